This is an optimization exercise on Yosys and OpenROAD, whose aim is small area, not a production implementation. Where RTL was checked, it was by simulation tests only, not by an equivalence proof against the original. Runs are listed by start time; runs that overlapped did not see each other's results, and the first one shown may already differ from the original design. Not every run is shown, and edits may drop behaviour that the tests do not exercise. Only the layout flow was run in runs 2 to 8, 11, 12 and 17; the RTL was not checked for function there. Power and IR drop assume default switching activity.

==> design/flow/design.v <==
module L2RnR2L(clk8,reset8,frame_busy,cmd_inst,cmd_data,neo_size,sizeplus1,
   l2r_data,l2r_done,l2r_go);
   input clk8;
   input reset8;
   input frame_busy;
   input [3:0] cmd_inst;
   input [27:0] cmd_data;
   input [7:0] neo_size;
   input [7:0] sizeplus1;
   output l2r_done;
   output [25:0] l2r_data;
   output l2r_go;
   reg l2r_done;
   reg [25:0] l2r_data;
   reg l2r_go;
   reg [25:0] data_buf;
   reg [3:0] rite_blu;
   reg [3:0] rite_grn;
   reg [3:0] rite_red;
   reg [3:0] left_blu;
   reg [3:0] left_grn;
   reg [3:0] left_red;
   reg [4:0] mix_blu_int;
   reg [4:0] mix_grn_int;
   reg [4:0] mix_red_int;
   reg [3:0] nx_rite_blu;
   reg [3:0] nx_rite_grn;
   reg [3:0] nx_rite_red;
   reg [3:0] nx_left_blu;
   reg [3:0] nx_left_grn;
   reg [3:0] nx_left_red;
   reg [3:0] mix_blu;
   reg [3:0] mix_grn;
   reg [3:0] mix_red;
   wire [3:0] nx_mix_blu;
   wire [3:0] nx_mix_grn;
   wire [3:0] nx_mix_red;
   reg [2:0] num_lites;
   reg [4:0] address;
   reg [11:0] random;
   reg [3:0] mainsm;
   reg calc_start;
   reg calc_addr;
   reg calc_lim;
   reg do_compare;
   reg sel_color;
   reg [3:0] iteraysm;
   reg [4:0] num_lite_less1;
   reg [4:0] inner_rite_lite;
   reg [4:0] inner_rite_lim;
   reg [4:0] iteray;
   reg iteray_up;
   reg iteray_en;
   reg iteray_done;
   reg [2:0] colorsm;
   reg calc_randnum;
   reg calc_color;
   reg calc_mix;
   wire feedback = random[10] ~^ random[9];  
   reg [4:0] left_addr_lo;
   reg [4:0] left_addr_hi;
   reg [4:0] rite_addr_lo;
   reg [4:0] rite_addr_hi;
   reg left_cmp_lo;
   reg left_cmp_hi;
   reg rite_cmp_lo;
   reg rite_cmp_hi;
   reg [1:0] cmp;
   wire [1:0] cmp_int;
	reg [7:0] brite;	 
	reg [7:0] briter;	 
   localparam black = 4'h0;
   localparam s_init  = 4'b0000;
   localparam s_start = 4'b0001;
   localparam s_addr  = 4'b0011;
   localparam s_lim   = 4'b0010;
   localparam s_cmp   = 4'b0110;
   localparam s_color = 4'b0111;
   localparam s_go    = 4'b0101;
   localparam s_busy  = 4'b0100;
   localparam s_done  = 4'b1100;
   localparam s_cmd   = 4'b1001;
   localparam i_init  = 4'b0000;
   localparam i_start = 4'b0001;
   localparam i_addr  = 4'b0011;
   localparam i_loop  = 4'b0111;
   localparam i_iter  = 4'b1111;
   localparam i_next  = 4'b1011;
   localparam i_pause = 4'b0110;
   localparam c_init  = 3'b000;
   localparam c_num   = 3'b001;
   localparam c_color = 3'b011;
   localparam c_mix   = 3'b010;
   localparam c_wait  = 3'b110;
   localparam zero  = 2'b00;
   localparam seven = 2'b01;
   localparam eight = 2'b10;
   localparam fs    = 2'b11;
   localparam cmp_black = 2'b00;
   localparam cmp_rite  = 2'b01;
   localparam cmp_left  = 2'b10;
   localparam cmp_mix   = 2'b11;
   always @ (posedge clk8 or posedge reset8)
   begin
      if (reset8)
         begin
            l2r_done   <= 1'b0;
            l2r_go     <= 1'b0;
            num_lites  <= 3'b000;
				brite		  <= 8'h08;
            calc_start <= 1'b0;
            calc_addr  <= 1'b0;
            calc_lim   <= 1'b0;
            do_compare <= 1'b0;
            sel_color  <= 1'b0;
            mainsm     <= s_init;
         end
      else
         case (mainsm)
            s_init:
               begin
                  num_lites <= cmd_data[22:20];
						brite 	 <= cmd_data[19:12];
                  if (cmd_inst == 4'h6)
                     mainsm <= s_start;
               end
            s_start:
               begin
                  calc_start <= 1'b1;  
                  mainsm     <= s_addr;
               end
            s_addr:
               begin
                  calc_start <= 1'b0;
                  mainsm     <= s_lim;
               end
            s_lim:
               begin
                  calc_lim   <= 1'b1;
                  mainsm     <= s_cmp;
               end
            s_cmp:
               begin
                  calc_lim   <= 1'b0;
                  do_compare <= 1'b1;
                  mainsm     <= s_color;
               end
            s_color:
               begin
                  do_compare <= 1'b0;
                  sel_color  <= 1'b1;
                  mainsm     <= s_go;
               end
            s_go:
               begin
                  sel_color  <= 1'b0;
                  l2r_go     <= 1'b1;
                  if (frame_busy == 1)
                     mainsm <= s_busy;
               end
            s_busy:
               begin
                  l2r_go <= 1'b0;
                  if (frame_busy == 0)
                     mainsm <= s_done;
               end
            s_done:
               begin
                  calc_addr <= 1'b1;
                  l2r_done  <= 1'b1;
                  mainsm    <= s_cmd;
               end
            s_cmd:
               begin
                  calc_addr <= 1'b0;
                  l2r_done  <= 1'b0;
                  num_lites <= cmd_data[22:20];
						brite 	 <= cmd_data[19:12];
                  if (cmd_inst == 4'h6)
                     mainsm <= s_start;
               end
            default:
               begin
                  l2r_go <= 1'b0;
                  mainsm <= s_cmd;
               end
         endcase
   end
   always @ (posedge clk8 or posedge reset8)
   begin
      if (reset8)
         address <= 5'b00000;
      else
         if (calc_addr)
            begin
               if (address == neo_size[4:0])  
                  address <= 5'b00000;  
               else
                  address <= address + 1'b1;
            end
   end
   always @ (posedge clk8 or posedge reset8)
   begin
      if (reset8)
         begin
            left_addr_lo <= 5'b00000;
            left_addr_hi <= 5'b00000;
            rite_addr_lo <= 5'b00000;
            rite_addr_hi <= 5'b00000;
         end
      else
         if (calc_lim)
            begin
               left_addr_lo <= iteray;
               left_addr_hi <= num_lites + iteray;  
               rite_addr_lo <= inner_rite_lim - iteray;  
               rite_addr_hi <= neo_size[4:0] - iteray;  
            end
   end
   always @ (posedge clk8 or posedge reset8)
   begin
      if (reset8)
         begin
            left_cmp_lo <= 1'b0;
            left_cmp_hi <= 1'b0;
            rite_cmp_lo <= 1'b0;
            rite_cmp_hi <= 1'b0;
         end
      else
         if (do_compare)
            begin
               begin
                  if (address >= left_addr_lo)
                     left_cmp_lo <= 1'b1;
                  else
                     left_cmp_lo <= 1'b0;
               end
               begin
                  if (address <= left_addr_hi)
                     left_cmp_hi <= 1'b1;
                  else
                     left_cmp_hi <= 1'b0;
               end
               begin
                  if (address >= rite_addr_lo)
                     rite_cmp_lo <= 1'b1;
                  else
                     rite_cmp_lo <= 1'b0;
               end
               begin
                  if (address <= rite_addr_hi)
                     rite_cmp_hi <= 1'b1;
                  else
                     rite_cmp_hi <= 1'b0;
               end
            end
   end
   assign cmp_int = {left_cmp_lo & left_cmp_hi, rite_cmp_lo & rite_cmp_hi};
   always @ (cmp_int)
   begin
      cmp <= cmp_int;
   end
	always @ (posedge clk8 or posedge reset8)
   begin
      if (reset8)
         briter <= 8'h0C; 
		else
			begin
				if (calc_start)
					briter <= brite + {1'b0, brite[7:1]};
			end
	end
   always @ (posedge clk8 or posedge reset8)
   begin
      if (reset8)
         begin
            num_lite_less1  <= 5'b00000;
            inner_rite_lite <= 5'b00000;
            inner_rite_lim  <= 5'b00000;
            iteray_en       <= 1'b0;
            iteray_done     <= 1'b0;
            iteraysm        <= i_init;
         end
      else
         case (iteraysm)
            i_init:
               begin
                  iteray_en       <= 1'b0;
                  iteray_done     <= 1'b0;
                  if (sel_color)
                     iteraysm     <= i_start;
               end
            i_start:
               begin
                  num_lite_less1  <= num_lites - 3'b001;
                  inner_rite_lite <= sizeplus1[4:0] - num_lites; 
                  inner_rite_lim  <= neo_size[4:0] - num_lites; 
                  iteraysm        <= i_addr;
               end
            i_addr:
               begin
                  if (address[4:3] == 2'b01)
                     iteraysm <= i_loop;
               end
            i_loop:
               begin
                  if (iteray_up == 1'b0 && iteray == 5'b00000)
                     iteraysm <= i_pause;  
                  else
                     iteraysm <= i_iter;  
               end
            i_iter:
               begin
                  iteray_en <= 1'b1;
                  iteraysm  <= i_next;
               end
            i_next:
               begin
                  iteray_en <= 1'b0;
                  if (address[4] == 1'b1)
                     iteraysm <= i_addr;  
               end
            i_pause:
               begin
                  iteray_done <= 1'b1;
                  if (address == neo_size[4:0] && calc_addr == 1'b1)
                     iteraysm <= i_init;  
               end
            default:
               begin
                  iteraysm <= i_init;
               end
         endcase
   end
   always @ (posedge clk8 or posedge reset8)
   begin
      if (reset8)
         begin
            iteray    <= 5'b00000;
            iteray_up <= 1'b1;
         end
      else
         begin
            begin
               if (iteray_en == 1'b1 && iteray == inner_rite_lite)
                  iteray_up <= 1'b0;
               else if (iteray_done == 1'b1)
                  iteray_up <= 1'b1;
            end
            if (iteray_en)
               begin
                  if (iteray_up == 1'b1 && iteray < inner_rite_lite)
                     iteray <= iteray + 1'b1;
                  else
                     iteray <= iteray - 1'b1;
               end
         end
   end
   always @ (posedge clk8 or posedge reset8)
   begin
      if (reset8)
         begin
            calc_randnum <= 1'b0;
            calc_color   <= 1'b0;
            calc_mix     <= 1'b0;
            colorsm      <= c_init;
         end
      else
         case (colorsm)
            c_init:
               begin
                  calc_randnum <= 1'b0;
                  calc_color   <= 1'b0;
                  calc_mix     <= 1'b0;
                  if (address[4] == 1'b1)
                     colorsm <= c_num;
               end
            c_num:
               begin
                  calc_randnum <= 1'b1;
                  colorsm      <= c_color;
               end
            c_color:
               begin
                  calc_randnum <= 1'b0;
                  calc_color   <= 1'b1;
                  colorsm      <= c_mix;
               end
            c_mix:
               begin
                  calc_color   <= 1'b0;
                  calc_mix     <= 1'b1;
                  colorsm      <= c_wait;
               end
            c_wait:
               begin
                  calc_mix     <= 1'b0;
                  if (address[4] == 1'b0)
                     colorsm <= c_init;
               end
            default:
               colorsm <= c_init;
         endcase
   end
   always @ (posedge clk8 or posedge reset8)
   begin
      if (reset8)
         random <= 12'h563;  
      else
         begin
            if (calc_randnum)
               random <= {random[10:0], feedback};  
         end
   end
   always @ (posedge clk8 or posedge reset8)
   begin
      if (reset8)
         begin
            nx_rite_blu <= 4'h0;
            nx_rite_grn <= 4'h0;
            nx_rite_red <= 4'h0;
            nx_left_blu <= 4'h0;
            nx_left_grn <= 4'h0;
            nx_left_red <= 4'h0;
         end
      else
         begin
            if (calc_color)
               begin
                  case (random[11:10])
                     3'b00:
                        begin
                           nx_rite_blu <= 4'h0;
                           nx_rite_grn <= 4'h0;
                           nx_rite_red <= 4'hF;
                           nx_left_blu <= 4'h0;
                           nx_left_grn <= 4'h8;
                           nx_left_red <= 4'h0;
                        end
                     3'b01:
                        begin
                           nx_rite_blu <= 4'h0;
                           nx_rite_grn <= 4'h0;
                           nx_rite_red <= 4'hF;
                           nx_left_blu <= 4'h8; 
                           nx_left_grn <= 4'h0;
                           nx_left_red <= 4'h0;
                        end
                     3'b10:
                        begin
                           nx_rite_blu <= 4'h8;
                           nx_rite_grn <= 4'h0;
                           nx_rite_red <= 4'hF;
                           nx_left_blu <= 4'h0;
                           nx_left_grn <= 4'h8;
                           nx_left_red <= 4'hF;
                        end
                     3'b11:
                        begin
                           nx_rite_blu <= 4'h0;
                           nx_rite_grn <= 4'hF;
                           nx_rite_red <= 4'h0;
                           nx_left_blu <= 4'h8;
                           nx_left_grn <= 4'h0;
                           nx_left_red <= 4'h0;
                        end
                  endcase
               end
         end
   end
   always @ (posedge clk8 or posedge reset8)
   begin
      if (reset8)
         begin
            mix_blu_int <= 5'b00000;
            mix_grn_int <= 5'b00000;
            mix_red_int <= 5'b00000;
         end
      else
         if (calc_mix)
            begin
               mix_blu_int <= nx_rite_blu + nx_left_blu;
               mix_grn_int <= nx_rite_grn + nx_left_grn;
               mix_red_int <= nx_rite_red + nx_left_red;
            end
   end
   assign nx_mix_blu = mix_blu_int[4] ? 4'hF : mix_blu_int[3:0];
   assign nx_mix_grn = mix_grn_int[4] ? 4'hF : mix_grn_int[3:0];
   assign nx_mix_red = mix_red_int[4] ? 4'hF : mix_red_int[3:0];
   always @ (posedge clk8 or posedge reset8)
   begin
      if (reset8)
         begin
            rite_blu <= 4'h0;
            rite_grn <= 4'hF;
            rite_red <= 4'h0;
            left_blu <= 4'h0;
            left_grn <= 4'h0;
            left_red <= 4'hF;
            mix_blu  <= 4'h0;
            mix_grn  <= 4'hF;
            mix_red  <= 4'hF;
         end
      else
         begin
            if (iteray_done == 1'b1)
               begin
                  rite_blu <= nx_rite_blu;
                  rite_grn <= nx_rite_grn;
                  rite_red <= nx_rite_red;
                  left_blu <= nx_left_blu;
                  left_grn <= nx_left_grn;
                  left_red <= nx_left_red;
                  mix_blu  <= nx_mix_blu;
                  mix_grn  <= nx_mix_grn;
                  mix_red  <= nx_mix_red;
               end
         end
   end  
   always @ (posedge clk8 or posedge reset8)
   begin
      if (reset8)
         begin
            l2r_data <= 26'h0000000;
         end
      else
         begin
            if (sel_color)
               begin
                  case (cmp)
                     cmp_black:
                        begin
                           l2r_data <= {1'b0, address, brite, black, black, black};
                        end
                     cmp_rite:
                        begin
                           l2r_data <= {1'b0, address, brite, rite_blu, rite_grn, rite_red};
                        end
                     cmp_left:
                        begin
                           l2r_data <= {1'b0, address, brite, left_blu, left_grn, left_red};
                        end
                     cmp_mix:
                        begin
                           l2r_data <= {1'b0, address, briter, mix_blu, mix_grn, mix_red};
                        end
                  endcase
               end
         end
   end
endmodule            
==> design/flow/run.sh <==
#!/bin/bash
# synth_recipe.tcl (not shown) runs the flow's synth.tcl, then flattens the netlist and writes it again
# the make line also repeats each setting of config.mk as NAME=value (left out here)
make -C /OpenROAD-flow-scripts/flow DESIGN_CONFIG=/design/flow/config.mk WORK_HOME=/design/flow/orfs CLKGATE_MAP_FILE= SYNTH_SCRIPT=/design/flow/synth_recipe.tcl finish
==> design/flow/config.mk <==
export PLATFORM = sky130hd
export DESIGN_NAME = L2RnR2L
export DESIGN_NICKNAME = L2RnR2L
export VERILOG_FILES = /design/flow/design.v
export SDC_FILE = /design/flow/constraint.sdc
export NUM_CORES = 4
export LEC_CHECK = 0
export CAP_MARGIN = 20
export CORE_MARGIN = 2
export CORE_UTILIZATION = 40
export SLEW_MARGIN = 20
==> design/flow/constraint.sdc <==
create_clock -name core_clock -period 10.0 [get_ports {clk8}]
set_input_delay 2.0000 -clock core_clock [delete_from_list [all_inputs] [get_ports {clk8}]]
set_output_delay 2.0000 -clock core_clock [all_outputs]
set_load 0.01 [all_outputs]
==> run summary, run 1 <==
status complete, no violations; grt total ovfl 0; Worst Setup Path Type reg -> out; Die Wd 141 um; post-synthesis cell area 7470 um2; layout cells sized above 1 13.6%; RSZ-0062 raised after global routing false; total wire length 15.0 mm; post-route DRC violation count 0; Power Dens Cells 286 nW/um2; DIE AREA 19800 um2; Yosys cell types 57; Syn. warnings 1; port buffer count 54; CP Max Fanout 12; Area contributors post-synth dfrtp_1 42%, ha_1 9.5%, mux2_2 7.1%, dfstp_2 5.6%, a21oi_1 3.5%; DRT iter0 DRCs 267; Initial Util 41.2%; cts repair resizes 0; clk latency of the worst-skew pair 420 ps; placed wire-length estimate 10.5 mm; Clock Tree Buf Depth 2; switching pwr 0.872 mW; fin nets 872; Placer Congestion 0.803; Inserted Clock Buffers 17; chip height 141 um; startpoint type of the worst setup path flip-flop; Synth Area in Compound Gates 13.3%; CTS tree done; Pint 1.65 mW; most frequent cell after synthesis dfrtp_1; switch share 34.6%; WP buf/inv 1; final slew viol count 0; P_leak 3.98 nW; minimum clock period 3650 ps; synthesized area per cell 10.4 um2; tightest hold margin 477 ps; FF+latch count, synth 142; CP peak stage delay 630 ps; Core Region 18100 um2; xor/xnor cell area share of the yosys netlist 3.63%; via count 5170; Flop pwr share 35.8%; Setup violations, final 0; Max-Cap Viols 0; initial antenna violation count 0; cell taking the most area after synthesis dfrtp_1; Arr. time, crit path 1650 ps; global-route wire length before repair 25.4 mm; Area Growth Syn to Fin 17.9%; pin count of the biggest net entering global routing 78; Seq/Total Area, Yosys 47.8%; largest family of logic cells by synthesized area compound AO/OA/AOI/OAI gates; Tcrit/Tclk final 36.5%; Via-to-Cell Ratio 5.18; Fmax 0.274 GHz; Gate power share 36.4%; vias in the first global route 5130; number of fill cells 1654; top cells by count, synth 126 x dfrtp_1, 63 x inv_1, 57 x ha_1; setup TNS 0 ps; clock slew at reported path FFs 60 ps; mux share of post-synthesis cell area 8.29%; clk root buf clkbuf_16; Clock power frac 27.8%; CP Capture Type output port; Antenna Violating Nets Remaining 0; DRT Pass-1 Iters 5; wire length per cell 15.0 um; setup bufs post-CTS 0; number of flops mapped to enable cells by yosys 0; Slew headroom 50.8%; CTS Hold Bufs 0; Clock Skew 6.88 ps; Critical-path top delay cell clkdlybuf4s50_1; ys async rst share 100%; Syn Inst Count 716; total track usage 16.2%; Worst Hold Class reg -> reg; CP cell instances clkdlybuf4s50_1; worst slew pin tran 738 ps; Top delay family on crit path buffers and inverters; Post-Synth Adder-Cell Area 11.4%; Synth top area share 42.2%; top_reg_cell synth dfrtp_1; worst vdd ir 0.135 mV; Final Hold Viols 0; H-Tree Depth 4; CP Data Required Time 8000 ps; simple logic cell fraction of the synthesized area 9.99%; io pins 79; ANT cells 0; Row Count 49; clk sink count 142
## routing by layer
metal,up-vias,part of all wire [%],global-route usage (%)
met5,-,0,0
met4,0,2.3,6.89
met3,27,3.1,3.26
met2,99,49,26.9
met1,2505,45,20.7
li1,2539,-,-
## final cells by class
class	instances	area, um2	area share, %
clock buffers	19	443	5.03
clock inverters	13	211	2.40
inverters	63	241	2.74
multi-input cells	476	3490	39.6
flip-flops and latches	142	3570	40.6
well taps	229	287	3.25
repair buffers	57	567	6.43
## power by group through the flow
stage / clock [mW] / sequential, mW / combinational, mW
finish: 0.701 / 0.903 / 0.916
global placement: 0 / 0.906 / 0.877
global route: 0.745 / 0.927 / 1.03
CTS: 0.715 / 0.904 / 0.925
detailed placement: 0 / 0.914 / 0.917
floorplan: 0 / 0.850 / 0.720
## kinds of logic after synthesis
| group | after synthesis |
|---|---|
| adder cells (fa/ha/maj) | 64 |
| multiplexers | 56 |
| other | 1 |
| AO/OA/AOI/OAI | 164 |
| buffers and inverters | 98 |
| flip-flops | 142 |
| XOR/XNOR | 31 |
| AND/OR/NAND/NOR | 160 |
## state kept, by name (all words and copies together) (netlist names), 4 cells and up
name / count
briter: 8
iteray: 5
iteraysm: 4
inner_rite_lim: 5
inner_rite_lite: 5
rite_addr_hi: 5
brite: 8
left_addr_lo: 5
mainsm: 4
rite_addr_lo: 5
l2r_data: 19
left_addr_hi: 5
address: 5
random: 12
## path summary, 6_finish.rpt
path                            from         endpoint  slack, ps  cells after the start
max                        calc_addr         l2r_done       6350                      1
min in group asynchronous     reset8  rite_addr_hi[2]       2040                      2
min                        briter[4]        briter[4]        480                      1
min reg2reg                briter[4]        briter[4]        480                      1
max reg2reg                iteray[2]        iteray[4]       7390                     10
max in group asynchronous     reset8      left_cmp_lo       6860                      3
## stage by stage
stage	utilization, %	setup slack, ps	area (um2)	power (mW)	std cells
finish	48.6	6350	8810	2.52	999
global route	48.6	6270	8810	2.71	999
CTS	48.5	6320	8810	2.54	999
detailed placement	44.9	6010	8150	1.83	967
global placement	44.9	6050	8150	1.78	967
floorplan	-	4220	7470	1.57	716
## layout by cell type (no fill, tap or decap), drive strengths merged, types with 10 or more instances in the layout
cell type	n
dfrtp	126
inv	65
ha	57
nand2	56
clkdlybuf4s50	54
a21oi	53
o21ai	50
mux2	47
nor2	45
xnor2	20
clkbuf	19
a21o	17
nand3	16
dfstp	16
xor2	11
nor3	10
==> run 2, diff against run 1 <==
==> design/flow/design.v (replaced) <==
module L2RnR2L(clk8,reset8,frame_busy,cmd_inst,cmd_data,neo_size,sizeplus1,
   l2r_data,l2r_done,l2r_go);
   input clk8;
   input reset8;
   input frame_busy;
   input [3:0] cmd_inst;
   input [27:0] cmd_data;
   input [7:0] neo_size;
   input [7:0] sizeplus1;
   output l2r_done;
   output [25:0] l2r_data;
   output l2r_go;
   localparam s_cmd   = 4'b0000;  
   localparam s_start = 4'b0001;
   localparam s_addr  = 4'b0011;
   localparam s_lim   = 4'b0010;
   localparam s_cmp   = 4'b0110;
   localparam s_color = 4'b0111;
   localparam s_go1   = 4'b0101;  
   localparam s_go    = 4'b0100;
   localparam s_busy1 = 4'b1100;
   localparam s_busy  = 4'b1101;
   localparam s_done  = 4'b1111;
   localparam s_cmd1  = 4'b1110;  
   localparam i_init  = 4'b0000;
   localparam i_initd = 4'b1000;  
   localparam i_start = 4'b0001;
   localparam i_addr  = 4'b0011;
   localparam i_loop  = 4'b0111;
   localparam i_iter  = 4'b0101;
   localparam i_nexte = 4'b0100;  
   localparam i_next  = 4'b0110;
   localparam i_paus1 = 4'b0010;  
   localparam i_pause = 4'b1010;
   reg [3:0] mainsm;
   reg [3:0] iteraysm;
   reg [2:0] num_lites;
   reg [7:0] brite;
   reg wrap;             
   reg [4:0] la;         
   reg [7:0] lb;         
   reg [3:0] lc;         
   reg cmp_left, cmp_rite;
   reg [4:0] inner_rite_lite;
   reg [4:0] inner_rite_lim;
   reg [4:0] iteray;
   reg iteray_up;
   reg [11:0] random;
   reg rvalid;           
   reg [2:0] dcode;      
   assign l2r_data = {1'b0, la, lb, lc[3], 3'b000, lc[2], {3{lc[1]}}, {4{lc[0]}}};
   assign l2r_done = (mainsm == s_cmd1);
   assign l2r_go   = (mainsm == s_go) | (mainsm == s_busy1);
   wire cmdlike   = (mainsm == s_cmd) | (mainsm == s_cmd1);
   wire sel_color = (mainsm == s_go1);
   wire pend      = ~mainsm[3] & (mainsm != s_go);
   wire iteray_done = (iteraysm == i_pause) | (iteraysm == i_initd);
   wire iteray_en   = (iteraysm == i_nexte);
   function ge5(input [4:0] x, input [4:0] y);
      integer i; reg c;
      begin
         c = 1'b1;
         for (i = 0; i < 5; i = i + 1)
            c = (x[i] & ~y[i]) | (x[i] & c) | (~y[i] & c);
         ge5 = c;
      end
   endfunction
   function [4:0] sub5(input [4:0] x, input [4:0] y);
      integer i; reg c;
      begin
         c = 1'b1;
         for (i = 0; i < 5; i = i + 1) begin
            sub5[i] = x[i] ^ ~y[i] ^ c;
            c = (x[i] & ~y[i]) | (x[i] & c) | (~y[i] & c);
         end
      end
   endfunction
   function [4:0] add5(input [4:0] x, input [4:0] y);
      integer i; reg c;
      begin
         c = 1'b0;
         for (i = 0; i < 5; i = i + 1) begin
            add5[i] = x[i] ^ y[i] ^ c;
            c = (x[i] & y[i]) | (x[i] & c) | (y[i] & c);
         end
      end
   endfunction
   wire [4:0] inc  = la + 1'b1;
   wire [4:0] addr_p = wrap ? 5'd0 : inc;      
   wire [4:1] addr = pend ? addr_p[4:1] : la[4:1];
   wire at_max = (la == neo_size[4:0]);
   wire pend16 = pend & ~wrap & (la == 5'd15);
   always @ (posedge clk8 or posedge reset8)
   begin
      if (reset8)
         mainsm <= s_cmd;
      else
         case (mainsm)
            s_cmd, s_cmd1:
               if (cmd_inst == 4'h6) mainsm <= s_start;
               else mainsm <= s_cmd;
            s_start: mainsm <= s_addr;
            s_addr:  mainsm <= s_lim;
            s_lim:   mainsm <= s_cmp;
            s_cmp:   mainsm <= s_color;
            s_color: mainsm <= s_go1;
            s_go1, s_go:
               if (frame_busy) mainsm <= s_busy1;
               else mainsm <= s_go;
            s_busy1, s_busy:
               if (!frame_busy) mainsm <= s_done;
               else mainsm <= s_busy;
            s_done:  mainsm <= s_cmd1;
            default: mainsm <= s_cmd;
         endcase
   end
   always @ (posedge clk8 or posedge reset8)
   begin
      if (reset8)
         begin
            wrap <= 1'b1;
         end
      else
         begin
            if (mainsm == s_cmd1)
               wrap <= at_max;
         end
   end
   always @ (posedge clk8)
   begin
      if (cmdlike)
         begin
            num_lites <= cmd_data[22:20];
            brite     <= cmd_data[19:12];
         end
   end
   wire [4:0] left_addr_hi = add5({2'b00, num_lites}, iteray);
   wire [4:0] rite_addr_lo = sub5(inner_rite_lim, iteray);
   wire [4:0] rite_addr_hi = sub5(neo_size[4:0], iteray);
   always @ (posedge clk8)
   begin
      if (mainsm == s_cmp)
         begin
            cmp_left <= ge5(addr_p, iteray) & ge5(left_addr_hi, addr_p);
            cmp_rite <= ge5(addr_p, rite_addr_lo) & ge5(rite_addr_hi, addr_p);
         end
   end
   always @ (posedge clk8 or posedge reset8)
   begin
      if (reset8)
         iteraysm <= i_init;
      else
         case (iteraysm)
            i_init, i_initd:
               if (sel_color) iteraysm <= i_start;
               else iteraysm <= i_init;
            i_start: iteraysm <= i_addr;
            i_addr:
               if (addr[4:3] == 2'b01) iteraysm <= i_loop;
            i_loop:
               if (iteray_up == 1'b0 && iteray == 5'b00000)
                  iteraysm <= i_paus1;
               else
                  iteraysm <= i_iter;
            i_iter: iteraysm <= i_nexte;
            i_nexte, i_next:
               if (addr[4]) iteraysm <= i_addr;
               else iteraysm <= i_next;
            i_paus1, i_pause:
               if (mainsm == s_cmd1 && at_max) iteraysm <= i_initd;
               else iteraysm <= i_pause;
            default: iteraysm <= i_init;
         endcase
   end
   always @ (posedge clk8)
   begin
      if (iteraysm == i_start)
         inner_rite_lite <= sub5(sizeplus1[4:0], {2'b00, num_lites});
   end
   always @ (posedge clk8 or posedge reset8)
   begin
      if (reset8)
         inner_rite_lim <= 5'b00000;
      else if (iteraysm == i_start)
         inner_rite_lim <= sub5(neo_size[4:0], {2'b00, num_lites});
   end
   wire it_eq  = (iteray == inner_rite_lite);
   wire it_dec = ~iteray_up | it_eq;
   wire [4:0] it_z = iteray ^ {5{it_dec}};
   wire [4:0] it_t;
   assign it_t[0] = iteray_en;
   assign it_t[1] = it_t[0] & it_z[0];
   assign it_t[2] = it_t[1] & it_z[1];
   assign it_t[3] = it_t[2] & it_z[2];
   assign it_t[4] = it_t[3] & it_z[3];
   always @ (posedge clk8 or posedge reset8)
   begin
      if (reset8)
         begin
            iteray    <= 5'b00000;
            iteray_up <= 1'b1;
         end
      else
         begin
            if (iteray_en == 1'b1 && it_eq)
               iteray_up <= 1'b0;
            else if (iteray_done == 1'b1)
               iteray_up <= 1'b1;
            iteray <= iteray ^ it_t;
         end
   end
   wire feedback = random[10] ~^ random[9];
   wire [1:0] nx_code = pend16 ? random[10:9] : random[11:10];
   wire nx_valid = rvalid | pend16;
   always @ (posedge clk8 or posedge reset8)
   begin
      if (reset8)
         begin
            random <= 12'h563;
            rvalid <= 1'b0;
            dcode  <= 3'b000;
         end
      else
         begin
            if (sel_color & pend16)
               begin
                  random <= {random[10:0], feedback};
                  rvalid <= 1'b1;
               end
            if (iteray_done)
               dcode <= {nx_valid, nx_code};
         end
   end
   reg [3:0] rite_c, left_c, mix_c;
   always @*
   begin
      case (dcode)
         3'b000:  rite_c = 4'b0110;
         3'b100,
         3'b101:  rite_c = 4'b0001;
         3'b110:  rite_c = 4'b1001;
         3'b111:  rite_c = 4'b0110;
         default: rite_c = 4'b0000;
      endcase
      case (dcode)
         3'b000:  left_c = 4'b0001;
         3'b100:  left_c = 4'b0100;
         3'b101:  left_c = 4'b1000;
         3'b110:  left_c = 4'b0101;
         3'b111:  left_c = 4'b1000;
         default: left_c = 4'b0000;
      endcase
      case (dcode)
         3'b000:  mix_c = 4'b0111;
         3'b100:  mix_c = 4'b0101;
         3'b101:  mix_c = 4'b1001;
         3'b110:  mix_c = 4'b1101;
         3'b111:  mix_c = 4'b1110;
         default: mix_c = 4'b0000;
      endcase
   end
   reg [7:0] briter;
   reg bc;
   integer k;
   always @*
   begin
      bc = 1'b0;
      for (k = 0; k < 7; k = k + 1)
         begin
            briter[k] = brite[k] ^ brite[k+1] ^ bc;
            bc = (brite[k] & brite[k+1]) | (brite[k] & bc) | (brite[k+1] & bc);
         end
      briter[7] = brite[7] ^ bc;
   end
   always @ (posedge clk8 or posedge reset8)
   begin
      if (reset8)
         begin
            la <= 5'b00000;
            lb <= 8'h00;
            lc <= 4'h0;
         end
      else if (sel_color)
         begin
            la <= addr_p;
            case ({cmp_left, cmp_rite})
               2'b00: begin lb <= brite;  lc <= 4'h0;   end
               2'b01: begin lb <= brite;  lc <= rite_c; end
               2'b10: begin lb <= brite;  lc <= left_c; end
               2'b11: begin lb <= briter; lc <= mix_c;  end
            endcase
         end
   end
endmodule
==> run 2 against run 1 <==
Against the previous run: power down 52%; cell count down 41%; count of clock-buffer cells in the layout down 9; largest power group is now sequential cells; clock skew up 3.8 ps; first-iteration DRC count down 72%; worst hold slack about the same; utilization up 0.096 points; setup slack worse by 1200 ps; critical path depth up 11; largest cell class is now multi-input gates.
==> run summary, run 2 <==
status complete, no violations (unchanged); CP Max Fanout 4 (was 12); pre-CTS WS 4810 ps (was 6010 ps); setup bufs post-CTS 0 (unchanged); post-synthesis cell area 4240 um2 (was 7470 um2); Worst Hold Class reg -> reg (unchanged); wire length per cell 13.5 um (was 15.0 um); DIE AREA 11400 um2 (was 19800 um2); minimum clock period 4850 ps (was 3650 ps); chip height 107 um (was 141 um); total wire length 7.99 mm (was 15.0 mm); CTS tree done (unchanged); Power Dens Cells 243 nW/um2 (was 286 nW/um2); Gate power share 39.4% (was 36.4%); Initial Util 41.1% (was 41.2%); Via-to-Cell Ratio 5.03 (was 5.18); RSZ-0062 raised after global routing false (unchanged); switching pwr 0.455 mW (was 0.872 mW); ys async rst share 74.6% (was 100%); global-route wire length before repair 13.8 mm (was 25.4 mm); DRT iter0 DRCs 76 (was 267); grt total ovfl 0 (unchanged); area of the multi-input gates 2110 um2 (was 3490 um2); pin count of the biggest net entering global routing 54 (was 78); Area Growth Syn to Fin 18.5% (was 17.9%); final slew viol count 0 (unchanged); clk sink count 71 (was 142); final non-filler cell total 590 (was 999); Arr. time, crit path 5030 ps (was 1650 ps); Clock Skew 10.7 ps (was 6.88 ps); clock slew at reported path FFs 80 ps (was 60 ps); synthesized area per cell 10.4 um2 (about the same); number of fill cells 996 (was 1654); Tcrit/Tclk final 48.5% (was 36.5%); clk latency of the worst-skew pair 350 ps (was 420 ps); cell taking the most area after synthesis dfrtp_1 (unchanged); number of flops mapped to enable cells by yosys 18 (was 0); Flop pwr share 39.7% (was 35.8%); Inserted Clock Buffers 9 (was 17); startpoint type of the worst setup path primary input (was flip-flop); most frequent cell after synthesis dfrtp_1 (unchanged); Antenna Violating Nets Remaining 0 (unchanged); Seq/Total Area, Yosys 44.3% (was 47.8%); sequential cell area 1880 um2 (was 3570 um2); layout cells sized above 1 10.6% (was 13.6%); Clock power frac 20.9% (was 27.8%); Worst Setup Path Type in -> reg (was reg -> out); io pins 79 (unchanged); Slew headroom 40.1% (was 50.8%); commonest non-fill, non-tap cell in the layout clkdlybuf4s50_1 (was dfrtp_1); DP Cell Count 574 (was 967); Syn Inst Count 409 (was 716); Area contributors post-synth dfrtp_1 27%, edfxtp_1 13%, fa_1 7.6%, dfstp_2 5.0%, ha_1 4.4% (was dfrtp_1 42%, ha_1 9.5%, mux2_2 7.1%, dfstp_2 5.6%, a21oi_1 3.5%); top cells by count, synth 45 x dfrtp_1, 34 x nand2_1, 31 x nor2_1 (was 126 x dfrtp_1, 63 x inv_1, 57 x ha_1); CP peak stage delay 500 ps (was 630 ps); vias in the first global route 2960 (was 5130); worst vdd ir 0.0907 mV (was 0.135 mV); total track usage 15.4% (was 16.2%); tightest hold margin 477 ps (about the same); Total Power 1.22 mW (was 2.52 mW); H-Tree Depth 3 (was 4); Syn. warnings 1 (unchanged); Core Region 10300 um2 (was 18100 um2); Yosys cell types 56 (was 57); switch share 37.2% (was 34.6%); worst slew pin tran 898 ps (was 738 ps); FF+latch count, synth 71 (was 142); cts repair resizes 0 (unchanged); Placer Congestion 0.820 (was 0.803); fin nets 531 (was 872); CP cell instances clkdlybuf4s50_1 > inv_1 > ha_1 > fa_1 > fa_1 > fa_1 > xnor2_1 > mux2i_1 > xor2_1 > o21ai_0 > a32o_1 > a21oi_1 (was clkdlybuf4s50_1); Setup violations, final 0 (unchanged); port buffer count 51 (was 54); Largest register FFs 12 (was 19); CP dominant cell by count fa_1; Final Hold Viols 0 (unchanged); setup TNS 0 ps (unchanged); Max-Cap Viols 0 (unchanged); post-route DRC violation count 0 (unchanged); Row Count 37 (was 49); Fmax 0.206 GHz (was 0.274 GHz); via count 2969 (was 5170); Final WS setup 5150 ps (was 6350 ps); Die Wd 107 um (was 141 um); Clock Tree Buf Depth 2 (unchanged); placed wire-length estimate 6.00 mm (was 10.5 mm); CP Data Required Time 10180 ps (was 8000 ps); ANT cells 0 (unchanged); DRT Pass-1 Iters 4 (was 5); CP Capture Type flip-flop (was output port); top_reg_cell synth dfrtp_1 (unchanged); most frequent cells in the layout 51 x clkdlybuf4s50_1, 45 x dfrtp_1, 34 x nand2_1 (was 126 x dfrtp_1, 62 x inv_1, 57 x ha_1); Synth top area share 26.6% (was 42.2%); clk root buf clkbuf_8 (was clkbuf_16); initial antenna violation count 0 (unchanged); Reg2Reg Setup Slack 6640 ps (was 7390 ps); Pint 0.766 mW (was 1.65 mW); P_leak 2.18 nW (was 3.98 nW); Regs by FF count random x12, brite x8, lb x8 (was l2r_data x19, random x12); Critical-path top delay cell clkdlybuf4s50_1 (unchanged); CTS Hold Bufs 0 (unchanged); Largest Register random (was l2r_data)
[run 2: changes by cell type after synthesis, sizes merged, moves of 18 or more]
cell / previous run / this run
ha: 57 / 15
a21oi: 53 / 24
mux2: 47 / 12
edfxtp: 0 / 18
dfrtp: 126 / 45
o21ai: 50 / 29
nand2: 56 / 34
inv: 63 / 29
[run 2: power groups by stage]
stage          combinational (mW)  clock (mW)  sequential [mW]
2_1_floorplan               0.357           0            0.458
3_3_place_gp                0.474           0            0.486
3_5_place_dp                0.484           0            0.491
4_1_cts                     0.487       0.263            0.485
5_1_grt                     0.550       0.275            0.500
6_report                    0.481       0.255            0.484
[run 2: path summary, 6_finish.rpt]
check,cells after the start,start,to
worst min register to register,1,rvalid,rvalid
worst min-delay path,1,rvalid,rvalid
max in group asynchronous,3,reset8,inner_rite_lim[2]
worst max register to register,11,brite[1],lb[6]
worst max-delay path,12,neo_size[0],cmp_rite
min in group asynchronous,3,reset8,random[7]
[run 2: area by class of cell]
| class | instances | area share, % |
|---|---|---|
| well taps | 136 | 3.39 |
| clock buffers | 10 | 2.54 |
| repair buffers | 54 | 10.6 |
| inverters | 29 | 2.17 |
| multi-input cells | 284 | 42.1 |
| flip-flops and latches | 71 | 37.4 |
| clock inverters | 6 | 1.84 |
[run 2: per-stage QoR]
| stage | area (um2) | util, % |
|---|---|---|
| floorplan | 4250 | - |
| global placement | 4800 | 46.5 |
| detailed placement | 4800 | 46.5 |
| CTS | 5020 | 48.6 |
| global route | 5020 | 48.6 |
| finish | 5020 | 48.6 |
[run 2: routing by layer]
layer	share of wire (%)	global-route usage (%)	wire length, um
met5	0	0	0
met1	44	18.6	3500
met4	3.9	8.81	312
met2	49	26.3	3940
met3	3.1	2.31	244
[run 2: worst max-delay path: cells and delay by family]
kind / cells / cell delay, ps
xor gates and xnor gates: 2 / 450
buffers and inverters: 2 / 580
AOI/OAI and AO/OA: 3 / 470
adders and majority gates: 4 / 1380
muxes: 1 / 140
[run 2: logic make-up after synthesis]
kind of cell | synth area share [%]
and+or+nand+nor | 13.1
AOI/OAI and AO/OA | 10.3
muxes | 5.55
adders and majority gates | 14.0
buffers and inverters | 6.14
other | 0.0885
xor gates and xnor gates | 6.61
DFF | 44.3
==> run 3, diff against run 2 <==
--- a/design/flow/config.mk
+++ b/design/flow/config.mk
@@ -7,5 +7,6 @@
 export LEC_CHECK = 0
 export CAP_MARGIN = 20
 export CORE_MARGIN = 2
-export CORE_UTILIZATION = 40
+export CORE_UTILIZATION = 70
+export PLACE_DENSITY = 0.85
 export SLEW_MARGIN = 20
==> run 3 against run 2 <==
Against the previous run: maximum frequency fell by 0.47%; clock skew fell by 1.5 ps; global-route usage rose by 13 points; clock power fell by 13%; area after synthesis did not move; still clean on timing, DRC and antenna; first-iteration DRC count rose by 120%; combinational power rose by 2%; worst hold slack got worse by 13 ps; register-to-register slack got worse by 20 ps; design area fell by 2.3%; sequential power rose by 1%; non-clock buffer count fell by 2.
==> run summary, run 3 <==
status complete, no violations (unchanged); vias in the first global route 3057 (was 2960); setup bufs post-CTS 0 (unchanged); Fmax 0.205 GHz (was 0.206 GHz); post-synthesis cell area 4240 um2 (unchanged); RSZ-0062 raised after global routing false (unchanged); Critical-path top delay cell clkdlybuf4s50_1 (unchanged); Area Growth Syn to Fin 15.7% (was 18.5%); via count 3039 (was 2969); worst slew pin tran 964 ps (was 898 ps); fin nets 529 (was 531); worst vdd ir 0.165 mV (was 0.0907 mV); ANT cells 0 (unchanged); minimum clock period 4870 ps (was 4850 ps); Worst Setup Path Type in -> reg (unchanged); wire length per cell 16.1 um (was 13.5 um); Slew headroom 35.8% (was 40.1%); Regs by FF count random x12, brite x8, lb x8 (unchanged); Pint 0.729 mW (was 0.766 mW); Largest Register random (unchanged); clk root buf clkbuf_8 (unchanged); Die Wd 81.8 um (was 107 um); most frequent cells in the layout 51 x clkdlybuf4s50_1, 45 x dfrtp_1, 34 x nand2_1 (unchanged); H-Tree Depth 3 (unchanged); Syn Inst Count 409 (unchanged); global-route wire length before repair 14.0 mm (was 13.8 mm); Antenna Violating Nets Remaining 0 (unchanged); pin count of the biggest net entering global routing 54 (unchanged); switching pwr 0.471 mW (was 0.455 mW); grt total ovfl 0 (unchanged); post-route DRC violation count 0 (unchanged); Via-to-Cell Ratio 5.77 (was 5.03); Inserted Clock Buffers 9 (unchanged); Initial Util 72.0% (was 41.1%); io pins 79 (unchanged); CTS tree done (unchanged); Post-Synth Adder-Cell Area 14.0% (unchanged); port buffer count 51 (unchanged); Arr. time, crit path 5060 ps (was 5030 ps); Clock Tree Buf Depth 2 (unchanged); CP cell instances clkdlybuf4s50_1 > inv_1 > ha_1 > fa_1 > fa_1 > fa_1 > xnor2_1 > mux2i_1 > xor2_1 > o21ai_0 > a32o_1 > a21oi_1 (unchanged); Syn. warnings 1 (unchanged); Max-Cap Viols 0 (unchanged); chip height 81.8 um (was 107 um); DRT Pass-1 Iters 4 (unchanged); Clock power frac 18.4% (was 20.9%); Total Power 1.20 mW (was 1.22 mW); WP buf/inv 2 (unchanged); CP Max Fanout 4 (unchanged); clock slew at reported path FFs 80 ps (about the same); final slew viol count 0 (unchanged); CP dominant cell by count fa_1 (unchanged); Yosys cell types 56 (unchanged); Top delay family on crit path adder cells (unchanged); FF+latch count, synth 71 (unchanged); total track usage 28.7% (was 15.4%); top cells by count, synth 45 x dfrtp_1, 34 x nand2_1, 31 x nor2_1 (unchanged); Setup violations, final 0 (unchanged); R2R depth 11 (unchanged); Clock Skew 9.15 ps (was 10.7 ps); switch share 39.2% (was 37.2%); Gate power share 40.8% (was 39.4%); Row Count 28 (was 37); Largest register FFs 12 (unchanged); clk sink count 71 (unchanged); Area contributors post-synth dfrtp_1 27%, edfxtp_1 13%, fa_1 7.6%, dfstp_2 5.0%, ha_1 4.4% (unchanged); number of flops mapped to enable cells by yosys 18 (unchanged); total wire length 8.47 mm (was 7.99 mm); Tcrit/Tclk final 48.7% (was 48.5%); Core Region 5890 um2 (was 10300 um2); final non-filler cell total 527 (was 590); Core Util, Final 83.3% (was 48.6%); Worst Hold Class reg -> reg (unchanged); Final Hold Viols 0 (unchanged); Reg2Reg Setup Slack 6620 ps (was 6640 ps); CP Capture Type flip-flop (unchanged); cts repair resizes 0 (unchanged); CP peak stage delay 510 ps (was 500 ps); tightest hold margin 464 ps (was 477 ps); setup TNS 0 ps (unchanged); startpoint type of the worst setup path primary input (unchanged); Synth top area share 26.6% (unchanged); Flop pwr share 40.8% (was 39.7%); most frequent cell after synthesis dfrtp_1 (unchanged); xor/xnor cell area share of the yosys netlist 6.61% (unchanged); mux share of post-synthesis cell area 5.55% (unchanged); layout cells sized above 1 10.6% (about the same); synthesized area per cell 10.4 um2 (unchanged); top_reg_cell synth dfrtp_1 (unchanged); DRT iter0 DRCs 165 (was 76); initial antenna violation count 0 (unchanged); commonest non-fill, non-tap cell in the layout clkdlybuf4s50_1 (unchanged); simple logic cell fraction of the synthesized area 13.1% (unchanged); CP Depth 12 (unchanged); ys async rst share 74.6% (unchanged); Placer Congestion 0.839 (was 0.820); hold depth 1 (unchanged); Synth Area in Compound Gates 10.3% (unchanged); Seq/Total Area, Yosys 44.3% (unchanged); placed wire-length estimate 6.13 mm (was 6.00 mm); cell taking the most area after synthesis dfrtp_1 (unchanged); Power Dens Cells 245 nW/um2 (was 243 nW/um2); clk latency of the worst-skew pair 350 ps (about the same); CP Data Required Time 10190 ps (was 10180 ps); DIE AREA 6690 um2 (was 11400 um2); CTS Hold Bufs 0 (unchanged); DP Cell Count 511 (was 574); largest family of logic cells by synthesized area adder cells (unchanged); P_leak 2.16 nW (was 2.18 nW)
## run 3: cell types whose count changed in the layout (fill, tap and decap cells not counted), sizes merged
| cell | before | now |
|---|---|---|
| bufinv | 2 | 0 |
| buf | 3 | 1 |
| clkinv | 2 | 3 |
| clkinvlp | 0 | 1 |
## run 3: power groups by stage
stage	clock, mW	combinational [mW]	sequential [mW]
floorplan	0	0.357	0.458
global placement	0	0.464	0.484
detailed placement	0	0.486	0.493
CTS	0.226	0.491	0.488
global route	0.241	0.549	0.503
finish	0.221	0.489	0.490
## run 3: worst paths after layout
kind / from / end
min in group asynchronous: reset8 / mainsm[0]
worst min register to register: rvalid / rvalid
max in group asynchronous: reset8 / inner_rite_lim[0]
worst max register to register: brite[1] / lb[6]
worst min-delay path: rvalid / rvalid
worst max-delay path: neo_size[0] / cmp_rite
## run 3: cell type report
cell class                      instances  area (um2)
Fill cell                             351         981
Multi-Input combinational cell        284        2120
Sequential cell                        71        1880
Inverter                               29         110
Timing Repair Buffer                   52         518
Tap cell                               75        93.8
Clock inverter                          6        40.0
Clock buffer                           10         149
## run 3: metrics by stage
step	instance area (um2)	setup slack, ps
6_report	4900	5130
5_1_grt	4900	5020
4_1_cts	4900	5150
3_5_place_dp	4710	4810
3_3_place_gp	4710	4900
2_1_floorplan	4250	5590
## run 3: per-layer routing
layer	global-route usage, %	up-vias	share of wire, %
met1	33.5	1471	41
met3	7.80	18	4.3
li1	-	1468	-
met2	50.7	82	53
met4	9.83	0	2.1
met5	0	-	0
## run 3: logic make-up (layout without fill, tap and decap cells)
| kind of cell | count (synthesis) | after routing |
|---|---|---|
| buffers and inverters | 57 | 97 |
| flip-flops | 71 | 71 |
| multiplexers | 22 | 22 |
| AO/OA/AOI/OAI | 73 | 73 |
| XOR/XNOR | 32 | 32 |
| adder cells (fa/ha/maj) | 39 | 39 |
| AND/OR/NAND/NOR | 114 | 114 |
| other | 1 | 4 |
## run 3: worst reg2reg max path, stage by stage, from the launching register on
cell and delay, ps:
edfxtp_1 470, ha_1 250, a211o_1 330, a211o_1 310, fa_1 380, fa_1 400, fa_1 380, inv_1 80
fa_1 400, nor2_1 110, a21oi_1 50, o21ai_0 140
==> run 4, diff against run 3 <==
--- a/design/flow/config.mk
+++ b/design/flow/config.mk
@@ -8,5 +8,7 @@
 export CAP_MARGIN = 20
 export CORE_MARGIN = 2
 export CORE_UTILIZATION = 70
+export CTS_CLUSTER_DIAMETER = 200
+export CTS_CLUSTER_SIZE = 50
 export PLACE_DENSITY = 0.85
 export SLEW_MARGIN = 20
==> run 4 against run 3 <==
Against the previous run: maximum frequency did not move; via count did not move; global-route usage did not move; count of clock-buffer cells in the layout did not move; non-clock buffer count did not move; first-iteration DRC count did not move; highest routed layer unchanged; synthesized cell count did not move.
==> run summary, run 4 <==
clock slew at reported path FFs 80 ps (about the same); Post-DP Area 4710 um2 (unchanged); Antenna Violating Nets Remaining 0 (unchanged); Setup violations, final 0 (unchanged); clk sink count 71 (unchanged); FF-to-FF End lb[6] (unchanged); crit path launch neo_size[0] (unchanged); clk latency of the worst-skew pair 350 ps (about the same); post-synthesis cell area 4240 um2 (unchanged); via count 3039 (unchanged); fin nets 529 (unchanged); Row Count 28 (unchanged); Largest Register random (unchanged); Arr. time, crit path 5060 ps (about the same); total track usage 28.7% (unchanged); worst vdd ir 0.165 mV (unchanged); Regs by FF count random x12, brite x8, lb x8 (unchanged); port buffer count 51 (unchanged); placed wire-length estimate 6.13 mm (unchanged); Area Growth Syn to Fin 15.7% (unchanged); global-route wire length before repair 14.0 mm (unchanged); vias in the first global route 3057 (unchanged); CP dominant cell by count fa_1 (unchanged); startpoint type of the worst setup path primary input (unchanged); Area contributors post-synth dfrtp_1 27%, edfxtp_1 13%, fa_1 7.6%, dfstp_2 5.0%, ha_1 4.4% (unchanged); setup bufs post-CTS 0 (unchanged); minimum clock period 4870 ps (unchanged); Initial Util 72.0% (unchanged); layout cells sized above 1 10.6% (unchanged); RR Startpoint brite[1] (unchanged); CP Max Fanout 4 (unchanged); final instance area 4900 um2 (unchanged); Syn Inst Count 409 (unchanged); CP cell instances clkdlybuf4s50_1 > inv_1 > ha_1 > fa_1 > fa_1 > fa_1 > xnor2_1 > mux2i_1 > xor2_1 > o21ai_0 > a32o_1 > a21oi_1 (unchanged); Placer Congestion 0.839 (unchanged); Inserted Clock Buffers 9 (unchanged); Largest register FFs 12 (unchanged); R2R depth 11 (unchanged); pre-CTS WS 4810 ps (unchanged); clk root buf clkbuf_8 (unchanged); wire length per cell 16.1 um (unchanged); Synth top area share 26.6% (unchanged); critical hold path startpoint rvalid (unchanged); most frequent cells in the layout 51 x clkdlybuf4s50_1, 45 x dfrtp_1, 34 x nand2_1 (unchanged); H-Tree Depth 3 (unchanged); CP peak stage delay 510 ps (about the same); commonest non-fill, non-tap cell in the layout clkdlybuf4s50_1 (unchanged); most frequent cell after synthesis dfrtp_1 (unchanged); Fmax 0.205 GHz (unchanged); CP Data Required Time 10190 ps (about the same); Syn. warnings 1 (unchanged); top cells by count, synth 45 x dfrtp_1, 34 x nand2_1, 31 x nor2_1 (unchanged); P_leak 2.16 nW (unchanged); Seq/Total Area, Yosys 44.3% (unchanged); setup TNS 0 ps (unchanged); DIE AREA 6690 um2 (unchanged); Die Wd 81.8 um (unchanged); Yosys cell types 56 (unchanged); DRT Pass-1 Iters 4 (unchanged); Worst Setup Path Type in -> reg (unchanged); synthesized area per cell 10.4 um2 (unchanged); Tcrit/Tclk final 48.7% (unchanged); CTS Hold Bufs 0 (unchanged); Reg2Reg Setup Slack 6620 ps (about the same); Setup crit end cmp_rite (unchanged); number of flops mapped to enable cells by yosys 18 (unchanged); CP Capture Type flip-flop (unchanged); Clock Skew 9.15 ps (unchanged); pin count of the biggest net entering global routing 54 (unchanged); FF+latch count, synth 71 (unchanged); chip height 81.8 um (unchanged); Core Region 5890 um2 (unchanged); Power Dens Cells 245 nW/um2 (unchanged); post-route DRC violation count 0 (unchanged); ANT cells 0 (unchanged); final slew viol count 0 (unchanged); Worst Hold Class reg -> reg (unchanged); initial antenna violation count 0 (unchanged); cts repair resizes 0 (unchanged); status complete, no violations (unchanged); CTS tree done (unchanged); io pins 79 (unchanged); RSZ-0062 raised after global routing false (unchanged); Via-to-Cell Ratio 5.77 (unchanged); grt total ovfl 0 (unchanged); worst slew pin tran 964 ps (unchanged); number of fill cells 351 (unchanged); Critical-path top delay cell clkdlybuf4s50_1 (unchanged); Final WS setup 5130 ps (unchanged); cell taking the most area after synthesis dfrtp_1 (unchanged); Final Hold Viols 0 (unchanged); Max-Cap Viols 0 (unchanged); Slew headroom 35.8% (unchanged); total wire length 8.47 mm (unchanged); ys async rst share 74.6% (unchanged); DRT iter0 DRCs 165 (unchanged); Clock Tree Buf Depth 2 (unchanged); top_reg_cell synth dfrtp_1 (unchanged)
## run 4: cell counts in the layout (fill, tap and decap cells not counted)
Identical to the previous run, type by type.
## run 4: final cells by class
class / count / area [um2] / share of cell area, %
clock buffer: 10 / 149 / 3.04
timing repair buffer: 52 / 518 / 10.6
inverter: 29 / 110 / 2.24
tap: 75 / 93.8 / 1.91
multi-input combinational: 284 / 2120 / 43.2
clock inverter: 6 / 40.0 / 0.816
sequential: 71 / 1880 / 38.3
## run 4: worst min-delay path by stage
stage | to | slack (ps) | cells after the start
final | rvalid | 460 | 1
after detailed placement | rvalid | 450 | 1
after global placement | rvalid | 450 | 1
after global routing | rvalid | 490 | 1
after CTS | rvalid | 470 | 1
after floorplan | rvalid | 430 | 1
## run 4: critical path, delay by kind of cell
family	cells	cell delay (ps)
adder cells (fa/ha/maj)	4	1380
buffers and inverters	2	590
XOR/XNOR	2	480
AO/OA/AOI/OAI	3	460
multiplexers	1	150
## run 4: through the flow
step / hold WS (ps) / util, % / total power, mW / cells
after detailed placement: 447 / 80.0 / 0.979 / 511
after global placement: 446 / 80.0 / 0.948 / 511
after global routing: 485 / 83.3 / 1.29 / 527
after CTS: 469 / 83.2 / 1.21 / 527
after floorplan: 429 / - / 0.815 / 412
final: 464 / 83.3 / 1.20 / 527
## run 4: logic make-up (layout without fill, tap and decap cells)
family | Yosys count | in the layout | share of synthesized area [%]
AO/OA/AOI/OAI | 73 | 73 | 10.3
XOR/XNOR | 32 | 32 | 6.61
adder cells (fa/ha/maj) | 39 | 39 | 14.0
buffers and inverters | 57 | 97 | 6.14
flip-flops | 71 | 71 | 44.3
multiplexers | 22 | 22 | 5.55
other | 1 | 4 | 0.0885
AND/OR/NAND/NOR | 114 | 114 | 13.1
## run 4: per-layer routing
metal | up-vias | track usage (%) | share of wire [%]
li1 | 1468 | - | -
met3 | 18 | 7.80 | 4.3
met5 | - | 0 | 0
met4 | 0 | 9.83 | 2.1
met2 | 82 | 50.7 | 53
met1 | 1471 | 33.5 | 41
## run 4: where the power goes
part	internal [mW]	switching (mW)
sequential	0.382	0.108
clock	0.105	0.116
combinational	0.242	0.247
==> run 5, diff against run 4 <==
--- a/design/flow/config.mk
+++ b/design/flow/config.mk
@@ -8,7 +8,8 @@
 export CAP_MARGIN = 20
 export CORE_MARGIN = 2
 export CORE_UTILIZATION = 70
-export CTS_CLUSTER_DIAMETER = 200
-export CTS_CLUSTER_SIZE = 50
+export CTS_BUF_LIST = sky130_fd_sc_hd__clkbuf_4 sky130_fd_sc_hd__clkbuf_8
+export CTS_CLUSTER_DIAMETER = 100
+export CTS_CLUSTER_SIZE = 30
 export PLACE_DENSITY = 0.85
 export SLEW_MARGIN = 20
==> run 5 against run 4 <==
Against the previous run: still clean; non-clock buffer count did not move; routed wire length rose by 1.4%; design area rose by 0.10%; setup slack got worse by 2.0 ps; cell count did not move; critical endpoint unchanged; largest cell class unchanged; largest power group is now combinational logic; highest routed layer unchanged.
==> run summary, run 5 <==
CP cell instances clkdlybuf4s50_1 > inv_1 > ha_1 > fa_1 > fa_1 > fa_1 > xnor2_1 > mux2i_1 > xor2_1 > o21ai_0 > a32o_1 > a21oi_1 (unchanged); setup TNS 0 ps (unchanged); Reg2Reg Setup Slack 6530 ps (was 6620 ps); final slew viol count 0 (unchanged); worst slew pin tran 959 ps (was 964 ps); synthesized area per cell 10.4 um2 (unchanged); Worst Setup Path Type in -> reg (unchanged); cell taking the most area after synthesis dfrtp_1 (unchanged); Initial Util 72.0% (unchanged); Area Growth Syn to Fin 15.8% (was 15.7%); RSZ-0062 raised after global routing false (unchanged); Syn Inst Count 409 (unchanged); fin nets 529 (unchanged); Core Region 5890 um2 (unchanged); clk latency of the worst-skew pair 360 ps (was 350 ps); FF-to-FF End lb[6] (unchanged); M1 wire length 3.45 mm (was 3.47 mm); placed wire-length estimate 6.13 mm (unchanged); global-route wire length before repair 14.1 mm (was 14.0 mm); CP Capture Type flip-flop (unchanged); Fmax 0.205 GHz (about the same); area of the multi-input gates 2120 um2 (unchanged); Slew headroom 36.1% (was 35.8%); ANT cells 0 (unchanged); hold depth 1 (unchanged); commonest non-fill, non-tap cell in the layout clkdlybuf4s50_1 (unchanged); Antenna Violating Nets Remaining 0 (unchanged); status complete, no violations (unchanged); DRT iter0 DRCs 168 (was 165); clock slew at reported path FFs 80 ps (about the same); Yosys cell types 56 (unchanged); wire length per cell 16.3 um (was 16.1 um); Placer Congestion 0.839 (unchanged); Clock Tree Buf Depth 2 (unchanged); FF+latch count, synth 71 (unchanged); Arr. time, crit path 5070 ps (was 5060 ps); Clock Skew 7.22 ps (was 9.15 ps); critical hold path startpoint rvalid (unchanged); number of fill cells 349 (was 351); most frequent cells in the layout 51 x clkdlybuf4s50_1, 45 x dfrtp_1, 34 x nand2_1 (unchanged); Post-DP Area 4710 um2 (unchanged); CTS tree done (unchanged); Largest Register random (unchanged); io pins 79 (unchanged); setup bufs post-CTS 0 (unchanged); Syn. warnings 1 (unchanged); hold worst-path end rvalid (unchanged); top cells by count, synth 45 x dfrtp_1, 34 x nand2_1, 31 x nor2_1 (unchanged); layout cells sized above 1 10.6% (unchanged); R2R depth 11 (unchanged); Critical-path top delay cell clkdlybuf4s50_1 (unchanged); number of flops mapped to enable cells by yosys 18 (unchanged); vias in the first global route 3090 (was 3057); Regs by FF count random x12, brite x8, lb x8 (unchanged); Power Dens Cells 247 nW/um2 (was 245 nW/um2); CP Max Fanout 4 (unchanged); DIE AREA 6690 um2 (unchanged); CP peak stage delay 510 ps (about the same); via count 3079 (was 3039); CP dominant cell by count fa_1 (unchanged); crit path launch neo_size[0] (unchanged); Inserted Clock Buffers 9 (unchanged); Tcrit/Tclk final 48.7% (about the same); RR Startpoint brite[1] (unchanged); H-Tree Depth 3 (unchanged); P_leak 2.16 nW (about the same); clk root buf clkbuf_8 (unchanged); initial antenna violation count 0 (unchanged); chip height 81.8 um (unchanged); Max-Cap Viols 0 (unchanged); post-route DRC violation count 0 (unchanged); DRT Pass-1 Iters 4 (unchanged); total track usage 28.7% (about the same); Setup violations, final 0 (unchanged); Final Hold Viols 0 (unchanged); sequential cell area 1880 um2 (unchanged); Synth top area share 26.6% (unchanged); WL met2 4.55 mm (was 4.46 mm); final instance area 4910 um2 (was 4900 um2); most frequent cell after synthesis dfrtp_1 (unchanged); clk sink count 71 (unchanged); Area contributors post-synth dfrtp_1 27%, edfxtp_1 13%, fa_1 7.6%, dfstp_2 5.0%, ha_1 4.4% (unchanged); final non-filler cell total 527 (unchanged); Die Wd 81.8 um (unchanged); ys async rst share 74.6% (unchanged); pin count of the biggest net entering global routing 54 (unchanged); Core Util, Final 83.4% (was 83.3%); Largest register FFs 12 (unchanged); met3 WL 385 um (was 361 um); total wire length 8.59 mm (was 8.47 mm); Via-to-Cell Ratio 5.84 (was 5.77); top_reg_cell synth dfrtp_1 (unchanged); grt total ovfl 0 (unchanged); port buffer count 51 (unchanged); DP Cell Count 511 (unchanged); post-synthesis cell area 4240 um2 (unchanged); minimum clock period 4870 ps (about the same); worst vdd ir 0.156 mV (was 0.165 mV); cts repair resizes 0 (unchanged); startpoint type of the worst setup path primary input (unchanged); CP Data Required Time 10200 ps (was 10190 ps); CTS Hold Bufs 0 (unchanged); Max Used Layer met4 (unchanged); Worst Hold Class reg -> reg (unchanged); Seq/Total Area, Yosys 44.3% (unchanged); Row Count 28 (unchanged)
==> run 5: cell counts after synthesis <==
Identical to the previous run, type by type.
==> run 5: layout make-up <==
class	instances	share of cell area, %
Clock inverter	7	1.43
Multi-Input combinational cell	284	43.1
Timing Repair Buffer	52	10.6
Tap cell	75	1.91
Clock buffer	9	2.52
Inverter	29	2.24
Sequential cell	71	38.2
==> run 5: per-stage QoR <==
step	setup slack [ps]	power (mW)	hold slack, ps
3_5_place_dp	4810	0.979	447
5_1_grt	5020	1.30	485
3_3_place_gp	4900	0.948	446
4_1_cts	5140	1.22	469
6_report	5130	1.21	465
2_1_floorplan	5590	0.815	429
==> run 5: cell families (layout without fill, tap and decap cells) <==
kind of cell / after synthesis / count (layout) / share of synthesized area [%]
AND/OR/NAND/NOR: 114 / 114 / 13.1
buffers and inverters: 57 / 97 / 6.14
other: 1 / 4 / 0.0885
multiplexers: 22 / 22 / 5.55
flip-flops: 71 / 71 / 44.3
adder cells (fa/ha/maj): 39 / 39 / 14.0
XOR/XNOR: 32 / 32 / 6.61
AO/OA/AOI/OAI: 73 / 73 / 10.3
==> run 5: worst max path at each step <==
stage,to,slack (ps),cells past startpoint
after global routing,cmp_rite,5020,12
after floorplan,cmp_rite,5590,11
after detailed placement,cmp_rite,4810,12
after global placement,cmp_rite,4900,12
after CTS,cmp_rite,5140,12
final,cmp_rite,5130,12
==> run 5: layer usage <==
layer  GRT usage [%]  vias up
li1                -     1469
met1            33.5     1515
met2            51.2       74
met3            6.59       21
met4            11.0        0
met5               0        -
==> run 5: worst max-delay path: cells and delay by family <==
| family | cells | cell delay (ps) |
|---|---|---|
| adders and majority gates | 4 | 1380 |
| buffers and inverters | 2 | 590 |
| xor gates and xnor gates | 2 | 490 |
| AOI/OAI and AO/OA | 3 | 470 |
| muxes | 1 | 150 |
==> run 5: report_power, final <==
group / switching [mW] / total [mW] / internal (mW) / leakage, nW
Sequential: 0.109 / 0.491 / 0.382 / 0.813
Combinational: 0.249 / 0.492 / 0.243 / 1.25
Clock: 0.114 / 0.230 / 0.115 / 0.100
Total: 0.472 / 1.21 / 0.740 / 2.16
==> run 6, diff against run 5 <==
==> design/flow/flow/run.sh (new file) <==
#!/bin/bash
# Standard layout, with the smallest buffer as the port buffer.
set -euo pipefail
export BUFFER_PORTS_ARGS="-buffer_cell sky130_fd_sc_hd__buf_1"
bash standard.sh > standard.log 2>&1
==> design/flow/standard.sh (new file) <==
#!/bin/bash
# synth_recipe.tcl (not shown) runs the flow's synth.tcl, then flattens the netlist and writes it again
# the make line also repeats each setting of config.mk as NAME=value (left out here)
make -C /OpenROAD-flow-scripts/flow DESIGN_CONFIG=/design/flow/config.mk WORK_HOME=/design/flow/orfs CLKGATE_MAP_FILE= SYNTH_SCRIPT=/design/flow/synth_recipe.tcl "${@:-finish}"
--- a/design/flow/config.mk
+++ b/design/flow/config.mk
@@ -8,8 +8,5 @@
 export CAP_MARGIN = 20
 export CORE_MARGIN = 2
 export CORE_UTILIZATION = 70
-export CTS_BUF_LIST = sky130_fd_sc_hd__clkbuf_4 sky130_fd_sc_hd__clkbuf_8
-export CTS_CLUSTER_DIAMETER = 100
-export CTS_CLUSTER_SIZE = 30
 export PLACE_DENSITY = 0.85
 export SLEW_MARGIN = 20
removed: design/flow/run.sh
==> run 6 against run 5 <==
Against the previous run: power down 6.1%; first-iteration DRC count down 16%; via count is 1.2% lower; critical path type unchanged; utilization is 5.5 points lower; count of clock-buffer cells in the layout rose by 1.
==> run summary, run 6 <==
top cells by count, synth 45 x dfrtp_1, 34 x nand2_1, 31 x nor2_1 (unchanged); final slew viol count 0 (unchanged); final non-filler cell total 527 (unchanged); clk latency of the worst-skew pair 350 ps (was 360 ps); Row Count 28 (unchanged); CP peak stage delay 410 ps (was 510 ps); port buffer count 51 (unchanged); CTS tree done (unchanged); total wire length 7.93 mm (was 8.59 mm); Largest register FFs 12 (unchanged); clk sink count 71 (unchanged); DRT iter0 DRCs 141 (was 168); Syn. warnings 1 (unchanged); clock slew at reported path FFs 70 ps (was 80 ps); clk root buf clkbuf_8 (unchanged); FF+latch count, synth 71 (unchanged); Worst Hold Class reg -> reg (unchanged); pin count of the biggest net entering global routing 54 (unchanged); grt total ovfl 0 (unchanged); placed wire-length estimate 5.84 mm (was 6.13 mm); CP Data Required Time 10190 ps (was 10200 ps); Initial Util 72.0% (unchanged); Slew headroom 36.6% (was 36.1%); Core Util, Final 77.9% (was 83.4%); setup bufs post-CTS 0 (unchanged); CP Capture Type flip-flop (unchanged); Core Region 5890 um2 (unchanged); Synth top area share 26.6% (unchanged); Regs by FF count random x12, brite x8, lb x8 (unchanged); Largest Register random (unchanged); via count 3043 (was 3079); initial antenna violation count 0 (unchanged); Critical-path top delay cell fa_1 (was clkdlybuf4s50_1); cell taking the most area after synthesis dfrtp_1 (unchanged); DRT Pass-1 Iters 4 (unchanged); ANT cells 0 (unchanged); Setup violations, final 0 (unchanged); Power Dens Cells 248 nW/um2 (was 247 nW/um2); CP dominant cell by count fa_1 (unchanged); startpoint type of the worst setup path primary input (unchanged); Clock Tree Buf Depth 2 (unchanged); DP Cell Count 511 (unchanged); setup TNS 0 ps (unchanged); Area contributors post-synth dfrtp_1 27%, edfxtp_1 13%, fa_1 7.6%, dfstp_2 5.0%, ha_1 4.4% (unchanged); P_leak 2.02 nW (was 2.16 nW); hold depth 1 (unchanged); Arr. time, crit path 4770 ps (was 5070 ps); status complete, no violations (unchanged); wire length per cell 15.0 um (was 16.3 um); cts repair resizes 0 (unchanged); RSZ-0062 raised after global routing false (unchanged); post-synthesis cell area 4240 um2 (unchanged); worst vdd ir 0.138 mV (was 0.156 mV); global-route wire length before repair 13.2 mm (was 14.1 mm); H-Tree Depth 3 (unchanged); io pins 79 (unchanged); Placer Congestion 0.867 (was 0.839); Die Wd 81.8 um (unchanged); Inserted Clock Buffers 9 (unchanged); ys async rst share 74.6% (unchanged); Area Growth Syn to Fin 8.18% (was 15.8%); hold worst-path end rvalid (unchanged); R2R depth 11 (unchanged); vias in the first global route 2885 (was 3090); worst slew pin tran 944 ps (was 959 ps); CP cell instances buf_1 > inv_1 > ha_1 > fa_1 > fa_1 > fa_1 > xnor2_1 > mux2i_1 > xor2_1 > o21ai_0 > a32o_1 > a21oi_1 (was clkdlybuf4s50_1 > inv_1 > ha_1 > fa_1 > fa_1 > fa_1 > xnor2_1 > mux2i_1 > xor2_1 > o21ai_0 > a32o_1 > a21oi_1); critical hold path startpoint rvalid (unchanged); minimum clock period 4580 ps (was 4870 ps); most frequent cells in the layout 51 x buf_1, 45 x dfrtp_1, 34 x nand2_1 (was 51 x clkdlybuf4s50_1, 45 x dfrtp_1, 34 x nand2_1); most frequent cell after synthesis dfrtp_1 (unchanged); RR Startpoint brite[1] (unchanged); Tcrit/Tclk final 45.8% (was 48.7%); FF-to-FF End lb[6] (unchanged); Final Hold Viols 0 (unchanged); CTS Hold Bufs 0 (unchanged); Yosys cell types 56 (unchanged); total track usage 26.5% (was 28.7%); layout cells sized above 1 10.2% (was 10.6%); Clock Skew 11.3 ps (was 7.22 ps); CP Max Fanout 4 (unchanged); synthesized area per cell 10.4 um2 (unchanged); fin nets 529 (unchanged); chip height 81.8 um (unchanged); Worst Setup Path Type in -> reg (unchanged); Reg2Reg Setup Slack 6580 ps (was 6530 ps); commonest non-fill, non-tap cell in the layout buf_1 (was clkdlybuf4s50_1); Via-to-Cell Ratio 5.77 (was 5.84); top_reg_cell synth dfrtp_1 (unchanged); Antenna Violating Nets Remaining 0 (unchanged); Syn Inst Count 409 (unchanged); post-route DRC violation count 0 (unchanged); Seq/Total Area, Yosys 44.3% (unchanged); Fmax 0.218 GHz (was 0.205 GHz); number of flops mapped to enable cells by yosys 18 (unchanged); Max-Cap Viols 0 (unchanged); DIE AREA 6690 um2 (unchanged)
-- run 6: worst max-delay path by stage --
| stage | startpoint | to | slack (ps) | depth (start not counted) |
|---|---|---|---|---|
| after detailed placement | neo_size[0] | cmp_rite | 5130 | 12 |
| after CTS | neo_size[0] | cmp_rite | 5470 | 12 |
| after global placement | neo_size[0] | cmp_rite | 5230 | 12 |
| after floorplan | neo_size[0] | cmp_rite | 5590 | 11 |
| after global routing | neo_size[0] | cmp_rite | 5300 | 12 |
| final | neo_size[0] | cmp_rite | 5420 | 12 |
-- run 6: worst max-delay path, delay by kind of cell --
kind            cells  cell delay (ps)
fa+ha+maj           4             1410
xor+xnor            2              500
compound gates      3              470
buf+inv             2              210
mux                 1              180
-- run 6: per-layer routing --
layer	global-route usage, %	share of wire [%]	routed length [um]
met5	0	0	0
met4	9.50	1.7	136
met3	6.04	5.5	433
met2	44.4	51	4080
met1	34.0	41	3280
-- run 6: power by group --
group | total, mW | internal, mW | switching (mW)
Sequential | 0.485 | 0.382 | 0.104
Clock | 0.221 | 0.114 | 0.107
Combinational | 0.431 | 0.187 | 0.244
-- run 6: cell type report --
cell class	count	area, um2
Timing Repair Buffer	52	199
Clock inverter	6	61.3
Inverter	29	110
Sequential cell	71	1880
Clock buffer	10	128
Multi-Input combinational cell	284	2120
Tap cell	75	93.8
Fill cell	407	1300
-- run 6: kinds of logic (layout without fill, tap and decap cells) --
family / Yosys count / count (layout) / share of synthesized area [%]
and+or+nand+nor: 114 / 114 / 13.1
AOI/OAI and AO/OA: 73 / 73 / 10.3
DFF: 71 / 71 / 44.3
buffers and inverters: 57 / 97 / 6.14
adders and majority gates: 39 / 39 / 14.0
xor gates and xnor gates: 32 / 32 / 6.61
muxes: 22 / 22 / 5.55
other: 1 / 4 / 0.0885
-- run 6: through the flow --
stage | total power, mW | area [um2] | setup slack (ps) | hold slack, ps
3_3_place_gp | 0.890 | 4390 | 5230 | 447
2_1_floorplan | 0.815 | 4250 | 5590 | 429
6_report | 1.14 | 4590 | 5420 | 466
5_1_grt | 1.23 | 4590 | 5300 | 477
3_5_place_dp | 0.917 | 4390 | 5130 | 448
4_1_cts | 1.14 | 4580 | 5470 | 468
==> run 7, diff against run 6 <==
--- a/design/flow/design.v
+++ b/design/flow/design.v
@@ -259,18 +259,19 @@
          default: mix_c = 4'b0000;
       endcase
    end
-   reg [7:0] briter;
-   reg bc;
+   wire mixed = cmp_left & cmp_rite;
+   reg [7:0] lb_d;
+   reg bc, bh;
    integer k;
    always @*
    begin
       bc = 1'b0;
-      for (k = 0; k < 7; k = k + 1)
-         begin
-            briter[k] = brite[k] ^ brite[k+1] ^ bc;
-            bc = (brite[k] & brite[k+1]) | (brite[k] & bc) | (brite[k+1] & bc);
-         end
-      briter[7] = brite[7] ^ bc;
+      for (k = 0; k < 8; k = k + 1)
+         begin
+            bh = (k < 7) ? (brite[k+1] & mixed) : 1'b0;
+            lb_d[k] = brite[k] ^ bh ^ bc;
+            bc = (brite[k] & bh) | (brite[k] & bc) | (bh & bc);
+         end
    end
    always @ (posedge clk8 or posedge reset8)
    begin
@@ -283,11 +284,12 @@
       else if (sel_color)
          begin
             la <= addr_p;
+            lb <= lb_d;
             case ({cmp_left, cmp_rite})
-               2'b00: begin lb <= brite;  lc <= 4'h0;   end
-               2'b01: begin lb <= brite;  lc <= rite_c; end
-               2'b10: begin lb <= brite;  lc <= left_c; end
-               2'b11: begin lb <= briter; lc <= mix_c;  end
+               2'b00: lc <= 4'h0;
+               2'b01: lc <= rite_c;
+               2'b10: lc <= left_c;
+               2'b11: lc <= mix_c;
             endcase
          end
    end
==> design/flow/flow/run.sh (replaced) <==
#!/bin/bash
set -euo pipefail
export BUFFER_PORTS_ARGS="-buffer_cell sky130_fd_sc_hd__buf_1"
export CTS_ARGS="-sink_clustering_enable -repair_clock_nets -dont_use_dummy_load -sink_clustering_size 40 -sink_clustering_max_diameter 150 -buf_list sky130_fd_sc_hd__clkbuf_16"
bash standard.sh > standard.log 2>&1
==> run 7 against run 6 <==
Against the previous run: utilization increased by 1.4 points; via count is 0.43% higher; critical path type unchanged; critical endpoint unchanged; still clean on timing, DRC and antenna; sequential power is 3% lower; largest cell class unchanged; design area rose by 2.4%; die area rose by 1.6%.
==> run summary, run 7 <==
status complete, no violations (unchanged); Max-Cap Viols 0 (unchanged); hold depth 2 (was 1); worst slew pin tran 912 ps (was 944 ps); cell taking the most area after synthesis dfrtp_1 (unchanged); minimum clock period 4270 ps (was 4580 ps); Power Dens Cells 238 nW/um2 (was 248 nW/um2); number of fill cells 371 (was 407); Seq/Total Area, Yosys 43.5% (was 44.3%); Reg2Reg Setup Slack 6380 ps (was 6580 ps); synthesized area per cell 10.3 um2 (was 10.4 um2); number of flops mapped to enable cells by yosys 18 (unchanged); Setup violations, final 0 (unchanged); startpoint type of the worst setup path primary input (unchanged); Syn. warnings 1 (unchanged); RR Startpoint cmp_rite (was brite[1]); GR Util met2 50.5% (was 44.4%); setup bufs post-CTS 0 (unchanged); Clock Skew 19.4 ps (was 11.3 ps); ANT cells 0 (unchanged); hold worst-path end lb[4] (was rvalid); top cells by count, synth 46 x nand2_1, 45 x dfrtp_1, 38 x inv_1 (was 45 x dfrtp_1, 34 x nand2_1, 31 x nor2_1); Regs by FF count random x12, brite x8, lb x8 (unchanged); Arr. time, crit path 4420 ps (was 4770 ps); clk sink count 71 (unchanged); Yosys cell types 59 (was 56); Syn Inst Count 418 (was 409); cts repair resizes 0 (unchanged); vias in the first global route 3010 (was 2885); DIE AREA 6800 um2 (was 6690 um2); P_leak 2.05 nW (was 2.02 nW); via count 3056 (was 3043); placed wire-length estimate 6.26 mm (was 5.84 mm); wire length per cell 16.6 um (was 15.0 um); Post-DP Area 4470 um2 (was 4390 um2); CTS Hold Bufs 0 (unchanged); total track usage 28.8% (was 26.5%); post-synthesis cell area 4310 um2 (was 4240 um2); GRT Max-Usage Layer met2 (unchanged); crit path launch neo_size[0] (unchanged); critical hold path startpoint lb[4] (was rvalid); RSZ-0062 raised after global routing false (unchanged); R2R depth 12 (was 11); Inserted Clock Buffers 9 (unchanged); Synth top area share 26.1% (was 26.6%); most frequent cell after synthesis nand2_1 (was dfrtp_1); CTS tree done (unchanged); Worst Setup Path Type in -> reg (unchanged); setup TNS 0 ps (unchanged); initial antenna violation count 0 (unchanged); top_reg_cell synth dfrtp_1 (unchanged); CP Max Fanout 2 (was 4); Row Count 28 (unchanged); Clock Tree Buf Depth 2 (unchanged); layout cells sized above 1 9.89% (was 10.2%); DRT iter0 DRCs 221 (was 141); Final Hold Viols 0 (unchanged); FF+latch count, synth 71 (unchanged); Slew headroom 39.1% (was 36.6%); GRT met1 Usage 35.0% (was 34.0%); clk root buf clkbuf_16 (was clkbuf_8); Fmax 0.234 GHz (was 0.218 GHz); chip height 82.5 um (was 81.8 um); Largest Register random (unchanged); H-Tree Depth 3 (unchanged); fin nets 537 (was 529); global-route wire length before repair 14.2 mm (was 13.2 mm); most frequent cells in the layout 51 x buf_1, 46 x nand2_1, 45 x dfrtp_1 (was 51 x buf_1, 45 x dfrtp_1, 34 x nand2_1); DRT Pass-1 Iters 4 (unchanged); ys async rst share 74.6% (unchanged); port buffer count 51 (unchanged); final instance area 4700 um2 (was 4590 um2); FF-to-FF End lb[6] (unchanged); Core Region 5920 um2 (was 5890 um2); clock slew at reported path FFs 50 ps (was 70 ps); worst vdd ir 0.160 mV (was 0.138 mV); Antenna Violating Nets Remaining 0 (unchanged); Worst Hold Class reg -> reg (unchanged); final slew viol count 0 (unchanged); Largest register FFs 12 (unchanged); Placer Congestion 0.841 (was 0.867); CP Capture Type flip-flop (unchanged); met3 Use GR 4.35% (was 6.04%); grt total ovfl 0 (unchanged); total wire length 8.81 mm (was 7.93 mm); pin count of the biggest net entering global routing 37 (was 54); commonest non-fill, non-tap cell in the layout buf_1 (unchanged); CP Data Required Time 10160 ps (was 10190 ps); Area contributors post-synth dfrtp_1 26%, edfxtp_1 13%, fa_1 8.4%, dfstp_2 4.9%, nand2_1 4.0% (was dfrtp_1 27%, edfxtp_1 13%, fa_1 7.6%, dfstp_2 5.0%, ha_1 4.4%); Area Growth Syn to Fin 8.94% (was 8.18%); Tcrit/Tclk final 42.7% (was 45.8%); Via-to-Cell Ratio 5.77 (about the same); clk latency of the worst-skew pair 330 ps (was 350 ps); post-route DRC violation count 0 (unchanged); io pins 79 (unchanged); Initial Util 72.8% (was 72.0%); Die Wd 82.5 um (was 81.8 um)
run 7: area by class of cell:
| class | instances | area, um2 | share of cell area (%) |
|---|---|---|---|
| inverters | 40 | 163 | 3.46 |
| clock buffers | 9 | 225 | 4.80 |
| multi-input cells | 280 | 2100 | 44.8 |
| repair buffers | 55 | 234 | 4.98 |
| flip-flops and latches | 71 | 1880 | 40.0 |
| well taps | 75 | 93.8 | 2.00 |
run 7: where the power goes:
part           total, mW  internal [mW]  switching, mW
Clock              0.260          0.157          0.103
Sequential         0.470          0.379         0.0909
Combinational      0.389          0.158          0.231
run 7: through the flow:
stage                     total power, mW  setup WS [ps]  utilization [%]  hold WS, ps  instances
after floorplan                     0.753           5730                -          429        421
final                                1.12           5730             79.3          470        530
after global placement              0.828           5500             75.2          446        520
after CTS                            1.12           5740             79.3          471        530
after detailed placement            0.853           5410             75.5          456        521
after global routing                 1.20           5580             79.3          494        530
run 7: kinds of logic after synthesis:
logic type | count (synthesis) | synth area share (%)
buffers and inverters | 70 | 8.07
AOI/OAI and AO/OA | 69 | 9.46
xor gates and xnor gates | 28 | 5.86
muxes | 18 | 5.17
DFF | 71 | 43.5
and+or+nand+nor | 128 | 15.3
adders and majority gates | 33 | 12.5
other | 1 | 0.0870
run 7: how the worst max path moves through the flow:
stage / end / slack, ps / depth (start not counted)
final: cmp_rite / 5730 / 12
after global routing: cmp_rite / 5580 / 12
after CTS: cmp_rite / 5740 / 12
after detailed placement: cmp_rite / 5410 / 12
after global placement: cmp_rite / 5500 / 12
after floorplan: cmp_rite / 5730 / 11
run 7: worst max-delay path, stage by stage:
cell	delay, ps
buf_1	100
inv_1	90
ha_1	150
inv_1	60
fa_1	390
fa_1	430
fa_1	510
a21oi_1	40
o2111ai_1	200
nand3_1	120
a211o_1	280
o31ai_1	60
run 7: per-layer routing:
metal / wire length (um) / vias up
li1: - / 1460
met1: 3690 / 1477
met2: 4490 / 105
met3: 453 / 14
met4: 175 / 0
met5: 0 / -
==> run 8, diff against run 7 <==
==> design/flow/flow/run.sh (replaced) <==
#!/bin/bash
set -euo pipefail
export BUFFER_PORTS_ARGS="-buffer_cell sky130_fd_sc_hd__buf_1"
export CTS_ARGS="-sink_clustering_enable -repair_clock_nets -dont_use_dummy_load"
bash standard.sh > standard.log 2>&1
==> run 8 against run 7 <==
Against the previous run: global-route usage down 1.5 points; worst hold slack improved by 4.1 ps; critical path depth unchanged; design area is 2.2% lower; maximum frequency up 0.72%; flip-flop and latch count unchanged; power down 8.5%; synthesized cell count unchanged; routed wire length decreased by 5.6%; count of clock-buffer cells in the layout unchanged; non-clock buffer count unchanged.
==> run summary, run 8 <==
io pins 79 (unchanged); Slew headroom 36.3% (was 39.1%); DRT Pass-1 Iters 4 (unchanged); Seq/Total Area, Yosys 43.5% (unchanged); number of flops mapped to enable cells by yosys 18 (unchanged); Area contributors post-synth dfrtp_1 26%, edfxtp_1 13%, fa_1 8.4%, dfstp_2 4.9%, nand2_1 4.0% (unchanged); vias in the first global route 2983 (was 3010); Syn Inst Count 418 (unchanged); Die Wd 82.5 um (unchanged); placed wire-length estimate 6.26 mm (unchanged); FF-to-FF End lb[6] (unchanged); fin nets 537 (unchanged); Initial Util 72.8% (unchanged); Placer Congestion 0.841 (unchanged); P_leak 2.00 nW (was 2.05 nW); total wire length 8.31 mm (was 8.81 mm); critical hold path startpoint lb[5] (was lb[4]); Final WS setup 5760 ps (was 5730 ps); pin count of the biggest net entering global routing 37 (unchanged); DIE AREA 6800 um2 (unchanged); area of the multi-input gates 2100 um2 (unchanged); worst slew pin tran 954 ps (was 912 ps); cell taking the most area after synthesis dfrtp_1 (unchanged); pre-CTS WS 5410 ps (unchanged); most frequent cell after synthesis nand2_1 (unchanged); grt total ovfl 0 (unchanged); port buffer count 51 (unchanged); Regs by FF count random x12, brite x8, lb x8 (unchanged); RSZ-0062 raised after global routing false (unchanged); Largest register FFs 12 (unchanged); synthesized area per cell 10.3 um2 (unchanged); Setup violations, final 0 (unchanged); CP Capture Type flip-flop (unchanged); Synth top area share 26.1% (unchanged); startpoint type of the worst setup path primary input (unchanged); Clock Tree Buf Depth 2 (unchanged); Worst Setup Path Type in -> reg (unchanged); Row Count 28 (unchanged); Max-Cap Viols 0 (unchanged); CP Max Fanout 2 (unchanged); Via-to-Cell Ratio 5.65 (was 5.77); Power Dens Cells 223 nW/um2 (was 238 nW/um2); setup TNS 0 ps (unchanged); commonest non-fill, non-tap cell in the layout buf_1 (unchanged); hold worst-path end lb[5] (was lb[4]); cts repair resizes 0 (unchanged); number of fill cells 387 (was 371); minimum clock period 4240 ps (was 4270 ps); Worst Hold Class reg -> reg (unchanged); sequential cell area 1880 um2 (unchanged); clk latency of the worst-skew pair 350 ps (was 330 ps); Yosys cell types 59 (unchanged); ANT cells 0 (unchanged); Area Growth Syn to Fin 6.59% (was 8.94%); CTS tree done (unchanged); FF+latch count, synth 71 (unchanged); via count 2992 (was 3056); final slew viol count 0 (unchanged); total track usage 27.3% (was 28.8%); setup bufs post-CTS 0 (unchanged); Antenna Violating Nets Remaining 0 (unchanged); clk root buf clkbuf_8 (was clkbuf_16); DP Cell Count 521 (unchanged); post-route DRC violation count 0 (unchanged); clock slew at reported path FFs 70 ps (was 50 ps); initial antenna violation count 0 (unchanged); layout cells sized above 1 9.89% (unchanged); Reg2Reg Setup Slack 6460 ps (was 6380 ps); hold depth 2 (unchanged); Largest Register random (unchanged); Clock Skew 27.5 ps (was 19.4 ps); clk sink count 71 (unchanged); most frequent cells in the layout 51 x buf_1, 46 x nand2_1, 45 x dfrtp_1 (unchanged); RR Startpoint cmp_rite (unchanged); chip height 82.5 um (unchanged); wire length per cell 15.7 um (was 16.6 um); R2R depth 12 (unchanged); post-synthesis cell area 4310 um2 (unchanged); CTS Hold Bufs 0 (unchanged); top cells by count, synth 46 x nand2_1, 45 x dfrtp_1, 38 x inv_1 (unchanged); ys async rst share 74.6% (unchanged); status complete, no violations (unchanged); Inserted Clock Buffers 9 (unchanged); Arr. time, crit path 4410 ps (was 4420 ps); final non-filler cell total 530 (unchanged); Fmax 0.236 GHz (was 0.234 GHz); H-Tree Depth 3 (unchanged); worst vdd ir 0.121 mV (was 0.160 mV); Core Region 5920 um2 (unchanged); Core Util, Final 77.6% (was 79.3%); Tcrit/Tclk final 42.4% (was 42.7%); Syn. warnings 1 (unchanged); Final Hold Viols 0 (unchanged); DRT iter0 DRCs 216 (was 221); global-route wire length before repair 13.6 mm (was 14.2 mm); CP Data Required Time 10170 ps (was 10160 ps); top_reg_cell synth dfrtp_1 (unchanged)
[run 8: stage by stage]
step | total power [mW] | area (um2) | hold WS (ps)
after floorplan | 0.753 | 4320 | 429
after global routing | 1.11 | 4590 | 499
after global placement | 0.828 | 4450 | 446
after CTS | 1.03 | 4590 | 475
after detailed placement | 0.853 | 4470 | 456
final | 1.02 | 4590 | 474
[run 8: how the worst max path moves through the flow]
stage,start,end,slack [ps]
final,neo_size[0],cmp_rite,5760
after global routing,neo_size[0],cmp_rite,5610
after CTS,neo_size[0],cmp_rite,5760
after detailed placement,neo_size[0],cmp_rite,5410
after global placement,neo_size[0],cmp_rite,5500
after floorplan,neo_size[0],cmp_rite,5730
[run 8: critical path, cell delays in order]
cell and delay (ps):
buf_1 100, inv_1 90, ha_1 150, inv_1 60, fa_1 390, fa_1 410
fa_1 510, a21oi_1 40, o2111ai_1 200, nand3_1 120, a211o_1 280, o31ai_1 60
[run 8: cell families (layout without fill, tap and decap cells)]
logic type                 after synthesis  after routing  synth area share (%)
xor gates and xnor gates                28             28                  5.86
other                                    1              4                0.0870
AOI/OAI and AO/OA                       69             69                  9.46
muxes                                   18             18                  5.17
and+or+nand+nor                        128            128                  15.3
DFF                                     71             71                  43.5
buffers and inverters                   70            104                  8.07
adders and majority gates               33             33                  12.5
[run 8: power breakdown]
part,internal [mW],switching (mW)
sequential,0.379,0.0892
combinational,0.157,0.228
clock,0.0802,0.0913
[run 8: final cells by class]
class / instances / share of cell area (%)
repair buffers: 55 / 5.09
clock buffers: 9 / 2.70
multi-input cells: 280 / 45.8
flip-flops and latches: 71 / 40.8
inverters: 40 / 3.54
well taps: 75 / 2.04
[run 8: routing by layer]
layer,up-vias,part of all wire [%],global-route usage (%),wire length (um)
met5,-,0,0,0
met4,0,1.7,9.50,145
met3,12,4.9,5.87,407
met2,89,51,48.2,4220
met1,1440,43,32.8,3540
li1,1451,-,-,-
==> run 9, diff against run 8 <==
--- a/design/flow/design.v
+++ b/design/flow/design.v
@@ -137,11 +137,16 @@
    wire [4:0] left_addr_hi = add5({2'b00, num_lites}, iteray);
    wire [4:0] rite_addr_lo = sub5(inner_rite_lim, iteray);
    wire [4:0] rite_addr_hi = sub5(neo_size[4:0], iteray);
+   wire [4:0] cl_d = sub5(addr_p, iteray);
+   wire cl_c1 = iteray[0] & num_lites[0];
+   wire cl_c2 = (iteray[1] & num_lites[1]) | (iteray[1] & cl_c1) | (num_lites[1] & cl_c1);
+   wire cl_c3 = (iteray[2] & num_lites[2]) | (iteray[2] & cl_c2) | (num_lites[2] & cl_c2);
+   wire cl_b = ge5(addr_p, iteray) & ~(iteray[4] & iteray[3] & cl_c3) & ~cl_d[4] & ~cl_d[3] & ge5({2'b00, num_lites}, {2'b00, cl_d[2:0]});
    always @ (posedge clk8)
    begin
       if (mainsm == s_cmp)
          begin
-            cmp_left <= ge5(addr_p, iteray) & ge5(left_addr_hi, addr_p);
+            cmp_left <= cl_b;
             cmp_rite <= ge5(addr_p, rite_addr_lo) & ge5(rite_addr_hi, addr_p);
          end
    end
==> run 9 against run 8 <==
Against the previous run: critical path type unchanged; count of clock-buffer cells in the layout is the same; area after synthesis shrank 1.0%; via count grew 1.9%; still clean on timing, DRC and antenna; maximum frequency shrank 2.7%; flip-flop and latch count is the same; critical path depth is the same; first-iteration DRC count grew 26%; non-clock buffer count shrank 3; highest routed layer unchanged.
==> run summary, run 9 <==
largest family of logic cells by synthesized area simple AND/OR/NAND/NOR gates (unchanged); Arr. time, crit path 4500 ps (was 4410 ps); top_reg_cell synth dfrtp_1 (unchanged); Syn Inst Count 411 (was 418); post-route DRC violation count 0 (unchanged); total track usage 27.0% (was 27.3%); fin nets 527 (was 537); Worst Hold Class reg -> reg (unchanged); CP Capture Type flip-flop (unchanged); setup TNS 0 ps (unchanged); final slew viol count 0 (unchanged); Clock power frac 18.9% (was 16.7%); clk root buf clkbuf_8 (unchanged); ANT cells 0 (unchanged); Core Util, Final 76.4% (was 77.6%); Fmax 0.230 GHz (was 0.236 GHz); Post-DP Area 4400 um2 (was 4470 um2); total wire length 8.36 mm (was 8.31 mm); final instance area 4520 um2 (was 4590 um2); startpoint type of the worst setup path primary input (unchanged); layout cells sized above 1 9.23% (was 9.89%); Area Growth Syn to Fin 5.98% (was 6.59%); Pint 0.569 mW (was 0.615 mW); global-route wire length before repair 13.5 mm (was 13.6 mm); RSZ-0062 raised after global routing false (unchanged); setup bufs post-CTS 0 (unchanged); Flop pwr share 49.0% (was 45.7%); via count 3049 (was 2992); io pins 79 (unchanged); DIE AREA 6740 um2 (was 6800 um2); Core Region 5920 um2 (unchanged); Clock Tree Buf Depth 2 (unchanged); worst vdd ir 0.154 mV (was 0.121 mV); synthesized area per cell 10.4 um2 (was 10.3 um2); xor/xnor cell area share of the yosys netlist 5.34% (was 5.86%); DRT iter0 DRCs 273 (was 216); simple logic cell fraction of the synthesized area 15.7% (was 15.3%); Clock Skew 15.1 ps (was 27.5 ps); Seq/Total Area, Yosys 44.0% (was 43.5%); Power Dens Cells 205 nW/um2 (was 223 nW/um2); CP Max Fanout 4 (was 2); post-synthesis cell area 4270 um2 (was 4310 um2); Via-to-Cell Ratio 5.87 (was 5.65); clock slew at reported path FFs 70 ps (about the same); Area contributors post-synth dfrtp_1 26%, edfxtp_1 13%, fa_1 9.4%, dfstp_2 4.9%, nand2_1 3.9% (was dfrtp_1 26%, edfxtp_1 13%, fa_1 8.4%, dfstp_2 4.9%, nand2_1 4.0%); Row Count 28 (unchanged); Total Power 0.926 mW (was 1.02 mW); port buffer count 51 (unchanged); tightest hold margin 474 ps (about the same); clk sink count 71 (unchanged); Worst Setup Path Type in -> reg (unchanged); chip height 82.1 um (was 82.5 um); CP Data Required Time 10140 ps (was 10170 ps); number of flops mapped to enable cells by yosys 18 (unchanged); grt total ovfl 0 (unchanged); Placer Congestion 0.895 (was 0.841); Initial Util 72.1% (was 72.8%); vias in the first global route 2852 (was 2983); status complete, no violations (unchanged); Synth Area in Compound Gates 8.36% (was 9.46%); Regs by FF count random x12, brite x8, lb x8 (unchanged); FF+latch count, synth 71 (unchanged); Slew headroom 31.4% (was 36.3%); clk latency of the worst-skew pair 340 ps (was 350 ps); CTS tree done (unchanged); commonest non-fill, non-tap cell in the layout buf_1 (unchanged); Yosys cell types 56 (was 59); CTS Hold Bufs 0 (unchanged); minimum clock period 4360 ps (was 4240 ps); DP Cell Count 510 (was 521); Largest register FFs 12 (unchanged); pin count of the biggest net entering global routing 54 (was 37); Synth top area share 26.4% (was 26.1%); initial antenna violation count 0 (unchanged); cts repair resizes 0 (unchanged); Max-Cap Viols 0 (unchanged); H-Tree Depth 3 (unchanged); ys async rst share 74.6% (unchanged); Die Wd 82.1 um (was 82.5 um); DRT Pass-1 Iters 4 (unchanged); Final WS setup 5640 ps (was 5760 ps); Largest Register random (unchanged); Tcrit/Tclk final 43.6% (was 42.4%); pre-CTS WS 5310 ps (was 5410 ps); wire length per cell 16.1 um (was 15.7 um); Post-Synth Adder-Cell Area 13.3% (was 12.5%); worst slew pin tran 1020 ps (was 954 ps); Syn. warnings 1 (unchanged); switching pwr 0.356 mW (was 0.409 mW); Setup violations, final 0 (unchanged); switch share 38.5% (was 39.9%); top cells by count, synth 45 x dfrtp_1, 44 x nand2_1, 40 x inv_1 (was 46 x nand2_1, 45 x dfrtp_1, 38 x inv_1); Gate power share 32.1% (was 37.6%); Antenna Violating Nets Remaining 0 (unchanged); Final Hold Viols 0 (unchanged); mux share of post-synthesis cell area 5.57% (was 5.17%); P_leak 1.93 nW (was 2.00 nW); most frequent cells in the layout 51 x buf_1, 45 x dfrtp_1, 44 x nand2_1 (was 51 x buf_1, 46 x nand2_1, 45 x dfrtp_1); final non-filler cell total 519 (was 530); placed wire-length estimate 6.19 mm (was 6.26 mm); Inserted Clock Buffers 9 (unchanged); cell taking the most area after synthesis dfrtp_1 (unchanged); most frequent cell after synthesis dfrtp_1 (was nand2_1)
## run 9: cell types whose count changed after synthesis, sizes merged, moves of 3 or more
| cell | previous run | this run |
|---|---|---|
| xor2 | 13 | 8 |
| mux2i | 5 | 8 |
| xnor2 | 15 | 18 |
| a31oi | 1 | 6 |
| o31ai | 4 | 1 |
| a21oi | 21 | 11 |
| nand2b | 10 | 5 |
## run 9: cell families (layout without fill, tap and decap cells)
logic type,after synthesis,in the layout
compound gates,59,59
xor+xnor,26,26
fa+ha+maj,34,34
buf+inv,72,102
flops,71,71
mux,22,22
other cells,1,4
simple gates,126,126
## run 9: metal layers
metal / track usage (%) / wire [um]
met2: 40.9 / 3880
met3: 4.62 / 597
met5: 0 / 0
met4: 10.8 / 150
met1: 39.1 / 3730
## run 9: final cells by class
class | instances | area, um2
flip-flops and latches | 71 | 1880
repair buffers | 52 | 199
well taps | 75 | 93.8
inverters | 41 | 155
multi-input cells | 271 | 2070
fillers | 391 | 1400
clock buffers | 9 | 124
## run 9: power by group through the flow
stage,clock [mW],combinational [mW],sequential (mW)
5_1_grt,0.190,0.339,0.465
2_1_floorplan,0,0.247,0.421
4_1_cts,0.178,0.296,0.452
3_5_place_dp,0,0.293,0.457
6_report,0.175,0.297,0.454
3_3_place_gp,0,0.274,0.450
## run 9: worst max-delay path, cell delays in order
cell and delay [ps]:
buf_1 90, inv_1 90, ha_1 150, inv_1 50, fa_1 390, fa_1 390, fa_1 380, xor2_1 290
mux2i_1 160, xnor2_1 180, nand2_1 70, a221oi_1 270
## run 9: path summary, 6_finish.rpt
check | startpoint | end | slack, ps | cells after the start
hold reg to reg | lb[3] | lb[3] | 470 | 2
hold / removal | lb[3] | lb[3] | 470 | 2
setup reg to reg | cmp_rite | lb[6] | 6370 | 12
min in group asynchronous | reset8 | mainsm[3] | 1800 | 2
max in group asynchronous | reset8 | la[0] | 7660 | 2
setup / recovery | neo_size[0] | cmp_rite | 5640 | 12
==> run 10, diff against run 9 <==
--- a/design/flow/design.v
+++ b/design/flow/design.v
@@ -17,23 +17,21 @@
    localparam s_cmp   = 4'b0110;
    localparam s_color = 4'b0111;
    localparam s_go1   = 4'b0101;  
-   localparam s_go    = 4'b0100;
+   localparam s_go    = 4'b1110;
    localparam s_busy1 = 4'b1100;
    localparam s_busy  = 4'b1101;
-   localparam s_done  = 4'b1111;
-   localparam s_cmd1  = 4'b1110;  
-   localparam i_init  = 4'b0000;
-   localparam i_initd = 4'b1000;  
-   localparam i_start = 4'b0001;
-   localparam i_addr  = 4'b0011;
-   localparam i_loop  = 4'b0111;
-   localparam i_iter  = 4'b0101;
-   localparam i_nexte = 4'b0100;  
-   localparam i_next  = 4'b0110;
-   localparam i_paus1 = 4'b0010;  
-   localparam i_pause = 4'b1010;
+   localparam s_done  = 4'b1001;
+   localparam s_cmd1  = 4'b1000;  
+   localparam i_init  = 3'b000;
+   localparam i_start = 3'b001;
+   localparam i_addr  = 3'b011;
+   localparam i_loop  = 3'b010;
+   localparam i_iter  = 3'b110;
+   localparam i_nexte = 3'b111;  
+   localparam i_next  = 3'b101;
+   localparam i_pause = 3'b100;  
    reg [3:0] mainsm;
-   reg [3:0] iteraysm;
+   reg [2:0] iteraysm;
    reg [2:0] num_lites;
    reg [7:0] brite;
    reg wrap;             
@@ -46,15 +44,14 @@
    reg [4:0] iteray;
    reg iteray_up;
    reg [11:0] random;
-   reg rvalid;           
    reg [2:0] dcode;      
    assign l2r_data = {1'b0, la, lb, lc[3], 3'b000, lc[2], {3{lc[1]}}, {4{lc[0]}}};
    assign l2r_done = (mainsm == s_cmd1);
    assign l2r_go   = (mainsm == s_go) | (mainsm == s_busy1);
    wire cmdlike   = (mainsm == s_cmd) | (mainsm == s_cmd1);
    wire sel_color = (mainsm == s_go1);
-   wire pend      = ~mainsm[3] & (mainsm != s_go);
-   wire iteray_done = (iteraysm == i_pause) | (iteraysm == i_initd);
+   wire pend      = ~mainsm[3];
+   wire iteray_done = (iteraysm == i_pause);
    wire iteray_en   = (iteraysm == i_nexte);
    function ge5(input [4:0] x, input [4:0] y);
       integer i; reg c;
@@ -156,25 +153,22 @@
          iteraysm <= i_init;
       else
          case (iteraysm)
-            i_init, i_initd:
+            i_init:
                if (sel_color) iteraysm <= i_start;
-               else iteraysm <= i_init;
             i_start: iteraysm <= i_addr;
             i_addr:
                if (addr[4:3] == 2'b01) iteraysm <= i_loop;
             i_loop:
                if (iteray_up == 1'b0 && iteray == 5'b00000)
-                  iteraysm <= i_paus1;
+                  iteraysm <= i_pause;
                else
                   iteraysm <= i_iter;
             i_iter: iteraysm <= i_nexte;
             i_nexte, i_next:
                if (addr[4]) iteraysm <= i_addr;
                else iteraysm <= i_next;
-            i_paus1, i_pause:
-               if (mainsm == s_cmd1 && at_max) iteraysm <= i_initd;
-               else iteraysm <= i_pause;
-            default: iteraysm <= i_init;
+            i_pause:
+               if (mainsm == s_cmd1 && at_max) iteraysm <= i_init;
          endcase
    end
    always @ (posedge clk8)
@@ -216,53 +210,37 @@
    end
    wire feedback = random[10] ~^ random[9];
    wire [1:0] nx_code = pend16 ? random[10:9] : random[11:10];
-   wire nx_valid = rvalid | pend16;
    always @ (posedge clk8 or posedge reset8)
    begin
       if (reset8)
          begin
             random <= 12'h563;
-            rvalid <= 1'b0;
             dcode  <= 3'b000;
          end
       else
          begin
             if (sel_color & pend16)
-               begin
-                  random <= {random[10:0], feedback};
-                  rvalid <= 1'b1;
-               end
+               random <= {random[10:0], feedback};
             if (iteray_done)
-               dcode <= {nx_valid, nx_code};
+               dcode <= {1'b1, nx_code};
          end
    end
    reg [3:0] rite_c, left_c, mix_c;
    always @*
    begin
-      case (dcode)
-         3'b000:  rite_c = 4'b0110;
-         3'b100,
-         3'b101:  rite_c = 4'b0001;
-         3'b110:  rite_c = 4'b1001;
-         3'b111:  rite_c = 4'b0110;
-         default: rite_c = 4'b0000;
-      endcase
-      case (dcode)
-         3'b000:  left_c = 4'b0001;
-         3'b100:  left_c = 4'b0100;
-         3'b101:  left_c = 4'b1000;
-         3'b110:  left_c = 4'b0101;
-         3'b111:  left_c = 4'b1000;
-         default: left_c = 4'b0000;
-      endcase
-      case (dcode)
-         3'b000:  mix_c = 4'b0111;
-         3'b100:  mix_c = 4'b0101;
-         3'b101:  mix_c = 4'b1001;
-         3'b110:  mix_c = 4'b1101;
-         3'b111:  mix_c = 4'b1110;
-         default: mix_c = 4'b0000;
-      endcase
+      if (!dcode[2])
+         begin
+            rite_c = 4'b0110;
+            left_c = 4'b0001;
+            mix_c  = 4'b0111;
+         end
+      else
+         case (dcode[1:0])
+            2'b00:   begin rite_c = 4'b0001; left_c = 4'b0100; mix_c = 4'b0101; end
+            2'b01:   begin rite_c = 4'b0001; left_c = 4'b1000; mix_c = 4'b1001; end
+            2'b10:   begin rite_c = 4'b1001; left_c = 4'b0101; mix_c = 4'b1101; end
+            default: begin rite_c = 4'b0110; left_c = 4'b1000; mix_c = 4'b1110; end
+         endcase
    end
    wire mixed = cmp_left & cmp_rite;
    reg [7:0] lb_d;
==> run 10 against run 9 <==
Against the previous run: worst hold slack improved by 6.9 ps; critical path depth is the same; via count down 13%; flip-flop and latch count down 2; register-to-register slack gained 220 ps; area after synthesis decreased by 6.2%; power up 18%; global-route usage down 1.4 points; clock power fell by 4%; critical path type unchanged.
==> run summary, run 10 <==
simple logic cell fraction of the synthesized area 12.9% (was 15.7%); Post-DP Area 4150 um2 (was 4400 um2); largest family of logic cells by synthesized area adder cells (was simple AND/OR/NAND/NOR gates); clk root buf clkbuf_8 (unchanged); final instance area 4280 um2 (was 4520 um2); Area Growth Syn to Fin 6.87% (was 5.98%); worst vdd ir 0.182 mV (was 0.154 mV); mux share of post-synthesis cell area 5.09% (was 5.57%); P_leak 1.88 nW (was 1.93 nW); Arr. time, crit path 4310 ps (was 4500 ps); cts repair resizes 0 (unchanged); DRT Pass-1 Iters 4 (unchanged); Post-Synth Adder-Cell Area 14.4% (was 13.3%); CP Capture Type flip-flop (unchanged); H-Tree Depth 3 (unchanged); Seq/Total Area, Yosys 45.6% (was 44.0%); Antenna Violating Nets Remaining 0 (unchanged); Synth top area share 26.9% (was 26.4%); Slew headroom 42.5% (was 31.4%); Syn. warnings 1 (unchanged); Initial Util 72.7% (was 72.1%); Inserted Clock Buffers 9 (unchanged); CTS tree done (unchanged); Die Wd 79.6 um (was 82.1 um); chip height 79.6 um (was 82.1 um); Yosys cell types 62 (was 56); number of flops mapped to enable cells by yosys 18 (unchanged); cell taking the most area after synthesis dfrtp_1 (unchanged); Regs by FF count random x12, brite x8, lb x8 (unchanged); top_reg_cell synth dfrtp_1 (unchanged); Largest Register random (unchanged); FF+latch count, synth 69 (was 71); Via-to-Cell Ratio 5.53 (was 5.87); ys async rst share 73.9% (was 74.6%); tightest hold margin 481 ps (was 474 ps); ANT cells 0 (unchanged); Max-Cap Viols 0 (unchanged); Clock Tree Buf Depth 2 (unchanged); Worst Hold Class reg -> reg (unchanged); Tcrit/Tclk final 42.4% (was 43.6%); Clock Skew 26.5 ps (was 15.1 ps); Synth Area in Compound Gates 8.41% (was 8.36%); placed wire-length estimate 5.35 mm (was 6.19 mm); setup TNS 0 ps (unchanged); total track usage 25.6% (was 27.0%); Area contributors post-synth dfrtp_1 27%, edfxtp_1 14%, fa_1 10%, dfstp_2 5.3%, nand2_1 4.3% (was dfrtp_1 26%, edfxtp_1 13%, fa_1 9.4%, dfstp_2 4.9%, nand2_1 3.9%); fin nets 492 (was 527); DRT iter0 DRCs 146 (was 273); worst slew pin tran 862 ps (was 1020 ps); xor/xnor cell area share of the yosys netlist 6.12% (was 5.34%); RSZ-0062 raised after global routing false (unchanged); total wire length 7.10 mm (was 8.36 mm); via count 2660 (was 3049); pin count of the biggest net entering global routing 52 (was 54); final slew viol count 0 (unchanged); CTS Hold Bufs 0 (unchanged); Power Dens Cells 255 nW/um2 (was 205 nW/um2); post-synthesis cell area 4000 um2 (was 4270 um2); most frequent cell after synthesis nand2_1 (was dfrtp_1); top cells by count, synth 46 x nand2_1, 43 x dfrtp_1, 37 x inv_1 (was 45 x dfrtp_1, 44 x nand2_1, 40 x inv_1); DIE AREA 6340 um2 (was 6740 um2); grt total ovfl 0 (unchanged); layout cells sized above 1 11.0% (was 9.23%); most frequent cells in the layout 51 x buf_1, 46 x nand2_1, 43 x dfrtp_1 (was 51 x buf_1, 45 x dfrtp_1, 44 x nand2_1); startpoint type of the worst setup path primary input (unchanged); CP Data Required Time 10080 ps (was 10140 ps); vias in the first global route 2590 (was 2852); Placer Congestion 0.853 (was 0.895); Core Region 5510 um2 (was 5920 um2); commonest non-fill, non-tap cell in the layout buf_1 (unchanged); wire length per cell 14.8 um (was 16.1 um); initial antenna violation count 0 (unchanged); Largest register FFs 12 (unchanged); setup bufs post-CTS 0 (unchanged); io pins 79 (unchanged); CP Max Fanout 2 (was 4); minimum clock period 4240 ps (was 4360 ps); Row Count 27 (was 28); Syn Inst Count 370 (was 411); Fmax 0.236 GHz (was 0.230 GHz); post-route DRC violation count 0 (unchanged); synthesized area per cell 10.8 um2 (was 10.4 um2); Final Hold Viols 0 (unchanged); Worst Setup Path Type in -> reg (unchanged); Total Power 1.09 mW (was 0.926 mW); clk latency of the worst-skew pair 350 ps (was 340 ps); status complete, no violations (unchanged); global-route wire length before repair 12.2 mm (was 13.5 mm); clk sink count 69 (was 71); Setup violations, final 0 (unchanged); clock slew at reported path FFs 60 ps (was 70 ps); port buffer count 51 (unchanged)
[run 10: changes by cell type in the layout (fill, tap and decap cells not counted), moves of 3 or more]
cell and change:
inv_1 -3, nand2b_1 -3, nor2_1 -5, mux2i_1 -6, nand3_1 -4, and3_1 -3
nor3_1 -3, mux2_1 +4, mux2_2 -3, a31oi_1 -4, o21ai_0 -4
[run 10: cell type report]
class / count / area [um2]
well taps: 72 / 90.1
repair buffers: 52 / 199
clock buffers: 9 / 124
fillers: 369 / 1230
inverters: 38 / 144
multi-input cells: 241 / 1900
flip-flops and latches: 69 / 1830
[run 10: per-layer routing]
| metal | GRT usage, % | vias up | wire length [um] | share of wire, % |
|---|---|---|---|---|
| met3 | 5.88 | 12 | 367 | 5.2 |
| li1 | - | 1294 | - | - |
| met5 | 0 | - | 0 | 0 |
| met2 | 41.0 | 78 | 3460 | 49 |
| met1 | 35.0 | 1276 | 3130 | 44 |
| met4 | 8.45 | 0 | 146 | 2.1 |
[run 10: cells by family (layout without fill, tap and decap cells)]
family	Yosys count	count (layout)
compound gates	52	52
xor+xnor	28	28
fa+ha+maj	35	35
buf+inv	63	99
flops	69	69
mux	18	18
other cells	1	4
simple gates	104	104
[run 10: through the flow]
step / setup slack [ps] / std cells / utilization [%]
final: 5760 / 481 / 77.7
after global routing: 5620 / 481 / 77.7
after CTS: 5770 / 481 / 77.7
after detailed placement: 5480 / 472 / 75.4
after global placement: 5540 / 472 / 75.4
after floorplan: 5780 / 373 / -
[run 10: path summary, 6_finish.rpt]
path                             startpoint   endpoint  slack [ps]  cells past startpoint
worst max-delay path            neo_size[0]   cmp_rite        5760                     12
worst min-delay path                  lb[1]      lb[1]         480                      2
worst max register to register     cmp_rite      lb[6]        6590                     12
worst min register to register        lb[1]      lb[1]         480                      2
max in group asynchronous            reset8      lb[6]        7690                      2
min in group asynchronous            reset8  random[2]        1780                      2
[run 10: worst max-delay path, stage by stage]
cell and delay, ps:
buf_1 100, inv_1 100, ha_1 160, inv_1 50, fa_1 370, fa_1 390
fa_1 380, xnor2_1 230, a21oi_1 130, xnor2_1 220, a31oi_1 70, o211a_1 130
[run 10: power breakdown]
group	switching (mW)	total, mW	leakage (nW)	internal [mW]
clock network	0.0881	0.168	0.0647	0.0801
registers	0.0972	0.476	0.787	0.379
logic	0.249	0.448	1.03	0.199
==> run 11, diff against run 10 <==
--- a/design/flow/design.v
+++ b/design/flow/design.v
@@ -86,7 +86,6 @@
    wire [4:0] addr_p = wrap ? 5'd0 : inc;      
    wire [4:1] addr = pend ? addr_p[4:1] : la[4:1];
    wire at_max = (la == neo_size[4:0]);
-   wire pend16 = pend & ~wrap & (la == 5'd15);
    always @ (posedge clk8 or posedge reset8)
    begin
       if (reset8)
@@ -209,21 +208,25 @@
          end
    end
    wire feedback = random[10] ~^ random[9];
-   wire [1:0] nx_code = pend16 ? random[10:9] : random[11:10];
-   always @ (posedge clk8 or posedge reset8)
-   begin
-      if (reset8)
-         begin
-            random <= 12'h563;
-            dcode  <= 3'b000;
-         end
-      else
-         begin
-            if (sel_color & pend16)
+   always @ (posedge clk8 or posedge reset8)
+   begin
+      if (reset8)
+         begin
+            random   <= 12'h563;
+            dcode[2] <= 1'b0;
+         end
+      else
+         begin
+            if (mainsm == s_cmd1 && la == 5'd15 && !at_max)
                random <= {random[10:0], feedback};
             if (iteray_done)
-               dcode <= {1'b1, nx_code};
-         end
+               dcode[2] <= 1'b1;
+         end
+   end
+   always @ (posedge clk8)
+   begin
+      if (iteray_done)
+         dcode[1:0] <= random[11:10];
    end
    reg [3:0] rite_c, left_c, mix_c;
    always @*
==> run 11 against run 10 <==
Against the previous run: still clean on timing, DRC and antenna; flip-flop and latch count did not move; routed wire length grew 8.6%; via count grew 4.5%; sequential share of layout area fell by 0.99 points; critical path depth is 2 lower; power up 5.5%; design area increased by 2.9%; sequential power is 1% higher; cell count is 0.21% lower; worst hold slack worse by 41 ps.
==> run summary, run 11 <==
status complete, no violations (unchanged); total track usage 26.5% (was 25.6%); Top delay family on crit path adder cells (unchanged); synthesized area per cell 11.1 um2 (was 10.8 um2); Die Wd 80.9 um (was 79.6 um); setup bufs post-CTS 0 (unchanged); ANT cells 0 (unchanged); Regs by FF count random x12, brite x8, lb x8 (unchanged); clock slew at reported path FFs 70 ps (was 60 ps); fin nets 491 (was 492); Area Growth Syn to Fin 6.54% (was 6.87%); io pins 79 (unchanged); Setup violations, final 0 (unchanged); Reg2Reg Setup Slack 6480 ps (was 6590 ps); final instance area 4400 um2 (was 4280 um2); Clock Tree Buf Depth 2 (unchanged); vias in the first global route 2712 (was 2590); worst slew pin tran 822 ps (was 862 ps); Placer Congestion 0.869 (was 0.853); RSZ-0062 raised after global routing false (unchanged); CP Max Fanout 2 (unchanged); DRT Pass-1 Iters 5 (was 4); Via-to-Cell Ratio 5.79 (was 5.53); CP Data Required Time 10070 ps (was 10080 ps); port buffer count 51 (unchanged); top_reg_cell synth dfrtp_1 (unchanged); Slew headroom 45.2% (was 42.5%); Tcrit/Tclk final 42.5% (was 42.4%); WP buf/inv 3 (unchanged); DP Cell Count 470 (was 472); pin count of the biggest net entering global routing 50 (was 52); final slew viol count 0 (unchanged); Worst Setup Path Type in -> reg (unchanged); Inserted Clock Buffers 9 (unchanged); Largest Register random (unchanged); chip height 80.9 um (was 79.6 um); clk latency of the worst-skew pair 340 ps (was 350 ps); Critical-path top delay cell fa_1 (unchanged); setup TNS 0 ps (unchanged); DIE AREA 6540 um2 (was 6340 um2); Arr. time, crit path 4320 ps (was 4310 ps); cell taking the most area after synthesis dfrtp_1 (unchanged); CP cell instances buf_1 > inv_1 > ha_1 > inv_1 > fa_1 > fa_1 > fa_1 > a21o_1 > o41ai_1 > o32ai_1 (was buf_1 > inv_1 > ha_1 > inv_1 > fa_1 > fa_1 > fa_1 > xnor2_1 > a21oi_1 > xnor2_1 > a31oi_1 > o211a_1); DRT iter0 DRCs 200 (was 146); Antenna Violating Nets Remaining 0 (unchanged); layout cells sized above 1 10.0% (was 11.0%); CTS tree done (unchanged); most frequent cell after synthesis dfrtp_1 (was nand2_1); Fmax 0.235 GHz (was 0.236 GHz); clk root buf clkbuf_8 (unchanged); number of flops mapped to enable cells by yosys 20 (was 18); total wire length 7.71 mm (was 7.10 mm); minimum clock period 4250 ps (was 4240 ps); Area contributors post-synth dfrtp_1 25%, edfxtp_1 15%, fa_1 9.7%, dfstp_2 5.1%, mux2_1 3.3% (was dfrtp_1 27%, edfxtp_1 14%, fa_1 10%, dfstp_2 5.3%, nand2_1 4.3%); Core Region 5610 um2 (was 5510 um2); placed wire-length estimate 5.60 mm (was 5.35 mm); via count 2781 (was 2660); final non-filler cell total 480 (was 481); Yosys cell types 60 (was 62); CP peak stage delay 470 ps (was 390 ps); CTS Hold Bufs 0 (unchanged); Syn. warnings 1 (unchanged); post-synthesis cell area 4130 um2 (was 4000 um2); Syn Inst Count 371 (was 370); Post-DP Area 4270 um2 (was 4150 um2); Clock Skew 13.3 ps (was 26.5 ps); wire length per cell 16.1 um (was 14.8 um); initial antenna violation count 0 (unchanged); FF+latch count, synth 69 (unchanged); worst vdd ir 0.151 mV (was 0.182 mV); H-Tree Depth 3 (unchanged); grt total ovfl 0 (unchanged); Seq/Total Area, Yosys 44.4% (was 45.6%); CP dominant cell by count fa_1 (unchanged); Initial Util 73.7% (was 72.7%); post-route DRC violation count 0 (unchanged); ys async rst share 71.0% (was 73.9%); CP Capture Type flip-flop (unchanged); Row Count 27 (unchanged); startpoint type of the worst setup path primary input (unchanged); top cells by count, synth 41 x dfrtp_1, 34 x inv_1, 30 x nand2_1 (was 46 x nand2_1, 43 x dfrtp_1, 37 x inv_1); Worst Hold Class reg -> reg (unchanged); clk sink count 69 (unchanged); most frequent cells in the layout 51 x buf_1, 41 x dfrtp_1, 33 x inv_1 (was 51 x buf_1, 46 x nand2_1, 43 x dfrtp_1); global-route wire length before repair 12.8 mm (was 12.2 mm); Max-Cap Viols 0 (unchanged); Largest register FFs 12 (unchanged); Final Hold Viols 0 (unchanged); P_leak 1.91 nW (was 1.88 nW); Synth top area share 24.8% (was 26.9%); commonest non-fill, non-tap cell in the layout buf_1 (unchanged); cts repair resizes 0 (unchanged); Power Dens Cells 262 nW/um2 (was 255 nW/um2)
run 11: cell count changes after synthesis, sizes merged, moves of 3 or more:
cell,previous run,this run
mux2,16,19
nand2,47,30
nand3,8,5
mux2i,2,6
a21oi,11,15
inv,38,35
nor2b,3,10
nor3,5,10
xnor2,18,14
nor2,16,13
run 11: cell families after synthesis:
kind of cell    share of synthesized area, %
simple gates                            12.6
flops                                   44.4
buf+inv                                 7.38
compound gates                          9.72
fa+ha+maj                               13.4
mux                                     6.72
xor+xnor                                5.63
other cells                           0.0907
run 11: metrics by stage:
stage | setup WS (ps) | utilization (%) | power (mW) | hold slack [ps]
2_1_floorplan | 5720 | - | 0.860 | 418
3_3_place_gp | 5470 | 76.1 | 0.944 | 428
3_5_place_dp | 5410 | 76.1 | 0.977 | 426
4_1_cts | 5760 | 78.3 | 1.15 | 442
5_1_grt | 5600 | 78.5 | 1.25 | 475
6_report | 5750 | 78.5 | 1.15 | 440
run 11: cell type report:
type	count	area [um2]
Clock buffer	9	124
Multi-Input combinational cell	241	2000
Fill cell	353	1200
Timing Repair Buffer	54	218
Inverter	35	133
Tap cell	72	90.1
Sequential cell	69	1840
run 11: layer usage:
layer,global-route usage (%),wire length (um),part of all wire (%),up-vias
li1,-,-,-,1316
met1,36.8,3430,44,1352
met2,42.1,3760,49,102
met3,4.67,408,5.3,11
met4,10.3,114,1.5,0
met5,0,0,0,-
run 11: final timing paths:
| check | from | to | depth (start not counted) |
|---|---|---|---|
| min in group asynchronous | reset8 | random[3] | 2 |
| worst min register to register | random[11] | dcode[1] | 0 |
| max in group asynchronous | reset8 | inner_rite_lim[0] | 2 |
| worst max-delay path | neo_size[0] | cmp_rite | 10 |
| worst min-delay path | random[11] | dcode[1] | 0 |
| worst max register to register | cmp_rite | lb[6] | 12 |
run 11: power by group:
part	switching [mW]	internal [mW]	leakage [nW]	total, mW
Combinational	0.280	0.221	1.08	0.500
Clock	0.0901	0.0802	0.0647	0.170
Sequential	0.104	0.377	0.764	0.482
Total	0.474	0.678	1.91	1.15
==> run 12, diff against run 11 <==
--- a/design/flow/design.v
+++ b/design/flow/design.v
@@ -86,6 +86,7 @@
    wire [4:0] addr_p = wrap ? 5'd0 : inc;      
    wire [4:1] addr = pend ? addr_p[4:1] : la[4:1];
    wire at_max = (la == neo_size[4:0]);
+   wire pend16 = pend & ~wrap & (la == 5'd15);
    always @ (posedge clk8 or posedge reset8)
    begin
       if (reset8)
@@ -208,6 +209,7 @@
          end
    end
    wire feedback = random[10] ~^ random[9];
+   wire [1:0] nx_code = pend16 ? random[10:9] : random[11:10];
    always @ (posedge clk8 or posedge reset8)
    begin
       if (reset8)
@@ -217,7 +219,7 @@
          end
       else
          begin
-            if (mainsm == s_cmd1 && la == 5'd15 && !at_max)
+            if (sel_color & pend16)
                random <= {random[10:0], feedback};
             if (iteray_done)
                dcode[2] <= 1'b1;
@@ -226,7 +228,7 @@
    always @ (posedge clk8)
    begin
       if (iteray_done)
-         dcode[1:0] <= random[11:10];
+         dcode[1:0] <= nx_code;
    end
    reg [3:0] rite_c, left_c, mix_c;
    always @*
==> run 12 against run 11 <==
Against the previous run: still clean on timing, DRC and antenna; non-clock buffer count down 2; routed wire length decreased by 4.2%; sequential share of layout area increased by 1.3 points; maximum frequency shrank 3.5%; clock skew grew 11 ps; power rose by 4.6%; utilization down 1.4 points; area after synthesis decreased by 2.4%; critical path type unchanged; largest cell class unchanged; highest routed layer unchanged.
==> run summary, run 12 <==
status complete, no violations (unchanged); final non-filler cell total 467 (was 480); Worst Setup Path Type in -> reg (unchanged); CP Data Required Time 10120 ps (was 10070 ps); xor/xnor cell area share of the yosys netlist 6.08% (was 5.63%); Fmax 0.227 GHz (was 0.235 GHz); Core Region 5540 um2 (was 5610 um2); DRT Pass-1 Iters 4 (was 5); setup bufs post-CTS 0 (unchanged); Area Growth Syn to Fin 5.96% (was 6.54%); Via-to-Cell Ratio 5.71 (was 5.79); Final Hold Viols 0 (unchanged); Synth top area share 25.4% (was 24.8%); Initial Util 72.8% (was 73.7%); post-synthesis cell area 4030 um2 (was 4130 um2); simple logic cell fraction of the synthesized area 10.5% (was 12.6%); worst slew pin tran 975 ps (was 822 ps); switch share 40.9% (was 41.2%); most frequent cells in the layout 51 x buf_1, 41 x dfrtp_1, 38 x inv_1 (was 51 x buf_1, 41 x dfrtp_1, 33 x inv_1); Seq/Total Area, Yosys 45.5% (was 44.4%); post-route DRC violation count 0 (unchanged); initial antenna violation count 0 (unchanged); Gate power share 44.7% (was 43.4%); global-route wire length before repair 12.4 mm (was 12.8 mm); Die Wd 79.9 um (was 80.9 um); total track usage 26.0% (was 26.5%); mux share of post-synthesis cell area 6.64% (was 6.72%); most frequent cell after synthesis dfrtp_1 (unchanged); Antenna Violating Nets Remaining 0 (unchanged); H-Tree Depth 3 (unchanged); wire length per cell 15.8 um (was 16.1 um); clk sink count 69 (unchanged); Clock Tree Buf Depth 2 (unchanged); grt total ovfl 0 (unchanged); Worst Hold Class reg -> reg (unchanged); Row Count 27 (unchanged); CP peak stage delay 410 ps (was 470 ps); port buffer count 51 (unchanged); placed wire-length estimate 5.46 mm (was 5.60 mm); clk root buf clkbuf_8 (unchanged); vias in the first global route 2686 (was 2712); CTS Hold Bufs 0 (unchanged); Pint 0.713 mW (was 0.678 mW); Regs by FF count random x12, brite x8, lb x8 (unchanged); layout cells sized above 1 13.7% (was 10.0%); CP dominant cell by count fa_1 (unchanged); Setup violations, final 0 (unchanged); CP cell instances buf_1 > inv_1 > ha_1 > inv_1 > fa_1 > fa_1 > fa_1 > xor2_1 > nand2_1 > o21ai_0 > xnor2_1 > a2111oi_2 (was buf_1 > inv_1 > ha_1 > inv_1 > fa_1 > fa_1 > fa_1 > a21o_1 > o41ai_1 > o32ai_1); fin nets 478 (was 491); Synth Area in Compound Gates 8.31% (was 9.72%); top_reg_cell synth dfrtp_1 (unchanged); Inserted Clock Buffers 9 (unchanged); total wire length 7.39 mm (was 7.71 mm); Syn Inst Count 354 (was 371); switching pwr 0.493 mW (was 0.474 mW); ys async rst share 71.0% (unchanged); P_leak 1.85 nW (was 1.91 nW); critical hold path startpoint lb[7] (was random[11]); Power Dens Cells 282 nW/um2 (was 262 nW/um2); setup TNS 0 ps (unchanged); CP Max Fanout 2 (unchanged); DP Cell Count 458 (was 470); Arr. time, crit path 4520 ps (was 4320 ps); synthesized area per cell 11.4 um2 (was 11.1 um2); CTS tree done (unchanged); Slew headroom 34.7% (was 45.2%); Max-Cap Viols 0 (unchanged); via count 2667 (was 2781); DIE AREA 6390 um2 (was 6540 um2); cts repair resizes 0 (unchanged); top cells by count, synth 41 x dfrtp_1, 39 x inv_1, 25 x nand2_1 (was 41 x dfrtp_1, 34 x inv_1, 30 x nand2_1); cell taking the most area after synthesis dfrtp_1 (unchanged); ANT cells 0 (unchanged); startpoint type of the worst setup path primary input (unchanged); Flop pwr share 41.0% (was 41.8%); Area contributors post-synth dfrtp_1 25%, edfxtp_1 15%, fa_1 9.9%, mux2_2 6.1%, dfstp_2 5.2% (was dfrtp_1 25%, edfxtp_1 15%, fa_1 9.7%, dfstp_2 5.1%, mux2_1 3.3%); Clock Skew 24.2 ps (was 13.3 ps); RR Startpoint cmp_rite (unchanged); Placer Congestion 0.897 (was 0.869); crit path launch neo_size[0] (unchanged); io pins 79 (unchanged); Critical-path top delay cell fa_1 (unchanged); FF+latch count, synth 69 (unchanged); CP Capture Type flip-flop (unchanged); Largest Register random (unchanged); number of flops mapped to enable cells by yosys 20 (unchanged); Syn. warnings 1 (unchanged); Yosys cell types 56 (was 60); pin count of the biggest net entering global routing 50 (unchanged); chip height 79.9 um (was 80.9 um); minimum clock period 4400 ps (was 4250 ps); Clock power frac 14.3% (was 14.8%); Post-Synth Adder-Cell Area 14.6% (was 13.4%); commonest non-fill, non-tap cell in the layout buf_1 (unchanged); final slew viol count 0 (unchanged); clk latency of the worst-skew pair 350 ps (was 340 ps); clock slew at reported path FFs 60 ps (was 70 ps); largest family of logic cells by synthesized area adder cells (unchanged); RSZ-0062 raised after global routing false (unchanged); Largest register FFs 12 (unchanged); worst vdd ir 0.158 mV (was 0.151 mV); DRT iter0 DRCs 220 (was 200); Tcrit/Tclk final 44.0% (was 42.5%)
## run 12: cell count changes after synthesis, sizes merged, moves of 5 or more
cell,previous run,this run
nand2,30,25
nor2b,10,4
nor3,10,5
o21ai,21,16
## run 12: logic make-up after synthesis
family	count (synthesis)
xor+xnor	28
mux	24
simple gates	83
buf+inv	62
other cells	1
compound gates	51
flops	69
fa+ha+maj	36
## run 12: worst max-delay path: cells and delay by family
| family | cells | cell delay (ps) |
|---|---|---|
| and+or+nand+nor | 1 | 80 |
| buffers and inverters | 3 | 230 |
| adders and majority gates | 4 | 1340 |
| xor gates and xnor gates | 2 | 400 |
| AOI/OAI and AO/OA | 2 | 470 |
## run 12: per-layer routing
layer,wire (um),GRT usage [%],vias to the layer above
li1,-,-,1260
met4,98,9.83,0
met5,0,0,-
met2,3640,42.1,92
met1,3250,34.9,1303
met3,407,5.09,12
## run 12: final timing paths
path	end	slack, ps	cells after the start
max reg2reg	lb[6]	6460	12
min in group asynchronous	random[7]	1760	2
max	cmp_rite	5600	12
min	lb[7]	490	2
max in group asynchronous	inner_rite_lim[2]	7720	2
min reg2reg	lb[7]	490	2
## run 12: metrics by stage
stage / hold WS (ps) / instance area (um2) / util (%) / power, mW / setup WS [ps]
after detailed placement: 471 / 4150 / 74.9 / 1.03 / 5350
after CTS: 485 / 4270 / 77.1 / 1.21 / 5670
final: 489 / 4270 / 77.1 / 1.21 / 5600
after global routing: 510 / 4270 / 77.1 / 1.30 / 5470
after floorplan: 456 / 4050 / - / 0.927 / 5740
after global placement: 460 / 4150 / 74.9 / 0.995 / 5470
## run 12: power by group through the flow
stage	registers, mW	logic (mW)	clock network (mW)
global placement	0.492	0.503	0
global route	0.509	0.604	0.185
detailed placement	0.499	0.536	0
CTS	0.494	0.540	0.172
floorplan	0.459	0.468	0
finish	0.495	0.539	0.172
## run 12: cell type report
type                    count  area (um2)
inverters                  39         148
well taps                  72        90.1
flip-flops and latches     69        1840
multi-input cells         226        1880
clock buffers               9         124
repair buffers             52         199
fillers                   364        1270
==> run 13, diff against run 12 <==
--- a/design/flow/design.v
+++ b/design/flow/design.v
@@ -46,10 +46,12 @@
    reg [11:0] random;
    reg [2:0] dcode;      
    assign l2r_data = {1'b0, la, lb, lc[3], 3'b000, lc[2], {3{lc[1]}}, {4{lc[0]}}};
-   assign l2r_done = (mainsm == s_cmd1);
-   assign l2r_go   = (mainsm == s_go) | (mainsm == s_busy1);
-   wire cmdlike   = (mainsm == s_cmd) | (mainsm == s_cmd1);
-   wire sel_color = (mainsm == s_go1);
+   wire is_cmd1   = mainsm[3] & ~mainsm[2] & ~mainsm[0];                
+   wire is_cmp    = ~mainsm[3] & mainsm[2] & mainsm[1] & ~mainsm[0];    
+   assign l2r_done = is_cmd1;
+   assign l2r_go   = mainsm[3] & mainsm[2] & ~mainsm[0];                
+   wire cmdlike   = ~mainsm[2] & ~mainsm[1] & ~mainsm[0];               
+   wire sel_color = ~mainsm[3] & mainsm[2] & ~mainsm[1];               
    wire pend      = ~mainsm[3];
    wire iteray_done = (iteraysm == i_pause);
    wire iteray_en   = (iteraysm == i_nexte);
@@ -119,7 +121,7 @@
          end
       else
          begin
-            if (mainsm == s_cmd1)
+            if (is_cmd1)
                wrap <= at_max;
          end
    end
@@ -141,7 +143,7 @@
    wire cl_b = ge5(addr_p, iteray) & ~(iteray[4] & iteray[3] & cl_c3) & ~cl_d[4] & ~cl_d[3] & ge5({2'b00, num_lites}, {2'b00, cl_d[2:0]});
    always @ (posedge clk8)
    begin
-      if (mainsm == s_cmp)
+      if (is_cmp)
          begin
             cmp_left <= cl_b;
             cmp_rite <= ge5(addr_p, rite_addr_lo) & ge5(rite_addr_hi, addr_p);
@@ -168,7 +170,7 @@
                if (addr[4]) iteraysm <= i_addr;
                else iteraysm <= i_next;
             i_pause:
-               if (mainsm == s_cmd1 && at_max) iteraysm <= i_init;
+               if (is_cmd1 && at_max) iteraysm <= i_init;
          endcase
    end
    always @ (posedge clk8)
==> run 13 against run 12 <==
Against the previous run: still clean on timing, DRC and antenna; clock power fell by 2%; flip-flop and latch count did not move; maximum frequency rose by 5.7%; first-iteration DRC count fell by 39%; combinational power fell by 8.3%; setup slack improved by 240 ps; worst hold slack got worse by 5.9 ps; via count rose by 1.5%; sequential power barely moved; routed wire length fell by 4.3%; largest power group is now sequential cells.
==> run summary, run 13 <==
Flop pwr share 42.7% (was 41.0%); DP Cell Count 460 (was 458); final non-filler cell total 469 (was 467); largest family of logic cells by synthesized area adder cells (unchanged); clk sink count 69 (unchanged); simple logic cell fraction of the synthesized area 10.4% (was 10.5%); Regs by FF count random x12, brite x8, lb x8 (unchanged); io pins 79 (unchanged); CP Capture Type flip-flop (unchanged); Fmax 0.240 GHz (was 0.227 GHz); startpoint type of the worst setup path primary input (unchanged); Synth Area in Compound Gates 8.33% (was 8.31%); Post-Synth Adder-Cell Area 15.3% (was 14.6%); via count 2706 (was 2667); Tcrit/Tclk final 41.6% (was 44.0%); clk latency of the worst-skew pair 340 ps (was 350 ps); Clock power frac 14.5% (was 14.3%); Placer Congestion 0.867 (was 0.897); total track usage 24.9% (was 26.0%); DIE AREA 6220 um2 (was 6390 um2); CTS Hold Bufs 0 (unchanged); Die Wd 78.9 um (was 79.9 um); status complete, no violations (unchanged); setup TNS 0 ps (unchanged); minimum clock period 4160 ps (was 4400 ps); CTS tree done (unchanged); worst vdd ir 0.168 mV (was 0.158 mV); number of fill cells 368 (was 364); initial antenna violation count 0 (unchanged); ys async rst share 71.0% (unchanged); Seq/Total Area, Yosys 46.8% (was 45.5%); ANT cells 0 (unchanged); final slew viol count 0 (unchanged); worst slew pin tran 933 ps (was 975 ps); xor/xnor cell area share of the yosys netlist 6.03% (was 6.08%); Area contributors post-synth dfrtp_1 26%, edfxtp_1 15%, fa_1 10%, mux2_2 5.7%, dfstp_2 5.4% (was dfrtp_1 25%, edfxtp_1 15%, fa_1 9.9%, mux2_2 6.1%, dfstp_2 5.2%); top_reg_cell synth dfrtp_1 (unchanged); P_leak 1.84 nW (was 1.85 nW); Clock Skew 18.8 ps (was 24.2 ps); Syn. warnings 1 (unchanged); Worst Setup Path Type in -> reg (unchanged); cell taking the most area after synthesis dfrtp_1 (unchanged); global-route wire length before repair 11.8 mm (was 12.4 mm); Gate power share 42.7% (was 44.7%); Worst Hold Class reg -> reg (unchanged); layout cells sized above 1 12.8% (was 13.7%); FF+latch count, synth 69 (unchanged); DRT iter0 DRCs 134 (was 220); Arr. time, crit path 4310 ps (was 4520 ps); Row Count 27 (unchanged); Slew headroom 37.6% (was 34.7%); number of flops mapped to enable cells by yosys 20 (unchanged); Clock Tree Buf Depth 2 (unchanged); cts repair resizes 0 (unchanged); met3 WL 459 um (was 407 um); Largest register FFs 12 (unchanged); mux share of post-synthesis cell area 5.74% (was 6.64%); WL met2 3.42 mm (was 3.64 mm); Inserted Clock Buffers 9 (unchanged); CP Max Fanout 2 (unchanged); wire length per cell 15.1 um (was 15.8 um); Antenna Violating Nets Remaining 0 (unchanged); setup bufs post-CTS 0 (unchanged); port buffer count 51 (unchanged); Max-Cap Viols 0 (unchanged); clock slew at reported path FFs 70 ps (was 60 ps); Total Power 1.16 mW (was 1.21 mW); Syn Inst Count 356 (was 354); Largest Register random (unchanged); Via-to-Cell Ratio 5.77 (was 5.71); post-synthesis cell area 3920 um2 (was 4030 um2); H-Tree Depth 3 (unchanged); RSZ-0062 raised after global routing false (unchanged); top cells by count, synth 43 x inv_1, 41 x dfrtp_1, 31 x nand2_1 (was 41 x dfrtp_1, 39 x inv_1, 25 x nand2_1); switch share 40.6% (was 40.9%); Final Hold Viols 0 (unchanged); Yosys cell types 48 (was 56); clk root buf clkbuf_8 (unchanged); chip height 78.9 um (was 79.9 um); most frequent cells in the layout 51 x buf_1, 42 x inv_1, 41 x dfrtp_1 (was 51 x buf_1, 41 x dfrtp_1, 38 x inv_1); fin nets 480 (was 478); Area Growth Syn to Fin 7.69% (was 5.96%); synthesized area per cell 11.0 um2 (was 11.4 um2); vias in the first global route 2608 (was 2686); switching pwr 0.469 mW (was 0.493 mW); Initial Util 71.7% (was 72.8%); CP Data Required Time 10150 ps (was 10120 ps); post-route DRC violation count 0 (unchanged); Core Region 5470 um2 (was 5540 um2); M1 wire length 3.01 mm (was 3.25 mm); total wire length 7.07 mm (was 7.39 mm); Power Dens Cells 274 nW/um2 (was 282 nW/um2); DRT Pass-1 Iters 6 (was 4); Pint 0.688 mW (was 0.713 mW); pin count of the biggest net entering global routing 50 (unchanged); Synth top area share 26.2% (was 25.4%); Setup violations, final 0 (unchanged); grt total ovfl 0 (unchanged); Max Used Layer met4 (unchanged); most frequent cell after synthesis inv_1 (was dfrtp_1); commonest non-fill, non-tap cell in the layout buf_1 (unchanged); placed wire-length estimate 5.24 mm (was 5.46 mm)
## run 13: cell types whose count changed after synthesis, moves of 3 or more
cell      delta
nand2_1      +6
nor2_1       -5
nand3_1      +4
inv_1        +4
nor2b_1      -4
nor3_1       +3
clkbuf_1     +4
o21ai_0      +4
## run 13: area by class of cell
class / count / area (um2) / share of cell area, %
Clock buffer: 9 / 124 / 2.93
Inverter: 43 / 163 / 3.85
Timing Repair Buffer: 52 / 199 / 4.71
Sequential cell: 69 / 1840 / 43.5
Multi-Input combinational cell: 224 / 1810 / 42.9
Tap cell: 72 / 90.1 / 2.13
## run 13: cell families (layout without fill, tap and decap cells)
family | count (synthesis) | count (layout)
and+or+nand+nor | 84 | 84
DFF | 69 | 69
xor gates and xnor gates | 27 | 27
muxes | 20 | 20
adders and majority gates | 37 | 37
other | 1 | 4
AOI/OAI and AO/OA | 52 | 52
buffers and inverters | 66 | 104
## run 13: metrics by stage
step / utilization, % / setup WS (ps) / hold slack [ps] / cell area (um2)
floorplan: - / 5770 / 450 / 3930
global placement: 74.9 / 5560 / 461 / 4100
detailed placement: 74.9 / 5530 / 473 / 4100
CTS: 77.2 / 5870 / 488 / 4220
global route: 77.2 / 5800 / 517 / 4220
finish: 77.2 / 5840 / 483 / 4220
## run 13: worst paths after layout
path / start / to / slack [ps] / cells past startpoint
max: neo_size[0] / cmp_rite / 5840 / 11
min: lb[2] / lb[2] / 480 / 2
max reg2reg: cmp_rite / lb[6] / 6440 / 12
min reg2reg: lb[2] / lb[2] / 480 / 2
max in group asynchronous: reset8 / la[2] / 7730 / 2
min in group asynchronous: reset8 / lb[0] / 1760 / 2
## run 13: power by group through the flow
stage	registers [mW]	clock network [mW]	logic [mW]
2_1_floorplan	0.463	0	0.402
3_3_place_gp	0.491	0	0.467
3_5_place_dp	0.497	0	0.493
4_1_cts	0.492	0.170	0.497
5_1_grt	0.509	0.182	0.568
6_report	0.494	0.168	0.494
## run 13: critical path, cell delays in order
cell      delay (ps)
buf_1             90
inv_1            100
ha_1             150
inv_1             50
fa_1             370
fa_1             390
fa_1             400
xor2_1           250
xnor2_1          170
a211oi_2          90
a211oi_1         260
## run 13: metal layers
layer | up-vias | track usage [%]
met1 | 1310 | 33.7
met2 | 106 | 39.6
met3 | 22 | 5.00
met5 | - | 0
met4 | 0 | 11.2
li1 | 1268 | -
==> run 14, diff against run 13 <==
==> design/flow/flow/run.sh (replaced) <==
#!/bin/bash
set -euo pipefail
export BUFFER_PORTS_ARGS="-buffer_cell sky130_fd_sc_hd__buf_1"
export CTS_ARGS="-sink_clustering_enable -repair_clock_nets -dont_use_dummy_load -buf_list sky130_fd_sc_hd__clkbuf_4 -sink_clustering_size 8 -sink_clustering_max_diameter 40"
bash standard.sh > standard.log 2>&1
==> run 14 against run 13 <==
Against the previous run: sequential power about the same; critical path depth is 1 lower; die area stayed put; sequential share of layout area increased by 0.59 points; clock skew up 18 ps; critical endpoint unchanged; largest cell class unchanged; highest routed layer unchanged.
==> run summary, run 14 <==
post-route DRC violation count 0 (unchanged); Regs by FF count random x12, brite x8, lb x8 (unchanged); cell taking the most area after synthesis dfrtp_1 (unchanged); RR Startpoint cmp_rite (unchanged); Post-Synth Adder-Cell Area 15.3% (unchanged); Max-Cap Viols 0 (unchanged); status complete, no violations (unchanged); final instance area 4170 um2 (was 4220 um2); Reg2Reg Setup Slack 6450 ps (was 6440 ps); sequential cell area 1840 um2 (unchanged); number of fill cells 378 (was 368); post-synthesis cell area 3920 um2 (unchanged); grt total ovfl 0 (unchanged); Syn. warnings 1 (unchanged); startpoint type of the worst setup path primary input (unchanged); clk sink count 69 (unchanged); Clock Skew 36.7 ps (was 18.8 ps); global-route wire length before repair 11.7 mm (was 11.8 mm); Clock power frac 11.1% (was 14.5%); Synth top area share 26.2% (unchanged); hold worst-path end lb[2] (unchanged); initial antenna violation count 0 (unchanged); RSZ-0062 raised after global routing false (unchanged); number of flops mapped to enable cells by yosys 20 (unchanged); switching pwr 0.461 mW (was 0.469 mW); mux share of post-synthesis cell area 5.74% (unchanged); FF-to-FF End lb[6] (unchanged); CP Data Required Time 10160 ps (was 10150 ps); Area contributors post-synth dfrtp_1 26%, edfxtp_1 15%, fa_1 10%, mux2_2 5.7%, dfstp_2 5.4% (unchanged); top_reg_cell synth dfrtp_1 (unchanged); Arr. time, crit path 4200 ps (was 4310 ps); GRT Max-Usage Layer met2 (unchanged); met3 Use GR 6.59% (was 5.00%); setup TNS 0 ps (unchanged); FF+latch count, synth 69 (unchanged); critical hold path startpoint lb[2] (unchanged); io pins 79 (unchanged); placed wire-length estimate 5.24 mm (unchanged); CP Max Fanout 2 (unchanged); Final Hold Viols 0 (unchanged); Inserted Clock Buffers 9 (unchanged); Setup violations, final 0 (unchanged); Row Count 27 (unchanged); total wire length 6.96 mm (was 7.07 mm); xor/xnor cell area share of the yosys netlist 6.03% (unchanged); pin count of the biggest net entering global routing 50 (unchanged); DIE AREA 6220 um2 (unchanged); DRT Pass-1 Iters 4 (was 6); DRT iter0 DRCs 136 (was 134); switch share 41.6% (was 40.6%); commonest non-fill, non-tap cell in the layout buf_1 (unchanged); setup bufs post-CTS 0 (unchanged); Tcrit/Tclk final 40.4% (was 41.6%); worst vdd ir 0.150 mV (was 0.168 mV); Initial Util 71.7% (unchanged); top cells by count, synth 43 x inv_1, 41 x dfrtp_1, 31 x nand2_1 (unchanged); simple logic cell fraction of the synthesized area 10.4% (unchanged); wire length per cell 14.8 um (was 15.1 um); final non-filler cell total 469 (unchanged); Power Dens Cells 266 nW/um2 (was 274 nW/um2); Total Power 1.11 mW (was 1.16 mW); Area Growth Syn to Fin 6.25% (was 7.69%); Largest Register random (unchanged); Yosys cell types 48 (unchanged); DP Cell Count 460 (unchanged); Synth Area in Compound Gates 8.33% (unchanged); ANT cells 0 (unchanged); Gate power share 44.6% (was 42.7%); CTS Hold Bufs 0 (unchanged); layout cells sized above 1 12.8% (unchanged); Largest register FFs 12 (unchanged); port buffer count 51 (unchanged); Core Util, Final 76.2% (was 77.2%); worst slew pin tran 944 ps (was 933 ps); vias in the first global route 2574 (was 2608); fin nets 480 (unchanged); Seq/Total Area, Yosys 46.8% (unchanged); chip height 78.9 um (unchanged); Pint 0.648 mW (was 0.688 mW); hold depth 2 (unchanged); Fmax 0.248 GHz (was 0.240 GHz); Antenna Violating Nets Remaining 0 (unchanged); GR Util met2 38.5% (was 39.6%); Syn Inst Count 356 (unchanged); Die Wd 78.9 um (unchanged); Core Region 5470 um2 (unchanged); final slew viol count 0 (unchanged); P_leak 1.82 nW (was 1.84 nW); clock slew at reported path FFs 110 ps (was 70 ps); Worst Setup Path Type in -> reg (unchanged); ys async rst share 71.0% (unchanged); Flop pwr share 44.3% (was 42.7%); synthesized area per cell 11.0 um2 (unchanged); GRT met1 Usage 34.0% (was 33.7%); CTS tree done (unchanged); via count 2662 (was 2706); most frequent cell after synthesis inv_1 (unchanged); Post-DP Area 4100 um2 (unchanged); R2R depth 12 (unchanged); total track usage 24.9% (unchanged); Slew headroom 36.9% (was 37.6%); minimum clock period 4040 ps (was 4160 ps); Via-to-Cell Ratio 5.68 (was 5.77); clk root buf clkbuf_4 (was clkbuf_8); area of the multi-input gates 1810 um2 (unchanged); clk latency of the worst-skew pair 410 ps (was 340 ps); CP Capture Type flip-flop (unchanged); Placer Congestion 0.867 (unchanged); cts repair resizes 0 (unchanged); H-Tree Depth 3 (unchanged); Clock Tree Buf Depth 2 (unchanged); most frequent cells in the layout 51 x buf_1, 42 x inv_1, 41 x dfrtp_1 (unchanged); Worst Hold Class reg -> reg (unchanged); largest family of logic cells by synthesized area adder cells (unchanged)
==> run 14: cell type report <==
class	instances	area share, %
Multi-Input combinational cell	224	43.5
Sequential cell	69	44.1
Inverter	43	3.90
Tap cell	72	2.16
Timing Repair Buffer	52	4.77
Clock buffer	9	1.62
==> run 14: how the worst max path moves through the flow <==
stage	endpoint	from	cells past startpoint	slack [ps]
after detailed placement	cmp_rite	neo_size[0]	10	5530
after global routing	cmp_rite	neo_size[0]	11	5920
after floorplan	cmp_rite	neo_size[0]	9	5770
after global placement	cmp_rite	neo_size[0]	10	5560
final	cmp_rite	neo_size[0]	10	5960
after CTS	cmp_rite	neo_size[0]	10	5980
==> run 14: metal layers <==
| layer | part of all wire [%] | wire length (um) | vias to the layer above |
|---|---|---|---|
| met2 | 48 | 3350 | 88 |
| li1 | - | - | 1270 |
| met5 | 0 | 0 | - |
| met4 | 2.0 | 138 | 0 |
| met1 | 44 | 3060 | 1290 |
| met3 | 5.8 | 402 | 14 |
==> run 14: worst max-delay path, cell delays in order <==
cell and delay, ps:
buf_1 90, inv_1 100, ha_1 150, inv_1 50, fa_1 370, fa_1 390, fa_1 440, maj3_2 330
a211oi_2 190, a211oi_1 80
==> run 14: power groups by stage <==
stage | sequential (mW) | clock, mW | combinational (mW)
after floorplan | 0.463 | 0 | 0.402
after global placement | 0.491 | 0 | 0.467
after detailed placement | 0.497 | 0 | 0.493
after CTS | 0.491 | 0.126 | 0.497
after global routing | 0.508 | 0.139 | 0.569
final | 0.492 | 0.123 | 0.494
==> run 14: cells by family after synthesis <==
logic type                 count (synthesis)
DFF                                       69
buffers and inverters                     66
adders and majority gates                 37
muxes                                     20
xor gates and xnor gates                  27
other                                      1
and+or+nand+nor                           84
AOI/OAI and AO/OA                         52
==> run 14: stage by stage <==
stage               hold slack, ps  setup slack (ps)
floorplan                      450              5770
global placement               461              5560
detailed placement             473              5530
CTS                            496              5980
global route                   527              5920
finish                         492              5960
==> run 15, diff against run 14 <==
==> design/flow/flow/run.sh (replaced) <==
#!/bin/bash
set -euo pipefail
export BUFFER_PORTS_ARGS="-buffer_cell sky130_fd_sc_hd__buf_1"
export CTS_ARGS="-sink_clustering_enable -repair_clock_nets -dont_use_dummy_load -root_buf sky130_fd_sc_hd__clkbuf_8 -buf_list sky130_fd_sc_hd__clkbuf_4"
bash standard.sh > standard.log 2>&1
==> run 15 against run 14 <==
Against the previous run: still clean on timing, DRC and antenna; maximum frequency down 3.0%; flip-flop and latch count unchanged; first-iteration DRC count down 1.5%; design area grew 1.4%; count of clock-buffer cells in the layout did not move; worst hold slack worse by 9.0 ps; synthesized cell count unchanged; cell count unchanged; routed wire length grew 1.6%; critical path type unchanged; largest cell class unchanged.
==> run summary, run 15 <==
status complete, no violations (unchanged); clk latency of the worst-skew pair 340 ps (was 410 ps); top_reg_cell synth dfrtp_1 (unchanged); worst slew pin tran 933 ps (was 944 ps); CP Max Fanout 2 (unchanged); critical hold path startpoint lb[2] (unchanged); Inserted Clock Buffers 9 (unchanged); io pins 79 (unchanged); setup bufs post-CTS 0 (unchanged); Largest Register random (unchanged); DRT iter0 DRCs 134 (was 136); tightest hold margin 483 ps (was 492 ps); RR Startpoint cmp_rite (unchanged); Area Growth Syn to Fin 7.69% (was 6.25%); number of fill cells 368 (was 378); met3 Use GR 5.00% (was 6.59%); DIE AREA 6220 um2 (unchanged); Syn Inst Count 356 (unchanged); sequential cell area 1840 um2 (unchanged); Via-to-Cell Ratio 5.77 (was 5.68); layout cells sized above 1 12.8% (unchanged); Fmax 0.240 GHz (was 0.248 GHz); Syn. warnings 1 (unchanged); final slew viol count 0 (unchanged); port buffer count 51 (unchanged); Area contributors post-synth dfrtp_1 26%, edfxtp_1 15%, fa_1 10%, mux2_2 5.7%, dfstp_2 5.4% (unchanged); worst vdd ir 0.168 mV (was 0.150 mV); post-route DRC violation count 0 (unchanged); vias in the first global route 2608 (was 2574); clk sink count 69 (unchanged); most frequent cell after synthesis inv_1 (unchanged); Worst Setup Path Type in -> reg (unchanged); CTS Hold Bufs 0 (unchanged); GR Util met2 39.6% (was 38.5%); Final Hold Viols 0 (unchanged); crit path launch neo_size[0] (unchanged); cts repair resizes 0 (unchanged); chip height 78.9 um (unchanged); ys async rst share 71.0% (unchanged); Largest register FFs 12 (unchanged); Final WS setup 5840 ps (was 5960 ps); GRT met1 Usage 33.7% (was 34.0%); total track usage 24.9% (unchanged); Arr. time, crit path 4310 ps (was 4200 ps); setup TNS 0 ps (unchanged); CTS tree done (unchanged); CP Data Required Time 10150 ps (was 10160 ps); global-route wire length before repair 11.8 mm (was 11.7 mm); Yosys cell types 48 (unchanged); minimum clock period 4160 ps (was 4040 ps); area of the multi-input gates 1810 um2 (unchanged); clock slew at reported path FFs 70 ps (was 110 ps); H-Tree Depth 3 (unchanged); Clock Tree Buf Depth 2 (unchanged); final instance area 4220 um2 (was 4170 um2); Worst Hold Class reg -> reg (unchanged); Die Wd 78.9 um (unchanged); initial antenna violation count 0 (unchanged); GRT Max-Usage Layer met2 (unchanged); top cells by count, synth 43 x inv_1, 41 x dfrtp_1, 31 x nand2_1 (unchanged); wire length per cell 15.1 um (was 14.8 um); RSZ-0062 raised after global routing false (unchanged); Seq/Total Area, Yosys 46.8% (unchanged); Row Count 27 (unchanged); Core Region 5470 um2 (unchanged); ANT cells 0 (unchanged); via count 2706 (was 2662); Tcrit/Tclk final 41.6% (was 40.4%); Initial Util 71.7% (unchanged); total wire length 7.07 mm (was 6.96 mm); fin nets 480 (unchanged); startpoint type of the worst setup path primary input (unchanged); Setup violations, final 0 (unchanged); clk root buf clkbuf_8 (was clkbuf_4); Post-DP Area 4100 um2 (unchanged); pin count of the biggest net entering global routing 50 (unchanged); Power Dens Cells 274 nW/um2 (was 266 nW/um2); grt total ovfl 0 (unchanged); synthesized area per cell 11.0 um2 (unchanged); FF+latch count, synth 69 (unchanged); Placer Congestion 0.867 (unchanged); most frequent cells in the layout 51 x buf_1, 42 x inv_1, 41 x dfrtp_1 (unchanged); Regs by FF count random x12, brite x8, lb x8 (unchanged); DRT Pass-1 Iters 6 (was 4); pre-CTS WS 5530 ps (unchanged); Slew headroom 37.6% (was 36.9%); Max-Cap Viols 0 (unchanged); placed wire-length estimate 5.24 mm (unchanged); number of flops mapped to enable cells by yosys 20 (unchanged); Clock Skew 18.8 ps (was 36.7 ps); P_leak 1.84 nW (was 1.82 nW); cell taking the most area after synthesis dfrtp_1 (unchanged); Antenna Violating Nets Remaining 0 (unchanged); commonest non-fill, non-tap cell in the layout buf_1 (unchanged); CP Capture Type flip-flop (unchanged); Synth top area share 26.2% (unchanged); post-synthesis cell area 3920 um2 (unchanged)
[run 15: cell type report]
cell class | instances | area share [%]
clock buffers | 9 | 2.93
multi-input cells | 224 | 42.9
inverters | 43 | 3.85
flip-flops and latches | 69 | 43.5
repair buffers | 52 | 4.71
well taps | 72 | 2.13
[run 15: stage by stage]
stage	util (%)	power, mW	cells
after floorplan	-	0.865	359
after global placement	74.9	0.958	460
after detailed placement	74.9	0.990	460
after CTS	77.2	1.16	469
after global routing	77.2	1.26	469
final	77.2	1.16	469
[run 15: worst paths after layout]
kind                       endpoint  slack (ps)  depth (start not counted)
setup / recovery           cmp_rite        5840                         11
hold / removal                lb[2]         480                          2
setup reg to reg              lb[6]        6440                         12
hold reg to reg               lb[2]         480                          2
max in group asynchronous     la[2]        7730                          2
min in group asynchronous     lb[0]        1760                          2
[run 15: routing by layer]
| metal | vias to the layer above | wire length [um] | part of all wire, % |
|---|---|---|---|
| met4 | 0 | 178 | 2.5 |
| li1 | 1268 | - | - |
| met2 | 106 | 3420 | 48 |
| met1 | 1310 | 3010 | 43 |
| met3 | 22 | 459 | 6.5 |
| met5 | - | 0 | 0 |
[run 15: cell families (layout without fill, tap and decap cells)]
family,count (synthesis),after routing,share of synthesized area (%)
multiplexers,20,20,5.74
AO/OA/AOI/OAI,52,52,8.33
XOR/XNOR,27,27,6.03
AND/OR/NAND/NOR,84,84,10.4
other,1,4,0.0956
buffers and inverters,66,104,7.27
adder cells (fa/ha/maj),37,37,15.3
flip-flops,69,69,46.8
[run 15: worst max-delay path, stage by stage]
cell and delay [ps]:
buf_1 90, inv_1 100, ha_1 150, inv_1 50, fa_1 370, fa_1 390
fa_1 400, xor2_1 250, xnor2_1 170, a211oi_2 90, a211oi_1 260
[run 15: power by group]
group	internal [mW]	leakage [nW]	switching, mW
logic	0.217	1.00	0.278
clock network	0.0801	0.0647	0.0881
registers	0.391	0.779	0.103
total	0.688	1.84	0.469
==> run 16, diff against run 15 <==
==> design/flow/flow/run.sh (replaced) <==
#!/bin/bash
set -euo pipefail
export BUFFER_PORTS_ARGS="-buffer_cell sky130_fd_sc_hd__buf_1"
export CTS_ARGS="-sink_clustering_enable -repair_clock_nets -dont_use_dummy_load -buf_list sky130_fd_sc_hd__clkbuf_4"
bash standard.sh > standard.log 2>&1
==> run 16 against run 15 <==
Against the previous run: sequential power about the same; sequential share of layout area up 0.59 points; flip-flop and latch count unchanged; count of clock-buffer cells in the layout unchanged; non-clock buffer count unchanged; routed wire length down 1.6%; maximum frequency up 3.0%; critical path depth down 1; critical path type unchanged; largest cell class unchanged; largest power group is now combinational logic; highest routed layer unchanged.
==> run summary, run 16 <==
status complete, no violations (unchanged); Yosys cell types 48 (unchanged); Largest register FFs 12 (unchanged); DRT Pass-1 Iters 4 (was 6); CTS tree done (unchanged); Area contributors post-synth dfrtp_1 26%, edfxtp_1 15%, fa_1 10%, mux2_2 5.7%, dfstp_2 5.4% (unchanged); clk latency of the worst-skew pair 410 ps (was 340 ps); commonest non-fill, non-tap cell in the layout buf_1 (unchanged); grt total ovfl 0 (unchanged); Synth top area share 26.2% (unchanged); total track usage 24.9% (unchanged); Placer Congestion 0.867 (unchanged); Core Region 5470 um2 (unchanged); initial antenna violation count 0 (unchanged); Gate power share 44.6% (was 42.7%); Worst Hold Class reg -> reg (unchanged); Post-Synth Adder-Cell Area 15.3% (unchanged); Core Util, Final 76.2% (was 77.2%); post-synthesis cell area 3920 um2 (unchanged); Post-DP Area 4100 um2 (unchanged); Initial Util 71.7% (unchanged); Synth Area in Compound Gates 8.33% (unchanged); pre-CTS WS 5530 ps (unchanged); Row Count 27 (unchanged); cts repair resizes 0 (unchanged); total wire length 6.96 mm (was 7.07 mm); Regs by FF count random x12, brite x8, lb x8 (unchanged); H-Tree Depth 3 (unchanged); fin nets 480 (unchanged); startpoint type of the worst setup path primary input (unchanged); most frequent cells in the layout 51 x buf_1, 42 x inv_1, 41 x dfrtp_1 (unchanged); chip height 78.9 um (unchanged); Fmax 0.248 GHz (was 0.240 GHz); final slew viol count 0 (unchanged); simple logic cell fraction of the synthesized area 10.4% (unchanged); CP Capture Type flip-flop (unchanged); DRT iter0 DRCs 136 (was 134); synthesized area per cell 11.0 um2 (unchanged); clock slew at reported path FFs 110 ps (was 70 ps); Worst Setup Path Type in -> reg (unchanged); vias in the first global route 2574 (was 2608); Largest Register random (unchanged); layout cells sized above 1 12.8% (unchanged); top_reg_cell synth dfrtp_1 (unchanged); Die Wd 78.9 um (unchanged); worst vdd ir 0.150 mV (was 0.168 mV); RSZ-0062 raised after global routing false (unchanged); area of the multi-input gates 1810 um2 (unchanged); sequential cell area 1840 um2 (unchanged); Max-Cap Viols 0 (unchanged); Inserted Clock Buffers 9 (unchanged); Pint 0.648 mW (was 0.688 mW); xor/xnor cell area share of the yosys netlist 6.03% (unchanged); Clock power frac 11.1% (was 14.5%); Clock Tree Buf Depth 2 (unchanged); switching pwr 0.461 mW (was 0.469 mW); Area Growth Syn to Fin 6.25% (was 7.69%); most frequent cell after synthesis inv_1 (unchanged); Tcrit/Tclk final 40.4% (was 41.6%); mux share of post-synthesis cell area 5.74% (unchanged); pin count of the biggest net entering global routing 50 (unchanged); global-route wire length before repair 11.7 mm (was 11.8 mm); port buffer count 51 (unchanged); setup TNS 0 ps (unchanged); Syn Inst Count 356 (unchanged); CP Max Fanout 2 (unchanged); Arr. time, crit path 4200 ps (was 4310 ps); clk root buf clkbuf_4 (was clkbuf_8); via count 2662 (was 2706); Setup violations, final 0 (unchanged); io pins 79 (unchanged); number of flops mapped to enable cells by yosys 20 (unchanged); Seq/Total Area, Yosys 46.8% (unchanged); Clock Skew 36.7 ps (was 18.8 ps); cell taking the most area after synthesis dfrtp_1 (unchanged); number of fill cells 378 (was 368); largest family of logic cells by synthesized area adder cells (unchanged); Reg2Reg Setup Slack 6450 ps (was 6440 ps); ANT cells 0 (unchanged); FF+latch count, synth 69 (unchanged); minimum clock period 4040 ps (was 4160 ps); placed wire-length estimate 5.24 mm (unchanged); Slew headroom 36.9% (was 37.6%); top cells by count, synth 43 x inv_1, 41 x dfrtp_1, 31 x nand2_1 (unchanged); P_leak 1.82 nW (was 1.84 nW); final instance area 4170 um2 (was 4220 um2); setup bufs post-CTS 0 (unchanged); post-route DRC violation count 0 (unchanged); worst slew pin tran 944 ps (was 933 ps); CTS Hold Bufs 0 (unchanged); CP Data Required Time 10160 ps (was 10150 ps); clk sink count 69 (unchanged); Via-to-Cell Ratio 5.68 (was 5.77); Antenna Violating Nets Remaining 0 (unchanged); Final Hold Viols 0 (unchanged); Power Dens Cells 266 nW/um2 (was 274 nW/um2); ys async rst share 71.0% (unchanged); Total Power 1.11 mW (was 1.16 mW); DIE AREA 6220 um2 (unchanged); Flop pwr share 44.3% (was 42.7%); Final WS setup 5960 ps (was 5840 ps); switch share 41.6% (was 40.6%); wire length per cell 14.8 um (was 15.1 um); Syn. warnings 1 (unchanged)
-- run 16: through the flow --
step                hold slack, ps  cells
detailed placement             473    460
finish                         492    469
floorplan                      450    359
global placement               461    460
global route                   527    469
CTS                            496    469
-- run 16: worst max-delay path, cell delays in order --
cell and delay, ps:
buf_1 90, inv_1 100, ha_1 150, inv_1 50
fa_1 370, fa_1 390, fa_1 440, maj3_2 330
a211oi_2 190, a211oi_1 80
-- run 16: metal layers --
metal / share of wire, % / GRT usage (%) / wire length (um) / vias up
met5: 0 / 0 / 0 / -
met4: 2.0 / 10.3 / 138 / 0
met3: 5.8 / 6.59 / 402 / 14
met2: 48 / 38.5 / 3350 / 88
met1: 44 / 34.0 / 3060 / 1290
li1: - / - / - / 1270
-- run 16: cells by family (layout without fill, tap and decap cells) --
kind of cell	after synthesis	count (layout)
fa+ha+maj	37	37
simple gates	84	84
other cells	1	4
compound gates	52	52
buf+inv	66	104
flops	69	69
mux	20	20
xor+xnor	27	27
-- run 16: final timing paths --
check | depth (start not counted) | start | end
min in group asynchronous | 2 | reset8 | lb[0]
min reg2reg | 2 | lb[2] | lb[2]
max reg2reg | 12 | cmp_rite | lb[6]
max | 10 | neo_size[0] | cmp_rite
min | 2 | lb[2] | lb[2]
max in group asynchronous | 2 | reset8 | la[0]
-- run 16: power groups by stage --
| stage | sequential, mW | clock (mW) | combinational (mW) |
|---|---|---|---|
| 2_1_floorplan | 0.463 | 0 | 0.402 |
| 3_3_place_gp | 0.491 | 0 | 0.467 |
| 3_5_place_dp | 0.497 | 0 | 0.493 |
| 4_1_cts | 0.491 | 0.126 | 0.497 |
| 5_1_grt | 0.508 | 0.139 | 0.569 |
| 6_report | 0.492 | 0.123 | 0.494 |
-- run 16: final cells by class --
cell class                 instances  share of cell area, %
clock buffer                       9                   1.62
inverter                          43                   3.90
multi-input combinational        224                   43.5
sequential                        69                   44.1
tap                               72                   2.16
timing repair buffer              52                   4.77
==> run 17, diff against run 16 <==
--- a/design/flow/design.v
+++ b/design/flow/design.v
@@ -121,7 +121,7 @@
          end
       else
          begin
-            if (is_cmd1)
+            if (!pend)
                wrap <= at_max;
          end
    end
@@ -170,7 +170,7 @@
                if (addr[4]) iteraysm <= i_addr;
                else iteraysm <= i_next;
             i_pause:
-               if (is_cmd1 && at_max) iteraysm <= i_init;
+               if (pend && wrap) iteraysm <= i_init;
          endcase
    end
    always @ (posedge clk8)
@@ -211,7 +211,7 @@
          end
    end
    wire feedback = random[10] ~^ random[9];
-   wire [1:0] nx_code = pend16 ? random[10:9] : random[11:10];
+   wire [1:0] nx_code = random[11:10];
    always @ (posedge clk8 or posedge reset8)
    begin
       if (reset8)
@@ -221,7 +221,7 @@
          end
       else
          begin
-            if (sel_color & pend16)
+            if (is_cmd1 && la == 5'd15 && !at_max)
                random <= {random[10:0], feedback};
             if (iteray_done)
                dcode[2] <= 1'b1;
==> run 17 against run 16 <==
Against the previous run: die area grew 0.55%; routed wire length decreased by 0.95%; design area shrank 0.18%; clock skew is essentially flat; setup slack got worse by 80 ps; non-clock buffer count unchanged; area after synthesis grew 0.57%; sequential share of layout area grew 0.080 points; critical path type unchanged; largest cell class unchanged.
==> run summary, run 17 <==
status complete, no violations (unchanged); total wire length 6.89 mm (was 6.96 mm); CTS tree done (unchanged); Core Region 5470 um2 (unchanged); Top delay family on crit path adder cells (unchanged); Max-Cap Viols 0 (unchanged); Area Growth Syn to Fin 5.46% (was 6.25%); cts repair resizes 0 (unchanged); startpoint type of the worst setup path primary input (unchanged); Worst Setup Path Type in -> reg (unchanged); Yosys cell types 51 (was 48); hold worst-path end dcode[1] (was lb[2]); WP buf/inv 3 (unchanged); DRT Pass-1 Iters 4 (unchanged); Antenna Violating Nets Remaining 0 (unchanged); commonest non-fill, non-tap cell in the layout buf_1 (unchanged); R2R depth 12 (unchanged); RSZ-0062 raised after global routing false (unchanged); wire length per cell 14.8 um (about the same); DIE AREA 6250 um2 (was 6220 um2); Regs by FF count random x12, brite x8, lb x8 (unchanged); Die Wd 79.1 um (was 78.9 um); clk root buf clkbuf_4 (unchanged); P_leak 1.81 nW (was 1.82 nW); WL met2 3.43 mm (was 3.35 mm); global-route wire length before repair 11.6 mm (was 11.7 mm); via count 2591 (was 2662); tightest hold margin 457 ps (was 492 ps); worst vdd ir 0.163 mV (was 0.150 mV); fin nets 477 (was 480); io pins 79 (unchanged); ys async rst share 71.0% (unchanged); clk latency of the worst-skew pair 410 ps (about the same); Final WS setup 5880 ps (was 5960 ps); Via-to-Cell Ratio 5.56 (was 5.68); clk sink count 69 (unchanged); port buffer count 51 (unchanged); initial antenna violation count 0 (unchanged); Area contributors post-synth dfrtp_1 26%, edfxtp_1 15%, fa_1 10%, dfstp_2 5.3%, mux2_2 5.1% (was dfrtp_1 26%, edfxtp_1 15%, fa_1 10%, mux2_2 5.7%, dfstp_2 5.4%); final non-filler cell total 466 (was 469); Tcrit/Tclk final 41.2% (was 40.4%); setup TNS 0 ps (unchanged); Setup violations, final 0 (unchanged); cell taking the most area after synthesis dfrtp_1 (unchanged); top_reg_cell synth dfrtp_1 (unchanged); Worst Hold Class reg -> reg (unchanged); most frequent cell after synthesis dfrtp_1 (was inv_1); layout cells sized above 1 11.7% (was 12.8%); Slew headroom 36.7% (was 36.9%); minimum clock period 4120 ps (was 4040 ps); most frequent cells in the layout 51 x buf_1, 41 x dfrtp_1, 38 x inv_1 (was 51 x buf_1, 42 x inv_1, 41 x dfrtp_1); vias in the first global route 2519 (was 2574); setup bufs post-CTS 0 (unchanged); CP cell instances buf_1 > inv_1 > ha_1 > inv_1 > fa_1 > fa_1 > fa_1 > xnor2_1 > xnor2_1 > nand2_1 > o21ai_0 > a31oi_1 > a21oi_1 (was buf_1 > inv_1 > ha_1 > inv_1 > fa_1 > fa_1 > fa_1 > maj3_2 > a211oi_2 > a211oi_1); pin count of the biggest net entering global routing 50 (unchanged); met3 WL 356 um (was 402 um); CP Max Fanout 2 (unchanged); DRT iter0 DRCs 177 (was 136); Reg2Reg Setup Slack 6400 ps (was 6450 ps); FF+latch count, synth 69 (unchanged); DP Cell Count 457 (was 460); post-synthesis cell area 3950 um2 (was 3920 um2); critical hold path startpoint random[11] (was lb[2]); Max Used Layer met4 (unchanged); ANT cells 0 (unchanged); CP Data Required Time 10160 ps (about the same); CP dominant cell by count fa_1 (unchanged); Clock Tree Buf Depth 2 (unchanged); total track usage 24.5% (was 24.9%); Largest register FFs 12 (unchanged); Total Power 1.24 mW (was 1.11 mW); worst slew pin tran 950 ps (was 944 ps); post-route DRC violation count 0 (unchanged); Critical-path top delay cell fa_1 (unchanged); FF-to-FF End lb[6] (unchanged); CP Capture Type flip-flop (unchanged); CTS Hold Bufs 0 (unchanged); clock slew at reported path FFs 100 ps (was 110 ps); number of flops mapped to enable cells by yosys 20 (unchanged); chip height 79.1 um (was 78.9 um); Clock Skew 36.7 ps (about the same); Final Hold Viols 0 (unchanged); Power Dens Cells 298 nW/um2 (was 266 nW/um2); Syn Inst Count 354 (was 356); Syn. warnings 1 (unchanged); CP Depth 13 (was 10); Row Count 27 (unchanged); top cells by count, synth 41 x dfrtp_1, 39 x inv_1, 31 x nand2_1 (was 43 x inv_1, 41 x dfrtp_1, 31 x nand2_1); Arr. time, crit path 4280 ps (was 4200 ps); hold depth 0 (was 2); Largest Register random (unchanged); placed wire-length estimate 5.18 mm (was 5.24 mm); Fmax 0.243 GHz (was 0.248 GHz); Inserted Clock Buffers 9 (unchanged); CP peak stage delay 380 ps (was 440 ps); grt total ovfl 0 (unchanged); Synth top area share 26.0% (was 26.2%); H-Tree Depth 3 (unchanged); Seq/Total Area, Yosys 46.6% (was 46.8%); synthesized area per cell 11.1 um2 (was 11.0 um2); M1 wire length 2.98 mm (was 3.06 mm); Initial Util 72.1% (was 71.7%); RR Startpoint cmp_rite (unchanged); Placer Congestion 0.884 (was 0.867); pre-CTS WS 5450 ps (was 5530 ps); final slew viol count 0 (unchanged)
## run 17: cell type report
cell class / instances / area [um2]
clock buffers: 9 / 67.6
fillers: 369 / 1310
multi-input cells: 225 / 1820
flip-flops and latches: 69 / 1840
repair buffers: 52 / 199
well taps: 72 / 90.1
inverters: 39 / 148
## run 17: worst max-delay path by stage
| stage | from | endpoint |
|---|---|---|
| floorplan | neo_size[0] | cmp_rite |
| global placement | neo_size[0] | cmp_rite |
| global route | neo_size[0] | cmp_rite |
| detailed placement | neo_size[0] | cmp_rite |
| finish | neo_size[0] | cmp_rite |
| CTS | neo_size[0] | cmp_rite |
## run 17: layer usage
metal	vias up	global-route usage (%)
met5	-	0
met4	0	10.3
met3	12	4.89
met2	79	38.8
met1	1238	33.5
li1	1262	-
## run 17: cell families after synthesis
logic type      Yosys count  share of synthesized area [%]
fa+ha+maj                35                           14.6
mux                      18                           5.14
flops                    69                           46.6
xor+xnor                 26                           5.77
compound gates           58                           9.20
simple gates             84                           11.0
buf+inv                  63                           7.61
other cells               1                         0.0951
## run 17: stage by stage
step           area, um2  utilization, %
3_5_place_dp        4090            74.8
3_3_place_gp        4090            74.8
4_1_cts             4160            76.0
2_1_floorplan       3960               -
6_report            4160            76.0
5_1_grt             4160            76.0
## run 17: report_power, final
part           leakage, nW  internal, mW  switching (mW)
sequential           0.781         0.397           0.115
combinational        0.982         0.271           0.333
clock               0.0414        0.0419          0.0839
total                 1.81         0.709           0.532
## run 17: worst reg2reg max path, cell delays in order, from the launching register on
cell	delay, ps
edfxtp_1	560
and3_1	250
ha_1	190
fa_1	380
inv_1	80
fa_1	160
inv_1	50
fa_1	400
fa_1	400
fa_1	370
inv_1	80
fa_1	400
o21ai_0	190
==> run 18, diff against run 17 <==
--- a/design/flow/design.v
+++ b/design/flow/design.v
@@ -121,7 +121,7 @@
          end
       else
          begin
-            if (!pend)
+            if (is_cmd1)
                wrap <= at_max;
          end
    end
@@ -170,7 +170,7 @@
                if (addr[4]) iteraysm <= i_addr;
                else iteraysm <= i_next;
             i_pause:
-               if (pend && wrap) iteraysm <= i_init;
+               if (is_cmd1 && at_max) iteraysm <= i_init;
          endcase
    end
    always @ (posedge clk8)
@@ -211,7 +211,7 @@
          end
    end
    wire feedback = random[10] ~^ random[9];
-   wire [1:0] nx_code = random[11:10];
+   wire [1:0] nx_code = pend16 ? random[10:9] : random[11:10];
    always @ (posedge clk8 or posedge reset8)
    begin
       if (reset8)
@@ -221,7 +221,7 @@
          end
       else
          begin
-            if (is_cmd1 && la == 5'd15 && !at_max)
+            if (sel_color & pend16)
                random <= {random[10:0], feedback};
             if (iteray_done)
                dcode[2] <= 1'b1;
==> design/flow/flow/run.sh (replaced) <==
#!/bin/bash
# Layout flow: the standard flow, with three changes in how the layout
# is made:
#  1. after the standard synthesis, the combinational logic is mapped again
#     with a stronger ABC script (flow/reopt.tcl, flow/deepsyn.abc); every
#     register, and the adder and tie cells, stay the standard synthesis's
#     instances with their names and cell types;
#  2. the port buffers are the smallest buffer, sky130_fd_sc_hd__buf_1;
#  3. the clock tree uses sky130_fd_sc_hd__clkbuf_4 and no dummy loads.
set -euo pipefail
export BUFFER_PORTS_ARGS="-buffer_cell sky130_fd_sc_hd__buf_1"
export CTS_ARGS="-sink_clustering_enable -repair_clock_nets -dont_use_dummy_load -buf_list sky130_fd_sc_hd__clkbuf_4"

bash standard.sh synth > standard_synth.log 2>&1

R=orfs/results/$FLOW_PLATFORM/L2RnR2L/base
YOSYS=yosys
if [[ -x $FLOW_HOME/../tools/install/yosys/bin/yosys ]]; then
  YOSYS=$FLOW_HOME/../tools/install/yosys/bin/yosys
fi
cp $R/1_2_yosys.v std_1_2_yosys.v
export REOPT_LIB=$FLOW_HOME/platforms/$FLOW_PLATFORM/lib/sky130_fd_sc_hd__tt_025C_1v80.lib
export REOPT_IN=$PWD/std_1_2_yosys.v
export REOPT_OUT=$PWD/reopt_1_2_yosys.v
export REOPT_SCRIPT=$PWD/flow/deepsyn.abc
export DONT_USE_LIST="$(sed -n '/DONT_USE_CELLS/,/^$/p' $FLOW_HOME/platforms/$FLOW_PLATFORM/config.mk | grep -o 'sky130_fd_sc_hd__[a-z0-9_]*' | tr '\n' ' ')"
if $YOSYS -c flow/reopt.tcl > reopt.log 2>&1 && [[ -s $REOPT_OUT ]]; then
  cp $REOPT_OUT $R/1_2_yosys.v
else
  echo "re-mapping failed; keeping the standard synthesis netlist" >> reopt.log
fi

bash standard.sh > standard.log 2>&1
==> design/flow/flow/deepsyn.abc (new file) <==
strash
&get -n
&st
&deepsyn -T 40
&st
&dch
&nf -R 1000
&put
==> design/flow/flow/reopt.tcl (new file) <==
# Re-map the combinational logic of the standard synthesis netlist with a
# stronger ABC script. Registers (and the full/half adders and tie cell)
# stay the standard synthesis's instances, with their names and cell types.
set lib $::env(REOPT_LIB)
yosys read_liberty -ignore_miss_func $lib
yosys read_liberty -lib -ignore_redef $lib
yosys blackbox sky130_fd_sc_hd__df* sky130_fd_sc_hd__edf* sky130_fd_sc_hd__conb_1 sky130_fd_sc_hd__fa_* sky130_fd_sc_hd__ha_*
yosys read_verilog $::env(REOPT_IN)
yosys hierarchy -top L2RnR2L
yosys flatten
yosys opt -purge
set du {}
foreach c $::env(DONT_USE_LIST) { lappend du -dont_use $c }
yosys abc -liberty $lib {*}$du -script $::env(REOPT_SCRIPT)
yosys read_liberty -lib -ignore_redef $lib
yosys opt_clean -purge
yosys splitnets
yosys opt_clean -purge
yosys rename -hide w:*.*
yosys insbuf -buf sky130_fd_sc_hd__buf_4 A X
yosys hierarchy -top L2RnR2L
yosys check -assert
yosys tee -o $::env(REOPT_OUT).stat stat -liberty $lib
yosys select L2RnR2L
yosys write_verilog -noattr -nohex -nodec -selected $::env(REOPT_OUT)
==> run 18 against run 17 <==
Against the previous run: clock skew is 1.7 ps higher; setup slack better by 120 ps; via count is 6.8% higher; routed wire length is 3.6% higher; critical path depth is 2 lower; register-to-register slack better by 140 ps; global-route usage is 2.3 points higher; worst hold slack better by 35 ps; synthesized cell count is 2.3% higher; first-iteration DRC count is 11% lower; sequential share of layout area is 0.78 points higher; sequential power hardly changed; still clean.
==> run summary, run 18 <==
Via-to-Cell Ratio 5.84 (was 5.56); clk sink count 69 (unchanged); Total Power 1.20 mW (was 1.24 mW); via count 2766 (was 2591); met3 Use GR 6.55% (was 4.89%); io pins 79 (unchanged); Pint 0.676 mW (was 0.709 mW); commonest non-fill, non-tap cell in the layout buf_1 (unchanged); Core Util, Final 75.2% (was 76.0%); GRT Max-Usage Layer met2 (unchanged); port buffer count 51 (unchanged); final slew viol count 0 (unchanged); Final Hold Viols 0 (unchanged); Syn Inst Count 362 (was 354); pre-CTS WS 5610 ps (was 5450 ps); minimum clock period 4000 ps (was 4120 ps); post-route DRC violation count 0 (unchanged); Clock Tree Buf Depth 2 (unchanged); status complete, no violations (unchanged); Flop pwr share 42.9% (was 41.2%); RSZ-0062 raised after global routing false (unchanged); DRT Pass-1 Iters 4 (unchanged); Largest Register random (unchanged); switching pwr 0.525 mW (was 0.532 mW); Tcrit/Tclk final 40.0% (was 41.2%); Clock Skew 38.4 ps (was 36.7 ps); synthesized area per cell 10.8 um2 (was 11.1 um2); pin count of the biggest net entering global routing 50 (unchanged); wire length per cell 15.1 um (was 14.8 um); Die Wd 78.6 um (was 79.1 um); chip height 78.6 um (was 79.1 um); Fmax 0.250 GHz (was 0.243 GHz); Reg2Reg Setup Slack 6540 ps (was 6400 ps); Arr. time, crit path 4150 ps (was 4280 ps); tightest hold margin 491 ps (was 457 ps); total track usage 26.9% (was 24.5%); Antenna Violating Nets Remaining 0 (unchanged); ANT cells 0 (unchanged); Syn. warnings 1 (unchanged); post-synthesis cell area 3890 um2 (was 3950 um2); placed wire-length estimate 5.33 mm (was 5.18 mm); global-route wire length before repair 12.7 mm (was 11.6 mm); P_leak 1.64 nW (was 1.81 nW); DIE AREA 6170 um2 (was 6250 um2); setup TNS 0 ps (unchanged); Setup violations, final 0 (unchanged); Initial Util 71.6% (was 72.1%); vias in the first global route 2959 (was 2519); CP Data Required Time 10150 ps (was 10160 ps); Placer Congestion 0.890 (was 0.884); number of fill cells 411 (was 369); H-Tree Depth 3 (unchanged); Power Dens Cells 294 nW/um2 (was 298 nW/um2); worst vdd ir 0.170 mV (was 0.163 mV); GR Util met2 44.6% (was 38.8%); Row Count 27 (unchanged); clk latency of the worst-skew pair 420 ps (was 410 ps); Gate power share 46.4% (was 48.7%); Critical-path top delay cell fa_1 (unchanged); worst slew pin tran 1000 ps (was 950 ps); most frequent cells in the layout 51 x buf_1, 41 x dfrtp_1, 40 x clkinv_1 (was 51 x buf_1, 41 x dfrtp_1, 38 x inv_1); CP dominant cell by count fa_1 (unchanged); Core Region 5440 um2 (was 5470 um2); total wire length 7.14 mm (was 6.89 mm); Regs by FF count random x12, brite x8, lb x8 (unchanged); Clock power frac 10.6% (was 10.1%); CP Max Fanout 3 (was 2); CTS Hold Bufs 0 (unchanged); clk root buf clkbuf_4 (unchanged); initial antenna violation count 0 (unchanged); layout cells sized above 1 5.47% (was 11.7%); CP Capture Type flip-flop (unchanged); grt total ovfl 0 (unchanged); DRT iter0 DRCs 157 (was 177); Max-Cap Viols 0 (unchanged); GRT met1 Usage 32.2% (was 33.5%); fin nets 485 (was 477); cts repair resizes 0 (unchanged); Slew headroom 33.0% (was 36.7%); Area Growth Syn to Fin 4.98% (was 5.46%); Worst Setup Path Type in -> reg (unchanged); CTS tree done (unchanged); setup bufs post-CTS 0 (unchanged); CP cell instances buf_1 > clkinv_1 > ha_1 > clkinv_1 > fa_1 > fa_1 > fa_1 > o22ai_1 > o22ai_1 > a21oi_1 > a211oi_1 (was buf_1 > inv_1 > ha_1 > inv_1 > fa_1 > fa_1 > fa_1 > xnor2_1 > xnor2_1 > nand2_1 > o21ai_0 > a31oi_1 > a21oi_1); Worst Hold Class reg -> reg (unchanged); startpoint type of the worst setup path primary input (unchanged); Largest register FFs 12 (unchanged); switch share 43.7% (was 42.8%); Final WS setup 6000 ps (was 5880 ps); clock slew at reported path FFs 90 ps (was 100 ps); Inserted Clock Buffers 9 (unchanged); CP peak stage delay 480 ps (was 380 ps)
-- run 18: worst paths after layout --
| check | start | end | depth (start not counted) |
|---|---|---|---|
| max | neo_size[0] | cmp_rite | 11 |
| min | lb[2] | lb[2] | 2 |
| max reg2reg | cmp_left | lb[6] | 12 |
| min reg2reg | lb[2] | lb[2] | 2 |
| max in group asynchronous | reset8 | iteraysm[0] | 2 |
| min in group asynchronous | reset8 | iteray[2] | 2 |
-- run 18: power by group through the flow --
| stage | clock network (mW) | logic [mW] | registers (mW) |
|---|---|---|---|
| 2_1_floorplan | 0 | 0.473 | 0.486 |
| 3_3_place_gp | 0 | 0.521 | 0.511 |
| 3_5_place_dp | 0 | 0.557 | 0.518 |
| 4_1_cts | 0.128 | 0.560 | 0.513 |
| 5_1_grt | 0.139 | 0.650 | 0.534 |
| 6_report | 0.128 | 0.557 | 0.515 |
-- run 18: metrics by stage --
stage                     cell area (um2)  instances
after floorplan                      3910        365
after global placement               4020        465
after detailed placement             4020        465
after CTS                            4090        474
after global routing                 4090        474
final                                4090        474
-- run 18: area by class of cell --
| type | instances | area [um2] | share of cell area (%) |
|---|---|---|---|
| clock buffer | 9 | 67.6 | 1.65 |
| inverter | 41 | 155 | 3.80 |
| multi-input combinational | 229 | 1720 | 42.2 |
| sequential | 69 | 1840 | 44.9 |
| tap | 72 | 90.1 | 2.20 |
| timing repair buffer | 54 | 214 | 5.23 |
-- run 18: layer usage --
metal,vias up,share of wire [%]
li1,1300,-
met3,33,4.8
met1,1341,41
met2,92,50
met4,0,4.1
met5,-,0
-- run 18: critical path, delay by kind of cell --
kind	cells	cell delay (ps)
adder cells (fa/ha/maj)	4	1410
buffers and inverters	3	240
AO/OA/AOI/OAI	4	490
==> run 19, diff against run 18 <==
--- a/design/flow/config.mk
+++ b/design/flow/config.mk
@@ -5,8 +5,8 @@
 export SDC_FILE = /design/flow/constraint.sdc
 export NUM_CORES = 4
 export LEC_CHECK = 0
-export CAP_MARGIN = 20
+export CAP_MARGIN = 0
 export CORE_MARGIN = 2
 export CORE_UTILIZATION = 70
 export PLACE_DENSITY = 0.85
-export SLEW_MARGIN = 20
+export SLEW_MARGIN = 0
==> run 19 against run 18 <==
Against the previous run: still clean on timing, DRC and antenna; utilization hardly changed; setup slack better by 5.0 ps; clock power barely moved; sequential power is essentially flat; critical path type unchanged; highest routed layer unchanged.
==> run summary, run 19 <==
CP dominant cell by count fa_1 (unchanged); setup TNS 0 ps (unchanged); WP buf/inv 3 (unchanged); startpoint type of the worst setup path primary input (unchanged); Placer Congestion 0.890 (unchanged); Power Dens Cells 294 nW/um2 (about the same); Flop pwr share 42.9% (about the same); Clock power frac 10.7% (was 10.6%); Max Used Layer met4 (unchanged); Via-to-Cell Ratio 5.86 (was 5.84); clock slew at reported path FFs 90 ps (about the same); clk root buf clkbuf_4 (unchanged); layout cells sized above 1 5.47% (unchanged); post-synthesis cell area 3890 um2 (unchanged); worst slew pin tran 1030 ps (was 1000 ps); Area Growth Syn to Fin 4.95% (was 4.98%); H-Tree Depth 3 (unchanged); setup bufs post-CTS 0 (unchanged); vias in the first global route 2959 (unchanged); Inserted Clock Buffers 9 (unchanged); grt total ovfl 0 (unchanged); Die Wd 78.6 um (unchanged); Final Hold Viols 0 (unchanged); Initial Util 71.6% (unchanged); chip height 78.6 um (unchanged); wire length per cell 15.1 um (about the same); Reg2Reg Setup Slack 6540 ps (about the same); area of the multi-input gates 1720 um2 (unchanged); Final WS setup 6000 ps (about the same); Setup violations, final 0 (unchanged); met3 WL 376 um (was 339 um); Clock Skew 38.9 ps (was 38.4 ps); placed wire-length estimate 5.33 mm (unchanged); Antenna Violating Nets Remaining 0 (unchanged); CP Max Fanout 3 (unchanged); post-route DRC violation count 0 (unchanged); critical hold path startpoint lb[2] (unchanged); Pint 0.676 mW (about the same); P_leak 1.64 nW (about the same); clk latency of the worst-skew pair 430 ps (was 420 ps); global-route wire length before repair 12.7 mm (unchanged); WL met2 3.56 mm (was 3.57 mm); Clock Tree Buf Depth 2 (unchanged); ANT cells 0 (unchanged); DIE AREA 6170 um2 (unchanged); Tcrit/Tclk final 40.0% (about the same); Arr. time, crit path 4160 ps (was 4150 ps); DRT Pass-1 Iters 4 (unchanged); Critical-path top delay cell fa_1 (unchanged); io pins 79 (unchanged); cts repair resizes 0 (unchanged); Syn Inst Count 362 (unchanged); Fmax 0.250 GHz (about the same); CTS tree done (unchanged); pin count of the biggest net entering global routing 50 (unchanged); FF-to-FF End lb[6] (unchanged); Total Power 1.20 mW (about the same); hold depth 2 (unchanged); number of fill cells 411 (unchanged); Row Count 27 (unchanged); via count 2777 (was 2766); total wire length 7.17 mm (was 7.14 mm); M1 wire length 2.92 mm (was 2.93 mm); Top delay family on crit path adder cells (unchanged); R2R depth 12 (unchanged); initial antenna violation count 0 (unchanged); sequential cell area 1840 um2 (unchanged); CP Data Required Time 10160 ps (was 10150 ps); switching pwr 0.526 mW (was 0.525 mW); final slew viol count 0 (unchanged); final instance area 4090 um2 (about the same); synthesized area per cell 10.8 um2 (unchanged); Regs by FF count random x12, brite x8, lb x8 (unchanged); worst vdd ir 0.170 mV (about the same); Worst Setup Path Type in -> reg (unchanged); Gate power share 46.4% (about the same); commonest non-fill, non-tap cell in the layout buf_1 (unchanged); Syn. warnings 1 (unchanged); port buffer count 51 (unchanged); Max-Cap Viols 0 (unchanged); switch share 43.8% (was 43.7%); minimum clock period 4000 ps (about the same); Worst Hold Class reg -> reg (unchanged); Post-DP Area 4020 um2 (unchanged); total track usage 26.9% (unchanged); CP peak stage delay 480 ps (about the same); pre-CTS WS 5610 ps (unchanged); fin nets 485 (unchanged); CP Capture Type flip-flop (unchanged); Core Region 5440 um2 (unchanged); most frequent cells in the layout 51 x buf_1, 41 x dfrtp_1, 40 x clkinv_1 (unchanged); CTS Hold Bufs 0 (unchanged); Slew headroom 31.4% (was 33.0%); clk sink count 69 (unchanged); RSZ-0062 raised after global routing false (unchanged); hold worst-path end lb[2] (unchanged); CP cell instances buf_1 > clkinv_1 > ha_1 > clkinv_1 > fa_1 > fa_1 > fa_1 > o22ai_1 > o22ai_1 > a21oi_1 > a211oi_1 (unchanged); DRT iter0 DRCs 168 (was 157); RR Startpoint cmp_left (unchanged); status complete, no violations (unchanged); Largest Register random (unchanged); Largest register FFs 12 (unchanged)
[run 19: worst max-delay path by stage]
stage	depth (start not counted)	start	end	slack (ps)
3_5_place_dp	11	neo_size[0]	cmp_rite	5610
5_1_grt	11	neo_size[0]	cmp_rite	5920
2_1_floorplan	10	neo_size[0]	cmp_rite	5880
3_3_place_gp	11	neo_size[0]	cmp_rite	5680
6_report	11	neo_size[0]	cmp_rite	6000
4_1_cts	11	neo_size[0]	cmp_rite	6020
[run 19: final cells by class]
type	count	area share, %
clock buffers	9	1.65
inverters	41	3.77
multi-input cells	229	42.2
flip-flops and latches	69	44.9
well taps	72	2.20
repair buffers	54	5.24
[run 19: routing by layer]
layer  up-vias  GRT usage (%)
met3        36           6.55
met2       101           44.6
li1       1303              -
met1      1337           32.2
met4         0           14.7
met5         -              0
[run 19: power groups by stage]
stage	combinational [mW]	sequential [mW]	clock (mW)
global placement	0.521	0.511	0
detailed placement	0.557	0.518	0
finish	0.558	0.515	0.129
floorplan	0.473	0.486	0
global route	0.650	0.534	0.139
CTS	0.560	0.513	0.128
[run 19: through the flow]
stage               hold WS [ps]  util (%)  cells
floorplan                    443         -    365
global placement             456      73.9    465
detailed placement           473      73.9    465
CTS                          496      75.1    474
global route                 511      75.1    474
finish                       491      75.1    474
[run 19: tightest hold or removal path, stage by stage, from the launching register on]
cell	delay (ps)
dfrtp_1	350
nand2_1	50
o21ai_0	60

## re-timing with driven ports
In the flow no input, the clock included, has a driving cell. The finished layouts below were timed again as built, in two steps. Step 1 assumes that a clkbuf_16 drives the clock port and a buf_2 every other input. Step 2 moves the port delays by t, midway between the first and last clock arrival at a register: inputs arrive t later, outputs are due t later. That takes back most of the time a late clock gives input paths. Slacks: ideal / step 1 / step 2; pairs: ideal / step 1.
| run | t (ns) | slack for setup (ns) | slew at the worst register clock pin (ns) |
|---|---|---|---|
| run 1 | 0.460 | 6.346 / 6.304 / 6.092 | 0.06 / 0.06 |
| run 2 | 0.371 | 5.154 / 5.162 / 4.790 | 0.08 / 0.08 |
| run 3 | 0.379 | 5.131 / 5.134 / 4.755 | 0.08 / 0.08 |
| run 4 | 0.379 | 5.131 / 5.134 / 4.755 | 0.08 / 0.08 |
| run 5 | 0.382 | 5.129 / 5.132 / 4.750 | 0.08 / 0.08 |
| run 6 | 0.373 | 5.418 / 5.417 / 5.044 | 0.08 / 0.08 |
| run 7 | 0.359 | 5.733 / 5.739 / 5.380 | 0.06 / 0.06 |
| run 8 | 0.366 | 5.763 / 5.767 / 5.400 | 0.08 / 0.08 |
| run 9 | 0.361 | 5.644 / 5.653 / 5.291 | 0.07 / 0.07 |
| run 10 | 0.365 | 5.764 / 5.773 / 5.408 | 0.09 / 0.09 |
| run 11 | 0.365 | 5.753 / 5.763 / 5.398 | 0.07 / 0.07 |
| run 12 | 0.366 | 5.601 / 5.607 / 5.241 | 0.08 / 0.08 |
| run 13 | 0.363 | 5.838 / 5.841 / 5.478 | 0.08 / 0.08 |
| run 14 | 0.418 | 5.961 / 5.961 / 5.542 | 0.11 / 0.11 |
| run 15 | 0.363 | 5.838 / 5.841 / 5.478 | 0.08 / 0.08 |
| run 16 | 0.418 | 5.961 / 5.961 / 5.542 | 0.11 / 0.11 |
| run 17 | 0.422 | 5.881 / 5.886 / 5.463 | 0.12 / 0.12 |
| run 18 | 0.424 | 5.997 / 6.000 / 5.575 | 0.11 / 0.11 |
| run 19 | 0.435 | 6.002 / 6.005 / 5.569 | 0.11 / 0.11 |
After both steps setup and hold are still met in every run listed. The setup slack of run 19, which loses most, moves by +0.003 ns with the drivers and by -0.433 ns with both steps.
